Context: an optimization exercise on an open-source flow, tuned for small area. The choices shown serve that exercise and are no tape-out recipe. Only simulation tests tie the RTL to the original design; equivalence was not proved. Order is by start time. A run may have started before the one above it ended, and the first run may already hold edits. The series may have gaps, and a smaller design here may also do less where the tests do not look. Power figures rest on the tool's default switching activity, not on a simulated workload.

==> design.v <==
module Sync_top(
    input   wire        PCK,
    input   wire        RSTN,
    input   wire        MRX_FLAG_RE,
    input   [14:0]      MAD,
    input   [31:0]      MDI,
    input   [31:0]      MBE,
    input               MWE,
    input   [9:0]       DI,
    output  [31:0]      MDO_SYNC_TOP,
    output  reg         HLOCK,
    output  reg         VLOCK,
    output  reg         SYNC_ACT,
    output  reg[9:0]    SYNC_DO
);
	reg  [10:0]	SYNC_HSP;
	wire		aSYNC_HSP = MWE&(MAD==15'h0020);
	wire [10:0]	bSYNC_HSP = MDI[10:0];
	always @(posedge PCK or negedge RSTN) begin
		if(!RSTN)		SYNC_HSP <= 11'd1;
		else if(aSYNC_HSP)	SYNC_HSP <= (MBE[10:0] & bSYNC_HSP) | (~MBE[10:0] & SYNC_HSP);
	end
	wire [31:0]	wSYNC_HSP = {32{MAD==15'h0020}} & {21'd0, SYNC_HSP};
	reg  [10:0]	SYNC_VSP;
	wire		aSYNC_VSP = MWE&(MAD==15'h0021);
	wire [10:0]	bSYNC_VSP = MDI[10:0];
	always @(posedge PCK or negedge RSTN) begin
		if(!RSTN)		SYNC_VSP <= 11'd28;
		else if(aSYNC_VSP)	SYNC_VSP <= (MBE[10:0] & bSYNC_VSP) | (~MBE[10:0] & SYNC_VSP);
	end
	wire [31:0]	wSYNC_VSP = {32{MAD==15'h0021}} & {21'd0, SYNC_VSP};
	reg  [11:0]	SYNC_HTW;
	wire		aSYNC_HTW = MWE&(MAD==15'h0016);
	wire [11:0]	bSYNC_HTW = MDI[11:0];
	always @(posedge PCK or negedge RSTN) begin
		if(!RSTN)		SYNC_HTW <= 12'd2200;
		else if(aSYNC_HTW)	SYNC_HTW <= (MBE[11:0] & bSYNC_HTW) | (~MBE[11:0] & SYNC_HTW);
	end
	wire [31:0]	wSYNC_HTW = {32{MAD==15'h0016}} & {20'd0, SYNC_HTW};
	reg  [10:0]	SYNC_VTW;
	wire		aSYNC_VTW = MWE&(MAD==15'h0017);
	wire [10:0]	bSYNC_VTW = MDI[10:0];
	always @(posedge PCK or negedge RSTN) begin
		if(!RSTN)		SYNC_VTW <= 11'd1125;
		else if(aSYNC_VTW)	SYNC_VTW <= (MBE[10:0] & bSYNC_VTW) | (~MBE[10:0] & SYNC_VTW);
	end
	wire [31:0]	wSYNC_VTW = {32{MAD==15'h0017}} & {21'd0, SYNC_VTW};
	reg  [10:0]	SYNC_HW;
	wire		aSYNC_HW = MWE&(MAD==15'h0018);
	wire [10:0]	bSYNC_HW = MDI[10:0];
	always @(posedge PCK or negedge RSTN) begin
		if(!RSTN)		SYNC_HW <= 11'd1920;
		else if(aSYNC_HW)	SYNC_HW <= (MBE[10:0] & bSYNC_HW) | (~MBE[10:0] & SYNC_HW);
	end
	wire [31:0]	wSYNC_HW = {32{MAD==15'h0018}} & {21'd0, SYNC_HW};
	reg  [10:0]	SYNC_VW;
	wire		aSYNC_VW = MWE&(MAD==15'h0019);
	wire [10:0]	bSYNC_VW = MDI[10:0];
	always @(posedge PCK or negedge RSTN) begin
		if(!RSTN)		SYNC_VW <= 11'd1080;
		else if(aSYNC_VW)	SYNC_VW <= (MBE[10:0] & bSYNC_VW) | (~MBE[10:0] & SYNC_VW);
	end
	wire [31:0]	wSYNC_VW = {32{MAD==15'h0019}} & {21'd0, SYNC_VW};
	reg  [ 2:0]	CH;
	wire		aCH = MWE&(MAD==15'h002a);
	wire [ 2:0]	bCH = MDI[2:0];
	always @(posedge PCK or negedge RSTN) begin
		if(!RSTN)		CH <= 3'd0;
		else if(aCH)	CH <= (MBE[2:0] & bCH) | (~MBE[2:0] & CH);
	end
	wire [31:0]	wCH = {32{MAD==15'h002a}} & {29'd0, CH};
	reg  [ 0:0]	SYNC_UP;
	wire		aSYNC_UP = MWE&(MAD==15'h002b);
	wire [ 0:0]	bSYNC_UP = MDI[0:0];
	always @(posedge PCK or negedge RSTN) begin
		if(!RSTN)		SYNC_UP <= 1'd0;
		else if(aSYNC_UP)	SYNC_UP <= (MBE[0:0] & bSYNC_UP) | (~MBE[0:0] & SYNC_UP);
	end
	wire [31:0]	wSYNC_UP = {32{MAD==15'h002b}} & {31'd0, SYNC_UP};
	reg  [11:0]	DOT_H;
	wire		aDOT_H = MWE&(MAD==15'h0030);
	wire [11:0]	bDOT_H = MDI[11:0];
	always @(posedge PCK or negedge RSTN) begin
		if(!RSTN)		DOT_H <= 12'd960;
		else if(aDOT_H)	DOT_H <= (MBE[11:0] & bDOT_H) | (~MBE[11:0] & DOT_H);
	end
	wire [31:0]	wDOT_H = {32{MAD==15'h0030}} & {20'd0, DOT_H};
	reg  [11:0]	DOT_V;
	wire		aDOT_V = MWE&(MAD==15'h0031);
	wire [11:0]	bDOT_V = MDI[11:0];
	always @(posedge PCK or negedge RSTN) begin
		if(!RSTN)		DOT_V <= 12'd540;
		else if(aDOT_V)	DOT_V <= (MBE[11:0] & bDOT_V) | (~MBE[11:0] & DOT_V);
	end
	wire [31:0]	wDOT_V = {32{MAD==15'h0031}} & {20'd0, DOT_V};
	reg  [11:0]	DOT_W;
	wire		aDOT_W = MWE&(MAD==15'h0032);
	wire [11:0]	bDOT_W = MDI[11:0];
	always @(posedge PCK or negedge RSTN) begin
		if(!RSTN)		DOT_W <= 12'd10;
		else if(aDOT_W)	DOT_W <= (MBE[11:0] & bDOT_W) | (~MBE[11:0] & DOT_W);
	end
	wire [31:0]	wDOT_W = {32{MAD==15'h0032}} & {20'd0, DOT_W};
	wire [31:0]	W_SYNC_TOP = wSYNC_HSP|wSYNC_VSP|wSYNC_HTW|wSYNC_VTW|wSYNC_HW|wSYNC_VW|wCH|wSYNC_UP|wDOT_H|wDOT_V|wDOT_W;
    assign  MDO_SYNC_TOP = W_SYNC_TOP;
reg [11:0] HCNT;  
reg [10:0] VCNT;  
wire ACT_H = (SYNC_HSP <= HCNT) & (HCNT < SYNC_HSP + SYNC_HW);
wire ACT_V = (SYNC_VSP <= VCNT) & (VCNT < SYNC_VSP + SYNC_VW);
wire ACT_T = ACT_H & ACT_V;
reg         SYNC_ON;
always @(posedge PCK or negedge RSTN) begin
    if(!RSTN)           SYNC_ON <= 1'd0;
    else if(aSYNC_UP)   SYNC_ON <= 1'd1;
    else if(MRX_FLAG_RE)   SYNC_ON <= 1'd0;
end
wire CNT_RST = SYNC_ON&MRX_FLAG_RE;
always @ (posedge PCK or negedge RSTN) begin
    if(!RSTN)
        HCNT <= 12'b0;
    else
        if(HLOCK | CNT_RST) HCNT <= 12'b0;
        else                HCNT <= HCNT + 12'b1;
end
always @ (posedge PCK or negedge RSTN) begin
    if(!RSTN)           VCNT <= 11'b0;
    else if(CNT_RST)    VCNT <= 11'b0;
    else if(HLOCK) begin
        if(VLOCK)       VCNT <= 11'b0;
        else            VCNT <= VCNT + 11'b1;
    end
end
always @ (posedge PCK or negedge RSTN) begin
    if(!RSTN)
        HLOCK <= 1'b0;
    else begin
        if(HCNT == SYNC_HTW - 2'd2)
            HLOCK <= 1'b1;
        else
            HLOCK <= 1'b0;
    end
end
wire VLOCK_CON = (VCNT == SYNC_VTW -1)&(HCNT == SYNC_HTW -2);
always @ (posedge PCK or negedge RSTN) begin
    if(!RSTN)
        VLOCK <= 1'b0;
    else begin
        if(VLOCK_CON)
            VLOCK <= 1'b1;
        else
            VLOCK <= 1'b0;
    end 
end
always @ (posedge PCK or negedge RSTN) begin
    if(!RSTN)
        SYNC_ACT <= 1'b0;
    else 
        SYNC_ACT <= ACT_T;
end
reg [11:0] MOVING_H;
reg TURN_H;
wire [5:0] PIXEL_W = 6'd20;
wire [11:0] PIXEL_SPEED = 11'd15;
always @ (posedge PCK or negedge RSTN) begin
    if(!RSTN) begin
        MOVING_H <= 12'd1;    
        TURN_H <= 1'b1;
    end else if(VLOCK) begin
        if(MOVING_H >= SYNC_HSP + SYNC_HW - 1'b1- PIXEL_W)
            TURN_H <= 1'b0;
        else if(MOVING_H <= SYNC_HSP + PIXEL_W)
            TURN_H <= 1'b1;
        else
            TURN_H <= TURN_H;
        MOVING_H <= TURN_H ? (MOVING_H + PIXEL_SPEED) : (MOVING_H - PIXEL_SPEED);
    end else MOVING_H <= MOVING_H;
end
reg [11:0] MOVING_V;
reg TURN_V;
always @(posedge PCK or negedge RSTN) begin
    if(!RSTN) begin
        MOVING_V <= 12'd28;   
        TURN_V <= 1'b1;
    end else if(VLOCK) begin
        if(MOVING_V >= SYNC_VSP + SYNC_VW - 1'b1 - PIXEL_W)
            TURN_V <= 1'b0;
        else if(MOVING_V <= SYNC_VSP + PIXEL_W)
            TURN_V <= 1'b1;
        else
            TURN_V <= TURN_V;
        MOVING_V <= TURN_V ? (MOVING_V + PIXEL_SPEED) : (MOVING_V - PIXEL_SPEED);
    end else MOVING_V <= MOVING_V;
end
wire [7:0] PIXEL = (((MOVING_V - PIXEL_W <= VCNT)&
                (VCNT <= MOVING_V + PIXEL_W))&
                ((MOVING_H - PIXEL_W < HCNT)&
                (HCNT < MOVING_H + PIXEL_W))
                )?
                8'b11111111:8'b0;
wire [7:0] DOT = (((DOT_V - DOT_W <= VCNT)&
                (VCNT <= DOT_V + DOT_W))&
                ((DOT_H - DOT_W < HCNT)&
                (HCNT < DOT_H + DOT_W))
                )?
                8'b11111111:8'b0;
always @ (posedge PCK or negedge RSTN) begin
    if(!RSTN)
        SYNC_DO <= 10'b0;
    else begin
        if(ACT_T)
            case(CH)
                3'd0:
                    SYNC_DO <= {DI};
                3'd1:
                    SYNC_DO <= {PIXEL,2'b0};
                3'd2:
                    SYNC_DO <= {HCNT[7:0],2'b0};
                3'd3:
                    SYNC_DO <= {VCNT[7:0],2'b0};
                3'd4:
                    SYNC_DO <= {HCNT[7:0]^VCNT[7:0],2'b0};
                3'd5:
                    SYNC_DO <= {DI[7:0], 2'b0};
                4'd6:
                    SYNC_DO <= {DOT};
                default:
                    SYNC_DO <= {DI};
            endcase
        else
            SYNC_DO <= 10'b0;
    end
end
endmodule
==> run.sh <==
#!/bin/bash
# synth_recipe.tcl (not shown) runs the flow's synth.tcl, then flattens the netlist and writes it again
# the make line also repeats each setting of config.mk as NAME=value (left out here)
make -C /OpenROAD-flow-scripts/flow DESIGN_CONFIG=/design/flow/config.mk WORK_HOME=/design/flow/orfs CLKGATE_MAP_FILE= SYNTH_SCRIPT=/design/flow/synth_recipe.tcl finish
==> config.mk <==
export PLATFORM = sky130hd
export DESIGN_NAME = Sync_top
export DESIGN_NICKNAME = Sync_top
export VERILOG_FILES = /design/flow/design.v
export SDC_FILE = /design/flow/constraint.sdc
export NUM_CORES = 4
export LEC_CHECK = 0
export CAP_MARGIN = 20
export CORE_MARGIN = 2
export CORE_UTILIZATION = 40
export SLEW_MARGIN = 20
==> constraint.sdc <==
create_clock -name core_clock -period 6.7 [get_ports {PCK}]
set_input_delay 1.3400 -clock core_clock [delete_from_list [all_inputs] [get_ports {PCK}]]
set_output_delay 1.3400 -clock core_clock [all_outputs]
set_load 0.01 [all_outputs]
==> implementation parameters, run 1 <==
Parameter                              Value

Worst setup path
  Critical Path RT    5.36 ns
  Number of cells on the critical path    8
  Cell family with most CP delay    simple AND/OR/NAND/NOR gates
  Critical-path cell list    clkdlybuf4s50_1, nor4_2, nand2_2, or4_1, nor3b_1, a21oi_1, nand3_1, clkdlybuf4s50_1
  Startpoint-to-endpoint class of the critical path    primary input to primary output
  Worst Setup End Kind    primary output
  Largest fanout of any net on the critical path    14
  Origin of the worst setup path    MAD[12]
  Sum of buffers and inverters on the critical path    2
  Longest individual stage delay on the worst path    0.87 ns
  Startpoint type of the worst setup path    primary input
  Library cell appearing most often on the critical path    clkdlybuf4s50_1
  Critical path's slowest cell    or4_1
  Critical Path AT    4.56 ns
  Depth of the worst register-to-register path    18

Floorplan
  Initial core utilization    0.404
  Overall die height    218 um
  Total core area    45200 sq um
  Placement Rows    78
  Die Span X    218 um
  Die Area    47400 sq um
  Number of placed I/O pins    138

GRT
  Largest net degree at the start of global routing    78
  Number of global-route vias before repair    15500
  Total congestion overflow after global routing    0
  Aggregate global-route resource usage    0.274
  Number of antenna violations at the first check in global routing    0
  Global-route wire length before repair    95900 um

Yosys
  Total number of yosys warnings    1
  Sequential cell area fraction in the yosys report    0.235
  Library cell with the highest instance count after synthesis    ha_1
  Ranking of synthesized cells by area    ha_1 20%, dfrtp_1 18%, mux2_2 6.1%
  Count of flip-flops with a built-in enable after synthesis    0
  Share of synthesized flip-flops with an asynchronous set or reset    1.00
  Dominant cell type by area after synthesis    ha_1
  Post-Synthesis Cell Area    18300 sq um
  Primary flip-flop cell chosen by synthesis mapping    dfrtp_1
  Cells after Synth    2099
  Number of register bits inferred by synthesis    170
  Number of distinct library cells after synthesis    80
  List of most frequent post-synthesis cells    292 x ha_1, 188 x nand2_1, 156 x inv_1
  Mean cell area of the mapped netlist    8.70 sq um
  Share of the synthesized area in the top cell type    0.200

Route
  Final WL    64600 um
  Vias per std cell    5.88
  Number of iterations in the first detailed-routing pass    5
  Violation count after the first detailed-routing iteration    1419
  Antenna Nets Post-Route    0
  Drt drc    0
  Wire length per cell    23.6 um
  Routed via count    16100

Timing
  RSZ-0062 raised after global routing    no
  Max Fclk    169 MHz
  Tightest slew margin relative to the limit    0.275
  Sum of negative setup slack    0 ns
  Final critical-path required period    5.90 ns
  Final hold vios    0
  Max Clock Skew    0.0188 ns
  Slew at the pin with the worst max-slew slack    1.09 ns
  Ratio of final minimum period to clock period    0.881
  Slew Limit Fails    0
  Count of endpoints failing setup in the final report    0

Power and ir drop
  Worst supply voltage drop on vdd    0.198 mV
  P per Cell Area    146 nW/um^2
  Static power due to leakage    0.00912 uW

CTS
  Count of instances resized after the clock tree is built    0
  Number of buffers inserted for hold repair after clock tree synthesis    0
  Clock transition time at the flip-flop clock pins of the worst setup and hold paths    0.08 ns
  Largest buffer count on any clock path    2
  Number of clock sinks    170
  Number of buffers inserted by post-CTS setup repair    0
  H-tree level count    4
  Root buf cell    clkbuf_16
  Number of clock buffers inserted by TritonCTS    17
  CTS tree    yes
  Clock insertion delay at the later pin of the skew report    0.51 ns

Placement
  Count of placed standard cells including taps    2707
  Total half-perimeter wirelength after legalization and detailed placement    49600 um
  Number of port buffers    77
  Global placer's final weighted congestion    0.985

Final layout
  Sequential cell area    4300 sq um
  Growth of design area from synthesis to finish    9.98%
  Post-layout nets    2522
  Count of antenna diodes in the layout    0
  Final cell count without fillers    2739
  Share of layout cells above drive strength 1    0.102
  Fillers    4407
  Final core occ    0.445
  Footprint of the multi-input gates    13000 sq um

Min path
  Type of the worst min-delay path    flop to flop
  Number of cells on the worst hold path    1

Job
  # Max-Cap Violations    0

Outcome
  Result of the run    complete, no violations
## cell usage in the layout (no fill, tap or decap), types with 14 or more instances in the layout
cell | netlist | final
ha_1 | 292 | 292
clkdlybuf4s50_1 | 0 | 76
o21ai_0 | 105 | 105
nor3_1 | 47 | 47
nand3_1 | 33 | 33
xor2_1 | 52 | 52
nand4_1 | 30 | 30
dfrtp_1 | 133 | 133
mux2i_1 | 19 | 19
nor2b_1 | 24 | 23
nand2_1 | 188 | 188
o21bai_1 | 14 | 14
mux2_2 | 99 | 99
a21oi_1 | 125 | 125
nand2b_1 | 22 | 22
xnor2_1 | 115 | 115
inv_1 | 156 | 156
dfstp_2 | 37 | 37
a211oi_1 | 24 | 24
a22oi_1 | 22 | 22
conb_1 | 1 | 20
and3_1 | 18 | 18
clkbuf_16 | 0 | 17
a21o_1 | 39 | 39
nor2_1 | 148 | 148
## final timing paths
path	to	slack [ns]
setup / recovery	MDO_SYNC_TOP[0]	0.80
hold / removal	flop	0.52
setup reg to reg	SYNC_DO[6]	1.65
hold reg to reg	flop	0.52
max in group asynchronous	asynchronous set/reset pin	4.65
min in group asynchronous	asynchronous set/reset pin	0.85
## kinds of logic (layout without fill, tap and decap cells)
kind of cell	after synthesis	count (layout)	share of synthesized area
AO/OA/AOI/OAI	487	487	0.176
XOR/XNOR	167	167	0.0801
adder cells (fa/ha/maj)	303	303	0.212
other	1	20	0.000205
flip-flops	170	170	0.235
multiplexers	133	133	0.0846
AND/OR/NAND/NOR	581	581	0.151
buffers and inverters	257	278	0.0599
## stage by stage
step	total power (uW)	instance area [sq um]	hold slack [ns]	worst slack, ns
2_1_floorplan	1520	18300	0.480	2.34
3_5_place_dp	1820	19400	0.502	0.909
3_3_place_gp	1800	19400	0.503	0.881
4_1_cts	2950	20100	0.520	0.896
6_report	2940	20100	0.524	0.796
5_1_grt	3070	20100	0.535	0.706
## per-layer routing
layer	vias up	GRT usage	part of all wire
li1	7564	-	-
met1	7801	0.358	0.43
met2	632	0.440	0.46
met3	117	0.0561	0.075
met4	0	0.117	0.039
met5	-	0	0
## report_power, final
part           leakage [uW]  internal [uW]  switching, uW
clock              0.000301            603            519
sequential          0.00218           1050            113
combinational       0.00664            243            413
total               0.00912           1900           1050
## final cells by class
cell class | count | area share
clock buffer | 18 | 0.0214
clock inverter | 14 | 0.0103
inverter | 157 | 0.0293
multi-input combinational | 1691 | 0.645
sequential | 170 | 0.214
tap | 600 | 0.0374
timing repair buffer | 89 | 0.0429
==> run 2, diff against run 1 <==
==> design.v (replaced) <==
module Sync_top(
    input   wire        PCK,
    input   wire        RSTN,
    input   wire        MRX_FLAG_RE,
    input   [14:0]      MAD,
    input   [31:0]      MDI,
    input   [31:0]      MBE,
    input               MWE,
    input   [9:0]       DI,
    output  [31:0]      MDO_SYNC_TOP,
    output  reg         HLOCK,
    output  reg         VLOCK,
    output  reg         SYNC_ACT,
    output  reg[9:0]    SYNC_DO
);
function [11:0] add12(input [11:0] a, input [11:0] b);
    integer i; reg c;
    begin
        c = 1'b0;
        for (i = 0; i < 12; i = i + 1) begin
            add12[i] = a[i] ^ b[i] ^ c;
            c = (a[i] & b[i]) | (a[i] & c) | (b[i] & c);
        end
    end
endfunction
function cmp12(input [11:0] a, input [11:0] b, input eq);
    integer i; reg c;
    begin
        c = eq;
        for (i = 0; i < 12; i = i + 1)
            c = (~a[i] & b[i]) | (~a[i] & c) | (b[i] & c);
        cmp12 = c;
    end
endfunction
function cmp11(input [10:0] a, input [10:0] b, input eq);
    integer i; reg c;
    begin
        c = eq;
        for (i = 0; i < 11; i = i + 1)
            c = (~a[i] & b[i]) | (~a[i] & c) | (b[i] & c);
        cmp11 = c;
    end
endfunction
wire hi0 = (MAD[14:6] == 9'd0);
wire s16 = hi0 & (MAD[5:0] == 6'h16);
wire s17 = hi0 & (MAD[5:0] == 6'h17);
wire s18 = hi0 & (MAD[5:0] == 6'h18);
wire s19 = hi0 & (MAD[5:0] == 6'h19);
wire s20 = hi0 & (MAD[5:0] == 6'h20);
wire s21 = hi0 & (MAD[5:0] == 6'h21);
wire s2a = hi0 & (MAD[5:0] == 6'h2a);
wire s2b = hi0 & (MAD[5:0] == 6'h2b);
wire s30 = hi0 & (MAD[5:0] == 6'h30);
wire s31 = hi0 & (MAD[5:0] == 6'h31);
wire s32 = hi0 & (MAD[5:0] == 6'h32);
reg [10:0] SYNC_HSP, SYNC_VSP, SYNC_VTW, SYNC_HW, SYNC_VW;
reg [11:0] SYNC_HTW, DOT_H, DOT_V, DOT_W;
reg [2:0]  CH;
reg        SYNC_UP;
wire [11:0] wd = MDI[11:0];
wire [11:0] wm = MBE[11:0];
always @(posedge PCK or negedge RSTN) begin
    if (!RSTN) begin
        SYNC_HSP <= 11'd1;
        SYNC_VSP <= 11'd28;
        SYNC_HTW <= 12'd2200;
        SYNC_VTW <= 11'd1125;
        SYNC_HW  <= 11'd1920;
        SYNC_VW  <= 11'd1080;
        CH       <= 3'd0;
        SYNC_UP  <= 1'b0;
        DOT_H    <= 12'd960;
        DOT_V    <= 12'd540;
        DOT_W    <= 12'd10;
    end else if (MWE) begin
        if (s20) SYNC_HSP <= (wm[10:0] & wd[10:0]) | (~wm[10:0] & SYNC_HSP);
        if (s21) SYNC_VSP <= (wm[10:0] & wd[10:0]) | (~wm[10:0] & SYNC_VSP);
        if (s16) SYNC_HTW <= (wm & wd) | (~wm & SYNC_HTW);
        if (s17) SYNC_VTW <= (wm[10:0] & wd[10:0]) | (~wm[10:0] & SYNC_VTW);
        if (s18) SYNC_HW  <= (wm[10:0] & wd[10:0]) | (~wm[10:0] & SYNC_HW);
        if (s19) SYNC_VW  <= (wm[10:0] & wd[10:0]) | (~wm[10:0] & SYNC_VW);
        if (s2a) CH       <= (wm[2:0] & wd[2:0]) | (~wm[2:0] & CH);
        if (s2b) SYNC_UP  <= (wm[0] & wd[0]) | (~wm[0] & SYNC_UP);
        if (s30) DOT_H    <= (wm & wd) | (~wm & DOT_H);
        if (s31) DOT_V    <= (wm & wd) | (~wm & DOT_V);
        if (s32) DOT_W    <= (wm & wd) | (~wm & DOT_W);
    end
end
assign MDO_SYNC_TOP = {20'd0,
      ({12{s20}} & {1'b0, SYNC_HSP})
    | ({12{s21}} & {1'b0, SYNC_VSP})
    | ({12{s16}} & SYNC_HTW)
    | ({12{s17}} & {1'b0, SYNC_VTW})
    | ({12{s18}} & {1'b0, SYNC_HW})
    | ({12{s19}} & {1'b0, SYNC_VW})
    | ({12{s2a}} & {9'd0, CH})
    | ({12{s2b}} & {11'd0, SYNC_UP})
    | ({12{s30}} & DOT_H)
    | ({12{s31}} & DOT_V)
    | ({12{s32}} & DOT_W)};
wire aSYNC_UP = MWE & s2b;
reg [11:0] HCNT;
reg [10:0] VCNT;
wire [11:0] VCNT12 = {1'b0, VCNT};
wire [11:0] SH = add12({1'b0, SYNC_HSP}, {1'b0, SYNC_HW});
wire [11:0] SV = add12({1'b0, SYNC_VSP}, {1'b0, SYNC_VW});
wire ACT_H = cmp12({1'b0, SYNC_HSP}, HCNT, 1'b1) & cmp12(HCNT, SH, 1'b0);
wire ACT_V = cmp11(SYNC_VSP, VCNT, 1'b1) & cmp11(VCNT, SV[10:0], 1'b0);
wire ACT_T = ACT_H & ACT_V;
reg SYNC_ON;
always @(posedge PCK or negedge RSTN) begin
    if (!RSTN)             SYNC_ON <= 1'd0;
    else if (aSYNC_UP)     SYNC_ON <= 1'd1;
    else if (MRX_FLAG_RE)  SYNC_ON <= 1'd0;
end
wire CNT_RST = SYNC_ON & MRX_FLAG_RE;
always @(posedge PCK or negedge RSTN) begin
    if (!RSTN)                  HCNT <= 12'b0;
    else if (HLOCK | CNT_RST)   HCNT <= 12'b0;
    else                        HCNT <= HCNT + 12'b1;
end
always @(posedge PCK or negedge RSTN) begin
    if (!RSTN)           VCNT <= 11'b0;
    else if (CNT_RST)    VCNT <= 11'b0;
    else if (HLOCK) begin
        if (VLOCK)       VCNT <= 11'b0;
        else             VCNT <= VCNT + 11'b1;
    end
end
wire HEND = (HCNT == SYNC_HTW - 12'd2);
wire VEND = ({1'b0, VCNT} + 12'd1 == {1'b0, SYNC_VTW});
wire HTW_GE2 = |SYNC_HTW[11:1];
always @(posedge PCK or negedge RSTN) begin
    if (!RSTN) begin
        HLOCK <= 1'b0;
        VLOCK <= 1'b0;
        SYNC_ACT <= 1'b0;
    end else begin
        HLOCK <= HEND;
        VLOCK <= HEND & HTW_GE2 & VEND;
        SYNC_ACT <= ACT_T;
    end
end
reg [11:0] MOVING_H, MOVING_V;
reg TURN_H, TURN_V;
wire [11:0] LIM_H = add12(SH, 12'hFEB);    
wire [11:0] LIM_V = add12(SV, 12'hFEB);
wire [11:0] LOW_H = add12({1'b0, SYNC_HSP}, 12'd20);
wire [11:0] LOW_V = add12({1'b0, SYNC_VSP}, 12'd20);
always @(posedge PCK or negedge RSTN) begin
    if (!RSTN) begin
        MOVING_H <= 12'd1;
        TURN_H <= 1'b1;
        MOVING_V <= 12'd28;
        TURN_V <= 1'b1;
    end else if (VLOCK) begin
        if (cmp12(LIM_H, MOVING_H, 1'b1))       TURN_H <= 1'b0;
        else if (cmp12(MOVING_H, LOW_H, 1'b1))  TURN_H <= 1'b1;
        MOVING_H <= add12(MOVING_H, TURN_H ? 12'd15 : 12'hFF1);
        if (cmp12(LIM_V, MOVING_V, 1'b1))       TURN_V <= 1'b0;
        else if (cmp12(MOVING_V, LOW_V, 1'b1))  TURN_V <= 1'b1;
        MOVING_V <= add12(MOVING_V, TURN_V ? 12'd15 : 12'hFF1);
    end
end
wire PIXEL = cmp12(add12(MOVING_V, 12'hFEC), VCNT12, 1'b1)
           & cmp12(VCNT12, add12(MOVING_V, 12'd20), 1'b1)
           & cmp12(add12(MOVING_H, 12'hFEC), HCNT, 1'b0)
           & cmp12(HCNT, add12(MOVING_H, 12'd20), 1'b0);
wire [11:0] nDW = add12(~DOT_W, 12'd1);
wire DOT = cmp12(add12(DOT_V, nDW), VCNT12, 1'b1)
         & cmp12(VCNT12, add12(DOT_V, DOT_W), 1'b1)
         & cmp12(add12(DOT_H, nDW), HCNT, 1'b0)
         & cmp12(HCNT, add12(DOT_H, DOT_W), 1'b0);
always @(posedge PCK or negedge RSTN) begin
    if (!RSTN)
        SYNC_DO <= 10'b0;
    else if (ACT_T)
        case (CH)
            3'd1:    SYNC_DO <= {{8{PIXEL}}, 2'b0};
            3'd2:    SYNC_DO <= {HCNT[7:0], 2'b0};
            3'd3:    SYNC_DO <= {VCNT[7:0], 2'b0};
            3'd4:    SYNC_DO <= {HCNT[7:0] ^ VCNT[7:0], 2'b0};
            3'd5:    SYNC_DO <= {DI[7:0], 2'b0};
            3'd6:    SYNC_DO <= {2'b0, {8{DOT}}};
            default: SYNC_DO <= DI;
        endcase
    else
        SYNC_DO <= 10'b0;
end
endmodule
==> run 2 against run 1 <==
Against the previous run:
- count of clock-buffer cells in the layout increased by 3
- cell count fell by 24%
- utilization up 1.5 points
- largest power group unchanged
- sequential power grew 6%
- via count shrank 24%
==> implementation parameters, run 2 <==
Parameter                              Value

Yosys
  Post-Synthesis Cell Area    14400 sq um
  Share of synthesized flip-flops with an asynchronous set or reset    1.00
  Mean cell area of the mapped netlist    9.27 sq um
  Primary flip-flop cell chosen by synthesis mapping    dfrtp_1
  List of most frequent post-synthesis cells    178 x nand2_1, 150 x inv_1, 133 x dfrtp_1
  Number of distinct library cells after synthesis    74
  Sequential cell area fraction in the yosys report    0.298
  Count of flip-flops with a built-in enable after synthesis    0
  Ranking of synthesized cells by area    dfrtp_1 23%, fa_1 11%, mux2_2 7.8%
  Number of register bits inferred by synthesis    170
  Total number of yosys warnings    1
  Library cell with the highest instance count after synthesis    nand2_1
  Dominant cell type by area after synthesis    dfrtp_1
  Share of the synthesized area in the top cell type    0.231
  Cells after Synth    1554

Worst setup path
  Longest individual stage delay on the worst path    0.55 ns
  Critical-path cell list    inv_2, ha_4, ha_4, fa_2, fa_2, fa_2, fa_2, fa_2, fa_2, fa_2, fa_2, fa_1, nor2b_4, a2111o_1, a221o_1, a31oi_1, o221ai_1, a21boi_2, a2111o_1, o21a_4, buf_4, nor3_2
  Critical path's slowest cell    dfstp_2
  Startpoint-to-endpoint class of the critical path    flop to flop
  Library cell appearing most often on the critical path    fa_2
  Worst Setup End Kind    flop
  Startpoint type of the worst setup path    flop
  Largest fanout of any net on the critical path    8
  Critical Path RT    7.07 ns
  Critical Path AT    6.97 ns

GRT
  Total congestion overflow after global routing    0
  Number of antenna violations at the first check in global routing    1
  Aggregate global-route resource usage    0.254
  Global-route wire length before repair    72900 um
  Number of global-route vias before repair    12100
  Largest net degree at the start of global routing    73

CTS
  H-tree level count    4
  Number of clock buffers inserted by TritonCTS    17
  Number of buffers inserted for hold repair after clock tree synthesis    0
  Clock transition time at the flip-flop clock pins of the worst setup and hold paths    0.07 ns
  Root buf cell    clkbuf_16
  CTS tree    yes
  Largest buffer count on any clock path    2
  Number of clock sinks    170
  Clock insertion delay at the later pin of the skew report    0.46 ns

Outcome
  Result of the run    complete, no violations

Floorplan
  Overall die height    194 um
  Die Span X    194 um
  Initial core utilization    0.405
  Total core area    35600 sq um
  Placement Rows    69
  Number of placed I/O pins    138
  Die Area    37600 sq um

Timing
  Slew at the pin with the worst max-slew slack    0.922 ns
  Slew Limit Fails    0
  RSZ-0062 raised after global routing    yes
  Max Clock Skew    0.0145 ns
  Final critical-path required period    6.60 ns
  Count of endpoints failing setup in the final report    0
  Worst Hold Margin    0.524 ns
  Final hold vios    0
  Ratio of final minimum period to clock period    0.985
  Max Fclk    152 MHz
  Tightest slew margin relative to the limit    0.381

Placement
  Placement Cell Area    15700 sq um
  Global placer's final weighted congestion    0.951
  Number of port buffers    77
  Total half-perimeter wirelength after legalization and detailed placement    36900 um

Final layout
  Share of layout cells above drive strength 1    0.159
  Post-layout nets    1869
  Most frequent standard cell in the layout excluding fill and tap cells    nand2_1
  Growth of design area from synthesis to finish    13.5%
  Fillers    3395
  Final core occ    0.460
  Total non-filler cell area in the finished layout    16400 sq um
  Commonest cells after routing, fill and taps aside    178 x nand2_1, 149 x inv_1, 132 x dfrtp_1
  Count of antenna diodes in the layout    0

Route
  Drt drc    0
  Routed via count    12300
  Wire length per cell    22.8 um
  Final WL    47500 um
  Violation count after the first detailed-routing iteration    1185
  Antenna Nets Post-Route    0
  Vias per std cell    5.91
  Number of iterations in the first detailed-routing pass    13

Power and ir drop
  P per Cell Area    167 nW/um^2
  Static power due to leakage    0.00689 uW
  Worst supply voltage drop on vdd    0.192 mV

Min path
  Type of the worst min-delay path    flop to flop

Job
  # Max-Cap Violations    0
==> run 2: changes by cell type in the layout (fill, tap and decap cells not counted), moves of 20 or more <==
| cell | change |
|---|---|
| o22ai_1 | +20 |
| nor2_1 | -62 |
| ha_1 | -208 |
| xor2_1 | -26 |
| o21ai_0 | -43 |
| buf_4 | +27 |
| a222oi_1 | +23 |
| fa_1 | +54 |
| a21oi_1 | -49 |
| xnor2_1 | -87 |
| a21o_1 | -36 |
| maj3_1 | +32 |
| nor3_1 | -21 |
| nand4_1 | -23 |
==> run 2: logic make-up (layout without fill, tap and decap cells) <==
| logic type | after synthesis | in the layout | synth area share |
|---|---|---|---|
| AND/OR/NAND/NOR | 413 | 413 | 0.131 |
| AO/OA/AOI/OAI | 346 | 346 | 0.166 |
| buffers and inverters | 253 | 304 | 0.0718 |
| adder cells (fa/ha/maj) | 207 | 207 | 0.214 |
| flip-flops | 170 | 170 | 0.298 |
| multiplexers | 110 | 110 | 0.0857 |
| XOR/XNOR | 54 | 54 | 0.0328 |
| other | 1 | 20 | 0.000260 |
==> run 2: power by group <==
part | internal, uW | switching [uW] | total, uW | leakage [uW]
combinational | 208 | 297 | 505 | 0.00441
clock | 536 | 453 | 988 | 0.000271
sequential | 1060 | 170 | 1230 | 0.00221
==> run 2: routing by layer <==
layer,global-route usage,wire length [um],part of all wire
met4,0.101,1800,0.038
met5,0,10,0.00021
met2,0.420,22400,0.47
met1,0.339,21000,0.44
met3,0.0327,2250,0.047
==> run 2: area by class of cell <==
cell class	count	area [sq um]	share of cell area
Sequential cell	170	4300	0.263
Timing Repair Buffer	116	1060	0.0651
Tap cell	461	577	0.0353
Clock inverter	11	110	0.00673
Multi-Input combinational cell	1150	9250	0.566
Clock buffer	21	460	0.0282
Inverter	156	586	0.0358
==> run 2: per-stage QoR <==
step	setup WS, ns	power [uW]	TNS [ns]	cells
after global placement	-0.385	1730	-2.96	2051
after CTS	0.0215	2720	0	2083
after detailed placement	-0.440	1740	-3.29	2051
after global routing	-0.0737	2840	-0.309	2085
after floorplan	0.0299	1550	0	1573
final	0.100	2730	0	2085
==> run 2: final timing paths <==
path                                               to  slack [ns]  cells past startpoint
min                                              flop        0.52                      1
max reg2reg                                SYNC_DO[1]        0.10                     22
min reg2reg                                      flop        0.52                      1
max in group asynchronous                       VLOCK        4.57                      2
max                                        SYNC_DO[1]        0.10                     22
min in group asynchronous  asynchronous set/reset pin        0.91                      1
==> run 2: worst max-delay path: cells and delay by family, from the launching register on <==
kind / cells / cell delay, ns
AOI/OAI and AO/OA: 7 / 1.74
buffers and inverters: 2 / 0.20
and+or+nand+nor: 2 / 0.28
DFF: 1 / 0.55
adders and majority gates: 11 / 3.73
==> run 2: repair_timing <==
item	CTS	global route
endpoints found under the setup margin	8	8
resized for setup	13	10
pin swaps	7	8
endpoints found under the hold margin	0	0
setup buffers	0	2
==> run 3, diff against run 2 <==
--- a/design.v
+++ b/design.v
@@ -13,14 +13,35 @@
     output  reg         SYNC_ACT,
     output  reg[9:0]    SYNC_DO
 );
-function [11:0] add12(input [11:0] a, input [11:0] b);
-    integer i; reg c;
-    begin
-        c = 1'b0;
+function [12:0] add12(input [11:0] a, input [11:0] b, input ci);
+    integer i; reg c;
+    begin
+        c = ci;
         for (i = 0; i < 12; i = i + 1) begin
             add12[i] = a[i] ^ b[i] ^ c;
             c = (a[i] & b[i]) | (a[i] & c) | (b[i] & c);
         end
+        add12[12] = c;
+    end
+endfunction
+function cout12(input [11:0] a, input [11:0] b, input ci);
+    integer i; reg c;
+    begin
+        c = ci;
+        for (i = 0; i < 12; i = i + 1)
+            c = (a[i] & b[i]) | (a[i] & c) | (b[i] & c);
+        cout12 = c;
+    end
+endfunction
+function [12:0] inc12(input [11:0] a, input ci);
+    integer i; reg c;
+    begin
+        c = ci;
+        for (i = 0; i < 12; i = i + 1) begin
+            inc12[i] = a[i] ^ c;
+            c = a[i] & c;
+        end
+        inc12[12] = c;
     end
 endfunction
 function cmp12(input [11:0] a, input [11:0] b, input eq);
@@ -30,15 +51,6 @@
         for (i = 0; i < 12; i = i + 1)
             c = (~a[i] & b[i]) | (~a[i] & c) | (b[i] & c);
         cmp12 = c;
-    end
-endfunction
-function cmp11(input [10:0] a, input [10:0] b, input eq);
-    integer i; reg c;
-    begin
-        c = eq;
-        for (i = 0; i < 11; i = i + 1)
-            c = (~a[i] & b[i]) | (~a[i] & c) | (b[i] & c);
-        cmp11 = c;
     end
 endfunction
 wire hi0 = (MAD[14:6] == 9'd0);
@@ -102,10 +114,12 @@
 reg [11:0] HCNT;
 reg [10:0] VCNT;
 wire [11:0] VCNT12 = {1'b0, VCNT};
-wire [11:0] SH = add12({1'b0, SYNC_HSP}, {1'b0, SYNC_HW});
-wire [11:0] SV = add12({1'b0, SYNC_VSP}, {1'b0, SYNC_VW});
-wire ACT_H = cmp12({1'b0, SYNC_HSP}, HCNT, 1'b1) & cmp12(HCNT, SH, 1'b0);
-wire ACT_V = cmp11(SYNC_VSP, VCNT, 1'b1) & cmp11(VCNT, SV[10:0], 1'b0);
+wire [11:0] HSP12 = {1'b0, SYNC_HSP};
+wire [11:0] VSP12 = {1'b0, SYNC_VSP};
+wire [11:0] SH = add12(HSP12, {1'b0, SYNC_HW}, 1'b0);
+wire [11:0] SV = add12(VSP12, {1'b0, SYNC_VW}, 1'b0);
+wire ACT_H = cmp12(HSP12, HCNT, 1'b1) & cmp12(HCNT, SH, 1'b0);
+wire ACT_V = cmp12(VSP12, VCNT12, 1'b1) & cmp12(VCNT12, {1'b0, SV[10:0]}, 1'b0);
 wire ACT_T = ACT_H & ACT_V;
 reg SYNC_ON;
 always @(posedge PCK or negedge RSTN) begin
@@ -114,21 +128,24 @@
     else if (MRX_FLAG_RE)  SYNC_ON <= 1'd0;
 end
 wire CNT_RST = SYNC_ON & MRX_FLAG_RE;
+wire [12:0] HINC = inc12(HCNT, 1'b1);
+wire [12:0] VINC = inc12(VCNT12, 1'b1);
 always @(posedge PCK or negedge RSTN) begin
     if (!RSTN)                  HCNT <= 12'b0;
     else if (HLOCK | CNT_RST)   HCNT <= 12'b0;
-    else                        HCNT <= HCNT + 12'b1;
+    else                        HCNT <= HINC[11:0];
 end
 always @(posedge PCK or negedge RSTN) begin
     if (!RSTN)           VCNT <= 11'b0;
     else if (CNT_RST)    VCNT <= 11'b0;
     else if (HLOCK) begin
         if (VLOCK)       VCNT <= 11'b0;
-        else             VCNT <= VCNT + 11'b1;
-    end
-end
-wire HEND = (HCNT == SYNC_HTW - 12'd2);
-wire VEND = ({1'b0, VCNT} + 12'd1 == {1'b0, SYNC_VTW});
+        else             VCNT <= VINC[10:0];
+    end
+end
+wire [12:0] HTWM2 = add12(SYNC_HTW, 12'hFFE, 1'b0);
+wire HEND = (HCNT == HTWM2[11:0]);
+wire VEND = (VINC[11:0] == {1'b0, SYNC_VTW});
 wire HTW_GE2 = |SYNC_HTW[11:1];
 always @(posedge PCK or negedge RSTN) begin
     if (!RSTN) begin
@@ -141,36 +158,45 @@
         SYNC_ACT <= ACT_T;
     end
 end
-reg [11:0] MOVING_H, MOVING_V;
+reg [11:0] K_H, K_V;
 reg TURN_H, TURN_V;
-wire [11:0] LIM_H = add12(SH, 12'hFEB);    
-wire [11:0] LIM_V = add12(SV, 12'hFEB);
-wire [11:0] LOW_H = add12({1'b0, SYNC_HSP}, 12'd20);
-wire [11:0] LOW_V = add12({1'b0, SYNC_VSP}, 12'd20);
+wire [12:0] ZH = add12(K_H, SH, 1'b0);
+wire [12:0] ZV = add12(K_V, SV, 1'b0);
+wire SH_GE21 = (SH > 12'd20);
+wire SV_GE21 = (SV > 12'd20);
+wire ZH_LE40 = (ZH[12:6] == 7'd0) & (ZH[5:0] <= 6'd40);
+wire ZV_LE41 = (ZV[12:6] == 7'd0) & (ZV[5:0] <= 6'd41);
+wire ZH_LEN  = ~ZH[12] | ((ZH[11:6] == 6'd0) & (ZH[5:0] <= 6'd40));
+wire ZV_LEN  = ~ZV[12] | ((ZV[11:6] == 6'd0) & (ZV[5:0] <= 6'd41));
+wire KH_GT19 = (K_H > 12'd19);
+wire KV_GT20 = (K_V > 12'd20);
+wire HI_H = KH_GT19 ? (SH_GE21 ? ZH_LEN : ZH_LE40) : (SH_GE21 & ZH_LE40);
+wire HI_V = KV_GT20 ? (SV_GE21 ? ZV_LEN : ZV_LE41) : (SV_GE21 & ZV_LE41);
+wire LO_H = ~KH_GT19 | cout12(K_H, HSP12, 1'b1);
+wire LO_V = ~KV_GT20 | cout12(K_V, VSP12, 1'b0);
 always @(posedge PCK or negedge RSTN) begin
     if (!RSTN) begin
-        MOVING_H <= 12'd1;
+        K_H <= 12'd18;       
         TURN_H <= 1'b1;
-        MOVING_V <= 12'd28;
+        K_V <= 12'd4088;     
         TURN_V <= 1'b1;
     end else if (VLOCK) begin
-        if (cmp12(LIM_H, MOVING_H, 1'b1))       TURN_H <= 1'b0;
-        else if (cmp12(MOVING_H, LOW_H, 1'b1))  TURN_H <= 1'b1;
-        MOVING_H <= add12(MOVING_H, TURN_H ? 12'd15 : 12'hFF1);
-        if (cmp12(LIM_V, MOVING_V, 1'b1))       TURN_V <= 1'b0;
-        else if (cmp12(MOVING_V, LOW_V, 1'b1))  TURN_V <= 1'b1;
-        MOVING_V <= add12(MOVING_V, TURN_V ? 12'd15 : 12'hFF1);
-    end
-end
-wire PIXEL = cmp12(add12(MOVING_V, 12'hFEC), VCNT12, 1'b1)
-           & cmp12(VCNT12, add12(MOVING_V, 12'd20), 1'b1)
-           & cmp12(add12(MOVING_H, 12'hFEC), HCNT, 1'b0)
-           & cmp12(HCNT, add12(MOVING_H, 12'd20), 1'b0);
-wire [11:0] nDW = add12(~DOT_W, 12'd1);
-wire DOT = cmp12(add12(DOT_V, nDW), VCNT12, 1'b1)
-         & cmp12(VCNT12, add12(DOT_V, DOT_W), 1'b1)
-         & cmp12(add12(DOT_H, nDW), HCNT, 1'b0)
-         & cmp12(HCNT, add12(DOT_H, DOT_W), 1'b0);
+        if (HI_H)       TURN_H <= 1'b0;
+        else if (LO_H)  TURN_H <= 1'b1;
+        K_H <= add12(K_H, TURN_H ? 12'hFF1 : 12'd15, 1'b0);
+        if (HI_V)       TURN_V <= 1'b0;
+        else if (LO_V)  TURN_V <= 1'b1;
+        K_V <= add12(K_V, TURN_V ? 12'hFF1 : 12'd15, 1'b0);
+    end
+end
+wire [11:0] PH = add12(HCNT, K_H, 1'b0);
+wire [11:0] PV = add12(VCNT12, K_V, 1'b0);
+wire PIXEL = (K_H > 12'd39) & (PH <= 12'd38)
+           & ((K_V == 12'd0) | (K_V > 12'd40)) & (PV <= 12'd40);
+wire DOT = cmp12(add12(DOT_V, ~DOT_W, 1'b1), VCNT12, 1'b1)
+         & cmp12(VCNT12, add12(DOT_V, DOT_W, 1'b0), 1'b1)
+         & cmp12(add12(DOT_H, ~DOT_W, 1'b1), HCNT, 1'b0)
+         & cmp12(HCNT, add12(DOT_H, DOT_W, 1'b0), 1'b0);
 always @(posedge PCK or negedge RSTN) begin
     if (!RSTN)
         SYNC_DO <= 10'b0;
==> run 3 against run 2 <==
Against the previous run:
- cell count down 7.1%
- critical path depth down 1
- cell area down 2.9%
- synthesized area down 4.0%
- largest cell class unchanged
- highest routed layer is now met4
==> implementation parameters, run 3 <==
Parameter                              Value

Route
  Wire length per cell    22.4 um
  Number of iterations in the first detailed-routing pass    9
  Vias per std cell    5.77
  Violation count after the first detailed-routing iteration    990
  Antenna Nets Post-Route    0
  Drt drc    0
  Final WL    43500 um
  Routed via count    11200

Final layout
  Share of layout cells above drive strength 1    0.176
  Final cell count without fillers    1937
  Growth of design area from synthesis to finish    14.8%
  Count of antenna diodes in the layout    0
  Total non-filler cell area in the finished layout    15900 sq um
  Commonest cells after routing, fill and taps aside    179 x inv_1, 166 x nand2_1, 126 x dfrtp_1
  Most frequent standard cell in the layout excluding fill and tap cells    inv_1
  Post-layout nets    1723

Power and ir drop
  Internal Power    1690 uW
  Static power due to leakage    0.00665 uW
  Total power draw    2480 uW
  Worst supply voltage drop on vdd    0.176 mV
  P per Cell Area    156 nW/um^2
  Proportion of total power due to net switching    0.321
  Part of the total power dissipated in the clock network    0.411
  Switching power total    797 uW
  Sequential cell fraction of total power    0.445
  Logic pwr share    0.144

Worst setup path
  Reg-to-Reg End    SYNC_DO[7]
  Startpoint type of the worst setup path    flop
  Critical Path AT    6.94 ns
  Startpoint-to-endpoint class of the critical path    flop to flop
  Largest fanout of any net on the critical path    6
  Slack of the worst reg-to-reg path    0.15 ns
  Sum of buffers and inverters on the critical path    3
  Longest individual stage delay on the worst path    0.48 ns
  Depth of the worst register-to-register path    21
  Worst Setup End Kind    flop
  Critical-path cell list    inv_1, ha_1, inv_1, fa_1, fa_2, fa_1, fa_2, fa_2, fa_2, fa_2, fa_1, fa_1, fa_1, nor2b_1, o21a_1, or4_1, a22oi_2, nand4_1, buf_4, o31ai_4, o221a_2
  Critical path's slowest cell    or4_1
  Critical Path RT    7.09 ns
  Cell family with most CP delay    adder cells

Yosys
  Sequential cell area fraction in the yosys report    0.311
  Library cell with the highest instance count after synthesis    inv_1
  Number of register bits inferred by synthesis    170
  Total number of yosys warnings    1
  Simple-gate share of the synthesized area    0.126
  Count of flip-flops with a built-in enable after synthesis    0
  List of most frequent post-synthesis cells    179 x inv_1, 166 x nand2_1, 126 x dfrtp_1
  Mux share of post-synthesis cell area    0.0982
  Number of distinct library cells after synthesis    72
  Dominant cell type by area after synthesis    dfrtp_1
  Mean cell area of the mapped netlist    9.98 sq um
  Ranking of synthesized cells by area    dfrtp_1 23%, fa_1 18%, dfstp_2 8.4%
  Dominant combinational cell family by area after synthesis    adder cells
  Adder-cell share of the synthesized area    0.226
  Post-Synthesis Cell Area    13800 sq um
  Cells after Synth    1387
  Share of synthesized flip-flops with an asynchronous set or reset    1.00
  Primary flip-flop cell chosen by synthesis mapping    dfrtp_1
  Compound-gate portion of the synthesized area    0.132
  Xor-xnor portion of the synthesized cell area    0.0253
  Share of the synthesized area in the top cell type    0.228

GRT
  Aggregate global-route resource usage    0.245
  Number of antenna violations at the first check in global routing    0
  Total congestion overflow after global routing    0
  Largest net degree at the start of global routing    78
  Number of global-route vias before repair    11300
  Global-route wire length before repair    66500 um

Timing
  Final critical-path required period    6.55 ns
  Slew at the pin with the worst max-slew slack    0.867 ns
  Max Fclk    153 MHz
  Max Clock Skew    0.0176 ns
  Final hold vios    0
  Ratio of final minimum period to clock period    0.978
  Tightest slew margin relative to the limit    0.422
  Slew Limit Fails    0
  Post-layout worst setup margin    0.149 ns
  Count of endpoints failing setup in the final report    0
  RSZ-0062 raised after global routing    no

CTS
  Number of buffers inserted for hold repair after clock tree synthesis    0
  H-tree level count    4
  Number of clock buffers inserted by TritonCTS    17
  CTS tree    yes
  Number of clock sinks    170
  Largest buffer count on any clock path    2
  Clock transition time at the flip-flop clock pins of the worst setup and hold paths    0.08 ns
  Root buf cell    clkbuf_16
  Clock insertion delay at the later pin of the skew report    0.47 ns

Placement
  Global placer's final weighted congestion    0.930
  Number of port buffers    77
  Worst slack after detailed placement    -0.0109 ns
  Total half-perimeter wirelength after legalization and detailed placement    33500 um
  Count of placed standard cells including taps    1903
  Placement Cell Area    15200 sq um

Min path
  Number of cells on the worst hold path    1
  Type of the worst min-delay path    flop to flop

Job
  # Max-Cap Violations    0

Floorplan
  Overall die height    190 um
  Initial core utilization    0.404
  Placement Rows    68
  Die Area    36100 sq um
  Number of placed I/O pins    138
  Die Span X    190 um
  Total core area    34300 sq um

Outcome
  Result of the run    complete, no violations
run 3: cell types whose count changed in the layout (fill, tap and decap cells not counted), sizes merged, moves of 27 or more:
cell,before,now
a21oi,78,29
inv,157,185
nor2,86,32
ha,86,39
fa,79,122
a22oi,40,13
run 3: logic make-up after synthesis:
family | count (synthesis)
other | 1
muxes | 122
adders and majority gates | 181
AOI/OAI and AO/OA | 252
and+or+nand+nor | 356
buffers and inverters | 265
DFF | 170
xor gates and xnor gates | 40
run 3: worst max-delay path by stage:
stage	cells after the start	slack (ns)	to
2_1_floorplan	20	0.43	TURN_H
3_3_place_gp	22	0.02	SYNC_DO[0]
3_5_place_dp	22	-0.01	SYNC_DO[1]
4_1_cts	22	0.02	SYNC_DO[1]
5_1_grt	21	0.02	SYNC_DO[5]
6_report	21	0.15	SYNC_DO[7]
run 3: final cells by class:
class / count / area, sq um
clock buffers: 18 / 439
clock inverters: 14 / 155
fillers: 3272 / 18400
inverters: 179 / 672
multi-input cells: 971 / 8570
flip-flops and latches: 170 / 4310
well taps: 455 / 569
repair buffers: 130 / 1170
run 3: power groups by stage:
stage	Clock (uW)	Sequential, uW	Combinational [uW]
3_5_place_dp	0	1120	353
2_1_floorplan	0	1090	220
5_1_grt	1070	1110	391
4_1_cts	1040	1100	354
6_report	1020	1100	358
3_3_place_gp	0	1120	344
run 3: layer usage:
| metal | GRT usage | vias up | wire length [um] |
|---|---|---|---|
| li1 | - | 4917 | - |
| met1 | 0.339 | 5740 | 19300 |
| met3 | 0.0415 | 74 | 2930 |
| met4 | 0.0766 | 0 | 1020 |
| met5 | 0 | - | 0 |
| met2 | 0.395 | 447 | 20200 |
run 3: repair_timing:
action / 4_1_cts / 5_1_grt
gates resized for setup: 1 / 26
pin swaps: 0 / 9
setup endpoints to repair: 8 / 10
buffers inserted: 0 / 2
run 3: per-stage QoR:
| step | setup TNS [ns] | hold WS (ns) | util |
|---|---|---|---|
| finish | 0 | 0.508 | 0.463 |
| global placement | 0 | 0.488 | 0.443 |
| CTS | 0 | 0.513 | 0.461 |
| global route | 0 | 0.527 | 0.463 |
| floorplan | 0 | 0.466 | - |
| detailed placement | -0.0203 | 0.495 | 0.443 |
==> run 4, diff against run 3 <==
==> flow/run.sh (new file) <==
#!/bin/bash
# Standard layout, with plain buf_1 cells as the port buffers.
set -euo pipefail
bash standard.sh "BUFFER_PORTS_ARGS=-buffer_cell sky130_fd_sc_hd__buf_1" finish > standard_flow.log 2>&1
==> standard.sh (new file) <==
#!/bin/bash
# synth_recipe.tcl (not shown) runs the flow's synth.tcl, then flattens the netlist and writes it again
# the make line also repeats each setting of config.mk as NAME=value (left out here)
make -C /OpenROAD-flow-scripts/flow DESIGN_CONFIG=/design/flow/config.mk WORK_HOME=/design/flow/orfs CLKGATE_MAP_FILE= SYNTH_SCRIPT=/design/flow/synth_recipe.tcl "${@:-finish}"
removed: run.sh
==> run 4 against run 3 <==
Against the previous run:
- still clean on timing, DRC and antenna
- global-route usage decreased by 0.091 points
- clock power about the same
- cell area fell by 3.2%
- critical endpoint unchanged
- largest cell class unchanged
==> implementation parameters, run 4 <==
Parameter                              Value

Outcome
  Result of the run    complete, no violations

Worst setup path
  Critical Path RT    7.09 ns
  Cell family with most CP delay    adder cells
  Library cell appearing most often on the critical path    fa_1
  Reg-to-Reg End    SYNC_DO[7]
  Startpoint-to-endpoint class of the critical path    flop to flop
  Depth of the worst register-to-register path    21
  Slack of the worst reg-to-reg path    0.17 ns
  Critical-path cell list    inv_1, ha_1, inv_1, fa_1, fa_1, fa_2, fa_1, fa_1, fa_2, fa_2, fa_1, fa_1, fa_1, nor2b_1, o21a_1, or4_1, a22oi_2, nand4_1, buf_4, o31ai_4, o221a_2
  Worst Setup End Kind    flop
  Largest fanout of any net on the critical path    6
  Sum of buffers and inverters on the critical path    3
  Number of cells on the critical path    21
  Longest individual stage delay on the worst path    0.50 ns
  Startpoint type of the worst setup path    flop
  Critical path's slowest cell    or4_1
  Critical Path AT    6.92 ns

Timing
  Final hold vios    0
  RSZ-0062 raised after global routing    no
  Count of endpoints failing setup in the final report    0
  Max Clock Skew    0.0168 ns
  Tightest slew margin relative to the limit    0.208
  Worst Hold Margin    0.508 ns
  Final critical-path required period    6.53 ns
  Max Fclk    153 MHz
  Ratio of final minimum period to clock period    0.974
  Slew Limit Fails    0
  Slew at the pin with the worst max-slew slack    1.18 ns

Yosys
  Number of register bits inferred by synthesis    170
  Total number of yosys warnings    1
  Primary flip-flop cell chosen by synthesis mapping    dfrtp_1
  Share of synthesized flip-flops with an asynchronous set or reset    1.00
  List of most frequent post-synthesis cells    179 x inv_1, 166 x nand2_1, 126 x dfrtp_1
  Count of flip-flops with a built-in enable after synthesis    0
  Dominant cell type by area after synthesis    dfrtp_1
  Library cell with the highest instance count after synthesis    inv_1
  Mean cell area of the mapped netlist    9.98 sq um
  Share of the synthesized area in the top cell type    0.228
  Ranking of synthesized cells by area    dfrtp_1 23%, fa_1 18%, dfstp_2 8.4%
  Number of distinct library cells after synthesis    72
  Post-Synthesis Cell Area    13800 sq um
  Cells after Synth    1387
  Sequential cell area fraction in the yosys report    0.311

Route
  Antenna Nets Post-Route    0
  Final WL    43000 um
  Routed via count    11000
  Number of iterations in the first detailed-routing pass    7
  Wire length per cell    22.2 um
  Violation count after the first detailed-routing iteration    1029
  Vias per std cell    5.71
  Drt drc    0

CTS
  Clock insertion delay at the later pin of the skew report    0.46 ns
  Clock transition time at the flip-flop clock pins of the worst setup and hold paths    0.08 ns
  Number of buffers inserted for hold repair after clock tree synthesis    0
  H-tree level count    4
  CTS tree    yes
  Root buf cell    clkbuf_16
  Number of clock buffers inserted by TritonCTS    17
  Number of clock sinks    170
  Largest buffer count on any clock path    2

Floorplan
  Total core area    34300 sq um
  Die Span X    190 um
  Overall die height    190 um
  Die Area    36100 sq um
  Placement Rows    68
  Initial core utilization    0.404
  Number of placed I/O pins    138

Final layout
  Share of layout cells above drive strength 1    0.169
  Growth of design area from synthesis to finish    11.1%
  Post-layout nets    1717
  Total non-filler cell area in the finished layout    15400 sq um
  Count of antenna diodes in the layout    0
  Most frequent standard cell in the layout excluding fill and tap cells    inv_1
  Commonest cells after routing, fill and taps aside    179 x inv_1, 166 x nand2_1, 126 x dfrtp_1
  Final cell count without fillers    1931
  Fillers    3246

Placement
  Total half-perimeter wirelength after legalization and detailed placement    32800 um
  Count of placed standard cells including taps    1896
  Placement Cell Area    14700 sq um
  Number of port buffers    77
  Global placer's final weighted congestion    0.955

GRT
  Aggregate global-route resource usage    0.244
  Total congestion overflow after global routing    0
  Largest net degree at the start of global routing    171
  Number of global-route vias before repair    11000
  Number of antenna violations at the first check in global routing    0
  Global-route wire length before repair    65700 um

Min path
  Number of cells on the worst hold path    1
  Type of the worst min-delay path    flop to flop

Job
  # Max-Cap Violations    0

Power and ir drop
  Static power due to leakage    0.00643 uW
  P per Cell Area    159 nW/um^2
  Worst supply voltage drop on vdd    0.191 mV
==> run 4: worst max path at each step <==
stage	endpoint	startpoint	slack [ns]
floorplan	TURN_H	flop	0.43
global placement	SYNC_DO[5]	flop	0.05
detailed placement	SYNC_DO[6]	flop	-0.02
CTS	SYNC_DO[6]	flop	0.003
global route	SYNC_DO[7]	flop	0.01
finish	SYNC_DO[7]	flop	0.17
==> run 4: what timing repair did <==
item,CTS,global route
buffers inserted,0,2
gates resized for setup,3,19
pin swaps,2,9
setup endpoints to repair,6,10
==> run 4: logic make-up after synthesis <==
logic type / after synthesis / synth area share
compound gates: 252 / 0.132
fa+ha+maj: 181 / 0.226
flops: 170 / 0.311
simple gates: 356 / 0.126
other cells: 1 / 0.000271
buf+inv: 265 / 0.0807
mux: 122 / 0.0982
xor+xnor: 40 / 0.0253
==> run 4: layout make-up <==
cell class | count | area, sq um | area share
Multi-Input combinational cell | 971 | 8580 | 0.558
Sequential cell | 170 | 4310 | 0.280
Inverter | 179 | 672 | 0.0437
Timing Repair Buffer | 124 | 658 | 0.0428
Tap cell | 455 | 569 | 0.0370
Clock buffer | 18 | 439 | 0.0286
Clock inverter | 14 | 151 | 0.00985
==> run 4: report_power, final <==
part	internal, uW	switching, uW
logic	109	202
clock network	509	502
registers	1050	77.1
==> run 4: layer usage <==
layer	vias up	share of wire	global-route usage
li1	4901	-	-
met3	72	0.077	0.0583
met4	0	0.026	0.0823
met5	-	0	0
met1	5589	0.44	0.338
met2	460	0.46	0.377
==> run 4: through the flow <==
step	utilization	setup TNS [ns]	setup slack, ns	total power, uW
after floorplan	-	0	0.428	1310
after CTS	0.446	0	0.00307	2460
after global routing	0.448	0	0.00985	2540
after detailed placement	0.428	-0.0781	-0.0206	1450
after global placement	0.428	0	0.0521	1440
final	0.448	0	0.174	2450
==> run 5, diff against run 4 <==
--- a/config.mk
+++ b/config.mk
@@ -8,4 +8,6 @@
 export CAP_MARGIN = 20
 export CORE_MARGIN = 2
 export CORE_UTILIZATION = 40
+export CTS_BUF_LIST = sky130_fd_sc_hd__clkbuf_8
+export CTS_CLUSTER_SIZE = 15
 export SLEW_MARGIN = 20
==> run 5 against run 4 <==
Against the previous run:
- synthesized cell count stayed put
- utilization is 0.55 points lower
- still clean on timing, DRC and antenna
- combinational power hardly changed
- critical path depth is 2 lower
- clock skew is 0.0067 ns higher
- cell count hardly changed
==> implementation parameters, run 5 <==
Parameter                              Value

Timing
  Slew Limit Fails    0
  RSZ-0062 raised after global routing    no
  Slew at the pin with the worst max-slew slack    1.20 ns
  Final critical-path required period    6.53 ns
  Max Clock Skew    0.0235 ns
  Final hold vios    0
  Max Fclk    153 MHz
  Post-layout worst setup margin    0.175 ns
  Ratio of final minimum period to clock period    0.974
  Tightest slew margin relative to the limit    0.197
  Count of endpoints failing setup in the final report    0

Yosys
  Share of the synthesized area in the top cell type    0.228
  Compound-gate portion of the synthesized area    0.132
  Adder-cell share of the synthesized area    0.226
  Xor-xnor portion of the synthesized cell area    0.0253
  Number of distinct library cells after synthesis    72
  Count of flip-flops with a built-in enable after synthesis    0
  Primary flip-flop cell chosen by synthesis mapping    dfrtp_1
  Post-Synthesis Cell Area    13800 sq um
  Total number of yosys warnings    1
  Library cell with the highest instance count after synthesis    inv_1
  Simple-gate share of the synthesized area    0.126
  Mean cell area of the mapped netlist    9.98 sq um
  Number of register bits inferred by synthesis    170
  Dominant combinational cell family by area after synthesis    adder cells
  Cells after Synth    1387
  Mux share of post-synthesis cell area    0.0982
  Ranking of synthesized cells by area    dfrtp_1 23%, fa_1 18%, dfstp_2 8.4%
  Share of synthesized flip-flops with an asynchronous set or reset    1.00
  List of most frequent post-synthesis cells    179 x inv_1, 166 x nand2_1, 126 x dfrtp_1
  Dominant cell type by area after synthesis    dfrtp_1
  Sequential cell area fraction in the yosys report    0.311

CTS
  Clock transition time at the flip-flop clock pins of the worst setup and hold paths    0.10 ns
  Number of clock buffers inserted by TritonCTS    17
  CTS tree    yes
  Root buf cell    clkbuf_8
  H-tree level count    4
  Clock insertion delay at the later pin of the skew report    0.51 ns
  Largest buffer count on any clock path    2
  Number of buffers inserted for hold repair after clock tree synthesis    0
  Number of clock sinks    170

Worst setup path
  Largest fanout of any net on the critical path    6
  Depth of the worst register-to-register path    19
  Reg-to-Reg End    SYNC_DO[7]
  Critical path's slowest cell    dfstp_2
  Slack of the worst reg-to-reg path    0.17 ns
  Worst Setup End Kind    flop
  Critical-path cell list    inv_1, fa_1, fa_1, fa_1, fa_1, fa_1, fa_1, fa_1, fa_1, fa_1, fa_2, nor2b_2, nor3_1, or4_1, a22oi_2, nand4_1, buf_4, o31ai_4, o221a_2
  Startpoint-to-endpoint class of the critical path    flop to flop
  Cell family with most CP delay    adder cells
  Library cell appearing most often on the critical path    fa_1
  Critical Path AT    6.97 ns
  Longest individual stage delay on the worst path    0.54 ns
  Sum of buffers and inverters on the critical path    2
  Startpoint type of the worst setup path    flop
  Critical Path RT    7.14 ns

GRT
  Number of global-route vias before repair    11000
  Number of antenna violations at the first check in global routing    0
  Total congestion overflow after global routing    0
  Largest net degree at the start of global routing    171
  Global-route wire length before repair    65800 um
  Aggregate global-route resource usage    0.244

Floorplan
  Die Span X    190 um
  Total core area    34300 sq um
  Initial core utilization    0.404
  Overall die height    190 um
  Number of placed I/O pins    138
  Placement Rows    68
  Die Area    36100 sq um

Power and ir drop
  Static power due to leakage    0.00635 uW
  Worst supply voltage drop on vdd    0.132 mV
  Total power draw    2200 uW
  P per Cell Area    145 nW/um^2

Placement
  Worst slack after detailed placement    -0.0206 ns
  Total half-perimeter wirelength after legalization and detailed placement    32800 um
  Global placer's final weighted congestion    0.955
  Placement Cell Area    14700 sq um
  Number of port buffers    77
  Count of placed standard cells including taps    1896

Final layout
  Most frequent standard cell in the layout excluding fill and tap cells    inv_1
  Share of layout cells above drive strength 1    0.169
  Final cell count without fillers    1932
  Footprint of the multi-input gates    8580 sq um
  Growth of design area from synthesis to finish    9.75%
  Commonest cells after routing, fill and taps aside    179 x inv_1, 166 x nand2_1, 126 x dfrtp_1
  Sequential cell area    4310 sq um
  Fillers    3267
  Total non-filler cell area in the finished layout    15200 sq um
  Post-layout nets    1717

Min path
  Type of the worst min-delay path    flop to flop
  Hold endpoint    VCNT[0]
  Worst Min Path Start    SYNC_ON
  Number of cells on the worst hold path    1

Route
  Number of iterations in the first detailed-routing pass    5
  Routed via count    11000
  Violation count after the first detailed-routing iteration    1016
  Final WL    42900 um
  Vias per std cell    5.70
  Antenna Nets Post-Route    0
  Wire length per cell    22.2 um
  Drt drc    0

Job
  # Max-Cap Violations    0

Outcome
  Result of the run    complete, no violations
[run 5: layout make-up]
class / instances / area share
Clock inverter: 14 / 0.00997
Sequential cell: 170 / 0.284
Inverter: 179 / 0.0442
Multi-Input combinational cell: 971 / 0.565
Tap cell: 455 / 0.0375
Timing Repair Buffer: 124 / 0.0433
Antenna cell: 1 / 0.000165
Clock buffer: 18 / 0.0163
[run 5: cells by family after synthesis]
kind of cell / count (synthesis)
compound gates: 252
mux: 122
other cells: 1
xor+xnor: 40
flops: 170
fa+ha+maj: 181
simple gates: 356
buf+inv: 265
[run 5: where the power goes]
part | switching (uW) | internal (uW)
clock | 469 | 290
sequential | 77.9 | 1050
combinational | 203 | 109
[run 5: per-stage QoR]
step	setup TNS (ns)	util	hold slack (ns)
2_1_floorplan	0	-	0.466
3_3_place_gp	0	0.428	0.488
3_5_place_dp	-0.0781	0.428	0.493
4_1_cts	0	0.440	0.518
5_1_grt	0	0.443	0.530
6_report	0	0.443	0.512
[run 5: how the worst max path moves through the flow]
stage / to / slack, ns / cells after the start
6_report: SYNC_DO[7] / 0.17 / 19
5_1_grt: TURN_H / 0.009 / 20
4_1_cts: SYNC_DO[7] / 0.0002 / 19
3_5_place_dp: SYNC_DO[6] / -0.02 / 21
3_3_place_gp: SYNC_DO[5] / 0.05 / 21
2_1_floorplan: TURN_H / 0.43 / 20
[run 5: metal layers]
metal  vias to the layer above  routed length, um  GRT usage
met4                         0               1180     0.0841
met5                         -                  0          0
met3                        71               3440     0.0559
met1                      5572              18800      0.339
li1                       4905                  -          -
met2                       462              19500      0.377
[run 5: repair_timing]
item                       in CTS  in global routing
buffers inserted                0                  2
pin swaps                       1                  7
resized for setup               3                 19
setup endpoints to repair       6                 10
hold endpoints to repair        0                  0
gates cloned                    0                  0
==> run 6, diff against run 5 <==
--- a/design.v
+++ b/design.v
@@ -180,13 +180,15 @@
         TURN_H <= 1'b1;
         K_V <= 12'd4088;     
         TURN_V <= 1'b1;
-    end else if (VLOCK) begin
-        if (HI_H)       TURN_H <= 1'b0;
-        else if (LO_H)  TURN_H <= 1'b1;
-        K_H <= add12(K_H, TURN_H ? 12'hFF1 : 12'd15, 1'b0);
-        if (HI_V)       TURN_V <= 1'b0;
-        else if (LO_V)  TURN_V <= 1'b1;
-        K_V <= add12(K_V, TURN_V ? 12'hFF1 : 12'd15, 1'b0);
+    end else begin
+        if (VLOCK) begin
+            if (HI_H)       TURN_H <= 1'b0;
+            else if (LO_H)  TURN_H <= 1'b1;
+            if (HI_V)       TURN_V <= 1'b0;
+            else if (LO_V)  TURN_V <= 1'b1;
+        end
+        K_H <= add12(K_H, {{8{VLOCK & TURN_H}}, {3{VLOCK & ~TURN_H}}, 1'b0}, VLOCK);
+        K_V <= add12(K_V, {{8{VLOCK & TURN_V}}, {3{VLOCK & ~TURN_V}}, 1'b0}, VLOCK);
     end
 end
 wire [11:0] PH = add12(HCNT, K_H, 1'b0);
==> run 6 against run 5 <==
Against the previous run:
- count of clock-buffer cells in the layout shrank 1
- critical endpoint is now SYNC_DO[1]
- cell count shrank 3.1%
- still clean on timing, DRC and antenna
- utilization grew 0.060 points
- non-clock buffer count shrank 10
- clock power grew 3.4%
- via count shrank 2.8%
- total power grew 1.0%
- sequential share of layout area grew 0.69 points
==> implementation parameters, run 6 <==
Parameter                              Value

Outcome
  Result of the run    complete, no violations

Power and ir drop
  Logic pwr share    0.147
  Part of the total power dissipated in the clock network    0.354
  Worst supply voltage drop on vdd    0.167 mV
  Proportion of total power due to net switching    0.311
  Switching power total    690 uW
  Sequential cell fraction of total power    0.499
  Static power due to leakage    0.00608 uW
  Internal Power    1530 uW
  P per Cell Area    150 nW/um^2

Final layout
  Most frequent standard cell in the layout excluding fill and tap cells    inv_1
  Footprint of the multi-input gates    8300 sq um
  Fillers    3228
  Count of antenna diodes in the layout    0
  Post-layout nets    1668
  Final cell count without fillers    1872
  Sequential cell area    4310 sq um
  Final core occ    0.443
  Share of layout cells above drive strength 1    0.178
  Commonest cells after routing, fill and taps aside    177 x inv_1, 135 x nand2_1, 124 x dfrtp_1
  Growth of design area from synthesis to finish    9.71%

Timing
  RSZ-0062 raised after global routing    no
  Max Clock Skew    0.0168 ns
  Slew at the pin with the worst max-slew slack    1.29 ns
  Final hold vios    0
  Slew Limit Fails    0
  Count of endpoints failing setup in the final report    0
  Max Fclk    154 MHz
  Post-layout worst setup margin    0.197 ns
  Ratio of final minimum period to clock period    0.971
  Final critical-path required period    6.50 ns
  Tightest slew margin relative to the limit    0.137

CTS
  Number of buffers inserted for hold repair after clock tree synthesis    0
  Root buf cell    clkbuf_8
  Clock transition time at the flip-flop clock pins of the worst setup and hold paths    0.10 ns
  Largest buffer count on any clock path    2
  Number of clock sinks    170
  CTS tree    yes
  Clock insertion delay at the later pin of the skew report    0.51 ns
  Number of buffers inserted by post-CTS setup repair    0
  Number of clock buffers inserted by TritonCTS    17
  H-tree level count    4

Placement
  Count of placed standard cells including taps    1841
  Number of port buffers    77
  Worst slack after detailed placement    -0.281 ns
  Total half-perimeter wirelength after legalization and detailed placement    32400 um
  Global placer's final weighted congestion    0.974

Yosys
  Number of distinct library cells after synthesis    74
  Share of the synthesized area in the top cell type    0.233
  Number of register bits inferred by synthesis    170
  Primary flip-flop cell chosen by synthesis mapping    dfrtp_1
  Mean cell area of the mapped netlist    10.1 sq um
  Cells after Synth    1339
  Ranking of synthesized cells by area    dfrtp_1 23%, fa_1 18%, mux2_2 9.0%
  Sequential cell area fraction in the yosys report    0.319
  Dominant cell type by area after synthesis    dfrtp_1
  Share of synthesized flip-flops with an asynchronous set or reset    1.00
  List of most frequent post-synthesis cells    178 x inv_1, 135 x nand2_1, 126 x dfrtp_1
  Post-Synthesis Cell Area    13500 sq um
  Count of flip-flops with a built-in enable after synthesis    0
  Library cell with the highest instance count after synthesis    inv_1
  Total number of yosys warnings    1

Min path
  Type of the worst min-delay path    flop to flop
  Number of cells on the worst hold path    2
  Hold endpoint    TURN_V
  Worst Min Path Start    TURN_V

GRT
  Largest net degree at the start of global routing    112
  Number of global-route vias before repair    10800
  Number of antenna violations at the first check in global routing    0
  Global-route wire length before repair    63700 um
  Aggregate global-route resource usage    0.239
  Total congestion overflow after global routing    0

Route
  Final WL    41200 um
  Vias per std cell    5.72
  Routed via count    10700
  Number of iterations in the first detailed-routing pass    9
  Drt drc    0
  Antenna Nets Post-Route    0
  Violation count after the first detailed-routing iteration    1041
  Wire length per cell    22.0 um

Worst setup path
  Critical Path RT    7.12 ns
  Longest individual stage delay on the worst path    0.58 ns
  Library cell appearing most often on the critical path    fa_1
  Critical-path cell list    clkinvlp_4, fa_2, fa_1, fa_1, fa_1, fa_1, fa_1, fa_1, fa_1, fa_1, fa_1, mux2i_1, xnor2_1, or4_4, a2111oi_4, buf_6, nand2_1, a21oi_1
  Depth of the worst register-to-register path    18
  Worst Setup End Kind    flop
  Largest fanout of any net on the critical path    7
  Slack of the worst reg-to-reg path    0.20 ns
  Critical path's slowest cell    dfstp_2
  Reg-to-Reg End    SYNC_DO[1]
  Critical Path AT    6.92 ns
  Startpoint-to-endpoint class of the critical path    flop to flop
  Startpoint type of the worst setup path    flop

Floorplan
  Die Area    35300 sq um
  Die Span X    188 um
  Total core area    33400 sq um
  Overall die height    188 um
  Placement Rows    67
  Initial core utilization    0.404
  Number of placed I/O pins    138

Job
  # Max-Cap Violations    0
## run 6: cell count changes after synthesis, sizes merged, moves of 11 or more
cell,delta
nand2,-31
a22oi,+25
buf,-21
nor2b,-17
nor2,+15
clkbuf,+14
mux2i,-11
## run 6: worst max-delay path: cells and delay by family, from the launching register on
| family | cells | cell delay, ns |
|---|---|---|
| muxes | 1 | 0.19 |
| and+or+nand+nor | 2 | 0.65 |
| buffers and inverters | 2 | 0.36 |
| xor gates and xnor gates | 1 | 0.11 |
| adders and majority gates | 10 | 4.12 |
| AOI/OAI and AO/OA | 2 | 0.41 |
| DFF | 1 | 0.58 |
## run 6: metrics by stage
step / instance area (sq um) / hold slack, ns / power, uW / TNS, ns
after floorplan: 13600 / 0.460 / 1300 / 0
after global placement: 14400 / 0.489 / 1440 / -0.192
after detailed placement: 14400 / 0.498 / 1450 / -0.281
after CTS: 14800 / 0.518 / 2230 / 0
after global routing: 14800 / 0.535 / 2320 / 0
final: 14800 / 0.517 / 2220 / 0
## run 6: worst max-delay path by stage
stage	start	end	slack, ns
6_report	flop	SYNC_DO[1]	0.20
5_1_grt	flop	TURN_H	0.007
4_1_cts	flop	TURN_H	0.004
3_5_place_dp	flop	TURN_H	-0.28
3_3_place_gp	flop	TURN_H	-0.19
2_1_floorplan	flop	TURN_H	0.09
## run 6: cells by family (layout without fill, tap and decap cells)
family / after synthesis / in the layout / share of synthesized area
XOR/XNOR: 39 / 39 / 0.0271
buffers and inverters: 257 / 323 / 0.0773
adder cells (fa/ha/maj): 178 / 178 / 0.230
AND/OR/NAND/NOR: 323 / 323 / 0.116
AO/OA/AOI/OAI: 262 / 262 / 0.140
flip-flops: 170 / 170 / 0.319
multiplexers: 109 / 109 / 0.0907
other: 1 / 20 / 0.000277
## run 6: power groups by stage
stage | clock network [uW] | registers, uW | logic (uW)
after floorplan | 0 | 1080 | 216
after global placement | 0 | 1120 | 313
after detailed placement | 0 | 1130 | 322
after CTS | 804 | 1110 | 323
after global routing | 845 | 1110 | 359
final | 785 | 1110 | 325
## run 6: area by class of cell
type                            instances  share of cell area
Sequential cell                       170               0.291
Inverter                              178              0.0453
Clock buffer                           17              0.0158
Multi-Input combinational cell        931               0.559
Tap cell                              448              0.0378
Timing Repair Buffer                  114              0.0396
Clock inverter                         14              0.0115
## run 6: routing by layer
metal	vias up	wire length (um)	global-route usage	share of wire
met4	0	1050	0.0739	0.025
met2	435	19100	0.374	0.46
met1	5464	18200	0.336	0.44
li1	4743	-	-	-
met5	-	0	0	0
met3	63	2870	0.0460	0.070
## run 6: timing repair
item,CTS,global route
pin swaps,0,3
setup endpoints to repair,1,11
resized for setup,6,18
==> run 7, diff against run 6 <==
--- a/config.mk
+++ b/config.mk
@@ -7,7 +7,7 @@
 export LEC_CHECK = 0
 export CAP_MARGIN = 20
 export CORE_MARGIN = 2
-export CORE_UTILIZATION = 40
+export CORE_UTILIZATION = 50
 export CTS_BUF_LIST = sky130_fd_sc_hd__clkbuf_8
 export CTS_CLUSTER_SIZE = 15
 export SLEW_MARGIN = 20
==> run 7 against run 6 <==
Against the previous run:
- combinational power grew 7.1%
- setup slack better by 0.017 ns
- clock power down 6.8%
- first-iteration DRC count shrank 11%
- synthesized cell count unchanged
- synthesized area did not move
- still clean
- count of clock-buffer cells in the layout unchanged
- fmax increased by 0.26%
- routed wire length about the same
- highest routed layer unchanged
- sequential cell count did not move
==> implementation parameters, run 7 <==
Parameter                              Value

Worst setup path
  Startpoint type of the worst setup path    flop
  Critical Path RT    7.12 ns
  Cell family with most CP delay    adder cells
  Longest individual stage delay on the worst path    0.53 ns
  Startpoint-to-endpoint class of the critical path    flop to flop
  Largest fanout of any net on the critical path    6
  Critical Path AT    6.91 ns
  Sum of buffers and inverters on the critical path    1
  Worst Setup End Kind    flop
  Critical path's slowest cell    fa_1
  Library cell appearing most often on the critical path    fa_1
  Slack of the worst reg-to-reg path    0.21 ns
  Critical-path cell list    inv_1, fa_1, fa_1, fa_1, fa_1, fa_1, fa_1, fa_1, fa_1, fa_1, fa_1, fa_1, fa_1, nand2_1, a211o_1, o21a_1, o221ai_1, a32oi_1

Yosys
  Primary flip-flop cell chosen by synthesis mapping    dfrtp_1
  List of most frequent post-synthesis cells    178 x inv_1, 135 x nand2_1, 126 x dfrtp_1
  Cells after Synth    1339
  Sequential cell area fraction in the yosys report    0.319
  Total number of yosys warnings    1
  Ranking of synthesized cells by area    dfrtp_1 23%, fa_1 18%, mux2_2 9.0%
  Library cell with the highest instance count after synthesis    inv_1
  Number of register bits inferred by synthesis    170
  Post-Synthesis Cell Area    13500 sq um
  Dominant cell type by area after synthesis    dfrtp_1
  Mean cell area of the mapped netlist    10.1 sq um
  Share of synthesized flip-flops with an asynchronous set or reset    1.00
  Share of the synthesized area in the top cell type    0.233
  Count of flip-flops with a built-in enable after synthesis    0
  Number of distinct library cells after synthesis    74

Final layout
  Fillers    2461
  Post-layout nets    1672
  Most frequent standard cell in the layout excluding fill and tap cells    inv_1
  Growth of design area from synthesis to finish    8.81%
  Final cell count without fillers    1771
  Sequential cell area    4310 sq um
  Commonest cells after routing, fill and taps aside    177 x inv_1, 135 x nand2_1, 126 x dfrtp_1
  Share of layout cells above drive strength 1    0.183
  Total non-filler cell area in the finished layout    14700 sq um
  Footprint of the multi-input gates    8310 sq um

CTS
  Number of clock buffers inserted by TritonCTS    17
  H-tree level count    4
  Root buf cell    clkbuf_8
  Number of clock sinks    170
  Clock transition time at the flip-flop clock pins of the worst setup and hold paths    0.11 ns
  CTS tree    yes
  Number of buffers inserted for hold repair after clock tree synthesis    0
  Largest buffer count on any clock path    2
  Clock insertion delay at the later pin of the skew report    0.50 ns

Timing
  Sum of negative setup slack    0 ns
  Max Clock Skew    0.0234 ns
  Ratio of final minimum period to clock period    0.968
  Max Fclk    154 MHz
  Final critical-path required period    6.49 ns
  RSZ-0062 raised after global routing    no
  Slew Limit Fails    0
  Slew at the pin with the worst max-slew slack    1.12 ns
  Count of endpoints failing setup in the final report    0
  Post-layout worst setup margin    0.214 ns
  Final hold vios    0
  Tightest slew margin relative to the limit    0.249

GRT
  Largest net degree at the start of global routing    171
  Number of antenna violations at the first check in global routing    1
  Global-route wire length before repair    63100 um
  Total congestion overflow after global routing    0
  Number of global-route vias before repair    10600
  Aggregate global-route resource usage    0.300

Floorplan
  Total core area    26700 sq um
  Overall die height    168 um
  Die Area    28400 sq um
  Placement Rows    60
  Die Span X    168 um
  Initial core utilization    0.506
  Number of placed I/O pins    138

Power and ir drop
  P per Cell Area    148 nW/um^2
  Part of the total power dissipated in the clock network    0.337
  Worst supply voltage drop on vdd    0.153 mV
  Internal Power    1440 uW
  Static power due to leakage    0.00609 uW
  Proportion of total power due to net switching    0.337
  Sequential cell fraction of total power    0.503
  Switching power total    732 uW
  Logic pwr share    0.160

Route
  Wire length per cell    23.3 um
  Routed metal-1 wire length    18000 um
  Top layer in use    met4
  Final WL    41200 um
  Vias per std cell    5.99
  Met3 WL post-DR    3200 um
  Number of iterations in the first detailed-routing pass    6
  Routed via count    10600
  DR WL met2    18600 um
  Violation count after the first detailed-routing iteration    925
  Drt drc    0
  Antenna Nets Post-Route    0

Outcome
  Result of the run    complete, no violations

Placement
  Number of port buffers    77
  Count of placed standard cells including taps    1737
  Worst slack after detailed placement    -0.288 ns
  Total half-perimeter wirelength after legalization and detailed placement    32100 um
  Placement Cell Area    14200 sq um
  Global placer's final weighted congestion    0.969

Job
  # Max-Cap Violations    0

Min path
  Type of the worst min-delay path    flop to flop
==> run 7: worst paths after layout <==
path | start | end | depth (start not counted)
max | flop | TURN_V | 18
min | SYNC_ON | VCNT[0] | 1
max reg2reg | flop | TURN_V | 18
min reg2reg | SYNC_ON | VCNT[0] | 1
max in group asynchronous | RSTN | asynchronous set/reset pin | 2
min in group asynchronous | RSTN | HCNT[11] | 2
==> run 7: cell families (layout without fill, tap and decap cells) <==
group | after synthesis | after routing | synth area share
simple gates | 323 | 323 | 0.116
buf+inv | 257 | 328 | 0.0773
fa+ha+maj | 178 | 178 | 0.230
flops | 170 | 170 | 0.319
compound gates | 262 | 262 | 0.140
mux | 109 | 109 | 0.0907
other cells | 1 | 21 | 0.000277
xor+xnor | 39 | 39 | 0.0271
==> run 7: repair_timing <==
item / CTS / global route
buffers inserted: 1 / 0
gates resized for setup: 10 / 17
pin swaps: 2 / 6
setup endpoints to repair: 1 / 10
==> run 7: area by class of cell <==
| cell class | count | share of cell area |
|---|---|---|
| Multi-Input combinational cell | 931 | 0.565 |
| Antenna cell | 1 | 0.000170 |
| Timing Repair Buffer | 118 | 0.0419 |
| Inverter | 178 | 0.0457 |
| Tap cell | 341 | 0.0290 |
| Clock buffer | 17 | 0.0159 |
| Sequential cell | 170 | 0.293 |
| Clock inverter | 15 | 0.00935 |
==> run 7: power by group through the flow <==
stage	sequential, uW	combinational (uW)	clock (uW)
floorplan	1080	216	0
global placement	1110	336	0
detailed placement	1110	345	0
CTS	1090	345	747
global route	1100	390	785
finish	1090	348	732
==> run 7: per-stage QoR <==
stage / power (uW) / utilization / hold WS (ns)
final: 2170 / 0.551 / 0.504
after global routing: 2270 / 0.550 / 0.517
after CTS: 2190 / 0.548 / 0.500
after detailed placement: 1460 / 0.533 / 0.486
after global placement: 1450 / 0.533 / 0.480
after floorplan: 1300 / - / 0.460
==> run 7: per-layer routing <==
layer / global-route usage / up-vias
li1: - / 4751
met1: 0.411 / 5396
met2: 0.460 / 392
met3: 0.0828 / 78
met4: 0.106 / 0
met5: 0 / -
==> run 8, diff against run 7 <==
==> flow/run.sh (replaced) <==
#!/bin/bash
# Standard layout, with plain buf_1 cells as the port buffers and no resizer
# changes kept from timing-driven global placement.
set -euo pipefail
bash standard.sh "BUFFER_PORTS_ARGS=-buffer_cell sky130_fd_sc_hd__buf_1" "GPL_KEEP_OVERFLOW=0" finish > standard_flow.log 2>&1
--- a/config.mk
+++ b/config.mk
@@ -7,7 +7,7 @@
 export LEC_CHECK = 0
 export CAP_MARGIN = 20
 export CORE_MARGIN = 2
-export CORE_UTILIZATION = 50
+export CORE_UTILIZATION = 40
 export CTS_BUF_LIST = sky130_fd_sc_hd__clkbuf_8
 export CTS_CLUSTER_SIZE = 15
 export SLEW_MARGIN = 20
==> run 8 against run 7 <==
Against the previous run:
- still clean on timing, DRC and antenna
- combinational power decreased by 23%
- cell area grew 0.89%
- sequential share of layout area is 0.23 points lower
- hold slack better by 0.0044 ns
- clock power rose by 12%
- global-route usage is 6.4 points lower
- total power up 3.3%
- register-to-register slack worse by 0.06 ns
- highest routed layer unchanged
==> implementation parameters, run 8 <==
Parameter                              Value

CTS
  Root buf cell    clkbuf_8
  Largest buffer count on any clock path    2
  Number of clock buffers inserted by TritonCTS    17
  Number of clock sinks    170
  CTS tree    yes
  Number of buffers inserted for hold repair after clock tree synthesis    0
  Clock insertion delay at the later pin of the skew report    0.52 ns
  H-tree level count    4
  Clock transition time at the flip-flop clock pins of the worst setup and hold paths    0.12 ns

Placement
  Worst slack after detailed placement    -0.319 ns
  Total half-perimeter wirelength after legalization and detailed placement    31700 um
  Number of port buffers    77
  Placement Cell Area    14200 sq um
  Count of placed standard cells including taps    1812
  Global placer's final weighted congestion    0.962

Yosys
  Share of synthesized flip-flops with an asynchronous set or reset    1.00
  Dominant cell type by area after synthesis    dfrtp_1
  Post-Synthesis Cell Area    13500 sq um
  Primary flip-flop cell chosen by synthesis mapping    dfrtp_1
  List of most frequent post-synthesis cells    178 x inv_1, 135 x nand2_1, 126 x dfrtp_1
  Count of flip-flops with a built-in enable after synthesis    0
  Mean cell area of the mapped netlist    10.1 sq um
  Share of the synthesized area in the top cell type    0.233
  Number of distinct library cells after synthesis    74
  Total number of yosys warnings    1
  Number of register bits inferred by synthesis    170
  Cells after Synth    1339
  Library cell with the highest instance count after synthesis    inv_1
  Sequential cell area fraction in the yosys report    0.319
  Ranking of synthesized cells by area    dfrtp_1 23%, fa_1 18%, mux2_2 9.0%

Power and ir drop
  Internal Power    1520 uW
  Proportion of total power due to net switching    0.322
  Worst supply voltage drop on vdd    0.155 mV
  Switching power total    722 uW
  Total power draw    2240 uW
  P per Cell Area    151 nW/um^2
  Sequential cell fraction of total power    0.516
  Static power due to leakage    0.00602 uW
  Part of the total power dissipated in the clock network    0.365
  Logic pwr share    0.119

Timing
  Count of endpoints failing setup in the final report    0
  Final critical-path required period    6.54 ns
  Max Fclk    153 MHz
  Max Clock Skew    0.0276 ns
  Slew Limit Fails    0
  Tightest slew margin relative to the limit    0.185
  Post-layout worst setup margin    0.159 ns
  Slew at the pin with the worst max-slew slack    1.22 ns
  Final hold vios    0
  Ratio of final minimum period to clock period    0.976
  Sum of negative setup slack    0 ns

Floorplan
  Die Area    35300 sq um
  Overall die height    188 um
  Total core area    33400 sq um
  Number of placed I/O pins    138
  Die Span X    188 um
  Placement Rows    67
  Initial core utilization    0.404

Job
  # Max-Cap Violations    0

Final layout
  Share of layout cells above drive strength 1    0.177
  Final cell count without fillers    1852
  Total non-filler cell area in the finished layout    14800 sq um
  Most frequent standard cell in the layout excluding fill and tap cells    inv_1
  Growth of design area from synthesis to finish    9.78%
  Fillers    3222
  Post-layout nets    1646
  Commonest cells after routing, fill and taps aside    176 x inv_1, 135 x nand2_1, 123 x dfrtp_1

Worst setup path
  Sum of buffers and inverters on the critical path    2
  Critical Path AT    7.00 ns
  Worst Setup End Kind    flop
  Critical path's slowest cell    dfstp_2
  Critical-path cell list    clkinvlp_4, fa_2, fa_1, fa_1, fa_1, fa_1, fa_1, fa_2, fa_1, fa_2, fa_1, o31ai_2, a21oi_1, nor2b_1, or4_4, a2111oi_4, buf_6, nand2_1, a21oi_2
  Startpoint-to-endpoint class of the critical path    flop to flop
  Critical Path RT    7.16 ns
  Library cell appearing most often on the critical path    fa_1
  Longest individual stage delay on the worst path    0.59 ns
  Cell family with most CP delay    adder cells
  Startpoint type of the worst setup path    flop
  Largest fanout of any net on the critical path    7

GRT
  Number of global-route vias before repair    10700
  Aggregate global-route resource usage    0.236
  Number of antenna violations at the first check in global routing    0
  Total congestion overflow after global routing    0
  Global-route wire length before repair    62900 um
  Largest net degree at the start of global routing    33

Route
  Top layer in use    met4
  Final WL    40800 um
  Routed via count    10700
  Wire length per cell    22.0 um
  Vias per std cell    5.76
  Drt drc    0
  Met3 WL post-DR    2810 um
  Number of iterations in the first detailed-routing pass    6
  Routed metal-1 wire length    17900 um
  Antenna Nets Post-Route    0
  Violation count after the first detailed-routing iteration    1072
  DR WL met2    18700 um

Outcome
  Result of the run    complete, no violations

Min path
  Type of the worst min-delay path    flop to flop
-- run 8: stage by stage --
| stage | utilization | hold slack [ns] |
|---|---|---|
| 6_report | 0.444 | 0.508 |
| 5_1_grt | 0.444 | 0.531 |
| 4_1_cts | 0.439 | 0.507 |
| 3_5_place_dp | 0.425 | 0.490 |
| 3_3_place_gp | 0.421 | 0.489 |
| 2_1_floorplan | - | 0.460 |
-- run 8: logic make-up (layout without fill, tap and decap cells) --
family,after synthesis,in the layout,synth area share
other,1,21,0.000277
adder cells (fa/ha/maj),178,178,0.230
AND/OR/NAND/NOR,323,323,0.116
XOR/XNOR,39,39,0.0271
multiplexers,109,109,0.0907
flip-flops,170,170,0.319
buffers and inverters,257,302,0.0773
AO/OA/AOI/OAI,262,262,0.140
-- run 8: power groups by stage --
stage / Clock [uW] / Combinational (uW) / Sequential [uW]
after CTS: 838 / 264 / 1150
after floorplan: 0 / 216 / 1080
after global routing: 877 / 303 / 1160
after global placement: 0 / 243 / 1170
after detailed placement: 0 / 262 / 1170
final: 819 / 267 / 1160
-- run 8: path summary, 6_finish.rpt --
| check | end | cells past startpoint | startpoint | slack, ns |
|---|---|---|---|---|
| min in group asynchronous | HCNT[5] | 1 | RSTN | 0.76 |
| min reg2reg | TURN_V | 2 | TURN_V | 0.51 |
| max reg2reg | SYNC_DO[1] | 19 | flop | 0.16 |
| max in group asynchronous | asynchronous set/reset pin | 5 | RSTN | 4.75 |
| min | TURN_V | 2 | TURN_V | 0.51 |
| max | SYNC_DO[1] | 19 | flop | 0.16 |
-- run 8: tightest hold or removal path, delay by kind of cell (launching register included) --
kind,cells,cell delay [ns]
AND/OR/NAND/NOR,1,0.07
flip-flops,1,0.39
AO/OA/AOI/OAI,1,0.05
-- run 8: cell type report --
class                      instances  area, sq um  area share
clock inverter                    13          173      0.0116
clock buffer                      19          262      0.0176
inverter                         178          672      0.0453
antenna                            1         2.50    0.000169
tap                              448          561      0.0378
multi-input combinational        931         8350       0.562
timing repair buffer              92          513      0.0346
sequential                       170         4310       0.291
-- run 8: layer usage --
metal / track usage / vias up
li1: - / 4699
met1: 0.323 / 5411
met2: 0.370 / 466
met3: 0.0477 / 89
met4: 0.0921 / 0
met5: 0 / -
-- run 8: timing repair --
action | CTS | global route
cloned | 0 | 0
buffers inserted | 2 | 4
resized for setup | 7 | 30
pin swaps | 2 | 7
setup endpoints to repair | 9 | 12
==> run 9, diff against run 8 <==
==> flow/run.sh (replaced) <==
#!/bin/bash
# Standard layout, with plain buf_1 cells as the port buffers.
set -euo pipefail
bash standard.sh "BUFFER_PORTS_ARGS=-buffer_cell sky130_fd_sc_hd__buf_1" finish > standard_flow.log 2>&1
--- a/config.mk
+++ b/config.mk
@@ -9,5 +9,6 @@
 export CORE_MARGIN = 2
 export CORE_UTILIZATION = 40
 export CTS_BUF_LIST = sky130_fd_sc_hd__clkbuf_8
-export CTS_CLUSTER_SIZE = 15
+export CTS_CLUSTER_DIAMETER = 60
+export CTS_CLUSTER_SIZE = 24
 export SLEW_MARGIN = 20
==> run 9 against run 8 <==
Against the previous run:
- first-iteration DRC count fell by 2.9%
- count of clock-buffer cells in the layout down 2
- fmax rose by 0.59%
- cell area hardly changed
- non-clock buffer count rose by 22
- utilization hardly changed
- critical path type unchanged
- highest routed layer unchanged
==> implementation parameters, run 9 <==
Parameter                              Value

Floorplan
  Die Span X    188 um
  Placement Rows    67
  Initial core utilization    0.404
  Number of placed I/O pins    138
  Overall die height    188 um
  Die Area    35300 sq um
  Total core area    33400 sq um

Power and ir drop
  Proportion of total power due to net switching    0.311
  Static power due to leakage    0.00608 uW
  Sequential cell fraction of total power    0.499
  Internal Power    1530 uW
  Switching power total    690 uW
  Worst supply voltage drop on vdd    0.167 mV
  P per Cell Area    150 nW/um^2
  Total power draw    2220 uW
  Logic pwr share    0.147
  Part of the total power dissipated in the clock network    0.354

Worst setup path
  Critical Path AT    6.92 ns
  Critical Path RT    7.12 ns
  Worst Setup End Kind    flop
  Startpoint type of the worst setup path    flop
  Startpoint-to-endpoint class of the critical path    flop to flop
  Depth of the worst register-to-register path    18
  Largest fanout of any net on the critical path    7

Yosys
  Number of distinct library cells after synthesis    74
  Dominant cell type by area after synthesis    dfrtp_1
  Cells after Synth    1339
  Share of synthesized flip-flops with an asynchronous set or reset    1.00
  Sequential cell area fraction in the yosys report    0.319
  Post-Synthesis Cell Area    13500 sq um
  List of most frequent post-synthesis cells    178 x inv_1, 135 x nand2_1, 126 x dfrtp_1
  Number of register bits inferred by synthesis    170
  Ranking of synthesized cells by area    dfrtp_1 23%, fa_1 18%, mux2_2 9.0%
  Mean cell area of the mapped netlist    10.1 sq um
  Count of flip-flops with a built-in enable after synthesis    0
  Share of the synthesized area in the top cell type    0.233
  Total number of yosys warnings    1
  Library cell with the highest instance count after synthesis    inv_1
  Primary flip-flop cell chosen by synthesis mapping    dfrtp_1

GRT
  Global-route wire length before repair    63700 um
  Met2 global-route usage    0.374
  Global Route met3 Usage    0.0460
  Busiest layer in global routing    met2
  Number of global-route vias before repair    10800
  Number of antenna violations at the first check in global routing    0
  GR Layer Usage met1    0.336
  Aggregate global-route resource usage    0.239
  Largest net degree at the start of global routing    112
  Total congestion overflow after global routing    0

Timing
  Worst Hold Margin    0.517 ns
  Count of endpoints failing setup in the final report    0
  Final hold vios    0
  Slew Limit Fails    0
  Max Clock Skew    0.0168 ns
  Post-layout worst setup margin    0.197 ns
  Slew at the pin with the worst max-slew slack    1.29 ns
  Max Fclk    154 MHz
  RSZ-0062 raised after global routing    no
  Final critical-path required period    6.50 ns
  Ratio of final minimum period to clock period    0.971
  Tightest slew margin relative to the limit    0.137

Route
  Final WL    41200 um
  Violation count after the first detailed-routing iteration    1041
  Drt drc    0
  Number of iterations in the first detailed-routing pass    9
  Antenna Nets Post-Route    0
  Routed via count    10700
  Wire length per cell    22.0 um
  Vias per std cell    5.72

CTS
  Clock insertion delay at the later pin of the skew report    0.51 ns
  Clock transition time at the flip-flop clock pins of the worst setup and hold paths    0.10 ns
  Number of clock buffers inserted by TritonCTS    17
  H-tree level count    4
  Root buf cell    clkbuf_8
  CTS tree    yes
  Number of clock sinks    170
  Number of buffers inserted by post-CTS setup repair    0
  Largest buffer count on any clock path    2
  Number of buffers inserted for hold repair after clock tree synthesis    0

Job
  # Max-Cap Violations    0

Final layout
  Final cell count without fillers    1872
  Sequential cell area    4310 sq um
  Fillers    3228
  Post-layout nets    1668
  Footprint of the multi-input gates    8300 sq um
  Final core occ    0.443
  Share of layout cells above drive strength 1    0.178
  Growth of design area from synthesis to finish    9.71%
  Commonest cells after routing, fill and taps aside    177 x inv_1, 135 x nand2_1, 124 x dfrtp_1
  Most frequent standard cell in the layout excluding fill and tap cells    inv_1
  Count of antenna diodes in the layout    0

Placement
  Worst slack after detailed placement    -0.281 ns
  Number of port buffers    77
  Count of placed standard cells including taps    1841
  Global placer's final weighted congestion    0.974
  Total half-perimeter wirelength after legalization and detailed placement    32400 um

Outcome
  Result of the run    complete, no violations

Min path
  Number of cells on the worst hold path    2
  Type of the worst min-delay path    flop to flop
==> run 9: changes by cell type in the layout (fill, tap and decap cells not counted), moves of 4 or more <==
cell	previous run	this run
buf_12	5	1
buf_4	6	35
clkinv_2	0	4
fa_1	101	105
fa_2	21	17
inv_8	4	0
==> run 9: kinds of logic after synthesis <==
kind of cell,count (synthesis),share of synthesized area
adders and majority gates,178,0.230
other,1,0.000277
DFF,170,0.319
muxes,109,0.0907
AOI/OAI and AO/OA,262,0.140
xor gates and xnor gates,39,0.0271
and+or+nand+nor,323,0.116
buffers and inverters,257,0.0773
==> run 9: critical path: stages, from the launching register on <==
cell	delay (ns)
dfstp_2	0.58
clkinvlp_4	0.17
fa_2	0.40
fa_1	0.39
fa_1	0.40
fa_1	0.41
fa_1	0.41
fa_1	0.44
fa_1	0.43
fa_1	0.40
fa_1	0.42
fa_1	0.42
mux2i_1	0.19
xnor2_1	0.11
or4_4	0.57
a2111oi_4	0.24
buf_6	0.19
nand2_1	0.08
a21oi_1	0.17
==> run 9: metal layers <==
layer	up-vias	wire length, um
li1	4743	-
met1	5464	18200
met2	435	19100
met3	63	2870
met4	0	1050
met5	-	0
==> run 9: power groups by stage <==
stage          registers [uW]  clock network (uW)  logic (uW)
6_report                 1110                 785         325
5_1_grt                  1110                 845         359
4_1_cts                  1110                 804         323
3_5_place_dp             1130                   0         322
3_3_place_gp             1120                   0         313
2_1_floorplan            1080                   0         216
==> run 9: metrics by stage <==
stage / area [sq um] / TNS (ns)
3_5_place_dp: 14400 / -0.281
6_report: 14800 / 0
2_1_floorplan: 13600 / 0
3_3_place_gp: 14400 / -0.192
4_1_cts: 14800 / 0
5_1_grt: 14800 / 0
==> run 9: what timing repair did <==
| item | 4_1_cts | 5_1_grt |
|---|---|---|
| setup endpoints to repair | 1 | 11 |
| pin swaps | 0 | 3 |
| resized for setup | 6 | 18 |
==> run 9: path summary, 6_finish.rpt <==
path / start / slack, ns / endpoint
max: flop / 0.20 / SYNC_DO[1]
min: TURN_V / 0.52 / TURN_V
max reg2reg: flop / 0.20 / SYNC_DO[1]
min reg2reg: TURN_V / 0.52 / TURN_V
max in group asynchronous: RSTN / 4.58 / asynchronous set/reset pin
min in group asynchronous: RSTN / 0.95 / HCNT[7]
==> run 9: cell type report <==
type	instances	share of cell area
tap	448	0.0378
clock inverter	14	0.0115
inverter	178	0.0453
timing repair buffer	114	0.0396
clock buffer	17	0.0158
multi-input combinational	931	0.559
sequential	170	0.291
==> run 10, diff against run 9 <==
==> flow/run.sh (replaced) <==
#!/bin/bash
# Standard layout, with plain buf_1 cells as the port buffers and a clock tree
# built without dummy balancing loads.
set -euo pipefail
bash standard.sh \
  "BUFFER_PORTS_ARGS=-buffer_cell sky130_fd_sc_hd__buf_1" \
  "CTS_ARGS=-sink_clustering_enable -repair_clock_nets -sink_clustering_size 15 -buf_list sky130_fd_sc_hd__clkbuf_8 -dont_use_dummy_load" \
  finish > standard_flow.log 2>&1
--- a/config.mk
+++ b/config.mk
@@ -9,6 +9,5 @@
 export CORE_MARGIN = 2
 export CORE_UTILIZATION = 40
 export CTS_BUF_LIST = sky130_fd_sc_hd__clkbuf_8
-export CTS_CLUSTER_DIAMETER = 60
-export CTS_CLUSTER_SIZE = 24
+export CTS_CLUSTER_SIZE = 15
 export SLEW_MARGIN = 20
==> run 10 against run 9 <==
Against the previous run:
- first-iteration DRC count decreased by 2.0%
- clock skew up 0.013 ns
- sequential share of layout area increased by 0.33 points
- highest routed layer unchanged
- clock power is 27% lower
==> implementation parameters, run 10 <==
Parameter                              Value

Outcome
  Result of the run    complete, no violations

CTS
  Number of clock buffers inserted by TritonCTS    17
  Number of buffers inserted for hold repair after clock tree synthesis    0
  H-tree level count    4
  Largest buffer count on any clock path    2
  Number of clock sinks    170
  Clock transition time at the flip-flop clock pins of the worst setup and hold paths    0.09 ns
  CTS tree    yes
  Clock insertion delay at the later pin of the skew report    0.50 ns
  Root buf cell    clkbuf_8

Yosys
  Total number of yosys warnings    1
  Dominant cell type by area after synthesis    dfrtp_1
  Number of register bits inferred by synthesis    170
  Cells after Synth    1339
  Number of distinct library cells after synthesis    74
  Dominant combinational cell family by area after synthesis    adder cells
  Share of the synthesized area in the top cell type    0.233
  Library cell with the highest instance count after synthesis    inv_1
  Post-Synthesis Cell Area    13500 sq um
  Count of flip-flops with a built-in enable after synthesis    0
  Xor-xnor portion of the synthesized cell area    0.0271
  Compound-gate portion of the synthesized area    0.140
  List of most frequent post-synthesis cells    178 x inv_1, 135 x nand2_1, 126 x dfrtp_1
  Sequential cell area fraction in the yosys report    0.319
  Simple-gate share of the synthesized area    0.116
  Primary flip-flop cell chosen by synthesis mapping    dfrtp_1
  Mux share of post-synthesis cell area    0.0907
  Adder-cell share of the synthesized area    0.230
  Mean cell area of the mapped netlist    10.1 sq um
  Share of synthesized flip-flops with an asynchronous set or reset    1.00
  Ranking of synthesized cells by area    dfrtp_1 23%, fa_1 18%, mux2_2 9.0%

Timing
  Max Fclk    154 MHz
  Final critical-path required period    6.50 ns
  Slew Limit Fails    0
  Sum of negative setup slack    0 ns
  Count of endpoints failing setup in the final report    0
  Slew at the pin with the worst max-slew slack    1.30 ns
  Max Clock Skew    0.0296 ns
  Ratio of final minimum period to clock period    0.970
  RSZ-0062 raised after global routing    no
  Worst Hold Margin    0.517 ns
  Final hold vios    0
  Tightest slew margin relative to the limit    0.131

Min path
  Type of the worst min-delay path    flop to flop
  Number of cells on the worst hold path    2
  Worst Min Path Start    TURN_V
  Hold endpoint    TURN_V

Worst setup path
  Reg-to-Reg End    SYNC_DO[1]
  Critical-path cell list    clkinvlp_4, fa_2, fa_1, fa_1, fa_1, fa_1, fa_1, fa_2, fa_1, fa_1, fa_1, o31ai_1, a21oi_1, nor2b_1, or4_4, a2111oi_4, buf_6, nand2_1, a21oi_1
  Critical Path AT    6.90 ns
  Library cell appearing most often on the critical path    fa_1
  Critical Path RT    7.10 ns
  Startpoint-to-endpoint class of the critical path    flop to flop
  Startpoint type of the worst setup path    flop
  Largest fanout of any net on the critical path    7
  Depth of the worst register-to-register path    19
  Critical path's slowest cell    dfstp_2
  Slack of the worst reg-to-reg path    0.20 ns
  Longest individual stage delay on the worst path    0.57 ns
  Worst Setup End Kind    flop

Final layout
  Fillers    3241
  Commonest cells after routing, fill and taps aside    177 x inv_1, 135 x nand2_1, 125 x dfrtp_1
  Share of layout cells above drive strength 1    0.170
  Most frequent standard cell in the layout excluding fill and tap cells    inv_1
  Post-layout nets    1668
  Growth of design area from synthesis to finish    8.44%
  Final core occ    0.438
  Footprint of the multi-input gates    8300 sq um
  Sequential cell area    4310 sq um
  Count of antenna diodes in the layout    0

Job
  # Max-Cap Violations    0

Floorplan
  Total core area    33400 sq um
  Die Span X    188 um
  Overall die height    188 um
  Placement Rows    67
  Number of placed I/O pins    138
  Initial core utilization    0.404
  Die Area    35300 sq um

Route
  Number of iterations in the first detailed-routing pass    9
  Wire length per cell    22.1 um
  Violation count after the first detailed-routing iteration    1020
  Drt drc    0
  Vias per std cell    5.75
  Routed via count    10700
  Final WL    41100 um
  Antenna Nets Post-Route    0

GRT
  Total congestion overflow after global routing    0
  Global-route wire length before repair    63400 um
  Number of global-route vias before repair    10700
  Number of antenna violations at the first check in global routing    0
  Aggregate global-route resource usage    0.238
  Largest net degree at the start of global routing    112

Power and ir drop
  Worst supply voltage drop on vdd    0.128 mV
  P per Cell Area    137 nW/um^2
  Static power due to leakage    0.00600 uW
  Total power draw    2010 uW

Placement
  Total half-perimeter wirelength after legalization and detailed placement    32400 um
  Number of port buffers    77
  Global placer's final weighted congestion    0.974
-- run 10: worst max-delay path, delay by kind of cell, from the launching register on --
family,cells,cell delay (ns)
and+or+nand+nor,3,0.67
adders and majority gates,10,4.04
buffers and inverters,2,0.36
AOI/OAI and AO/OA,4,0.79
DFF,1,0.57
-- run 10: cell type report --
class | instances | share of cell area
clock buffer | 17 | 0.0160
inverter | 178 | 0.0458
multi-input combinational | 931 | 0.566
sequential | 170 | 0.294
tap | 448 | 0.0382
timing repair buffer | 114 | 0.0400
-- run 10: cell families (layout without fill, tap and decap cells) --
kind of cell	after synthesis	count (layout)
AOI/OAI and AO/OA	262	262
xor gates and xnor gates	39	39
buffers and inverters	257	309
DFF	170	170
and+or+nand+nor	323	323
muxes	109	109
adders and majority gates	178	178
other	1	20
-- run 10: worst max-delay path by stage --
stage               start    endpoint  slack [ns]  cells past startpoint
finish               flop  SYNC_DO[1]        0.20                     19
global placement     flop      TURN_H       -0.19                     21
global route         flop      TURN_V       0.004                     18
detailed placement   flop      TURN_H       -0.28                     21
floorplan            flop      TURN_H        0.09                     21
CTS                  flop      TURN_H       0.009                     21
-- run 10: where the power goes --
group	internal (uW)	switching (uW)	leakage, uW
clock	224	351	0.000122
sequential	1050	60.7	0.00220
combinational	113	212	0.00368
total	1380	625	0.00600
-- run 10: what timing repair did --
action | CTS | global route
resized for setup | 6 | 17
setup endpoints to repair | 1 | 10
pin swaps | 0 | 3
setup buffers | 0 | 0
-- run 10: through the flow --
| step | setup slack [ns] | instance area [sq um] | cells |
|---|---|---|---|
| final | 0.200 | 14700 | 1858 |
| after global routing | 0.00436 | 14700 | 1858 |
| after CTS | 0.00908 | 14600 | 1858 |
| after detailed placement | -0.281 | 14400 | 1841 |
| after global placement | -0.192 | 14400 | 1840 |
| after floorplan | 0.0875 | 13600 | 1358 |
-- run 10: routing by layer --
layer  vias to the layer above  global-route usage  wire length [um]
met5                         -                   0                 0
met3                        68              0.0404              2800
li1                       4730                   -                 -
met2                       437               0.372             19000
met4                         0              0.0790              1110
met1                      5446               0.336             18100
==> run 11, diff against run 10 <==
==> flow/run.sh (replaced) <==
#!/bin/bash
# Layout flow: the standard flow (standard.sh) with these changes.
#  * Synthesis: the standard script, except that Yosys's quick ABC pass
#    before adder extraction is skipped (synth -noabc), and the final ABC
#    technology mapping uses flow/abc_area.script (area-recovering mapping,
#    no buffering or sizing; placement repairs timing). Registers, their names
#    and their cell types are as in the standard synthesis.
#  * Port buffers are plain buf_1 cells.
#  * Clock tree synthesis inserts no dummy balancing loads.
# Each tool's output is in orfs/logs/; make's output is in standard_flow.log.
set -euo pipefail
here=$PWD
abc_script=$here/flow/abc_area.script
# synthesis core: ORFS's synth.tcl with the ABC script swapped after the preamble
python3 - "$FLOW_HOME/scripts/synth.tcl" "$here/core_synth.tcl" "$abc_script" <<'PY'
import sys
src, dst, abc = sys.argv[1:]
v = open(src).read()
hook = "source $::env(SCRIPTS_DIR)/synth_preamble.tcl\n"
assert v.count(hook) == 1
v = v.replace(hook, hook + "set abc_args [lreplace $abc_args 1 1 {%s}]\n" % abc)
open(dst, "w").write(v)
PY
sed -e '1s/yosys synth -nofsm -noshare /yosys synth -nofsm -noshare -noabc /' \
    -e "s|source \$::env(SCRIPTS_DIR)/synth.tcl|source $here/core_synth.tcl|" \
    synth_recipe.tcl > own_synth.tcl
grep -q -- '-noabc' own_synth.tcl
grep -q "core_synth.tcl" own_synth.tcl
bash standard.sh \
  "SYNTH_SCRIPT=$here/own_synth.tcl" \
  "BUFFER_PORTS_ARGS=-buffer_cell sky130_fd_sc_hd__buf_1" \
  "CTS_ARGS=-sink_clustering_enable -repair_clock_nets -sink_clustering_size 15 -buf_list sky130_fd_sc_hd__clkbuf_8 -dont_use_dummy_load" \
  finish > standard_flow.log 2>&1
==> flow/abc_area.script (new file) <==
strash
&get -n
&st
&syn2
&dch -f
&nf -R 1000
&put
strash
&get -n
&st
&dch -f
&nf -R 1000
&put
topo
stime -c
==> run 11 against run 10 <==
Against the previous run:
- synthesized cell count down 15%
- critical path depth is 1 higher
- utilization grew 0.85 points
- sequential cell count unchanged
- sequential share of layout area is 2.3 points higher
- critical endpoint is now SYNC_DO[7]
- largest cell class unchanged
- largest power group unchanged
==> implementation parameters, run 11 <==
Parameter                              Value

Outcome
  Result of the run    complete, no violations

Timing
  Final hold vios    0
  Count of endpoints failing setup in the final report    0
  Slew Limit Fails    0
  Slew at the pin with the worst max-slew slack    1.06 ns
  Max Fclk    154 MHz
  Max Clock Skew    0.0419 ns
  Final critical-path required period    6.50 ns
  Post-layout worst setup margin    0.205 ns
  Tightest slew margin relative to the limit    0.292
  Ratio of final minimum period to clock period    0.969

CTS
  Number of clock buffers inserted by TritonCTS    17
  CTS tree    yes
  Clock transition time at the flip-flop clock pins of the worst setup and hold paths    0.08 ns
  Clock insertion delay at the later pin of the skew report    0.52 ns
  H-tree level count    4
  Largest buffer count on any clock path    2
  Number of clock sinks    170
  Root buf cell    clkbuf_8

Final layout
  Fillers    2956
  Commonest cells after routing, fill and taps aside    135 x nand2_1, 126 x dfrtp_1, 112 x fa_1
  Growth of design area from synthesis to finish    10.5%
  Share of layout cells above drive strength 1    0.0909
  Footprint of the multi-input gates    7740 sq um
  Most frequent standard cell in the layout excluding fill and tap cells    nand2_1
  Final core occ    0.447
  Count of antenna diodes in the layout    0
  Post-layout nets    1525
  Sequential cell area    4310 sq um

Power and ir drop
  Static power due to leakage    0.00590 uW
  Worst supply voltage drop on vdd    0.0984 mV
  P per Cell Area    151 nW/um^2

Yosys
  Count of flip-flops with a built-in enable after synthesis    0
  Number of register bits inferred by synthesis    170
  Number of distinct library cells after synthesis    48
  List of most frequent post-synthesis cells    135 x nand2_1, 126 x dfrtp_1, 122 x fa_1
  Share of the synthesized area in the top cell type    0.256
  Ranking of synthesized cells by area    dfrtp_1 26%, fa_1 20%, dfstp_2 9.4%
  Total number of yosys warnings    1
  Mean cell area of the mapped netlist    10.8 sq um
  Library cell with the highest instance count after synthesis    nand2_1
  Cells after Synth    1137
  Sequential cell area fraction in the yosys report    0.350
  Share of synthesized flip-flops with an asynchronous set or reset    1.00
  Primary flip-flop cell chosen by synthesis mapping    dfrtp_1
  Dominant cell type by area after synthesis    dfrtp_1
  Post-Synthesis Cell Area    12300 sq um

Job
  # Max-Cap Violations    0

GRT
  Largest net degree at the start of global routing    171
  Aggregate global-route resource usage    0.252
  Total congestion overflow after global routing    0
  Number of antenna violations at the first check in global routing    0
  Global-route wire length before repair    59400 um
  Number of global-route vias before repair    9969

Route
  Wire length per cell    23.0 um
  Drt drc    0
  Vias per std cell    5.86
  Final WL    38200 um
  Violation count after the first detailed-routing iteration    998
  Antenna Nets Post-Route    0
  Routed via count    9741
  Number of iterations in the first detailed-routing pass    9

Min path
  Number of cells on the worst hold path    1
  Worst Min Path Start    SYNC_UP
  Type of the worst min-delay path    flop to flop
  Hold endpoint    SYNC_UP

Floorplan
  Die Span X    179 um
  Initial core utilization    0.404
  Die Area    32200 sq um
  Total core area    30400 sq um
  Placement Rows    64
  Number of placed I/O pins    138
  Overall die height    179 um

Placement
  Global placer's final weighted congestion    0.939
  Worst slack after detailed placement    0.0525 ns
  Total half-perimeter wirelength after legalization and detailed placement    29700 um
  Number of port buffers    77

Worst setup path
  Depth of the worst register-to-register path    20
  Reg-to-Reg End    SYNC_DO[7]
  Worst Setup End Kind    flop
  Startpoint-to-endpoint class of the critical path    flop to flop
  Slack of the worst reg-to-reg path    0.20 ns
  Critical Path AT    6.86 ns
  Reg2reg start    DOT_W[0]
  Largest fanout of any net on the critical path    6
  Critical Path RT    7.06 ns
  Startpoint type of the worst setup path    flop
## run 11: cell types whose count changed after synthesis, moves of 30 or more
| cell | delta |
|---|---|
| inv_1 | -178 |
| nor2_1 | +30 |
| a21oi_1 | +31 |
| clkinv_1 | +66 |
| mux2_2 | -108 |
| clkbuf_1 | -50 |
| mux2_1 | +68 |
## run 11: repair_timing
item | in CTS | in global routing
endpoints found under the setup margin | 0 | 10
resized for setup | 0 | 18
hold buffers | 0 | 0
buffers inserted | 0 | 1
endpoints found under the hold margin | 0 | 0
## run 11: layout make-up
type / count / share of cell area
inverters: 66 / 0.0182
repair buffers: 112 / 0.0421
well taps: 396 / 0.0364
multi-input cells: 900 / 0.569
clock buffers: 17 / 0.0172
flip-flops and latches: 170 / 0.317
## run 11: worst max-delay path by stage
stage                 endpoint  slack (ns)      from
floorplan           SYNC_DO[6]        0.54   VCNT[0]
global placement    SYNC_DO[6]        0.04  DOT_V[0]
detailed placement  SYNC_DO[6]        0.05  DOT_V[0]
CTS                 SYNC_DO[6]        0.05  DOT_V[0]
global route        SYNC_DO[7]       -0.03   VCNT[0]
finish              SYNC_DO[7]        0.20  DOT_W[0]
## run 11: per-stage QoR
| step | power, uW | hold WS, ns | setup TNS (ns) | area, sq um | std cells |
|---|---|---|---|---|---|
| 2_1_floorplan | 1310 | 0.457 | 0 | 12400 | 1156 |
| 3_3_place_gp | 1460 | 0.483 | 0 | 13300 | 1642 |
| 3_5_place_dp | 1470 | 0.499 | 0 | 13300 | 1642 |
| 4_1_cts | 2060 | 0.517 | 0 | 13500 | 1659 |
| 5_1_grt | 2140 | 0.539 | -0.0467 | 13600 | 1661 |
| 6_report | 2050 | 0.510 | 0 | 13600 | 1661 |
## run 11: critical path, cell delays in order (launching register included)
cell and delay [ns]:
dfrtp_1 0.42, buf_4 0.17, ha_1 0.20, fa_1 0.41, fa_1 0.41, fa_1 0.41, fa_1 0.41, fa_1 0.42
fa_1 0.41, fa_1 0.41, fa_1 0.41, fa_1 0.41, fa_1 0.48, o22ai_1 0.17, o21ai_1 0.10, a21oi_1 0.17
nor2_1 0.08, o211ai_1 0.24, nand3b_1 0.31, a211oi_1 0.25, nor3_1 0.07
## run 11: layer usage
layer	wire (um)	GRT usage	part of all wire
met5	0	0	0
met4	894	0.0823	0.023
met1	16900	0.358	0.44
met3	2730	0.0414	0.071
met2	17700	0.395	0.46
## run 11: logic make-up (layout without fill, tap and decap cells)
kind of cell             after synthesis  in the layout  synth area share
AND/OR/NAND/NOR                      326            326             0.119
AO/OA/AOI/OAI                        248            248             0.137
adder cells (fa/ha/maj)              205            205             0.275
flip-flops                           170            170             0.350
buffers and inverters                 86            195            0.0323
multiplexers                          69             69            0.0631
XOR/XNOR                              32             32            0.0228
other                                  1             20          0.000305
## run 11: power by group
group,switching [uW],total [uW],internal [uW]
Clock,361,585,224
Combinational,204,315,111
Sequential,91.0,1150,1060
==> run 12, diff against run 11 <==
--- a/flow/run.sh
+++ b/flow/run.sh
@@ -3,16 +3,28 @@
 #  * Synthesis: the standard script, except that Yosys's quick ABC pass
 #    before adder extraction is skipped (synth -noabc), and the final ABC
 #    technology mapping uses flow/abc_area.script (area-recovering mapping,
-#    no buffering or sizing; placement repairs timing). Registers, their names
-#    and their cell types are as in the standard synthesis.
+#    no buffering or sizing; placement repairs timing). The registers are the
+#    standard synthesis's registers, in the same cell types; the standard
+#    synthesis is run first and flow/match_regs.py gives each register the
+#    instance name the standard synthesis gave it.
 #  * Port buffers are plain buf_1 cells.
 #  * Clock tree synthesis inserts no dummy balancing loads.
-# Each tool's output is in orfs/logs/; make's output is in standard_flow.log.
+# Logs: std_synth.log, own_synth.log, standard_flow.log (make), orfs/logs/
+# (each tool), std_logs/ (the standard synthesis's own tool logs).
 set -euo pipefail
 here=$PWD
-abc_script=$here/flow/abc_area.script
-# synthesis core: ORFS's synth.tcl with the ABC script swapped after the preamble
-python3 - "$FLOW_HOME/scripts/synth.tcl" "$here/core_synth.tcl" "$abc_script" <<'PY'
+res=$here/orfs/results/$FLOW_PLATFORM/Sync_top/base
+logs=$here/orfs/logs/$FLOW_PLATFORM/Sync_top/base
+
+# 1. the standard synthesis, for its register names
+bash standard.sh synth > std_synth.log 2>&1
+cp "$res/1_2_yosys.v" std_1_2_yosys.v
+mkdir -p std_logs
+cp "$logs"/1_* std_logs/ 2>/dev/null || true
+rm -f "$res"/1_* "$logs"/1_*
+
+# 2. own synthesis: ORFS's synth.tcl with the ABC script swapped after the preamble
+python3 - "$FLOW_HOME/scripts/synth.tcl" "$here/core_synth.tcl" "$here/flow/abc_area.script" <<'PY'
 import sys
 src, dst, abc = sys.argv[1:]
 v = open(src).read()
@@ -26,6 +38,12 @@
     synth_recipe.tcl > own_synth.tcl
 grep -q -- '-noabc' own_synth.tcl
 grep -q "core_synth.tcl" own_synth.tcl
+bash standard.sh "SYNTH_SCRIPT=$here/own_synth.tcl" "$res/1_2_yosys.v" > own_synth.log 2>&1
+
+# 3. the standard synthesis's register names
+python3 flow/match_regs.py std_1_2_yosys.v "$res/1_2_yosys.v" > match_regs.log 2>&1
+
+# 4. the rest of the standard flow
 bash standard.sh \
   "SYNTH_SCRIPT=$here/own_synth.tcl" \
   "BUFFER_PORTS_ARGS=-buffer_cell sky130_fd_sc_hd__buf_1" \
==> flow/match_regs.py (new file) <==
"""Give the registers of a netlist the instance names the standard synthesis
gave the same registers.

usage: match_regs.py STANDARD.v OWN.v

A register is identified by the net its Q pin drives, which is the RTL
register bit's name in both netlists. Private names (_123_) of OWN.v are moved
to _o123_ first so that the standard synthesis's private register names cannot
clash with them. Fails unless every register pairs, with the same cell type.
"""
import re
import sys

INST = re.compile(r'^(\s*)(sky130_fd_sc_hd__\w+)\s+(\\\S+|[\w$]+)\s*\((.*?)\);', re.M | re.S)
PRIV = re.compile(r'(?<![\w$\\\[])_(\d+)_(?![\w$])')


def regs(text):
    out = {}
    for m in INST.finditer(text):
        cell, name, pins = m.group(2), m.group(3).strip(), m.group(4)
        if not cell.startswith('sky130_fd_sc_hd__df'):
            continue
        q = re.search(r'\.Q\(\s*(\\\S+|[\w$\[\]]+)\s*\)', pins)
        if not q:
            sys.exit('register %s has no Q net' % name)
        net = q.group(1).strip()
        if net in out:
            sys.exit('two registers drive %s' % net)
        out[net] = (name, cell)
    return out


std_text = open(sys.argv[1]).read()
own_text = open(sys.argv[2]).read()
own_text = PRIV.sub(lambda m: '_o%s_' % m.group(1), own_text)

std = regs(std_text)
own = regs(own_text)
if set(std) != set(own):
    sys.exit('registers differ: %s' % sorted(set(std) ^ set(own))[:10])
rename = {}
for net, (name, cell) in own.items():
    sname, scell = std[net]
    if scell != cell:
        sys.exit('register %s: cell %s, standard %s' % (net, cell, scell))
    rename[name] = sname
if len(set(rename.values())) != len(rename):
    sys.exit('standard register names are not unique')


def fix(m):
    name = m.group(3).strip()
    if name not in rename:
        return m.group(0)
    new = rename[name]
    new = new + ' ' if new.startswith('\\') else new
    return m.group(0).replace(m.group(3), new, 1)


own_text = INST.sub(fix, own_text)
check = regs(own_text)
assert {n: v[0] for n, v in check.items()} == {n: v[0] for n, v in std.items()}
open(sys.argv[2], 'w').write(own_text)
print('renamed %d registers, %d kept their names' %
      (sum(1 for a, b in rename.items() if a != b), sum(1 for a, b in rename.items() if a == b)))
==> run 12 against run 11 <==
Against the previous run:
- die area stayed put
- hold slack better by 0.00063 ns
- clock power down 2%
- sequential cell count is the same
- total power is 0.58% lower
- via count shrank 0.54%
- fmax is 0.55% lower
- synthesized area did not move
- critical path depth down 3
- setup slack got worse by 0.036 ns
- global-route usage fell by 0.23 points
- routed wire length is 0.13% lower
==> implementation parameters, run 12 <==
Parameter                              Value

Worst setup path
  Critical Path RT    7.09 ns
  Worst Setup End Kind    flop
  Startpoint-to-endpoint class of the critical path    flop to flop
  Library cell appearing most often on the critical path    fa_1
  Longest individual stage delay on the worst path    0.46 ns
  Largest fanout of any net on the critical path    6
  Critical Path AT    6.92 ns
  Sum of buffers and inverters on the critical path    2
  Critical-path cell list    buf_4, ha_1, fa_1, fa_1, fa_1, fa_1, fa_1, fa_1, fa_1, fa_1, fa_1, fa_1, maj3_1, o211ai_1, nand3b_1, buf_4, o221a_1
  Critical path's slowest cell    fa_1
  Cell family with most CP delay    adder cells
  Startpoint type of the worst setup path    flop

Final layout
  Growth of design area from synthesis to finish    10.4%
  Most frequent standard cell in the layout excluding fill and tap cells    nand2_1
  Share of layout cells above drive strength 1    0.0895
  Count of antenna diodes in the layout    0
  Commonest cells after routing, fill and taps aside    135 x nand2_1, 126 x dfrtp_1, 115 x fa_1
  Fillers    2932
  Post-layout nets    1523

Outcome
  Result of the run    complete, no violations

Timing
  Count of endpoints failing setup in the final report    0
  Slew at the pin with the worst max-slew slack    1.18 ns
  Sum of negative setup slack    0 ns
  Final hold vios    0
  Final critical-path required period    6.53 ns
  Worst Hold Margin    0.511 ns
  Ratio of final minimum period to clock period    0.975
  Max Clock Skew    0.0354 ns
  Tightest slew margin relative to the limit    0.208
  Slew Limit Fails    0
  Max Fclk    153 MHz
  Post-layout worst setup margin    0.169 ns

GRT
  Total congestion overflow after global routing    0
  Global-route wire length before repair    59100 um
  Number of global-route vias before repair    9813
  Aggregate global-route resource usage    0.250
  Largest net degree at the start of global routing    74
  Number of antenna violations at the first check in global routing    1

CTS
  Number of buffers inserted for hold repair after clock tree synthesis    0
  Root buf cell    clkbuf_8
  Largest buffer count on any clock path    2
  CTS tree    yes
  Clock transition time at the flip-flop clock pins of the worst setup and hold paths    0.10 ns
  Number of clock sinks    170
  H-tree level count    4
  Clock insertion delay at the later pin of the skew report    0.49 ns
  Number of clock buffers inserted by TritonCTS    17

Yosys
  Number of register bits inferred by synthesis    170
  Dominant cell type by area after synthesis    dfrtp_1
  Library cell with the highest instance count after synthesis    nand2_1
  Share of the synthesized area in the top cell type    0.256
  Post-Synthesis Cell Area    12300 sq um
  Primary flip-flop cell chosen by synthesis mapping    dfrtp_1
  Count of flip-flops with a built-in enable after synthesis    0
  Mean cell area of the mapped netlist    10.8 sq um
  Cells after Synth    1137
  Total number of yosys warnings    1
  Share of synthesized flip-flops with an asynchronous set or reset    1.00
  Number of distinct library cells after synthesis    48
  Ranking of synthesized cells by area    dfrtp_1 26%, fa_1 20%, dfstp_2 9.4%
  Sequential cell area fraction in the yosys report    0.350
  List of most frequent post-synthesis cells    135 x nand2_1, 126 x dfrtp_1, 122 x fa_1

Placement
  Number of port buffers    77
  Total half-perimeter wirelength after legalization and detailed placement    30000 um
  Worst slack after detailed placement    0.00394 ns
  Global placer's final weighted congestion    0.945

Route
  Antenna Nets Post-Route    0
  Wire length per cell    23.0 um
  Routed via count    9688
  Number of iterations in the first detailed-routing pass    6
  Vias per std cell    5.84
  Final WL    38200 um
  Violation count after the first detailed-routing iteration    1088
  Drt drc    0

Floorplan
  Overall die height    179 um
  Total core area    30400 sq um
  Die Area    32200 sq um
  Number of placed I/O pins    138
  Placement Rows    64
  Initial core utilization    0.404
  Die Span X    179 um

Power and ir drop
  Worst supply voltage drop on vdd    0.110 mV
  Total power draw    2040 uW
  P per Cell Area    150 nW/um^2
  Static power due to leakage    0.00590 uW

Min path
  Type of the worst min-delay path    flop to flop

Job
  # Max-Cap Violations    0
[run 12: cell counts after synthesis]
Identical to the previous run, type by type.
[run 12: area by class of cell]
cell class                 count  area [sq um]  share of cell area
sequential                   170          4310               0.317
clock buffer                  17           234              0.0172
inverter                      66           248              0.0182
timing repair buffer         110           541              0.0398
tap                          396           495              0.0365
multi-input combinational    900          7750               0.571
[run 12: cells by family after synthesis]
family | Yosys count | share of synthesized area
AOI/OAI and AO/OA | 248 | 0.137
other | 1 | 0.000305
buffers and inverters | 86 | 0.0323
and+or+nand+nor | 326 | 0.119
xor gates and xnor gates | 32 | 0.0228
DFF | 170 | 0.350
muxes | 69 | 0.0631
adders and majority gates | 205 | 0.275
[run 12: final timing paths]
| kind | from | endpoint | slack (ns) | depth (start not counted) |
|---|---|---|---|---|
| setup / recovery | flop | SYNC_DO[3] | 0.17 | 17 |
| hold / removal | flop | flop | 0.51 | 1 |
| setup reg to reg | flop | SYNC_DO[3] | 0.17 | 17 |
| hold reg to reg | flop | flop | 0.51 | 1 |
| max in group asynchronous | RSTN | asynchronous set/reset pin | 4.52 | 2 |
| min in group asynchronous | RSTN | HCNT[1] | 0.85 | 1 |
[run 12: where the power goes]
group | leakage [uW] | internal, uW | switching [uW]
sequential | 0.00204 | 1060 | 91.2
combinational | 0.00374 | 111 | 202
clock | 0.000122 | 224 | 351
total | 0.00590 | 1390 | 645
[run 12: repair_timing]
action,CTS,global route
setup buffers,0,1
resized for setup,0,20
setup endpoints to repair,0,12
[run 12: per-stage QoR]
| stage | cells | cell area (sq um) | utilization |
|---|---|---|---|
| after floorplan | 1156 | 12400 | - |
| after global placement | 1641 | 13300 | 0.436 |
| after detailed placement | 1641 | 13300 | 0.436 |
| after CTS | 1658 | 13500 | 0.444 |
| after global routing | 1659 | 13600 | 0.446 |
| final | 1659 | 13600 | 0.446 |
[run 12: worst reg2reg max path: stages (launching register included)]
cell and delay [ns]:
dfrtp_1 0.43, buf_4 0.18, ha_1 0.18, fa_1 0.40, fa_1 0.41, fa_1 0.41, fa_1 0.42, fa_1 0.41
fa_1 0.42, fa_1 0.42, fa_1 0.44, fa_1 0.41, fa_1 0.46, maj3_1 0.34, o211ai_1 0.43, nand3b_1 0.30
buf_4 0.22, o221a_1 0.21
[run 12: metal layers]
| metal | share of wire | GRT usage |
|---|---|---|
| met5 | 0 | 0 |
| met4 | 0.016 | 0.0625 |
| met1 | 0.44 | 0.355 |
| met2 | 0.47 | 0.402 |
| met3 | 0.071 | 0.0376 |
==> run 13, diff against run 12 <==
--- a/flow/run.sh
+++ b/flow/run.sh
@@ -47,5 +47,5 @@
 bash standard.sh \
   "SYNTH_SCRIPT=$here/own_synth.tcl" \
   "BUFFER_PORTS_ARGS=-buffer_cell sky130_fd_sc_hd__buf_1" \
-  "CTS_ARGS=-sink_clustering_enable -repair_clock_nets -sink_clustering_size 15 -buf_list sky130_fd_sc_hd__clkbuf_8 -dont_use_dummy_load" \
+  "CTS_ARGS=-sink_clustering_enable -repair_clock_nets -sink_clustering_size 10 -buf_list {sky130_fd_sc_hd__clkbuf_4 sky130_fd_sc_hd__clkbuf_8} -dont_use_dummy_load" \
   finish > standard_flow.log 2>&1
==> config.mk (replaced) <==
export PLATFORM = sky130hd
export DESIGN_NAME = Sync_top
export DESIGN_NICKNAME = Sync_top
export VERILOG_FILES = /design/flow/design.v
export SDC_FILE = /design/flow/constraint.sdc
export NUM_CORES = 4
export LEC_CHECK = 0
export CAP_MARGIN = 10
export CORE_MARGIN = 2
export CORE_UTILIZATION = 40
export SLEW_MARGIN = 10
==> run 13 against run 12 <==
Against the previous run:
- first-iteration DRC count is the same
- setup slack is the same
- die area is the same
- critical path type unchanged
- critical endpoint unchanged
- largest power group unchanged
==> implementation parameters, run 13 <==
Parameter                              Value

Outcome
  Result of the run    complete, no violations

Floorplan
  Overall die height    179 um
  Number of placed I/O pins    138
  Die Span X    179 um
  Initial core utilization    0.404
  Placement Rows    64
  Die Area    32200 sq um
  Total core area    30400 sq um

Route
  Final WL    38200 um
  Drt drc    0
  Number of iterations in the first detailed-routing pass    6
  Antenna Nets Post-Route    0
  Wire length per cell    23.0 um
  Vias per std cell    5.84
  Routed via count    9688
  Violation count after the first detailed-routing iteration    1088

Yosys
  Number of register bits inferred by synthesis    170
  Mean cell area of the mapped netlist    10.8 sq um
  Total number of yosys warnings    1
  Share of synthesized flip-flops with an asynchronous set or reset    1.00
  Dominant combinational cell family by area after synthesis    adder cells
  Post-Synthesis Cell Area    12300 sq um
  Adder-cell share of the synthesized area    0.275
  Mux share of post-synthesis cell area    0.0631
  Cells after Synth    1137
  Count of flip-flops with a built-in enable after synthesis    0
  Simple-gate share of the synthesized area    0.119
  List of most frequent post-synthesis cells    135 x nand2_1, 126 x dfrtp_1, 122 x fa_1
  Primary flip-flop cell chosen by synthesis mapping    dfrtp_1
  Library cell with the highest instance count after synthesis    nand2_1
  Number of distinct library cells after synthesis    48
  Dominant cell type by area after synthesis    dfrtp_1
  Share of the synthesized area in the top cell type    0.256
  Compound-gate portion of the synthesized area    0.137
  Sequential cell area fraction in the yosys report    0.350
  Xor-xnor portion of the synthesized cell area    0.0228
  Ranking of synthesized cells by area    dfrtp_1 26%, fa_1 20%, dfstp_2 9.4%

Final layout
  Most frequent standard cell in the layout excluding fill and tap cells    nand2_1
  Share of layout cells above drive strength 1    0.0895
  Total non-filler cell area in the finished layout    13600 sq um
  Count of antenna diodes in the layout    0
  Post-layout nets    1523
  Commonest cells after routing, fill and taps aside    135 x nand2_1, 126 x dfrtp_1, 115 x fa_1
  Fillers    2932
  Footprint of the multi-input gates    7750 sq um
  Final core occ    0.446
  Sequential cell area    4310 sq um
  Final cell count without fillers    1659
  Growth of design area from synthesis to finish    10.4%

CTS
  CTS tree    yes
  Number of clock sinks    170
  Number of clock buffers inserted by TritonCTS    17
  Largest buffer count on any clock path    2
  H-tree level count    4
  Clock insertion delay at the later pin of the skew report    0.49 ns
  Root buf cell    clkbuf_8
  Number of buffers inserted for hold repair after clock tree synthesis    0
  Clock transition time at the flip-flop clock pins of the worst setup and hold paths    0.10 ns

GRT
  Busiest layer in global routing    met2
  Aggregate global-route resource usage    0.250
  Number of antenna violations at the first check in global routing    1
  Global Route met3 Usage    0.0376
  Largest net degree at the start of global routing    74
  Number of global-route vias before repair    9813
  Global-route wire length before repair    59100 um
  GR Layer Usage met1    0.355
  Met2 global-route usage    0.402
  Total congestion overflow after global routing    0

Placement
  Global placer's final weighted congestion    0.945
  Worst slack after detailed placement    0.00394 ns
  Total half-perimeter wirelength after legalization and detailed placement    30000 um
  Placement Cell Area    13300 sq um
  Count of placed standard cells including taps    1641
  Number of port buffers    77

Timing
  Slew Limit Fails    0
  Max Fclk    153 MHz
  Ratio of final minimum period to clock period    0.975
  Max Clock Skew    0.0354 ns
  Count of endpoints failing setup in the final report    0
  Post-layout worst setup margin    0.169 ns
  Tightest slew margin relative to the limit    0.208
  Final hold vios    0
  Final critical-path required period    6.53 ns
  Slew at the pin with the worst max-slew slack    1.18 ns

Worst setup path
  Largest fanout of any net on the critical path    6
  Critical Path AT    6.92 ns
  Worst Setup End Kind    flop
  Startpoint-to-endpoint class of the critical path    flop to flop
  Slack of the worst reg-to-reg path    0.17 ns
  Critical Path RT    7.09 ns
  Startpoint type of the worst setup path    flop

Power and ir drop
  Internal Power    1390 uW
  Proportion of total power due to net switching    0.317
  Logic pwr share    0.154
  P per Cell Area    150 nW/um^2
  Sequential cell fraction of total power    0.563
  Worst supply voltage drop on vdd    0.110 mV
  Part of the total power dissipated in the clock network    0.283
  Switching power total    645 uW
  Static power due to leakage    0.00590 uW

Min path
  Type of the worst min-delay path    flop to flop

Job
  # Max-Cap Violations    0
run 13: cell type report:
type	instances	area share
Multi-Input combinational cell	900	0.571
Sequential cell	170	0.317
Timing Repair Buffer	110	0.0398
Tap cell	396	0.0365
Inverter	66	0.0182
Clock buffer	17	0.0172
run 13: timing repair:
action                                 4_1_cts  5_1_grt
setup endpoints to repair                    0       12
setup buffers                                0        1
endpoints found under the hold margin        0        0
resized for setup                            0       20
run 13: stage by stage:
stage,setup TNS (ns),power [uW],hold slack [ns]
4_1_cts,0,2040,0.511
2_1_floorplan,0,1310,0.457
5_1_grt,-0.0562,2130,0.546
3_5_place_dp,0,1470,0.498
6_report,0,2040,0.511
3_3_place_gp,0,1460,0.486
run 13: final timing paths:
kind / start / end / cells past startpoint
worst max-delay path: flop / SYNC_DO[3] / 17
worst min-delay path: flop / flop / 1
worst max register to register: flop / SYNC_DO[3] / 17
worst min register to register: flop / flop / 1
max in group asynchronous: RSTN / asynchronous set/reset pin / 2
min in group asynchronous: RSTN / HCNT[1] / 1
run 13: logic make-up after synthesis:
logic type	Yosys count
simple gates	326
other cells	1
buf+inv	86
flops	170
fa+ha+maj	205
xor+xnor	32
compound gates	248
mux	69
run 13: power by group through the flow:
| stage | logic [uW] | clock network [uW] | registers [uW] |
|---|---|---|---|
| after CTS | 306 | 589 | 1140 |
| after global routing | 352 | 626 | 1150 |
| after floorplan | 173 | 0 | 1130 |
| after detailed placement | 305 | 0 | 1160 |
| after global placement | 301 | 0 | 1160 |
| final | 313 | 575 | 1150 |
run 13: metal layers:
layer	part of all wire	vias up	routed length (um)
li1	-	4338	-
met3	0.071	38	2690
met2	0.47	364	17900
met4	0.016	0	622
met1	0.44	4948	16900
met5	0	-	0
run 13: critical path: stages, from the launching register on:
cell	delay [ns]
dfrtp_1	0.43
buf_4	0.18
ha_1	0.18
fa_1	0.39
fa_1	0.41
fa_1	0.40
fa_1	0.42
fa_1	0.41
fa_1	0.42
fa_1	0.42
fa_1	0.44
fa_1	0.41
fa_1	0.46
maj3_1	0.34
o211ai_1	0.43
nand3b_1	0.30
buf_4	0.22
o221a_1	0.21
==> run 14, diff against run 13 <==
--- a/flow/run.sh
+++ b/flow/run.sh
@@ -47,5 +47,5 @@
 bash standard.sh \
   "SYNTH_SCRIPT=$here/own_synth.tcl" \
   "BUFFER_PORTS_ARGS=-buffer_cell sky130_fd_sc_hd__buf_1" \
-  "CTS_ARGS=-sink_clustering_enable -repair_clock_nets -sink_clustering_size 10 -buf_list {sky130_fd_sc_hd__clkbuf_4 sky130_fd_sc_hd__clkbuf_8} -dont_use_dummy_load" \
+  "CTS_ARGS=-sink_clustering_enable -repair_clock_nets -sink_clustering_size 12 -buf_list {sky130_fd_sc_hd__clkbuf_4 sky130_fd_sc_hd__clkbuf_8} -root_buf sky130_fd_sc_hd__clkbuf_8 -sink_clustering_buffer sky130_fd_sc_hd__clkbuf_4 -dont_use_dummy_load" \
   finish > standard_flow.log 2>&1
--- a/config.mk
+++ b/config.mk
@@ -5,7 +5,7 @@
 export SDC_FILE = /design/flow/constraint.sdc
 export NUM_CORES = 4
 export LEC_CHECK = 0
-export CAP_MARGIN = 10
+export CAP_MARGIN = 20
 export CORE_MARGIN = 2
 export CORE_UTILIZATION = 40
-export SLEW_MARGIN = 10
+export SLEW_MARGIN = 20
==> run 14 against run 13 <==
Against the previous run:
- still clean
- sequential cell count stayed put
- utilization stayed put
- first-iteration DRC count stayed put
- cell count stayed put
- synthesized cell count stayed put
- hold slack stayed put
- sequential power hardly changed
- clock skew stayed put
- critical path depth stayed put
- count of clock-buffer cells in the layout stayed put
- critical endpoint unchanged
==> implementation parameters, run 14 <==
Parameter                              Value

Yosys
  Total number of yosys warnings    1
  Number of register bits inferred by synthesis    170
  Share of synthesized flip-flops with an asynchronous set or reset    1.00
  Sequential cell area fraction in the yosys report    0.350
  Number of distinct library cells after synthesis    48
  Count of flip-flops with a built-in enable after synthesis    0
  Primary flip-flop cell chosen by synthesis mapping    dfrtp_1
  Ranking of synthesized cells by area    dfrtp_1 26%, fa_1 20%, dfstp_2 9.4%
  Mean cell area of the mapped netlist    10.8 sq um
  Post-Synthesis Cell Area    12300 sq um
  Library cell with the highest instance count after synthesis    nand2_1
  List of most frequent post-synthesis cells    135 x nand2_1, 126 x dfrtp_1, 122 x fa_1
  Cells after Synth    1137
  Dominant cell type by area after synthesis    dfrtp_1
  Share of the synthesized area in the top cell type    0.256

GRT
  Total congestion overflow after global routing    0
  Global-route wire length before repair    59100 um
  Number of antenna violations at the first check in global routing    1
  Aggregate global-route resource usage    0.250
  Largest net degree at the start of global routing    74
  Number of global-route vias before repair    9813

Final layout
  Share of layout cells above drive strength 1    0.0895
  Total non-filler cell area in the finished layout    13600 sq um
  Post-layout nets    1523
  Commonest cells after routing, fill and taps aside    135 x nand2_1, 126 x dfrtp_1, 115 x fa_1
  Count of antenna diodes in the layout    0
  Growth of design area from synthesis to finish    10.4%
  Final cell count without fillers    1659
  Most frequent standard cell in the layout excluding fill and tap cells    nand2_1

Job
  # Max-Cap Violations    0

Worst setup path
  Critical-path cell list    buf_4, ha_1, fa_1, fa_1, fa_1, fa_1, fa_1, fa_1, fa_1, fa_1, fa_1, fa_1, maj3_1, o211ai_1, nand3b_1, buf_4, o221a_1
  Largest fanout of any net on the critical path    6
  Startpoint-to-endpoint class of the critical path    flop to flop
  Worst Setup End Kind    flop
  Critical Path AT    6.92 ns
  Library cell appearing most often on the critical path    fa_1
  Longest individual stage delay on the worst path    0.46 ns
  Depth of the worst register-to-register path    17
  Startpoint type of the worst setup path    flop
  Critical Path RT    7.09 ns
  Critical path's slowest cell    fa_1

CTS
  Number of clock sinks    170
  CTS tree    yes
  Number of clock buffers inserted by TritonCTS    17
  Number of buffers inserted for hold repair after clock tree synthesis    0
  Largest buffer count on any clock path    2
  Clock insertion delay at the later pin of the skew report    0.49 ns
  Clock transition time at the flip-flop clock pins of the worst setup and hold paths    0.10 ns
  Root buf cell    clkbuf_8
  H-tree level count    4

Power and ir drop
  P per Cell Area    150 nW/um^2
  Worst supply voltage drop on vdd    0.110 mV
  Total power draw    2040 uW
  Static power due to leakage    0.00590 uW

Placement
  Total half-perimeter wirelength after legalization and detailed placement    30000 um
  Worst slack after detailed placement    0.00394 ns
  Global placer's final weighted congestion    0.945
  Number of port buffers    77
  Count of placed standard cells including taps    1641
  Placement Cell Area    13300 sq um

Route
  Violation count after the first detailed-routing iteration    1088
  Routed via count    9688
  Antenna Nets Post-Route    0
  Final WL    38200 um
  Wire length per cell    23.0 um
  Drt drc    0
  Vias per std cell    5.84
  Number of iterations in the first detailed-routing pass    6

Floorplan
  Die Area    32200 sq um
  Initial core utilization    0.404
  Total core area    30400 sq um
  Overall die height    179 um
  Number of placed I/O pins    138
  Placement Rows    64
  Die Span X    179 um

Timing
  Slew Limit Fails    0
  Final critical-path required period    6.53 ns
  Post-layout worst setup margin    0.169 ns
  Max Clock Skew    0.0354 ns
  Tightest slew margin relative to the limit    0.208
  Final hold vios    0
  Sum of negative setup slack    0 ns
  Ratio of final minimum period to clock period    0.975
  Max Fclk    153 MHz
  Count of endpoints failing setup in the final report    0
  Slew at the pin with the worst max-slew slack    1.18 ns

Outcome
  Result of the run    complete, no violations

Min path
  Number of cells on the worst hold path    1
  Type of the worst min-delay path    flop to flop
[run 14: cell counts after synthesis]
No cell type changed its count.
[run 14: layout make-up]
class                      count  area [sq um]
sequential                   170          4310
tap                          396           495
fill                        2932         16900
timing repair buffer         110           541
inverter                      66           248
clock buffer                  17           234
multi-input combinational    900          7750
[run 14: cell families after synthesis]
| logic type | after synthesis | share of synthesized area |
|---|---|---|
| mux | 69 | 0.0631 |
| other cells | 1 | 0.000305 |
| buf+inv | 86 | 0.0323 |
| flops | 170 | 0.350 |
| simple gates | 326 | 0.119 |
| compound gates | 248 | 0.137 |
| fa+ha+maj | 205 | 0.275 |
| xor+xnor | 32 | 0.0228 |
[run 14: critical path: cells and delay by family, from the launching register on]
| kind | cells | cell delay (ns) |
|---|---|---|
| adders and majority gates | 12 | 4.70 |
| AOI/OAI and AO/OA | 2 | 0.64 |
| DFF | 1 | 0.43 |
| buffers and inverters | 2 | 0.40 |
| and+or+nand+nor | 1 | 0.30 |
[run 14: power by group]
group / internal (uW) / total (uW) / leakage [uW] / switching (uW)
clock: 224 / 575 / 0.000122 / 351
combinational: 111 / 313 / 0.00374 / 202
sequential: 1060 / 1150 / 0.00204 / 91.2
total: 1390 / 2040 / 0.00590 / 645
[run 14: routing by layer]
layer  share of wire  vias to the layer above  GRT usage
li1                -                     4338          -
met1            0.44                     4948      0.355
met2            0.47                      364      0.402
met3           0.071                       38     0.0376
met4           0.016                        0     0.0625
met5               0                        -          0
[run 14: path summary, 6_finish.rpt]
| kind | slack, ns | to | startpoint |
|---|---|---|---|
| max reg2reg | 0.17 | SYNC_DO[3] | flop |
| min reg2reg | 0.51 | flop | flop |
| max | 0.17 | SYNC_DO[3] | flop |
| min | 0.51 | flop | flop |
| max in group asynchronous | 4.52 | asynchronous set/reset pin | RSTN |
| min in group asynchronous | 0.85 | HCNT[1] | RSTN |
[run 14: metrics by stage]
step / utilization / hold slack, ns
detailed placement: 0.436 / 0.498
global route: 0.446 / 0.546
global placement: 0.436 / 0.486
finish: 0.446 / 0.511
floorplan: - / 0.457
CTS: 0.444 / 0.511
[run 14: what timing repair did]
item                       in CTS  in global routing
buffers inserted                0                  1
setup endpoints to repair       0                 12
gates resized for setup         0                 20
==> run 15, diff against run 14 <==
--- a/flow/run.sh
+++ b/flow/run.sh
@@ -47,5 +47,5 @@
 bash standard.sh \
   "SYNTH_SCRIPT=$here/own_synth.tcl" \
   "BUFFER_PORTS_ARGS=-buffer_cell sky130_fd_sc_hd__buf_1" \
-  "CTS_ARGS=-sink_clustering_enable -repair_clock_nets -sink_clustering_size 12 -buf_list {sky130_fd_sc_hd__clkbuf_4 sky130_fd_sc_hd__clkbuf_8} -root_buf sky130_fd_sc_hd__clkbuf_8 -sink_clustering_buffer sky130_fd_sc_hd__clkbuf_4 -dont_use_dummy_load" \
+  "CTS_ARGS=-sink_clustering_enable -repair_clock_nets -sink_clustering_size 15 -buf_list sky130_fd_sc_hd__clkbuf_8 -dont_use_dummy_load" \
   finish > standard_flow.log 2>&1
--- a/config.mk
+++ b/config.mk
@@ -8,4 +8,5 @@
 export CAP_MARGIN = 20
 export CORE_MARGIN = 2
 export CORE_UTILIZATION = 40
+export GPL_TIMING_DRIVEN = 0
 export SLEW_MARGIN = 20
==> run 15 against run 14 <==
Against the previous run:
- register-to-register slack better by 0.04 ns
- sequential cell count stayed put
- combinational power decreased by 4%
- total power is 0.57% higher
- critical path depth unchanged
- fmax up 0.67%
- via count rose by 0.43%
- count of clock-buffer cells in the layout unchanged
- global-route usage increased by 0.11 points
- utilization is 0.70 points higher
- setup slack improved by 0.044 ns
- hold slack improved by 0.0048 ns
==> implementation parameters, run 15 <==
Parameter                              Value

GRT
  Number of antenna violations at the first check in global routing    0
  Total congestion overflow after global routing    0
  Global-route wire length before repair    58800 um
  Largest net degree at the start of global routing    33
  Number of global-route vias before repair    9907
  Aggregate global-route resource usage    0.251

Yosys
  Library cell with the highest instance count after synthesis    nand2_1
  Ranking of synthesized cells by area    dfrtp_1 26%, fa_1 20%, dfstp_2 9.4%
  Post-Synthesis Cell Area    12300 sq um
  Count of flip-flops with a built-in enable after synthesis    0
  Mean cell area of the mapped netlist    10.8 sq um
  Share of the synthesized area in the top cell type    0.256
  Sequential cell area fraction in the yosys report    0.350
  Primary flip-flop cell chosen by synthesis mapping    dfrtp_1
  List of most frequent post-synthesis cells    135 x nand2_1, 126 x dfrtp_1, 122 x fa_1
  Number of register bits inferred by synthesis    170
  Total number of yosys warnings    1
  Number of distinct library cells after synthesis    48
  Share of synthesized flip-flops with an asynchronous set or reset    1.00
  Dominant cell type by area after synthesis    dfrtp_1
  Cells after Synth    1137

CTS
  Number of clock buffers inserted by TritonCTS    17
  Number of clock sinks    170
  Number of buffers inserted for hold repair after clock tree synthesis    0
  Clock transition time at the flip-flop clock pins of the worst setup and hold paths    0.08 ns
  H-tree level count    4
  Clock insertion delay at the later pin of the skew report    0.53 ns
  Largest buffer count on any clock path    2
  Root buf cell    clkbuf_8
  CTS tree    yes

Outcome
  Result of the run    complete, no violations

Route
  Antenna Nets Post-Route    0
  Number of iterations in the first detailed-routing pass    7
  Routed via count    9730
  Vias per std cell    5.82
  Drt drc    0
  Wire length per cell    22.9 um
  Final WL    38300 um
  Violation count after the first detailed-routing iteration    1032

Min path
  Type of the worst min-delay path    flop to flop
  Number of cells on the worst hold path    1

Timing
  Post-layout worst setup margin    0.213 ns
  Final hold vios    0
  Ratio of final minimum period to clock period    0.968
  Final critical-path required period    6.49 ns
  Count of endpoints failing setup in the final report    0
  Max Fclk    154 MHz
  Slew at the pin with the worst max-slew slack    1.28 ns
  Max Clock Skew    0.0439 ns
  Tightest slew margin relative to the limit    0.144
  Slew Limit Fails    0

Worst setup path
  Depth of the worst register-to-register path    17
  Startpoint type of the worst setup path    flop
  Critical Path AT    6.89 ns
  Worst Setup End Kind    flop
  Largest fanout of any net on the critical path    3
  Critical Path RT    7.11 ns
  Reg-to-Reg End    TURN_H
  Slack of the worst reg-to-reg path    0.21 ns
  Startpoint-to-endpoint class of the critical path    flop to flop

Power and ir drop
  Static power due to leakage    0.00597 uW
  Worst supply voltage drop on vdd    0.110 mV
  P per Cell Area    148 nW/um^2

Final layout
  Total non-filler cell area in the finished layout    13800 sq um
  Most frequent standard cell in the layout excluding fill and tap cells    nand2_1
  Final core occ    0.453
  Post-layout nets    1533
  Growth of design area from synthesis to finish    12.1%
  Fillers    2923
  Commonest cells after routing, fill and taps aside    135 x nand2_1, 122 x dfrtp_1, 110 x fa_1
  Share of layout cells above drive strength 1    0.111

Floorplan
  Total core area    30400 sq um
  Placement Rows    64
  Overall die height    179 um
  Die Span X    179 um
  Number of placed I/O pins    138
  Initial core utilization    0.404
  Die Area    32200 sq um

Job
  # Max-Cap Violations    0

Placement
  Placement Cell Area    13400 sq um
  Total half-perimeter wirelength after legalization and detailed placement    30300 um
  Worst slack after detailed placement    -0.201 ns
  Number of port buffers    77
  Global placer's final weighted congestion    0.927
run 15: cell counts after synthesis:
Identical to the previous run, type by type.
run 15: where the power goes:
group | leakage, uW | switching, uW | total (uW) | internal [uW]
Sequential | 0.00203 | 107 | 1160 | 1060
Combinational | 0.00382 | 185 | 300 | 114
Clock | 0.000122 | 361 | 585 | 224
run 15: cell type report:
cell class | instances | area (sq um) | area share
Multi-Input combinational cell | 900 | 7800 | 0.566
Timing Repair Buffer | 100 | 544 | 0.0395
Sequential cell | 170 | 4310 | 0.313
Buffer | 20 | 150 | 0.0109
Inverter | 66 | 249 | 0.0181
Antenna cell | 2 | 5.00 | 0.000363
Tap cell | 396 | 495 | 0.0359
Clock buffer | 17 | 234 | 0.0170
run 15: through the flow:
| step | hold WS [ns] | setup TNS, ns | std cells | power (uW) |
|---|---|---|---|---|
| after floorplan | 0.457 | 0 | 1156 | 1310 |
| after global routing | 0.538 | -0.00907 | 1669 | 2140 |
| after global placement | 0.483 | -557.96 | 1629 | 1450 |
| after detailed placement | 0.504 | -1.05 | 1643 | 1470 |
| after CTS | 0.517 | 0 | 1662 | 2050 |
| final | 0.515 | 0 | 1671 | 2050 |
run 15: how the worst max path moves through the flow:
stage	to	slack, ns	cells after the start
after floorplan	SYNC_DO[6]	0.54	20
after global placement	asynchronous set/reset pin	-4.00	1
after detailed placement	SYNC_DO[6]	-0.20	21
after CTS	SYNC_DO[6]	0.002	22
after global routing	SYNC_DO[7]	-0.009	21
final	TURN_H	0.21	17
run 15: critical path, stage by stage (launching register included):
cell	delay (ns)
dfstp_2	0.55
ha_1	0.17
fa_2	0.48
fa_1	0.45
fa_1	0.40
fa_1	0.42
fa_1	0.41
fa_2	0.38
fa_1	0.41
fa_1	0.41
fa_1	0.40
fa_1	0.39
fa_1	0.39
fa_1	0.46
nor4_2	0.18
nand3_1	0.13
o31ai_1	0.26
a21oi_1	0.10
run 15: routing by layer:
metal	wire length [um]	up-vias	global-route usage
li1	-	4369	-
met1	16500	4938	0.348
met2	18200	384	0.405
met3	2810	39	0.0407
met4	720	0	0.0790
met5	0	-	0
run 15: logic make-up after synthesis:
kind of cell	synth area share
buf+inv	0.0323
xor+xnor	0.0228
compound gates	0.137
fa+ha+maj	0.275
mux	0.0631
simple gates	0.119
other cells	0.000305
flops	0.350
run 15: timing repair:
item | 4_1_cts | 5_1_grt
gates resized for setup | 5 | 24
endpoints found under the setup margin | 8 | 12
endpoints found under the hold margin | 0 | 0
pin swaps | 3 | 7
buffers inserted | 2 | 7
==> run 16, diff against run 15 <==
--- a/config.mk
+++ b/config.mk
@@ -7,6 +7,5 @@
 export LEC_CHECK = 0
 export CAP_MARGIN = 20
 export CORE_MARGIN = 2
-export CORE_UTILIZATION = 40
-export GPL_TIMING_DRIVEN = 0
+export CORE_UTILIZATION = 30
 export SLEW_MARGIN = 20
==> run 16 against run 15 <==
Against the previous run:
- still clean
- setup slack lost 0.030 ns
- first-iteration DRC count grew 2.9%
- total power is essentially flat
- fmax shrank 0.46%
- register-to-register slack lost 0.03 ns
- via count grew 0.21%
- die area grew 33%
- sequential share of layout area is essentially flat
- sequential power is essentially flat
- global-route usage shrank 6.1 points
- clock skew shrank 0.0053 ns
- largest cell class unchanged
- largest power group unchanged
==> implementation parameters, run 16 <==
Parameter                              Value

Outcome
  Result of the run    complete, no violations

GRT
  Aggregate global-route resource usage    0.189
  Total congestion overflow after global routing    0
  Largest net degree at the start of global routing    98
  Number of global-route vias before repair    9954
  Global-route wire length before repair    59800 um
  Number of antenna violations at the first check in global routing    1

Route
  Final WL    38900 um
  Met3 WL post-DR    2500 um
  Violation count after the first detailed-routing iteration    1062
  Top layer in use    met4
  Number of iterations in the first detailed-routing pass    8
  Drt drc    0
  Antenna Nets Post-Route    0
  Routed metal-1 wire length    17300 um
  Vias per std cell    5.43
  Wire length per cell    21.7 um
  DR WL met2    18000 um
  Routed via count    9750

Timing
  Slew Limit Fails    0
  Slew at the pin with the worst max-slew slack    1.13 ns
  Max Fclk    153 MHz
  Count of endpoints failing setup in the final report    0
  Final critical-path required period    6.52 ns
  RSZ-0062 raised after global routing    no
  Sum of negative setup slack    0 ns
  Max Clock Skew    0.0387 ns
  Final hold vios    0
  Ratio of final minimum period to clock period    0.973
  Tightest slew margin relative to the limit    0.242
  Worst Hold Margin    0.519 ns

Yosys
  Count of flip-flops with a built-in enable after synthesis    0
  Dominant cell type by area after synthesis    dfrtp_1
  Post-Synthesis Cell Area    12300 sq um
  Share of the synthesized area in the top cell type    0.256
  Ranking of synthesized cells by area    dfrtp_1 26%, fa_1 20%, dfstp_2 9.4%
  Number of distinct library cells after synthesis    48
  Cells after Synth    1137
  Number of register bits inferred by synthesis    170
  List of most frequent post-synthesis cells    135 x nand2_1, 126 x dfrtp_1, 122 x fa_1
  Library cell with the highest instance count after synthesis    nand2_1
  Total number of yosys warnings    1
  Primary flip-flop cell chosen by synthesis mapping    dfrtp_1
  Share of synthesized flip-flops with an asynchronous set or reset    1.00
  Sequential cell area fraction in the yosys report    0.350
  Mean cell area of the mapped netlist    10.8 sq um

Worst setup path
  Number of cells on the critical path    17
  Largest fanout of any net on the critical path    5
  Startpoint-to-endpoint class of the critical path    flop to flop
  Capture point of the worst path    SYNC_DO[3]
  Worst Setup End Kind    flop
  Critical path's slowest cell    dfrtp_2
  Critical Path AT    6.90 ns
  Cell family with most CP delay    adder cells
  Longest individual stage delay on the worst path    0.45 ns
  Critical-path cell list    buf_4, ha_1, fa_1, fa_1, fa_1, fa_1, fa_1, fa_1, fa_1, fa_1, fa_1, fa_1, maj3_1, o211ai_1, nand3b_1, buf_4, o221a_1
  Sum of buffers and inverters on the critical path    2
  Critical Path RT    7.09 ns
  Startpoint type of the worst setup path    flop
  Reg-to-Reg End    SYNC_DO[3]
  Slack of the worst reg-to-reg path    0.18 ns
  Library cell appearing most often on the critical path    fa_1
  Depth of the worst register-to-register path    17

Placement
  Number of port buffers    77
  Global placer's final weighted congestion    0.948
  Total half-perimeter wirelength after legalization and detailed placement    30600 um
  Count of placed standard cells including taps    1777

Final layout
  Footprint of the multi-input gates    7760 sq um
  Fillers    4115
  Final cell count without fillers    1795
  Commonest cells after routing, fill and taps aside    135 x nand2_1, 125 x dfrtp_1, 107 x fa_1
  Growth of design area from synthesis to finish    11.9%
  Post-layout nets    1522
  Share of layout cells above drive strength 1    0.0943
  Most frequent standard cell in the layout excluding fill and tap cells    nand2_1
  Sequential cell area    4310 sq um

CTS
  H-tree level count    4
  Number of clock sinks    170
  CTS tree    yes
  Largest buffer count on any clock path    2
  Number of buffers inserted for hold repair after clock tree synthesis    0
  Clock insertion delay at the later pin of the skew report    0.52 ns
  Root buf cell    clkbuf_8
  Number of clock buffers inserted by TritonCTS    17
  Clock transition time at the flip-flop clock pins of the worst setup and hold paths    0.09 ns

Power and ir drop
  P per Cell Area    149 nW/um^2
  Total power draw    2050 uW
  Worst supply voltage drop on vdd    0.106 mV
  Static power due to leakage    0.00588 uW

Floorplan
  Placement Rows    74
  Initial core utilization    0.303
  Die Span X    207 um
  Die Area    42600 sq um
  Total core area    40600 sq um
  Number of placed I/O pins    138
  Overall die height    207 um

Min path
  Type of the worst min-delay path    flop to flop
  Number of cells on the worst hold path    1

Job
  # Max-Cap Violations    0
run 16: cell counts after synthesis:
No cell type changed its count.
run 16: kinds of logic after synthesis:
group,Yosys count,synth area share
xor+xnor,32,0.0228
simple gates,326,0.119
other cells,1,0.000305
mux,69,0.0631
buf+inv,86,0.0323
fa+ha+maj,205,0.275
compound gates,248,0.137
flops,170,0.350
run 16: routing by layer:
| metal | vias up | GRT usage |
|---|---|---|
| met5 | - | 0 |
| met4 | 0 | 0.0689 |
| met3 | 64 | 0.0334 |
| met2 | 382 | 0.298 |
| met1 | 4958 | 0.261 |
| li1 | 4346 | - |
run 16: worst min-delay path by stage:
stage | from | to
floorplan | flop | flop
global placement | flop | flop
detailed placement | flop | flop
CTS | flop | flop
global route | flop | flop
finish | flop | flop
run 16: report_power, final:
part / internal, uW / switching (uW) / total (uW)
Sequential: 1060 / 90.7 / 1150
Clock: 224 / 359 / 583
Combinational: 111 / 205 / 316
Total: 1390 / 655 / 2050
run 16: final cells by class:
type,instances,area share
Antenna cell,1,0.000182
Clock buffer,17,0.0170
Inverter,66,0.0180
Multi-Input combinational cell,900,0.564
Sequential cell,170,0.313
Tap cell,532,0.0484
Timing Repair Buffer,109,0.0396
run 16: per-stage QoR:
stage / worst slack, ns / util / area (sq um)
2_1_floorplan: 0.539 / - / 12400
3_3_place_gp: 0.123 / 0.331 / 13500
3_5_place_dp: 0.0454 / 0.331 / 13500
4_1_cts: 0.0247 / 0.337 / 13700
5_1_grt: 0.00463 / 0.339 / 13800
6_report: 0.183 / 0.339 / 13800
run 16: what timing repair did:
| item | CTS | global route |
|---|---|---|
| gates resized for setup | 0 | 25 |
| endpoints found under the setup margin | 0 | 12 |
| buffers inserted | 0 | 0 |
run 16: worst register-to-register path: stages (launching register included):
cell	delay, ns
dfrtp_2	0.45
buf_4	0.17
ha_1	0.20
fa_1	0.40
fa_1	0.41
fa_1	0.40
fa_1	0.41
fa_1	0.41
fa_1	0.42
fa_1	0.41
fa_1	0.44
fa_1	0.42
fa_1	0.45
maj3_1	0.33
o211ai_1	0.45
nand3b_1	0.22
buf_4	0.20
o221a_1	0.22
==> run 17, diff against run 16 <==
--- a/config.mk
+++ b/config.mk
@@ -7,5 +7,5 @@
 export LEC_CHECK = 0
 export CAP_MARGIN = 20
 export CORE_MARGIN = 2
-export CORE_UTILIZATION = 30
+export CORE_UTILIZATION = 55
 export SLEW_MARGIN = 20
==> run 17 against run 16 <==
Against the previous run:
- routed wire length decreased by 1.6%
- synthesized area unchanged
- non-clock buffer count up 2
- cell area fell by 2.2%
- synthesized cell count stayed put
- largest cell class unchanged
==> implementation parameters, run 17 <==
Parameter                              Value

Outcome
  Result of the run    complete, no violations

Route
  Drt drc    0
  Final WL    38300 um
  Vias per std cell    6.36
  Number of iterations in the first detailed-routing pass    8
  Wire length per cell    24.8 um
  Routed via count    9816
  Violation count after the first detailed-routing iteration    912
  Antenna Nets Post-Route    0

Power and ir drop
  Static power due to leakage    0.00589 uW
  Worst supply voltage drop on vdd    0.123 mV
  P per Cell Area    152 nW/um^2

Worst setup path
  Startpoint type of the worst setup path    flop
  Longest individual stage delay on the worst path    0.53 ns
  Worst Setup End Kind    flop
  Critical-path cell list    buf_4, ha_1, fa_1, fa_1, fa_1, fa_1, fa_1, fa_1, fa_1, fa_1, fa_1, fa_1, o22ai_1, o21ai_0, a21oi_1, nor2_1, o211ai_1, nand3b_1, buf_4, a211oi_2, nor3_1
  Slack of the worst reg-to-reg path    0.17 ns
  Startpoint-to-endpoint class of the critical path    flop to flop
  Critical Path RT    7.08 ns
  Critical path's slowest cell    fa_1
  Largest fanout of any net on the critical path    6
  Critical Path AT    6.91 ns
  Library cell appearing most often on the critical path    fa_1

Yosys
  Post-Synthesis Cell Area    12300 sq um
  Total number of yosys warnings    1
  Share of synthesized flip-flops with an asynchronous set or reset    1.00
  Library cell with the highest instance count after synthesis    nand2_1
  Sequential cell area fraction in the yosys report    0.350
  Ranking of synthesized cells by area    dfrtp_1 26%, fa_1 20%, dfstp_2 9.4%
  Count of flip-flops with a built-in enable after synthesis    0
  Share of the synthesized area in the top cell type    0.256
  Cells after Synth    1137
  Number of distinct library cells after synthesis    48
  List of most frequent post-synthesis cells    135 x nand2_1, 126 x dfrtp_1, 122 x fa_1
  Number of register bits inferred by synthesis    170
  Dominant cell type by area after synthesis    dfrtp_1
  Primary flip-flop cell chosen by synthesis mapping    dfrtp_1
  Mean cell area of the mapped netlist    10.8 sq um

CTS
  Number of buffers inserted for hold repair after clock tree synthesis    0
  H-tree level count    4
  Number of clock sinks    170
  CTS tree    yes
  Largest buffer count on any clock path    2
  Root buf cell    clkbuf_8
  Clock transition time at the flip-flop clock pins of the worst setup and hold paths    0.08 ns
  Clock insertion delay at the later pin of the skew report    0.50 ns
  Number of clock buffers inserted by TritonCTS    17

Timing
  Tightest slew margin relative to the limit    0.260
  Final hold vios    0
  Ratio of final minimum period to clock period    0.975
  Slew Limit Fails    0
  Sum of negative setup slack    0 ns
  Slew at the pin with the worst max-slew slack    1.11 ns
  Final critical-path required period    6.53 ns
  Max Fclk    153 MHz
  Max Clock Skew    0.0501 ns
  Count of endpoints failing setup in the final report    0

Final layout
  Most frequent standard cell in the layout excluding fill and tap cells    nand2_1
  Sequential cell area    4310 sq um
  Commonest cells after routing, fill and taps aside    135 x nand2_1, 125 x dfrtp_1, 110 x fa_1
  Fillers    1880
  Post-layout nets    1524
  Footprint of the multi-input gates    7750 sq um
  Growth of design area from synthesis to finish    9.38%
  Final core occ    0.615
  Final cell count without fillers    1544
  Share of layout cells above drive strength 1    0.0941
  Count of antenna diodes in the layout    0

Floorplan
  Die Span X    154 um
  Placement Rows    54
  Die Area    23600 sq um
  Overall die height    154 um
  Total core area    21900 sq um
  Number of placed I/O pins    138
  Initial core utilization    0.562

GRT
  Number of antenna violations at the first check in global routing    1
  Largest net degree at the start of global routing    171
  Global-route wire length before repair    58700 um
  Total congestion overflow after global routing    0
  Aggregate global-route resource usage    0.334
  Number of global-route vias before repair    10000

Placement
  Total half-perimeter wirelength after legalization and detailed placement    29200 um
  Count of placed standard cells including taps    1526
  Global placer's final weighted congestion    0.928
  Number of port buffers    77

Min path
  Type of the worst min-delay path    flop to flop

Job
  # Max-Cap Violations    0
run 17: cell count changes in the layout (fill, tap and decap cells not counted), sizes merged:
cell / before / now
buf: 109 / 110
clkbuf: 17 / 18
diode: 1 / 0
run 17: timing repair:
action | CTS | global route
setup buffers | 0 | 1
resized for setup | 2 | 20
gates cloned | 0 | 0
pin swaps | 0 | 5
setup endpoints to repair | 4 | 11
run 17: cell families after synthesis:
group / after synthesis / share of synthesized area
fa+ha+maj: 205 / 0.275
other cells: 1 / 0.000305
xor+xnor: 32 / 0.0228
mux: 69 / 0.0631
buf+inv: 86 / 0.0323
compound gates: 248 / 0.137
flops: 170 / 0.350
simple gates: 326 / 0.119
run 17: final cells by class:
type                    instances  share of cell area
multi-input cells             900               0.576
flip-flops and latches        170               0.320
repair buffers                111              0.0417
well taps                     280              0.0260
inverters                      66              0.0184
clock buffers                  17              0.0174
run 17: worst paths after layout:
check                      start          to  depth (start not counted)
setup / recovery            flop  SYNC_DO[7]                         21
hold / removal              flop        flop                          2
setup reg to reg            flop  SYNC_DO[7]                         21
hold reg to reg             flop        flop                          2
max in group asynchronous   RSTN       VLOCK                          2
min in group asynchronous   RSTN  SYNC_DO[1]                          2
run 17: worst max-delay path, delay by kind of cell, from the launching register on:
| kind | cells | cell delay (ns) |
|---|---|---|
| buffers and inverters | 2 | 0.34 |
| and+or+nand+nor | 3 | 0.50 |
| adders and majority gates | 11 | 4.39 |
| DFF | 1 | 0.45 |
| AOI/OAI and AO/OA | 5 | 0.76 |
run 17: routing by layer:
layer	vias to the layer above	GRT usage	wire length [um]
li1	4343	-	-
met1	4969	0.454	16200
met2	418	0.526	17700
met3	84	0.0753	3030
met4	2	0.131	1350
met5	-	0	13
run 17: per-stage QoR:
stage,hold WS [ns],setup WS (ns),total power [uW],area [sq um]
after floorplan,0.457,0.539,1310,12400
after global placement,0.479,0.0530,1460,13100
after detailed placement,0.484,0.00784,1470,13100
after CTS,0.495,0.0199,2040,13400
after global routing,0.526,-0.0209,2130,13500
final,0.499,0.170,2050,13500
run 17: power breakdown:
part           leakage [uW]  total (uW)  switching [uW]  internal (uW)
logic               0.00373         325             212            114
clock network      0.000122         586             361            225
registers           0.00204        1140            81.7           1060
total               0.00589        2050             655           1390

[separate check: timing with driven ports]
In the flow no input, the clock included, has a driving cell. The finished layouts below were timed again as built, in two steps.
Step 1: set_driving_cell puts a clkbuf_16 on PCK and a buf_2 on each other input, an assumption about the parent block.
Step 2 adds t to the input delays and takes it off the output delays; t is the mean of the earliest and latest rising clock arrival at the registers after step 1. Input paths then give back, and output paths get back, about the clock's delay inside the block.
Slacks: ideal ports / drivers / drivers and shift; pairs: ideal ports / drivers.
run | t, ns | setup slack, ns | worst hold slack (ns) | worst setup path at the end
run 1 | 0.559 | 0.796 / 0.772 / 0.772 | 0.524 / 0.524 / 0.524 | input to output
run 2 | 0.506 | 0.100 / 0.100 / 0.100 | 0.524 / 0.524 / 0.524 | register to register
run 3 | 0.508 | 0.149 / 0.149 / 0.149 | 0.508 / 0.508 / 0.508 | register to register
run 4 | 0.508 | 0.174 / 0.174 / 0.174 | 0.508 / 0.508 / 0.508 | register to register
run 5 | 0.548 | 0.175 / 0.175 / 0.175 | 0.512 / 0.512 / 0.512 | register to register
run 6 | 0.546 | 0.197 / 0.197 / 0.197 | 0.517 / 0.517 / 0.517 | register to register
run 7 | 0.536 | 0.214 / 0.214 / 0.214 | 0.504 / 0.504 / 0.504 | register to register
run 8 | 0.552 | 0.159 / 0.159 / 0.159 | 0.508 / 0.508 / 0.508 | register to register
run 9 | 0.546 | 0.197 / 0.197 / 0.197 | 0.517 / 0.517 / 0.517 | register to register
run 10 | 0.536 | 0.200 / 0.200 / 0.200 | 0.517 / 0.517 / 0.517 | register to register
run 11 | 0.543 | 0.205 / 0.205 / 0.205 | 0.510 / 0.510 / 0.510 | register to register
run 12 | 0.525 | 0.169 / 0.169 / 0.169 | 0.511 / 0.511 / 0.511 | register to register
run 13 | 0.525 | 0.169 / 0.169 / 0.169 | 0.511 / 0.511 / 0.511 | register to register
run 14 | 0.525 | 0.169 / 0.169 / 0.169 | 0.511 / 0.511 / 0.511 | register to register
run 15 | 0.548 | 0.213 / 0.213 / 0.213 | 0.515 / 0.515 / 0.515 | register to register
run 16 | 0.536 | 0.183 / 0.183 / 0.183 | 0.519 / 0.519 / 0.519 | register to register
run 17 | 0.519 | 0.170 / 0.170 / 0.170 | 0.499 / 0.499 / 0.499 | register to register
After both steps setup and hold are still met in every run listed. For run 1, which loses most, drivers alone change the setup slack by -0.024 ns; drivers and shift together by -0.024 ns.
